This design comes from an exercise in tuning for small area, a short achievable clock period and few clock cycles per item on the open sky130 flow, not from production work.
At most, simulation tests tie the RTL to the original design; equivalence was not proved.
Order is by start time. A run may have started before the one above it ended, and the first run may already hold edits.
The series may have gaps, and a smaller design here may also do less where the tests do not look.
The RTL of runs 3 to 10, 13, 16 and 19 to 21 was laid out without a check of its function.
Power and IR drop assume default switching activity.

--- run.sh ---
#!/bin/bash
# synth_recipe.tcl (not shown) runs the flow's synth.tcl, then flattens the netlist and writes it again
# the make line also repeats each setting of config.mk as NAME=value (left out here)
make -C /OpenROAD-flow-scripts/flow DESIGN_CONFIG=/design/flow/config.mk WORK_HOME=/design/flow/orfs CLKGATE_MAP_FILE= SYNTH_SCRIPT=/design/flow/synth_recipe.tcl finish
--- config.mk ---
export PLATFORM = sky130hd
export DESIGN_NAME = acc_cpu
export DESIGN_NICKNAME = acc_cpu
export VERILOG_FILES = /design/flow/design.v
export SDC_FILE = /design/flow/constraint.sdc
export NUM_CORES = 4
export LEC_CHECK = 0
export CAP_MARGIN = 20
export CORE_MARGIN = 2
export CORE_UTILIZATION = 40
export PLACE_DENSITY = 0.6
export SLEW_MARGIN = 20
--- constraint.sdc ---
create_clock -name core_clock -period 7.0 [get_ports {clk}]
set_input_delay 1.4000 -clock core_clock [delete_from_list [all_inputs] [get_ports {clk}]]
set_output_delay 1.4000 -clock core_clock [all_outputs]
set_load 0.01 [all_outputs]
--- design.v ---
`timescale 1ns / 1ps
module mux_2x1_rtl(in_0, in_1, select, out);
	input	select;
	input in_0; 
	input in_1;
	output out;
	assign out = (in_0 && ~select) || (in_1 && select);
endmodule
`timescale 1ns / 1ps
module mux_4x1_behavioral(in_0, in_1, in_2, in_3, select, out);
	input in_0;
	input in_1;
	input in_2;
	input in_3;
	input [1:0] select;
	output out;
	reg out;
	always@(select, in_0, in_1, in_2, in_3)
	begin
		case(select)
			2'b00: out = in_0;
			2'b01: out = in_1;
			2'b10: out = in_2;
			2'b11: out = in_3;
		endcase
	end
endmodule
`timescale 1ns / 1ps
module bfa_gl(in_0, in_1, carry_in, result, carry_out);
	input in_0, in_1, carry_in;
	output result, carry_out;
	wire w_xor, w_and_0, w_and_1;
	xor X0(w_xor, in_0, in_1);
	xor X1(result, w_xor, carry_in);
	and A0(w_and_0, w_xor, carry_in);
	and A1(w_and_1, in_0, in_1);
	or O1(carry_out, w_and_0, w_and_1);
endmodule
`timescale 1ns / 1ps
module alu_bitslice(in_a, in_b, in_carry, in_control, out_carry, out_result);
	input in_a, in_b, in_carry;
	input [2:0] in_control;
	wire w_xor_b_c0, w_invert_a, w_and_a_b, w_or_a_b, w_sum, w_2x1;
	output out_result;
	output out_carry;
	xor (w_xor_b_c0, in_b, in_control[0]);
	or  (w_or_a_b, in_a, w_xor_b_c0);
	and (w_and_a_b, in_a, w_xor_b_c0);
	not (w_invert_a, in_a);
	bfa_gl bfa (in_a, w_xor_b_c0, in_carry, w_sum, out_carry);
	mux_2x1_rtl mux_2x1 (w_invert_a, w_xor_b_c0, in_control[0], w_2x1);
	mux_4x1_behavioral mux_4x1 (w_sum, w_or_a_b, w_and_a_b, w_2x1, in_control[2:1], out_result);
endmodule
`timescale 1ns / 1ps
module n_bit_alu(a_in, b_in, control_in, sum_out, carry_out, overflow_out, zero_out);
	parameter n = 8;
	input [7:0] a_in;
	input [7:0] b_in;
	input [2:0] control_in;
	output [7:0] sum_out; 
	output carry_out, overflow_out, zero_out;
	wire [8:0] carry;
	wire is_zero_out;
	and is_zero(is_zero_out, ~sum_out[0], ~sum_out[1], ~sum_out[2], ~sum_out[3], ~sum_out[4], ~sum_out[5], ~sum_out[6], ~sum_out[7]);
	genvar i;
	assign carry_out = carry[n];
	assign overflow_out = carry[n - 1] ^ carry[n];
	assign zero_out = is_zero_out;
	assign carry[0] = control_in[0];
	alu_bitslice adder(a_in[0], b_in[0], carry[0], control_in, carry[1], sum_out[0]); 
	generate 
		for (i = 1; i < n; i = i + 1)
			begin: aluBitGen
				alu_bitslice adder(a_in[i], b_in[i], carry[i], control_in, carry[i+1], sum_out[i]);
			end
	endgenerate
endmodule
`timescale 1ns / 1ps
module acc_cpu(
	input clk,
	input rst,
	output [7:0] imem_addr,
	input [15:0] imem_rdata,
	output reg dmem_req,
	output reg dmem_we,
	output reg [7:0] dmem_addr,
	output [7:0] dmem_wdata,
	input dmem_ack,
	input [7:0] dmem_rdata,
	input [7:0] in_data,
	input in_valid,
	output in_ready,
	output [7:0] out_data,
	output out_valid,
	input out_ready,
	output halted,
	output [7:0] acc,
	output flag_c,
	output flag_z,
	output flag_v
);
parameter S_F0 = 4'd0;    
parameter S_F1 = 4'd1;    
parameter S_DEC = 4'd2;   
parameter S_IND = 4'd3;   
parameter S_MEM = 4'd4;   
parameter S_EX = 4'd5;    
parameter S_ST = 4'd6;    
parameter S_MUL = 4'd7;   
parameter S_DIV = 4'd8;   
parameter S_DIVW = 4'd9;  
parameter S_IN = 4'd10;   
parameter S_OUT = 4'd11;  
parameter S_NX = 4'd12;   
parameter S_HLT = 4'd13;  
reg [3:0] state;
reg [7:0] pc, npc;
reg [15:0] ir;
reg [7:0] ACC;
reg C, Z, V;
reg [7:0] mdata;
reg [7:0] JSRaddrReg;
reg [7:0] InteruptAdrReg;
reg [3:0] HVPIReg;
reg [7:0] MULreg, MULreg2;
reg [7:0] DIVreg;
reg ev_ov, ev_bi, ev_ba;
wire [4:0] op = ir[15:11];
wire [2:0] mode = ir[10:8];
wire [7:0] imm = ir[7:0];
wire is_alu = (op[4:3] == 2'b00);
wire is_ld = (op == 5'b01000);
wire is_st = (op == 5'b01001);
wire is_shl = (op == 5'b01010);
wire is_shr = (op == 5'b01011);
wire is_in = (op == 5'b01100);
wire is_out = (op == 5'b01101);
wire is_hlt = (op == 5'b01110);
wire is_hv = (op == 5'b01111);
wire is_mul = (op == 5'b11000);
wire is_div = (op == 5'b11001);
wire is_br = (op == 5'b11010);
wire is_bz = (op == 5'b11011);
wire is_jsr = (op == 5'b11100);
wire is_rts = (op == 5'b11101);
wire is_rti = (op == 5'b11110);
wire is_bad = (op[4:3] == 2'b10) || (op == 5'b11111);
wire bad_mode = (is_alu || is_ld) && (mode > 3'd2);
reg [7:0] alu_b;
reg [2:0] alu_ctl;
wire [7:0] alu_out;
wire alu_c, alu_v, alu_z;
n_bit_alu ALU(ACC, alu_b, alu_ctl, alu_out, alu_c, alu_v, alu_z);
always @(*) begin
	alu_b = (mode == 3'd0) ? imm : mdata;
	alu_ctl = op[2:0];
	if (state == S_MUL) begin
		alu_b = MULreg2;
		alu_ctl = 3'b000;
	end else if (state == S_DIV) begin
		alu_b = imm;
		alu_ctl = 3'b001;
	end
end
wire ovf_en = (HVPIReg == 4'b0000) || HVPIReg[0];
wire bi_en = (HVPIReg == 4'b0000) || HVPIReg[1];
wire ba_en = (HVPIReg == 4'b0000) || HVPIReg[2];
assign imem_addr = pc;
assign dmem_wdata = ACC;
assign in_ready = (state == S_IN);
assign out_valid = (state == S_OUT);
assign out_data = ACC;
assign halted = (state == S_HLT);
assign acc = ACC;
assign flag_c = C;
assign flag_z = Z;
assign flag_v = V;
always @(posedge clk) begin
	if (rst) begin
		state <= S_F0;
		pc <= 8'd0;
		npc <= 8'd0;
		ir <= 16'd0;
		ACC <= 8'd0;
		C <= 1'b0;
		Z <= 1'b0;
		V <= 1'b0;
		mdata <= 8'd0;
		JSRaddrReg <= 8'd0;
		InteruptAdrReg <= 8'd0;
		HVPIReg <= 4'd0;
		MULreg <= 8'd0;
		MULreg2 <= 8'd0;
		DIVreg <= 8'd0;
		ev_ov <= 1'b0;
		ev_bi <= 1'b0;
		ev_ba <= 1'b0;
		dmem_req <= 1'b0;
		dmem_we <= 1'b0;
		dmem_addr <= 8'd0;
	end else begin
		case (state)
		S_F0: begin
			ev_ov <= 1'b0;
			ev_bi <= 1'b0;
			ev_ba <= 1'b0;
			state <= S_F1;
		end
		S_F1: begin
			ir <= imem_rdata;
			state <= S_DEC;
		end
		S_DEC: begin
			npc <= pc + 8'd1;
			if (bad_mode) begin
				ev_ba <= 1'b1;
				state <= S_NX;
			end else if (is_bad) begin
				ev_bi <= 1'b1;
				state <= S_NX;
			end else if ((is_alu || is_ld) && mode == 3'd1) begin
				dmem_req <= 1'b1;
				dmem_we <= 1'b0;
				dmem_addr <= imm;
				state <= S_MEM;
			end else if ((is_alu || is_ld) && mode == 3'd2) begin
				dmem_req <= 1'b1;
				dmem_we <= 1'b0;
				dmem_addr <= imm;
				state <= S_IND;
			end else if (is_alu || is_ld) begin
				state <= S_EX;
			end else if (is_st) begin
				dmem_req <= 1'b1;
				dmem_we <= 1'b1;
				dmem_addr <= imm;
				state <= S_ST;
			end else if (is_mul) begin
				MULreg <= imm;
				MULreg2 <= ACC;
				state <= S_MUL;
			end else if (is_div) begin
				if (imm == 8'd0) begin
					ACC <= 8'hff;
					state <= S_NX;
				end else begin
					DIVreg <= 8'd0;
					state <= S_DIV;
				end
			end else if (is_in) begin
				state <= S_IN;
			end else if (is_out) begin
				state <= S_OUT;
			end else if (is_hlt) begin
				state <= S_HLT;
			end else begin
				if (is_shl) ACC <= {ACC[6:0], 1'b0};
				if (is_shr) ACC <= {1'b0, ACC[7:1]};
				if (is_hv) HVPIReg <= imm[3:0];
				if (is_br || (is_bz && Z)) npc <= imm;
				if (is_jsr) begin
					JSRaddrReg <= pc + 8'd1;
					npc <= imm;
				end
				if (is_rts) npc <= JSRaddrReg;
				if (is_rti) npc <= InteruptAdrReg;
				state <= S_NX;
			end
		end
		S_IND: begin
			if (dmem_ack) begin
				dmem_req <= 1'b0;
				dmem_addr <= dmem_rdata;
				state <= S_MEM;
			end else if (!dmem_req) begin
				dmem_req <= 1'b1;
			end
		end
		S_MEM: begin
			if (dmem_ack) begin
				dmem_req <= 1'b0;
				mdata <= dmem_rdata;
				state <= S_EX;
			end else begin
				dmem_req <= 1'b1;
			end
		end
		S_EX: begin
			if (is_ld) begin
				ACC <= (mode == 3'd0) ? imm : mdata;
			end else begin
				ACC <= alu_out;
				C <= alu_c;
				Z <= alu_z;
				V <= alu_v;
				ev_ov <= alu_v;
			end
			state <= S_NX;
		end
		S_ST: begin
			if (dmem_ack) begin
				dmem_req <= 1'b0;
				dmem_we <= 1'b0;
				state <= S_NX;
			end
		end
		S_MUL: begin
			ACC <= alu_out;
			MULreg <= MULreg - 8'd1;
			if (MULreg == 8'd2) state <= S_NX;
		end
		S_DIV: begin
			if (alu_c) begin
				ACC <= alu_out;
				DIVreg <= DIVreg + 8'd1;
			end else begin
				state <= S_DIVW;
			end
		end
		S_DIVW: begin
			ACC <= DIVreg;
			state <= S_NX;
		end
		S_IN: begin
			if (in_valid) begin
				ACC <= in_data;
				state <= S_NX;
			end
		end
		S_OUT: begin
			if (out_ready) state <= S_NX;
		end
		S_NX: begin
			if (ev_ov && ovf_en) begin
				InteruptAdrReg <= npc;
				pc <= 8'd100;
			end else if (ev_bi && bi_en) begin
				InteruptAdrReg <= npc;
				pc <= 8'd110;
			end else if (ev_ba && ba_en) begin
				InteruptAdrReg <= npc;
				pc <= 8'd120;
			end else begin
				pc <= npc;
			end
			state <= S_F0;
		end
		S_HLT: begin
		end
		default: state <= S_F0;
		endcase
	end
end
endmodule
==> flow_summary.yaml, run 1 <==
cells_and_area:
  num-nets-final: 1015
  area_growth_pct: 15.39
  drive_gt1_frac: 0.06276
  mostFrequentLayoutCell: "dfxtp_1"
  n_antenna_cell: 0
  postLayoutCoreUtil: 0.4711
  final_cell_mix: "dfxtp_1 (112), nor2_1 (110), nand2_1 (103), clkdlybuf4s50_1 (83), a21oi_1 (75)"
  fillCellCount: 1836
sta:
  fin_crit_sh: 0.9260
  maxSlewViolCount: 0
  clock.fmax_mhz: 154.3
  fin_tns_setup_ns: 0
  min_period_ns: 6.482
  hold_viol: 0
  skew_ns: 0.009360
  rsz0062_at_grt: "false"
  setup_viol: 0
  worstMarginPinSlew_ns: 1.011
  slew_headroom: 0.3248
power_and_ir_drop:
  intPower_mw: 1.728
  p_switching_mw: 1.433
  sequentialPowerShare: 0.292
  power_frac_comb: 0.524
  p_sw_frac: 0.4533
  power_density_nw_per_um2: 373.6
  cellLeakagePower_nw: 2.991
  p_clk_frac: 0.184
  peakVddDrop_uv: 329.8
die:
  core_um2: 17960
  initial_core_util: 0.4083
  die_h_um: 139.4
  die_area_um2: 19440
  ios: 85
  dieWidth_um: 139.4
  row_count: 49
drt:
  vias: 7186
  dr.pass1.iters: 5
  ant_nets: 0
  via_per_inst: 6.064
  post_drt_wl_per_cell_um: 20.55
  drc_errors: 0
  first_iter_violations: 699
  routed_wl_um: 24350
cts:
  clockBufferDepth: 2
  htree_levels: 3
  clockRootBuffer: "clkbuf_16"
  clk_pin_slew_ns: 0.08
  cts_tree: "yes"
  ctsResizeCount: 0
  numCtsBuffers: 9
  hold_buffers: 0
  postCtsSetupRepairBufs: 0
  clock_latency_ns: 0.37
  clkSinkCount: 112
place:
  globalplace.congestion: 0.9808
  hpwl_um: 17600
  portBuffers: 84
logic_synthesis:
  seq_area_frac_synth: 0.3057
  synth_edf_count: 0
  ys_types: 89
  syn_nets: 990
  synthFlopType: "dfxtp_1"
  async_flop_share: 0
  yosys_warnings: 2
  syn_area_per_cell_um2: 7.921
  syn_inst: 926
  ys_ff_latch: 112
  netlist_area_um2: 7335
grt:
  grt_pass1_vias: 6464
  grt_usage: 0.2487
  grt_first_pass_wirelength_um: 38270
  overflow: 0
  grt_max_degree: 63
  antenna_found_initial: 0
critical_path:
  crit_slowest_cell: "nor3_2"
  startpoint_type: "flop"
  crit_chain: "nor3_2, nor2_1, mux2i_1, o21ai_0, mux2_2, fa_1, fa_1, fa_1, fa_1, fa_1, fa_1, fa_1, and2_1, a2111oi_2, o21ai_1, a211o_1, a21oi_1"
  cp_common_cell: "fa_1"
  crit_cells: 17
  crit_family: "adder cells"
  path_buf_inv: 0
  cp_max_fo: 10
  arrival_ns: 6.78
  worstPathRequired_ns: 7.29
  rr_worst_depth: 17
  critPathKind: "reg -> reg"
  crit_path_max_incr_delay_ns: 0.56
  cp-end-kind: "flop"
flow_run:
  cap_violations: 0
hold_path:
  hp-class: "reg -> reg"
  holdPathStages: 2
status:
  status: "finished clean"
[logic make-up after synthesis]
group	synth area share
fa+ha+maj	0.05322
mux	0.06073
simple gates	0.2192
buf+inv	0.07540
xor+xnor	0.02150
flops	0.3057
compound gates	0.2642
[metal layers]
layer  up-vias  share of wire  track usage
li1       3398              -            -
met1      3440           0.47       0.3692
met2       306           0.42       0.3535
met3        42          0.087      0.05919
met4         0          0.023      0.07815
met5         -              0            0
[worst reg2reg max path: stages, from the launching register on]
cell and delay (ns):
dfxtp_1 0.40, nor3_2 0.57, nor2_1 0.18, mux2i_1 0.18, o21ai_0 0.26, mux2_2 0.38
fa_1 0.43, fa_1 0.43, fa_1 0.43, fa_1 0.44, fa_1 0.48, fa_1 0.49
fa_1 0.50, and2_1 0.21, a2111oi_2 0.39, o21ai_1 0.21, a211o_1 0.32, a21oi_1 0.12
[cells in the mapped netlist (9+ instances only)]
cell | number | area share
a221oi_1 | 12 | 0.014
nor3_1 | 21 | 0.014
nor2_1 | 111 | 0.057
a21oi_1 | 75 | 0.051
buf_4 | 26 | 0.027
buf_2 | 15 | 0.010
a31oi_1 | 9 | 0.0077
ha_1 | 20 | 0.034
mux2i_1 | 40 | 0.055
dfxtp_1 | 112 | 0.31
nand2_1 | 103 | 0.053
nand2b_1 | 11 | 0.0094
xor2_1 | 9 | 0.011
and3_1 | 10 | 0.0085
a211oi_1 | 24 | 0.025
inv_1 | 19 | 0.0097
xnor2_1 | 9 | 0.011
clkbuf_1 | 41 | 0.021
o21ai_0 | 47 | 0.032
nand3_1 | 17 | 0.012
[cell type report]
cell class / count / area (um2) / share of cell area
Clock buffer: 10 / 239.0 / 0.02824
Clock inverter: 6 / 90.09 / 0.01064
Inverter: 21 / 78.83 / 0.009314
Multi-Input combinational cell: 704 / 4548 / 0.5374
Sequential cell: 112 / 2242 / 0.2649
Tap cell: 229 / 286.5 / 0.03386
Timing Repair Buffer: 103 / 978.4 / 0.1156
[power by group through the flow]
stage | registers [mW] | logic, mW | clock network (mW)
6_report | 0.924 | 1.66 | 0.582
3_3_place_gp | 0.927 | 1.61 | 0
5_1_grt | 0.943 | 1.81 | 0.617
4_1_cts | 0.918 | 1.62 | 0.591
2_1_floorplan | 0.832 | 1.24 | 0
3_5_place_dp | 0.932 | 1.61 | 0
[state kept, by name, indices dropped and copies added, names as in the netlist]
| name | cells |
|---|---|
| JSRaddrReg | 8 |
| ACC | 8 |
| V | 1 |
| ev_bi | 1 |
| dmem_req | 1 |
| DIVreg | 8 |
| dmem_addr | 8 |
| C | 1 |
| dmem_we | 1 |
| Z | 1 |
| ev_ba | 1 |
| MULreg2 | 8 |
| HVPIReg | 4 |
| InteruptAdrReg | 8 |
| npc | 8 |
| ev_ov | 1 |
| MULreg | 8 |
| ir | 16 |
| state | 4 |
| pc | 8 |
| mdata | 8 |
[path summary, 6_finish.rpt]
kind	startpoint	end	slack [ns]
worst min-delay path	C	C	0.46
worst max register to register	ir[9]	state[0]	0.52
worst min register to register	C	C	0.46
worst max-delay path	ir[9]	state[0]	0.52
[stage by stage]
step	total power, mW	instance area, um2	hold WS [ns]	worst slack, ns	instances
after global routing	3.367	8463	0.4731	0.1086	1185
after global placement	2.538	8134	0.4469	0.7570	1169
final	3.162	8463	0.4595	0.5182	1185
after detailed placement	2.545	8134	0.4524	0.6363	1169
after floorplan	2.073	7335	0.4366	1.022	926
after CTS	3.134	8463	0.4649	0.5921	1185
Testbench counts, summed over its fixed seeds: cycles 707,973, programs 480.
==> run 2: changes to the inputs <==
==> design.v (replaced) <==
`timescale 1ns / 1ps
module acc_cpu(
	input clk,
	input rst,
	output [7:0] imem_addr,
	input [15:0] imem_rdata,
	output dmem_req,
	output dmem_we,
	output [7:0] dmem_addr,
	output [7:0] dmem_wdata,
	input dmem_ack,
	input [7:0] dmem_rdata,
	input [7:0] in_data,
	input in_valid,
	output in_ready,
	output [7:0] out_data,
	output out_valid,
	input out_ready,
	output halted,
	output [7:0] acc,
	output flag_c,
	output flag_z,
	output flag_v
);
localparam S_EXE = 3'd0;   
localparam S_RD1 = 3'd1;   
localparam S_RD2 = 3'd2;   
localparam S_STP = 3'd3;   
localparam S_OVF = 3'd4;   
localparam S_MUL = 3'd5;   
localparam S_DIV = 3'd6;   
reg [2:0] state;
reg [7:0] pc;        
reg [7:0] ACC;
reg C, Z, V;
reg [7:0] RET, IRET;
reg [3:0] HVPI;
reg hlt;
reg [7:0] P;         
reg [2:0] cnt;
reg hi;              
wire [15:0] I = imem_rdata;
wire [4:0] op = I[15:11];
wire [2:0] md = I[10:8];
wire [7:0] n = I[7:0];
wire is_alu = (op[4:3] == 2'b00);
wire is_ld  = (op == 5'b01000);
wire is_st  = (op == 5'b01001);
wire is_shl = (op == 5'b01010);
wire is_shr = (op == 5'b01011);
wire is_in  = (op == 5'b01100);
wire is_out = (op == 5'b01101);
wire is_hlt = (op == 5'b01110);
wire is_hv  = (op == 5'b01111);
wire is_mul = (op == 5'b11000);
wire is_div = (op == 5'b11001);
wire is_br  = (op == 5'b11010);
wire is_bz  = (op == 5'b11011);
wire is_jsr = (op == 5'b11100);
wire is_rts = (op == 5'b11101);
wire is_rti = (op == 5'b11110);
wire is_bad = (op[4:3] == 2'b10) || (op == 5'b11111);
wire aluld = is_alu | is_ld;
wire bad_mode = aluld & (md[2] | (md[1] & md[0]));
wire rd = aluld & ~bad_mode & (md[1] | md[0]);
wire needmem = rd | is_st;
wire ovf_en = (HVPI == 4'd0) | HVPI[0];
wire bi_en = (HVPI == 4'd0) | HVPI[1];
wire ba_en = (HVPI == 4'd0) | HVPI[2];
wire go = ~hlt & ((state == S_EXE) | ((state == S_STP) & dmem_ack & ~needmem));
wire rdv = (state == S_RD1) | (state == S_RD2);
wire [7:0] b = (state == S_MUL) ? P : rdv ? dmem_rdata : n;
wire [2:0] f = op[2:0];
wire [7:0] bx = b ^ {8{f[0]}};
wire [7:0] s7 = {1'b0, ACC[6:0]} + {1'b0, bx[6:0]} + {7'b0, f[0]};
wire c8 = (ACC[7] & bx[7]) | ((ACC[7] ^ bx[7]) & s7[7]);
wire [7:0] sum = {ACC[7] ^ bx[7] ^ s7[7], s7[6:0]};
reg [7:0] res;
always @(*) begin
	case (f[2:1])
	2'b00: res = sum;
	2'b01: res = ACC | bx;
	2'b10: res = ACC & bx;
	default: res = f[0] ? bx : ~ACC;
	endcase
end
wire vout = s7[7] ^ c8;
reg mbit, mlast;
always @(*) begin
	case (cnt)
	3'd0: begin mbit = n[0]; mlast = (n[7:1] == 7'd0); end
	3'd1: begin mbit = n[1]; mlast = (n[7:2] == 6'd0); end
	3'd2: begin mbit = n[2]; mlast = (n[7:3] == 5'd0); end
	3'd3: begin mbit = n[3]; mlast = (n[7:4] == 4'd0); end
	3'd4: begin mbit = n[4]; mlast = (n[7:5] == 3'd0); end
	3'd5: begin mbit = n[5]; mlast = (n[7:6] == 2'd0); end
	3'd6: begin mbit = n[6]; mlast = (n[7] == 1'b0); end
	default: begin mbit = n[7]; mlast = 1'b1; end
	endcase
end
wire dge = hi | c8;
wire [7:0] drem = dge ? sum : ACC;
wire n_one = (n == 8'd1);
wire dq0 = n_one & ACC[7];
wire [7:0] pc1 = pc + 8'd1;
reg [7:0] nxt;
reg adv;             
always @(*) begin
	adv = 1'b0;
	nxt = pc1;
	if (state == S_OVF) begin
		adv = 1'b1;
		nxt = 8'd100;
	end else if (go) begin
		adv = 1'b1;
		if (bad_mode) begin
			if (ba_en) nxt = 8'd120;
		end else if (is_bad) begin
			if (bi_en) nxt = 8'd110;
		end else if (rd) begin
			adv = 1'b0;
		end else if (is_in) begin
			adv = in_valid;
		end else if (is_out) begin
			adv = out_ready;
		end else if (is_hlt) begin
			adv = 1'b0;
		end else if (is_mul) begin
			adv = mlast;
		end else if (is_div) begin
			adv = (n == 8'd0) | ~c8;
		end else if (is_br | (is_bz & Z) | is_jsr) begin
			nxt = n;
		end else if (is_rts) begin
			nxt = RET;
		end else if (is_rti) begin
			nxt = IRET;
		end
	end else if (state == S_RD1) begin
		adv = dmem_ack & ~md[1];
	end else if (state == S_RD2) begin
		adv = dmem_ack;
	end else if (state == S_MUL) begin
		adv = mlast;
	end else if (state == S_DIV) begin
		adv = (cnt == 3'd7);
	end
end
assign imem_addr = rst ? 8'd0 : adv ? nxt : pc;
assign dmem_req = ~rst & ((go & needmem) | (state == S_RD1) | (state == S_RD2) | (state == S_STP));
assign dmem_we = (state == S_STP) | (go & is_st);
assign dmem_addr = ((state == S_RD2) | (state == S_STP)) ? P : n;
assign dmem_wdata = ACC;
assign in_ready = ~rst & go & is_in;
assign out_valid = ~rst & go & is_out;
assign out_data = ACC;
assign halted = hlt;
assign acc = ACC;
assign flag_c = C;
assign flag_z = Z;
assign flag_v = V;
wire ex_op = (go & aluld & ~bad_mode & ~rd) | (rdv & dmem_ack & ~((state == S_RD1) & md[1]));
always @(posedge clk) begin
	if (rst) begin
		state <= S_EXE;
		pc <= 8'd0;
		ACC <= 8'd0;
		C <= 1'b0;
		Z <= 1'b0;
		V <= 1'b0;
		RET <= 8'd0;
		IRET <= 8'd0;
		HVPI <= 4'd0;
		hlt <= 1'b0;
		P <= 8'd0;
		cnt <= 3'd0;
		hi <= 1'b0;
	end else begin
		pc <= imem_addr;
		if (ex_op) begin
			if (is_ld) begin
				ACC <= b;
				state <= S_EXE;
			end else begin
				ACC <= res;
				C <= c8;
				Z <= (res == 8'd0);
				V <= vout;
				if (vout & ovf_en) begin
					IRET <= pc1;
					state <= S_OVF;
				end else begin
					state <= S_EXE;
				end
			end
		end else if (state == S_OVF) begin
			state <= S_EXE;
		end else if (go) begin
			state <= S_EXE;
			if (bad_mode) begin
				if (ba_en) IRET <= pc1;
			end else if (is_bad) begin
				if (bi_en) IRET <= pc1;
			end else if (rd) begin
				state <= S_RD1;
			end else if (is_st) begin
				P <= n;
				state <= S_STP;
			end else if (is_shl) begin
				ACC <= {ACC[6:0], 1'b0};
			end else if (is_shr) begin
				ACC <= {1'b0, ACC[7:1]};
			end else if (is_in) begin
				if (in_valid) ACC <= in_data;
			end else if (is_hlt) begin
				hlt <= 1'b1;
			end else if (is_hv) begin
				HVPI <= n[3:0];
			end else if (is_mul) begin
				ACC <= mbit ? ACC : 8'd0;
				P <= {ACC[6:0], 1'b0};
				if (!mlast) begin
					cnt <= 3'd1;
					state <= S_MUL;
				end
			end else if (is_div) begin
				if (n == 8'd0) begin
					ACC <= 8'hff;
				end else if (!c8) begin
					ACC <= 8'd0;
				end else begin
					P <= {ACC[6:0], dq0};
					ACC <= {6'd0, ACC[7] & ~dq0, ACC[6]};
					hi <= 1'b0;
					cnt <= 3'd1;
					state <= S_DIV;
				end
			end else if (is_jsr) begin
				RET <= pc1;
			end
		end else if (state == S_RD1) begin
			if (dmem_ack) begin
				P <= dmem_rdata;
				state <= S_RD2;
			end
		end else if (state == S_STP) begin
			if (dmem_ack) state <= S_EXE;
		end else if (state == S_MUL) begin
			if (mbit) ACC <= sum;
			P <= {P[6:0], 1'b0};
			cnt <= cnt + 3'd1;
			if (mlast) begin
				cnt <= 3'd0;
				state <= S_EXE;
			end
		end else if (state == S_DIV) begin
			P <= {P[6:0], dge};
			cnt <= cnt + 3'd1;
			if (cnt == 3'd7) begin
				ACC <= {P[6:0], dge};
				state <= S_EXE;
			end else begin
				ACC <= {drem[6:0], P[6]};
				hi <= drem[7];
			end
		end
	end
end
endmodule
==> flow_summary.yaml, run 2 <==
cts:
  numCtsBuffers: 5
  cts_tree: "yes"
  clockRootBuffer: "clkbuf_16"
  htree_levels: 2
  clockBufferDepth: 2
  hold_buffers: 0
  clock_latency_ns: 0.32
  clk_pin_slew_ns: 0.08
  clkSinkCount: 55
place:
  pre_cts_ws_ns: -0.4582
  dpl_cell_area_um2: 7343
  placed_cells: 1127
  portBuffers: 84
  globalplace.congestion: 0.9674
  hpwl_um: 18350
logic_synthesis:
  syn_area_per_cell_um2: 7.100
  ys_ff_latch: 55
  syn_nets: 916
  synth_edf_count: 0
  yosys.area.top_type_share: 0.1816
  post-synth-top-count-cell: "nand2_1"
  netlist_area_um2: 6063
  synthTopCellsByCount: "nand2_1 (98), nor2_1 (95), dfxtp_1 (55)"
  seq_area_frac_synth: 0.1816
  yosys_warnings: 1
  syn_inst: 854
  synthFlopType: "dfxtp_1"
  async_flop_share: 0
  ys_types: 78
  synthTopCellsByArea: "dfxtp_1 (18%), mux2i_1 (6.1%), nand2_1 (6.1%)"
  yosysTopAreaCell: "dfxtp_1"
critical_path:
  critPathKind: "in -> out"
  rr_worst_depth: 23
  startpoint_type: "input pin"
  arrival_ns: 5.37
  cp-end-kind: "output pin"
  worstPathRequired_ns: 5.60
  cp_max_fo: 7
die:
  ios: 85
  initial_core_util: 0.4033
  row_count: 45
  die_h_um: 127.1
  core_um2: 15030
  dieWidth_um: 127.1
  die_area_um2: 16160
grt:
  antenna_found_initial: 0
  grt_pass1_vias: 6562
  grt_max_degree: 36
  grt_usage: 0.2899
  overflow: 0
  grt_first_pass_wirelength_um: 36890
sta:
  skew_ns: 0.008744
  setup_ws_ns: 0.2332
  slew_headroom: 0.3031
  hold_viol: 0
  clock.fmax_mhz: 147.8
  fin_tns_setup_ns: 0
  whs_ns: 0.4851
  fin_crit_sh: 0.9667
  worstMarginPinSlew_ns: 1.040
  maxSlewViolCount: 0
  setup_viol: 0
  rsz0062_at_grt: "true"
  min_period_ns: 6.767
drt:
  dr.pass1.iters: 5
  via_per_inst: 6.204
  first_iter_violations: 677
  ant_nets: 0
  drc_errors: 0
  routed_wl_um: 24080
  vias: 7066
  post_drt_wl_per_cell_um: 21.14
cells_and_area:
  drive_gt1_frac: 0.1483
  instances_no_fill: 1139
  fillCellCount: 1542
  multi_input_area_um2: 4577
  mostFrequentLayoutCell: "nand2_1"
  seq_area_um2: 1101
  final_area_um2: 7626
  num-nets-final: 1012
  final_cell_mix: "nand2_1 (97), nor2_1 (95), buf_4 (81), clkdlybuf4s50_1 (74), dfxtp_1 (55)"
  postLayoutCoreUtil: 0.5073
  area_growth_pct: 25.77
  n_antenna_cell: 0
power_and_ir_drop:
  cellLeakagePower_nw: 3.010
  peakVddDrop_uv: 138.9
  power_mw: 1.275
  p_sw_frac: 0.3987
  power_density_nw_per_um2: 167.2
  power_frac_comb: 0.457
  intPower_uw: 766.6
  p_switching_uw: 508.4
  sequentialPowerShare: 0.293
  p_clk_frac: 0.250
status:
  status: "finished clean"
hold_path:
  holdPathStages: 2
  hp-class: "reg -> reg"
flow_run:
  cap_violations: 0
## run 2: cell types whose count changed after synthesis, sizes merged, moves of 11 or more
| cell | previous run | this run |
|---|---|---|
| nor4 | 4 | 16 |
| nor2 | 111 | 96 |
| nor3 | 22 | 35 |
| dfxtp | 112 | 55 |
| nor2b | 8 | 20 |
| a21oi | 75 | 45 |
| inv | 19 | 30 |
## run 2: cell families (layout without fill, tap and decap cells)
family / after synthesis / in the layout / synth area share
buffers and inverters: 108 / 205 / 0.08192
adders and majority gates: 25 / 25 / 0.05407
and+or+nand+nor: 346 / 346 / 0.2784
AOI/OAI and AO/OA: 259 / 259 / 0.3058
muxes: 43 / 43 / 0.07222
xor gates and xnor gates: 18 / 18 / 0.02600
DFF: 55 / 55 / 0.1816
## run 2: timing repair
action                                 CTS  global route
buffers inserted                         3             1
resized for setup                       28            23
endpoints found under the hold margin    0             0
pin swaps                                6            11
setup endpoints to repair                8             8
## run 2: worst paths after layout
kind | slack [ns] | endpoint | from
max | 0.23 | imem_addr[4] | dmem_rdata[4]
max reg2reg | 2.19 | ACC[3] | state[2]
min | 0.49 | IRET[1] | IRET[1]
min reg2reg | 0.49 | IRET[1] | IRET[1]
## run 2: power groups by stage
stage               logic (mW)  registers [mW]  clock network, mW
floorplan                0.338           0.365                  0
global placement         0.557           0.378                  0
detailed placement       0.556           0.378                  0
CTS                      0.568           0.371              0.321
finish                   0.583           0.373              0.319
global route             0.626           0.377              0.333
## run 2: metal layers
layer	vias up	GRT usage	wire (um)
met2	342	0.4807	11070
met4	0	0.1054	981
li1	3343	-	-
met5	-	0	0
met1	3313	0.3894	10490
met3	68	0.03392	1549
## run 2: cell type report
cell class,instances,area share
clock inverter,3,0.006563
sequential,55,0.1444
clock buffer,5,0.01641
multi-input combinational,691,0.6002
inverter,31,0.01526
timing repair buffer,166,0.1864
tap,188,0.03085
## run 2: critical path, stage by stage
cell	delay, ns
clkdlybuf4s50_1	0.43
nor2b_1	0.16
a21o_1	0.18
a32oi_1	0.12
o21ai_0	0.10
buf_4	0.17
xnor2_2	0.15
inv_1	0.09
ha_4	0.27
nand2_1	0.05
a21oi_1	0.11
a211oi_1	0.06
buf_4	0.16
a31oi_4	0.18
nand2_2	0.08
fa_2	0.35
nor3_2	0.13
o21ai_2	0.10
o2111a_1	0.15
nor3_2	0.18
buf_6	0.14
buf_4	0.14
buf_4	0.12
nand3b_1	0.08
o21ai_1	0.09
buf_2	0.15
Testbench counts for the RTL of run 2, summed over its fixed seeds: cycles 152,102, programs 480.
==> run 3: changes to the inputs <==
--- a/design.v
+++ b/design.v
@@ -85,6 +85,10 @@
 	endcase
 end
 wire vout = s7[7] ^ c8;
+wire [7:0] hx = ACC ^ bx;
+wire [7:0] ho = ACC | bx;
+wire zsum = (hx == {ho[6:0], f[0]});
+wire zres = (f[2:1] == 2'b00) ? zsum : (res == 8'd0);
 reg mbit, mlast;
 always @(*) begin
 	case (cnt)
@@ -128,7 +132,7 @@
 		end else if (is_mul) begin
 			adv = mlast;
 		end else if (is_div) begin
-			adv = (n == 8'd0) | ~c8;
+			adv = (n == 8'd0);
 		end else if (is_br | (is_bz & Z) | is_jsr) begin
 			nxt = n;
 		end else if (is_rts) begin
@@ -184,7 +188,7 @@
 			end else begin
 				ACC <= res;
 				C <= c8;
-				Z <= (res == 8'd0);
+				Z <= zres;
 				V <= vout;
 				if (vout & ovf_en) begin
 					IRET <= pc1;
@@ -227,7 +231,11 @@
 				if (n == 8'd0) begin
 					ACC <= 8'hff;
 				end else if (!c8) begin
+					P <= 8'd0;
 					ACC <= 8'd0;
+					hi <= 1'b0;
+					cnt <= 3'd7;
+					state <= S_DIV;
 				end else begin
 					P <= {ACC[6:0], dq0};
 					ACC <= {6'd0, ACC[7] & ~dq0, ACC[6]};
==> flow_summary.yaml, run 3 <==
drt:
  drc_errors: 0
  dr.pass1.iters: 6
  post_drt_wl_per_cell_um: 22.63
  routed_wl_um: 25520
  first_iter_violations: 1074
  vias: 7297
  via_per_inst: 6.469
  ant_nets: 0
logic_synthesis:
  post-synth-top-count-cell: "nor2_1"
  syn_area_per_cell_um2: 7.328
  yosys_warnings: 1
  syn_nets: 930
  synthTopCellsByCount: "nor2_1 (84), nand2_1 (80), dfxtp_1 (55)"
  synthFlopType: "dfxtp_1"
  syn_inst: 868
  synth_edf_count: 0
  synthTopCellsByArea: "dfxtp_1 (17%), nor2_1 (5.0%), nand2_1 (4.7%)"
  ys_ff_latch: 55
  async_flop_share: 0
  yosys.area.top_type_share: 0.1731
  yosysTopAreaCell: "dfxtp_1"
  ys_types: 92
  netlist_area_um2: 6361
  seq_area_frac_synth: 0.1731
critical_path:
  reg2reg_to: "ACC[7]"
  worstPathRequired_ns: 5.60
  crit_start: "imem_rdata[11]"
  worstReg2RegStart: "state[1]"
  critPathKind: "in -> out"
  endpoint: "imem_addr[5]"
  startpoint_type: "input pin"
  arrival_ns: 4.89
  cp_max_fo: 11
  rrSetupSlack_ns: 1.29
  cp-end-kind: "output pin"
  rr_worst_depth: 19
grt:
  antenna_found_initial: 0
  grt_usage: 0.2984
  overflow: 0
  grt_max_degree: 35
  grt_pass1_vias: 6639
  grt_first_pass_wirelength_um: 38480
power_and_ir_drop:
  p_clk_frac: 0.199
  power_density_nw_per_um2: 190.3
  intPower_uw: 793.4
  p_sw_frac: 0.4398
  sequentialPowerShare: 0.283
  p_switching_uw: 622.8
  cellLeakagePower_nw: 2.650
  power_frac_comb: 0.518
  peakVddDrop_uv: 105.3
cells_and_area:
  n_antenna_cell: 0
  seq_area_um2: 1101
  drive_gt1_frac: 0.09649
  mostFrequentLayoutCell: "nor2_1"
  fillCellCount: 1583
  final_cell_mix: "nor2_1 (84), clkdlybuf4s50_1 (83), nand2_1 (80), dfxtp_1 (55), a21oi_1 (45)"
  area_growth_pct: 17.01
  num-nets-final: 973
  multi_input_area_um2: 4732
status:
  status: "finished clean"
cts:
  clock_latency_ns: 0.32
  clockBufferDepth: 2
  clkSinkCount: 55
  cts_tree: "yes"
  hold_buffers: 0
  numCtsBuffers: 5
  ctsResizeCount: 0
  clockRootBuffer: "clkbuf_16"
  postCtsSetupRepairBufs: 0
  clk_pin_slew_ns: 0.07
  htree_levels: 2
die:
  initial_core_util: 0.4048
  row_count: 46
  dieWidth_um: 130.1
  ios: 85
  core_um2: 15710
  die_h_um: 130.1
  die_area_um2: 16930
sta:
  skew_ns: 0.01236
  whs_ns: 0.4669
  clock.fmax_mhz: 158.9
  fin_crit_sh: 0.8992
  hold_viol: 0
  worstMarginPinSlew_ns: 0.9763
  maxSlewViolCount: 0
  setup_viol: 0
  slew_headroom: 0.3409
  rsz0062_at_grt: "false"
  min_period_ns: 6.294
  fin_tns_setup_ns: 0
hold_path:
  holdPathStages: 2
  hp-class: "reg -> reg"
flow_run:
  cap_violations: 0
place:
  portBuffers: 84
  globalplace.congestion: 1.018
  hpwl_um: 19500
-- run 3: cell types whose count changed after synthesis, moves of 6 or more --
cell	change
nor2_1	-11
a311oi_1	+12
o221ai_1	+6
and3_1	+8
a32oi_1	-8
nor4_1	-7
mux2_4	+6
mux2i_1	-25
nand2_1	-18
o21ai_0	-8
a221o_1	-9
o311ai_0	+6
-- run 3: kinds of logic after synthesis --
logic type                 share of synthesized area
adders and majority gates                    0.05154
AOI/OAI and AO/OA                             0.3403
DFF                                           0.1731
buffers and inverters                        0.08301
xor gates and xnor gates                     0.04131
muxes                                        0.05075
and+or+nand+nor                               0.2600
-- run 3: worst min-delay path by stage --
| stage | from | endpoint |
|---|---|---|
| 2_1_floorplan | IRET[1] | IRET[1] |
| 3_3_place_gp | V | V |
| 3_5_place_dp | V | V |
| 4_1_cts | V | V |
| 5_1_grt | V | V |
| 6_report | V | V |
-- run 3: cell type report --
type	count	share of cell area
Multi-Input combinational cell	701	0.6357
Sequential cell	55	0.1479
Timing Repair Buffer	113	0.1415
Tap cell	216	0.03631
Clock buffer	6	0.01866
Inverter	35	0.01765
Clock inverter	2	0.002185
-- run 3: per-stage QoR --
step                setup slack (ns)  instance area [um2]  utilization  instances  total power, mW
CTS                           0.7004                 7443       0.4737       1128            1.406
global placement              0.6732                 7288       0.4638       1120            1.123
floorplan                      1.337                 6361            -        868           0.8740
detailed placement            0.5781                 7288       0.4638       1120            1.122
finish                        0.7056                 7443       0.4737       1128            1.416
global route                  0.4774                 7443       0.4737       1128            1.491
-- run 3: critical path, cell delays in order --
cell,delay (ns)
clkdlybuf4s50_1,0.73
buf_4,0.26
inv_1,0.17
buf_4,0.23
a2bb2oi_1,0.22
o221ai_2,0.18
o21a_1,0.23
a21oi_2,0.35
nor3_1,0.10
a2111oi_0,0.41
clkdlybuf4s50_1,0.61
-- run 3: layer usage --
metal  global-route usage  routed length (um)
met3              0.05371                2435
met4               0.1069                 891
met1               0.4116               10960
met5                    0                   0
met2               0.4669               11240
-- run 3: power groups by stage --
| stage | Clock [mW] | Combinational, mW | Sequential [mW] |
|---|---|---|---|
| after floorplan | 0 | 0.489 | 0.385 |
| after global placement | 0 | 0.717 | 0.406 |
| after detailed placement | 0 | 0.716 | 0.406 |
| after CTS | 0.286 | 0.721 | 0.399 |
| after global routing | 0.296 | 0.789 | 0.406 |
| final | 0.282 | 0.734 | 0.401 |
==> run 4: changes to the inputs <==
--- a/config.mk
+++ b/config.mk
@@ -5,8 +5,10 @@
 export SDC_FILE = /design/flow/constraint.sdc
 export NUM_CORES = 4
 export LEC_CHECK = 0
+export ABC_CLOCK_PERIOD_IN_PS = 3500
 export CAP_MARGIN = 20
 export CORE_MARGIN = 2
 export CORE_UTILIZATION = 40
 export PLACE_DENSITY = 0.6
+export SETUP_SLACK_MARGIN = 3.5
 export SLEW_MARGIN = 20
==> flow_summary.yaml, run 4 <==
logic_synthesis:
  async_flop_share: 0
  synth_edf_count: 0
  syn_area_per_cell_um2: 7.328
  syn_nets: 930
  yosys_warnings: 1
  post-synth-top-count-cell: "nor2_1"
  yosys.area.top_type_share: 0.1731
  synthTopCellsByArea: "dfxtp_1 (17%), nor2_1 (5.0%), nand2_1 (4.7%)"
  syn_inst: 868
  yosysTopAreaCell: "dfxtp_1"
  netlist_area_um2: 6361
  synthFlopType: "dfxtp_1"
  synthTopCellsByCount: "nor2_1 (84), nand2_1 (80), dfxtp_1 (55)"
  seq_area_frac_synth: 0.1731
  ys_types: 92
  ys_ff_latch: 55
place:
  globalplace.congestion: 0.9744
  portBuffers: 84
  placed_cells: 1110
  hpwl_um: 19320
  dpl_cell_area_um2: 7497
  pre_cts_ws_ns: 0.7227
sta:
  clock.fmax_mhz: 198.0
  fin_tns_setup_ns: 0
  maxSlewViolCount: 0
  setup_ws_ns: 1.950
  whs_ns: 0.4776
  hold_viol: 0
  min_period_ns: 5.050
  skew_ns: 0.01025
  slew_headroom: 0.3320
  worstMarginPinSlew_ns: 0.9983
  setup_viol: 0
  fin_crit_sh: 0.7214
  rsz0062_at_grt: "true"
critical_path:
  cp-end-kind: "output pin"
  path_buf_inv: 3
  crit_path_max_incr_delay_ns: 0.37
  worstPathRequired_ns: 5.60
  reg2reg_to: "ACC[3]"
  startpoint_type: "input pin"
  crit_start: "imem_rdata[12]"
  rr_worst_depth: 20
  crit_family: "compound AO/OA/AOI/OAI gates"
  cp_common_cell: "buf_6"
  rrSetupSlack_ns: 2.49
  crit_slowest_cell: "a311oi_1"
  arrival_ns: 3.65
  critPathKind: "in -> out"
  cp_max_fo: 19
  worstReg2RegStart: "state[0]"
  crit_chain: "buf_6, buf_6, nor2_4, a22oi_1, or2_4, nor2_1, a311oi_1, o32ai_1, a2111oi_4, buf_2"
power_and_ir_drop:
  power_density_nw_per_um2: 189.3
  peakVddDrop_uv: 119.4
  power_mw: 1.745
  cellLeakagePower_nw: 3.414
hold_path:
  hp-class: "reg -> reg"
  holdPathStages: 2
  whs_endpoint: "C"
  worstHoldStart: "C"
grt:
  grt_max_degree: 60
  grt_usage: 0.3331
  grt_pass1_vias: 7466
  overflow: 0
  grt_first_pass_wirelength_um: 43280
  antenna_found_initial: 0
die:
  row_count: 46
  die_h_um: 130.1
  core_um2: 15710
  ios: 85
  initial_core_util: 0.4048
  dieWidth_um: 130.1
  die_area_um2: 16930
cts:
  clkSinkCount: 55
  clockBufferDepth: 2
  clk_pin_slew_ns: 0.08
  clockRootBuffer: "clkbuf_16"
  hold_buffers: 0
  htree_levels: 2
  numCtsBuffers: 5
  cts_tree: "yes"
  clock_latency_ns: 0.32
cells_and_area:
  fillCellCount: 1437
  seq_area_um2: 1109
  mostFrequentLayoutCell: "buf_4"
  multi_input_area_um2: 5635
  final_cell_mix: "buf_4 (83), nor2_1 (76), nand2_1 (67), dfxtp_1 (53)"
  area_growth_pct: 44.93
  drive_gt1_frac: 0.3367
  num-nets-final: 1062
  final_area_um2: 9219
  instances_no_fill: 1217
  postLayoutCoreUtil: 0.5867
  n_antenna_cell: 0
status:
  status: "finished clean"
drt:
  dr.pass1.iters: 8
  post_drt_wl_per_cell_um: 23.39
  met1_length_um: 11600
  first_iter_violations: 1223
  drc_errors: 0
  routed_wl_um: 28470
  route.met3.wl_um: 3185
  via_per_inst: 6.514
  wl_met2_um: 12420
  vias: 7927
  top_layer: "met4"
  ant_nets: 0
flow_run:
  cap_violations: 0
run 4: final cells by class:
| cell class | instances | area share |
|---|---|---|
| Multi-Input combinational cell | 701 | 0.6113 |
| Timing Repair Buffer | 202 | 0.2081 |
| Sequential cell | 55 | 0.1202 |
| Tap cell | 216 | 0.02932 |
| Inverter | 35 | 0.01493 |
| Clock buffer | 5 | 0.01357 |
| Clock inverter | 3 | 0.002579 |
run 4: kinds of logic after synthesis:
group | synth area share
compound gates | 0.3403
xor+xnor | 0.04131
fa+ha+maj | 0.05154
buf+inv | 0.08301
flops | 0.1731
mux | 0.05075
simple gates | 0.2600
run 4: what timing repair did:
item | 4_1_cts | 5_1_grt
buffers inserted | 77 | 20
resized for setup | 294 | 67
cloned | 2 | 0
endpoints found under the setup margin | 74 | 57
pin swaps | 79 | 38
endpoints found under the hold margin | 0 | 0
run 4: metal layers:
| metal | vias to the layer above | track usage |
|---|---|---|
| met3 | 125 | 0.07462 |
| met5 | - | 0 |
| met4 | 0 | 0.1373 |
| met2 | 542 | 0.5045 |
| li1 | 3542 | - |
| met1 | 3718 | 0.4579 |
run 4: power breakdown:
part           switching (mW)  internal (mW)
logic                   0.555          0.498
registers              0.0618          0.344
clock network           0.151          0.136
total                   0.767          0.978
run 4: how the worst max path moves through the flow:
| stage | to | slack [ns] | cells past startpoint |
|---|---|---|---|
| final | imem_addr[5] | 1.95 | 10 |
| after global routing | imem_addr[5] | 1.89 | 11 |
| after CTS | imem_addr[5] | 1.91 | 11 |
| after detailed placement | imem_addr[6] | 0.72 | 11 |
| after global placement | imem_addr[6] | 0.78 | 10 |
| after floorplan | ACC[7] | 2.21 | 21 |
run 4: tightest hold or removal path, stage by stage, from the launching register on:
cell and delay [ns]:
dfxtp_1 0.32, nand2_1 0.05, a21oi_1 0.06
==> run 5: changes to the inputs <==
==> design.v (replaced) <==
`timescale 1ns / 1ps
module acc_cpu(
	input clk,
	input rst,
	output [7:0] imem_addr,
	input [15:0] imem_rdata,
	output dmem_req,
	output dmem_we,
	output [7:0] dmem_addr,
	output [7:0] dmem_wdata,
	input dmem_ack,
	input [7:0] dmem_rdata,
	input [7:0] in_data,
	input in_valid,
	output in_ready,
	output [7:0] out_data,
	output out_valid,
	input out_ready,
	output halted,
	output [7:0] acc,
	output flag_c,
	output flag_z,
	output flag_v
);
localparam S_EXE = 3'b000;   
localparam S_RD1 = 3'b001;   
localparam S_RD2 = 3'b011;   
localparam S_ST  = 3'b010;   
localparam S_OVF = 3'b100;   
localparam S_MUL = 3'b101;   
localparam S_DIV = 3'b110;   
localparam S_HLT = 3'b111;   
reg [2:0] state;
reg [7:0] pc;        
reg [7:0] ACC;
reg C, Z, V;
reg [7:0] RET, IRET;
reg [3:0] HVPI;
reg [7:0] P;         
reg [2:0] cnt;       
wire exe = (state == S_EXE);
wire rd1 = (state == S_RD1);
wire rd2 = (state == S_RD2);
wire sst = (state == S_ST);
wire ovf = (state == S_OVF);
wire mul = (state == S_MUL);
wire div = (state == S_DIV);
wire rdv = rd1 | rd2;
wire [4:0] op = imem_rdata[15:11];
wire [2:0] md = imem_rdata[10:8];
wire [7:0] n = imem_rdata[7:0];
wire is_alu = (op[4:3] == 2'b00);
wire is_ld  = (op == 5'b01000);
wire is_st  = (op == 5'b01001);
wire is_shl = (op == 5'b01010);
wire is_shr = (op == 5'b01011);
wire is_in  = (op == 5'b01100);
wire is_out = (op == 5'b01101);
wire is_hlt = (op == 5'b01110);
wire is_hv  = (op == 5'b01111);
wire is_mul = (op == 5'b11000);
wire is_div = (op == 5'b11001);
wire is_br  = (op == 5'b11010);
wire is_bz  = (op == 5'b11011);
wire is_jsr = (op == 5'b11100);
wire is_rts = (op == 5'b11101);
wire is_rti = (op == 5'b11110);
wire is_bad = (op[4:3] == 2'b10) | (op == 5'b11111);
wire aluld = is_alu | is_ld;
wire bad_mode = aluld & (md[2] | (md[1] & md[0]));
wire m0 = (md == 3'd0);
wire rd = aluld & ~md[2] & (md[1] ^ md[0]);
wire hv0 = (HVPI == 4'd0);
wire ovf_en = hv0 | HVPI[0];
wire bi_en = hv0 | HVPI[1];
wire ba_en = hv0 | HVPI[2];
wire [7:0] a = div ? {P[6:0], ACC[7]} : ACC;
wire [7:0] b = rdv ? dmem_rdata : mul ? P : n;
wire [2:0] f = op[2:0];
wire [7:0] bx = b ^ {8{f[0]}};
wire [7:0] s7 = {1'b0, a[6:0]} + {1'b0, bx[6:0]} + {7'b0, f[0]};
wire c8 = (a[7] & bx[7]) | ((a[7] ^ bx[7]) & s7[7]);
wire [7:0] sum = {a[7] ^ bx[7] ^ s7[7], s7[6:0]};
reg [7:0] res;
always @(*) begin
	case (f[2:1])
	2'b00: res = sum;
	2'b01: res = a | bx;
	2'b10: res = a & bx;
	default: res = f[0] ? bx : ~a;
	endcase
end
wire vout = s7[7] ^ c8;
wire [7:0] hx = a ^ bx;
wire [7:0] ho = a | bx;
wire zsum = (hx == {ho[6:0], f[0]});
wire zres = (f[2:1] == 2'b00) ? zsum : (res == 8'd0);
reg mbit, mlast;
always @(*) begin
	case (cnt)
	3'd0: begin mbit = n[0]; mlast = (n[7:1] == 7'd0); end
	3'd1: begin mbit = n[1]; mlast = (n[7:2] == 6'd0); end
	3'd2: begin mbit = n[2]; mlast = (n[7:3] == 5'd0); end
	3'd3: begin mbit = n[3]; mlast = (n[7:4] == 4'd0); end
	3'd4: begin mbit = n[4]; mlast = (n[7:5] == 3'd0); end
	3'd5: begin mbit = n[5]; mlast = (n[7:6] == 2'd0); end
	3'd6: begin mbit = n[6]; mlast = ~n[7]; end
	default: begin mbit = n[7]; mlast = 1'b1; end
	endcase
end
wire dge = P[7] | c8;
wire nz = (n == 8'd0);
wire dq0 = (n == 8'd1) & ACC[7];    
wire ex_now = exe & aluld & m0;
wire ex_rd = (rd1 & ~md[1] | rd2) & dmem_ack;
wire ex = ex_now | ex_rd;
wire ex_alu = ex & is_alu;
wire ex_ld = ex & is_ld;
wire [7:0] pc1 = pc + 8'd1;
wire j_n   = exe & (is_br | (is_bz & Z) | is_jsr);
wire j_ret = exe & is_rts;
wire j_iret = exe & is_rti;
wire j_110 = exe & is_bad & bi_en;
wire j_120 = exe & bad_mode & ba_en;
wire stay_exe = rd | is_st | (is_in & ~in_valid) | (is_out & ~out_ready) | is_hlt |
	(is_mul & ~mlast) | (is_div & ~nz);
wire adv = (exe & ~stay_exe) | ovf | ex_rd | (sst & dmem_ack) | (mul & mlast) | (div & (cnt == 3'd7));
wire [7:0] jt = j_n ? n : j_ret ? RET : j_iret ? IRET :
	j_110 ? 8'd110 : j_120 ? 8'd120 : ovf ? 8'd100 : pc1;
assign imem_addr = rst ? 8'd0 : adv ? jt : pc;
assign dmem_req = ~rst & ((exe & (rd | is_st)) | rdv | sst);
assign dmem_we = sst | (exe & is_st);
assign dmem_addr = rd2 ? P : n;
assign dmem_wdata = ACC;
assign in_ready = ~rst & exe & is_in;
assign out_valid = ~rst & exe & is_out;
assign out_data = ACC;
assign halted = (state == S_HLT);
assign acc = ACC;
assign flag_c = C;
assign flag_z = Z;
assign flag_v = V;
wire div_go = exe & is_div & ~nz & c8;     
wire div_0 = exe & is_div & ~nz & ~c8;     
wire acc_res = ex_alu | (mul & mbit);
wire acc_b = ex_ld;
wire acc_in = exe & is_in & in_valid;
wire acc_shl = (exe & is_shl) | div | div_go;
wire acc_shr = exe & is_shr;
wire acc_ff = exe & is_div & nz;
wire acc_clr = div_0 | (exe & is_mul & ~mbit);
wire acc_keep = ~(acc_res | acc_b | acc_in | acc_shl | acc_shr | acc_ff | acc_clr);
wire shl_in = div ? dge : div_go & dq0;
wire [7:0] acc_nx = ({8{acc_res}} & res) | ({8{acc_b}} & b) | ({8{acc_in}} & in_data) |
	({8{acc_shl}} & {ACC[6:0], shl_in}) | ({8{acc_shr}} & {1'b0, ACC[7:1]}) |
	{8{acc_ff}} | ({8{acc_keep}} & ACC);
wire p_ptr = rd1 & dmem_ack;
wire p_sub = div & dge;
wire p_shift = mul | (div & ~dge);
wire p_mstart = exe & is_mul;
wire p_dfirst = div_go;
wire p_keep = ~(p_ptr | p_sub | p_shift | p_mstart | p_dfirst | div_0);
wire [7:0] p_nx = ({8{p_ptr}} & dmem_rdata) | ({8{p_sub}} & sum) |
	({8{p_shift}} & {P[6:0], div & ACC[7]}) | ({8{p_mstart}} & {ACC[6:0], 1'b0}) |
	{7'd0, p_dfirst & ACC[7] & ~dq0} | ({8{p_keep}} & P);
reg [2:0] st_nx;
always @(*) begin
	st_nx = state;
	case (state)
	S_EXE: begin
		if (ex_now) st_nx = (is_alu & vout & ovf_en) ? S_OVF : S_EXE;
		else if (rd) st_nx = S_RD1;
		else if (is_st) st_nx = S_ST;
		else if (is_hlt) st_nx = S_HLT;
		else if (is_mul & ~mlast) st_nx = S_MUL;
		else if (is_div & ~nz) st_nx = S_DIV;
	end
	S_RD1: if (dmem_ack) st_nx = md[1] ? S_RD2 : (is_alu & vout & ovf_en) ? S_OVF : S_EXE;
	S_RD2: if (dmem_ack) st_nx = (is_alu & vout & ovf_en) ? S_OVF : S_EXE;
	S_ST: if (dmem_ack) st_nx = S_EXE;
	S_OVF: st_nx = S_EXE;
	S_MUL: if (mlast) st_nx = S_EXE;
	S_DIV: if (cnt == 3'd7) st_nx = S_EXE;
	default: st_nx = state;
	endcase
end
always @(posedge clk) begin
	pc <= imem_addr;
	P <= p_nx;
	if (rst) begin
		state <= S_EXE;
		ACC <= 8'd0;
		C <= 1'b0;
		Z <= 1'b0;
		V <= 1'b0;
		RET <= 8'd0;
		IRET <= 8'd0;
		HVPI <= 4'd0;
		cnt <= 3'd0;
	end else begin
		state <= st_nx;
		ACC <= acc_nx;
		if (ex_alu) begin
			C <= c8;
			Z <= zres;
			V <= vout;
		end
		if ((ex_alu & vout & ovf_en) | j_110 | j_120) IRET <= pc1;
		if (exe & is_jsr) RET <= pc1;
		if (exe & is_hv) HVPI <= n[3:0];
		if (div_0) cnt <= 3'd7;
		else if ((exe & is_mul & ~mlast) | div_go | div | (mul & ~mlast)) cnt <= cnt + 3'd1;
		else if (mul) cnt <= 3'd0;
	end
end
endmodule
--- a/config.mk
+++ b/config.mk
@@ -5,10 +5,8 @@
 export SDC_FILE = /design/flow/constraint.sdc
 export NUM_CORES = 4
 export LEC_CHECK = 0
-export ABC_CLOCK_PERIOD_IN_PS = 3500
 export CAP_MARGIN = 20
 export CORE_MARGIN = 2
 export CORE_UTILIZATION = 40
 export PLACE_DENSITY = 0.6
-export SETUP_SLACK_MARGIN = 3.5
 export SLEW_MARGIN = 20
==> flow_summary.yaml, run 5 <==
hold_path:
  hp-class: "reg -> reg"
logic_synthesis:
  ys_types: 85
  synthTopCellsByCount: "nor2_1 (60), dfxtp_1 (53), nand2_1 (45)"
  ys_ff_latch: 53
  syn_area_per_cell_um2: 7.805
  synthTopCellsByArea: "dfxtp_1 (21%), ha_1 (6.1%), nor2_1 (4.4%)"
  syn_nets: 719
  synthFlopType: "dfxtp_1"
  post-synth-top-count-cell: "nor2_1"
  syn_inst: 655
  synth_edf_count: 0
  netlist_area_um2: 5112
  yosys_warnings: 1
  yosys.area.top_type_share: 0.2075
  yosysTopAreaCell: "dfxtp_1"
  seq_area_frac_synth: 0.2075
  async_flop_share: 0
die:
  core_um2: 12570
  die_area_um2: 13700
  initial_core_util: 0.4068
  row_count: 41
  ios: 85
  die_h_um: 117.1
  dieWidth_um: 117.1
critical_path:
  startpoint_type: "input pin"
  reg2reg_to: "P[5]"
  cp_max_fo: 13
  endpoint: "imem_addr[3]"
  worstReg2RegStart: "state[1]"
  crit_slowest_cell: "clkdlybuf4s50_1"
  critPathKind: "in -> out"
  path_buf_inv: 3
  crit_start: "imem_rdata[2]"
  crit_path_max_incr_delay_ns: 0.63
  worstPathRequired_ns: 5.60
  crit_cells: 11
  arrival_ns: 4.81
  cp-end-kind: "output pin"
  rrSetupSlack_ns: 1.60
  crit_chain: "clkdlybuf4s50_1, nor4b_1, o21bai_1, a31o_2, a41o_1, nor4_1, a221oi_1, buf_4, nor3_1, a31o_2, clkdlybuf4s50_1"
  rr_worst_depth: 15
  crit_family: "buffers and inverters"
drt:
  routed_wl_um: 18770
  met1_length_um: 8457
  top_layer: "met4"
  dr.pass1.iters: 6
  wl_met2_um: 8093
  post_drt_wl_per_cell_um: 21.33
  vias: 5425
  drc_errors: 0
  route.met3.wl_um: 1661
  first_iter_violations: 617
  ant_nets: 0
  via_per_inst: 6.165
cts:
  postCtsSetupRepairBufs: 0
  cts_tree: "yes"
  ctsResizeCount: 0
  hold_buffers: 0
  numCtsBuffers: 5
  clockBufferDepth: 2
  clock_latency_ns: 0.31
  clk_pin_slew_ns: 0.07
  clockRootBuffer: "clkbuf_16"
  htree_levels: 2
  clkSinkCount: 53
cells_and_area:
  num-nets-final: 771
  postLayoutCoreUtil: 0.4916
  final_cell_mix: "clkdlybuf4s50_1 (83), nor2_1 (60), dfxtp_1 (53), nand2_1 (45), a21oi_1 (40)"
  n_antenna_cell: 0
  drive_gt1_frac: 0.09181
  mostFrequentLayoutCell: "clkdlybuf4s50_1"
  area_growth_pct: 20.85
place:
  portBuffers: 84
  hpwl_um: 14020
  globalplace.congestion: 0.9187
flow_run:
  cap_violations: 0
power_and_ir_drop:
  power_density_nw_per_um2: 330.2
  peakVddDrop_uv: 157.4
  power_mw: 2.040
  cellLeakagePower_nw: 2.248
sta:
  slew_headroom: 0.3268
  min_period_ns: 6.207
  rsz0062_at_grt: "false"
  worstMarginPinSlew_ns: 0.9902
  clock.fmax_mhz: 161.1
  setup_viol: 0
  fin_tns_setup_ns: 0
  skew_ns: 0.01094
  whs_ns: 0.4980
  fin_crit_sh: 0.8867
  hold_viol: 0
  maxSlewViolCount: 0
grt:
  grt_first_pass_wirelength_um: 28810
  overflow: 0
  antenna_found_initial: 0
  grt_usage: 0.2750
  grt_max_degree: 47
  grt_pass1_vias: 5087
status:
  status: "finished clean"
-- run 5: cell count changes after synthesis, sizes merged, moves of 9 or more --
cell,before,now
nand2,80,45
nor2,86,60
clkbuf,44,22
a211oi,36,20
a31oi,20,6
a311oi,15,2
and3,15,2
a221oi,4,15
nand3,19,9
nor2b,18,9
-- run 5: per-layer routing --
metal / up-vias / GRT usage
met5: - / 0
li1: 2529 / -
met1: 2553 / 0.3910
met3: 44 / 0.05767
met4: 0 / 0.1020
met2: 299 / 0.4092
-- run 5: logic make-up after synthesis --
| logic type | share of synthesized area |
|---|---|
| DFF | 0.2075 |
| adders and majority gates | 0.06902 |
| muxes | 0.07905 |
| and+or+nand+nor | 0.2212 |
| buffers and inverters | 0.08639 |
| AOI/OAI and AO/OA | 0.2888 |
| xor gates and xnor gates | 0.04797 |
-- run 5: final cells by class --
class	instances	area [um2]
Multi-Input combinational cell	509	3621
Tap cell	172	215.2
Clock inverter	3	65.06
Inverter	40	150.1
Fill cell	1268	6390
Sequential cell	53	1061
Timing Repair Buffer	98	940.9
Clock buffer	5	125.1
-- run 5: where the power goes --
part	internal, mW	switching, mW	total (mW)
registers	0.373	0.0996	0.472
logic	0.534	0.698	1.23
clock network	0.205	0.131	0.336
-- run 5: worst reg2reg max path: stages, from the launching register on --
cell and delay, ns:
dfxtp_1 0.96, and3b_1 0.68, mux2i_1 0.41, inv_1 0.08, ha_1 0.36, a21oi_1 0.21
o21ai_0 0.13, a41oi_2 0.26, o21a_4 0.21, fa_1 0.45, inv_1 0.15, or4_1 0.48
a21oi_1 0.54, a22o_1 0.23, a221oi_1 0.05, o21ai_0 0.12
-- run 5: worst min path at each step --
stage | start | to | slack, ns | cells past startpoint
after floorplan | cnt[1] | cnt[1] | 0.45 | 2
after global placement | cnt[1] | cnt[1] | 0.47 | 2
after detailed placement | cnt[1] | cnt[1] | 0.48 | 2
after CTS | cnt[1] | cnt[1] | 0.49 | 2
after global routing | cnt[1] | cnt[1] | 0.53 | 2
final | cnt[1] | cnt[1] | 0.50 | 2
-- run 5: through the flow --
step,std cells,setup slack (ns),instance area (um2)
finish,880,0.7928,6178
global route,880,0.5867,6178
global placement,872,0.9815,5983
detailed placement,872,0.8301,5983
floorplan,655,1.519,5112
CTS,880,0.8294,6173
==> run 6: changes to the inputs <==
--- a/config.mk
+++ b/config.mk
@@ -9,4 +9,5 @@
 export CORE_MARGIN = 2
 export CORE_UTILIZATION = 40
 export PLACE_DENSITY = 0.6
+export SETUP_SLACK_MARGIN = 3.0
 export SLEW_MARGIN = 20
==> flow_summary.yaml, run 6 <==
status:
  status: "finished clean"
cells_and_area:
  n_antenna_cell: 0
  area_growth_pct: 52.28
  num-nets-final: 871
  mostFrequentLayoutCell: "buf_4"
  drive_gt1_frac: 0.3589
  final_cell_mix: "buf_4 (75), nor2_1 (53), dfxtp_1 (51), clkdlybuf4s50_1 (48), buf_6 (44)"
  postLayoutCoreUtil: 0.6194
  fillCellCount: 1075
critical_path:
  startpoint_type: "input pin"
  crit_chain: "buf_12, or4_4, nor3_4, a21oi_2, nor4_4, a221oi_2, buf_6, buf_4, nor3_2, a31o_4, buf_6"
  path_buf_inv: 4
  cp_common_cell: "buf_6"
  crit_family: "simple AND/OR/NAND/NOR gates"
  worstPathRequired_ns: 5.60
  arrival_ns: 3.61
  rrSetupSlack_ns: 2.54
  cp-end-kind: "output pin"
  critPathKind: "in -> out"
  crit_slowest_cell: "or4_4"
  reg2reg_to: "pc[1]"
  cp_max_fo: 5
  crit_path_max_incr_delay_ns: 0.56
  rr_worst_depth: 26
  worstReg2RegStart: "cnt[2]"
sta:
  skew_ns: 0.007828
  min_period_ns: 5.015
  worstMarginPinSlew_ns: 0.8820
  setup_viol: 0
  fin_tns_setup_ns: 0
  maxSlewViolCount: 0
  rsz0062_at_grt: "true"
  hold_viol: 0
  clock.fmax_mhz: 199.4
  fin_crit_sh: 0.7164
  slew_headroom: 0.4098
cts:
  clkSinkCount: 53
  clockRootBuffer: "clkbuf_16"
  htree_levels: 2
  clock_latency_ns: 0.31
  clockBufferDepth: 2
  cts_tree: "yes"
  clk_pin_slew_ns: 0.08
  hold_buffers: 0
  numCtsBuffers: 5
die:
  core_um2: 12570
  die_h_um: 117.1
  dieWidth_um: 117.1
  initial_core_util: 0.4068
  ios: 85
  die_area_um2: 13700
  row_count: 41
logic_synthesis:
  synth_top_family_by_area: "compound AO/OA/AOI/OAI gates"
  syn_nets: 719
  syn_inst: 655
  synth_compound_area_frac: 0.2888
  synthMuxAreaShare: 0.07905
  synth_xor_area_frac: 0.04797
  ys_ff_latch: 53
  ys_types: 85
  synthAdderAreaFrac: 0.06902
  synthTopCellsByArea: "dfxtp_1 (21%), ha_1 (6.1%), nor2_1 (4.4%)"
  yosys.area.top_type_share: 0.2075
  synthTopCellsByCount: "nor2_1 (60), dfxtp_1 (53), nand2_1 (45)"
  yosysTopAreaCell: "dfxtp_1"
  synth_edf_count: 0
  syn_area_per_cell_um2: 7.805
  async_flop_share: 0
  yosys_warnings: 1
  synthFlopType: "dfxtp_1"
  seq_area_frac_synth: 0.2075
  synth-simple-area-share: 0.2212
  post-synth-top-count-cell: "nor2_1"
  netlist_area_um2: 5112
place:
  portBuffers: 84
  globalplace.congestion: 0.9453
  hpwl_um: 14220
drt:
  routed_wl_um: 21570
  ant_nets: 0
  dr.pass1.iters: 7
  vias: 6037
  via_per_inst: 6.160
  first_iter_violations: 642
  post_drt_wl_per_cell_um: 22.01
  drc_errors: 0
hold_path:
  hp-class: "reg -> reg"
  worstHoldStart: "IRET[1]"
  whs_endpoint: "IRET[1]"
  holdPathStages: 2
grt:
  grt_max_degree: 27
  grt_first_pass_wirelength_um: 31800
  overflow: 0
  antenna_found_initial: 0
  grt_usage: 0.3030
  grt_pass1_vias: 5679
power_and_ir_drop:
  peakVddDrop_uv: 182.2
  power_mw: 2.680
  cellLeakagePower_nw: 3.014
  power_density_nw_per_um2: 344.2
flow_run:
  cap_violations: 0
## run 6: cell counts after synthesis
Identical to the previous run, type by type.
## run 6: worst max-delay path by stage
stage,from,to,cells past startpoint
after floorplan,imem_rdata[3],imem_addr[7],8
after global placement,imem_rdata[12],imem_addr[5],10
after detailed placement,imem_rdata[12],imem_addr[6],10
after CTS,imem_rdata[3],imem_addr[0],12
after global routing,imem_rdata[6],imem_addr[3],11
final,imem_rdata[6],imem_addr[3],11
## run 6: where the power goes
part / total (mW) / internal, mW / switching [mW]
Sequential: 0.482 / 0.374 / 0.108
Combinational: 1.93 / 0.961 / 0.964
Clock: 0.272 / 0.135 / 0.137
## run 6: worst min-delay path, stage by stage, from the launching register on
cell and delay, ns:
dfxtp_1 0.30, inv_1 0.07, o41ai_2 0.07
## run 6: cells by family after synthesis
logic type | count (synthesis)
AND/OR/NAND/NOR | 217
AO/OA/AOI/OAI | 202
buffers and inverters | 93
flip-flops | 53
multiplexers | 35
XOR/XNOR | 28
adder cells (fa/ha/maj) | 27
## run 6: layout make-up
| type | instances | area [um2] | area share |
|---|---|---|---|
| multi-input combinational | 509 | 4310 | 0.5537 |
| clock buffer | 5 | 125.1 | 0.01607 |
| inverter | 40 | 152.6 | 0.01961 |
| tap | 172 | 215.2 | 0.02764 |
| clock inverter | 3 | 25.02 | 0.003214 |
| sequential | 53 | 1064 | 0.1366 |
| timing repair buffer | 198 | 1893 | 0.2432 |
## run 6: metal layers
metal | part of all wire | wire length [um] | vias to the layer above | track usage
met4 | 0.041 | 875 | 0 | 0.1388
met3 | 0.077 | 1671 | 69 | 0.05149
li1 | - | - | 2734 | -
met5 | 0 | 0 | - | 0
met2 | 0.47 | 10130 | 323 | 0.4956
met1 | 0.41 | 8891 | 2911 | 0.3912
## run 6: timing repair
| action | 4_1_cts | 5_1_grt |
|---|---|---|
| resized for setup | 238 | 71 |
| gates cloned | 1 | 1 |
| pin swaps | 48 | 41 |
| setup endpoints to repair | 53 | 47 |
| endpoints found under the hold margin | 0 | 0 |
| setup buffers | 78 | 21 |
## run 6: stage by stage
step	area [um2]	hold slack (ns)	setup slack, ns	std cells
global placement	6188	0.4733	0.8394	871
floorplan	5391	0.4511	2.493	655
finish	7785	0.4847	1.985	980
CTS	7322	0.4875	2.022	958
global route	7785	0.5034	1.902	980
detailed placement	6188	0.4838	0.8459	871
==> run 7: changes to the inputs <==
--- a/design.v
+++ b/design.v
@@ -38,6 +38,7 @@
 reg [3:0] HVPI;
 reg [7:0] P;         
 reg [2:0] cnt;       
+reg mdone;           
 wire exe = (state == S_EXE);
 wire rd1 = (state == S_RD1);
 wire rd2 = (state == S_RD2);
@@ -78,9 +79,34 @@
 wire [7:0] b = rdv ? dmem_rdata : mul ? P : n;
 wire [2:0] f = op[2:0];
 wire [7:0] bx = b ^ {8{f[0]}};
-wire [7:0] s7 = {1'b0, a[6:0]} + {1'b0, bx[6:0]} + {7'b0, f[0]};
-wire c8 = (a[7] & bx[7]) | ((a[7] ^ bx[7]) & s7[7]);
-wire [7:0] sum = {a[7] ^ bx[7] ^ s7[7], s7[6:0]};
+wire [7:0] g0 = a & bx;
+wire [7:0] p0 = a ^ bx;
+wire [7:0] t0 = a | bx;
+wire [7:0] G1, T1, G2, T2, G3;
+assign G1[0] = g0[0] | (t0[0] & f[0]);
+genvar gi;
+generate for (gi = 1; gi < 8; gi = gi + 1) begin : pf1
+	assign G1[gi] = g0[gi] | (t0[gi] & g0[gi-1]);
+	assign T1[gi] = t0[gi] & t0[gi-1];
+end endgenerate
+assign G2[0] = G1[0];
+assign G2[1] = G1[1] | (T1[1] & f[0]);
+generate for (gi = 2; gi < 8; gi = gi + 1) begin : pf2
+	assign G2[gi] = G1[gi] | (T1[gi] & (gi == 2 ? G1[0] : G1[gi-2]));
+	if (gi >= 3) begin : t2
+		assign T2[gi] = T1[gi] & T1[gi-2];
+	end
+end endgenerate
+assign G3[0] = G2[0];
+assign G3[1] = G2[1];
+assign G3[2] = G2[2];
+assign G3[3] = G2[3] | (T2[3] & f[0]);
+generate for (gi = 4; gi < 8; gi = gi + 1) begin : pf3
+	assign G3[gi] = G2[gi] | (T2[gi] & G3[gi-4]);
+end endgenerate
+wire [8:0] cy = {G3, f[0]};
+wire c8 = cy[8];
+wire [7:0] sum = p0 ^ cy[7:0];
 reg [7:0] res;
 always @(*) begin
 	case (f[2:1])
@@ -90,22 +116,19 @@
 	default: res = f[0] ? bx : ~a;
 	endcase
 end
-wire vout = s7[7] ^ c8;
-wire [7:0] hx = a ^ bx;
-wire [7:0] ho = a | bx;
-wire zsum = (hx == {ho[6:0], f[0]});
+wire vout = cy[7] ^ c8;
+wire zsum = (p0 == {t0[6:0], f[0]});
 wire zres = (f[2:1] == 2'b00) ? zsum : (res == 8'd0);
-reg mbit, mlast;
+reg mbit, mnext;
 always @(*) begin
 	case (cnt)
-	3'd0: begin mbit = n[0]; mlast = (n[7:1] == 7'd0); end
-	3'd1: begin mbit = n[1]; mlast = (n[7:2] == 6'd0); end
-	3'd2: begin mbit = n[2]; mlast = (n[7:3] == 5'd0); end
-	3'd3: begin mbit = n[3]; mlast = (n[7:4] == 4'd0); end
-	3'd4: begin mbit = n[4]; mlast = (n[7:5] == 3'd0); end
-	3'd5: begin mbit = n[5]; mlast = (n[7:6] == 2'd0); end
-	3'd6: begin mbit = n[6]; mlast = ~n[7]; end
-	default: begin mbit = n[7]; mlast = 1'b1; end
+	3'd0: begin mbit = n[0]; mnext = (n[7:2] == 6'd0); end
+	3'd1: begin mbit = n[1]; mnext = (n[7:3] == 5'd0); end
+	3'd2: begin mbit = n[2]; mnext = (n[7:4] == 4'd0); end
+	3'd3: begin mbit = n[3]; mnext = (n[7:5] == 3'd0); end
+	3'd4: begin mbit = n[4]; mnext = (n[7:6] == 2'd0); end
+	3'd5: begin mbit = n[5]; mnext = ~n[7]; end
+	default: begin mbit = n[cnt]; mnext = 1'b1; end
 	endcase
 end
 wire dge = P[7] | c8;
@@ -122,9 +145,8 @@
 wire j_iret = exe & is_rti;
 wire j_110 = exe & is_bad & bi_en;
 wire j_120 = exe & bad_mode & ba_en;
-wire stay_exe = rd | is_st | (is_in & ~in_valid) | (is_out & ~out_ready) | is_hlt |
-	(is_mul & ~mlast) | (is_div & ~nz);
-wire adv = (exe & ~stay_exe) | ovf | ex_rd | (sst & dmem_ack) | (mul & mlast) | (div & (cnt == 3'd7));
+wire stay_exe = rd | is_st | (is_in & ~in_valid) | (is_out & ~out_ready) | is_hlt | is_mul | is_div;
+wire adv = (exe & ~stay_exe) | ovf | ex_rd | (sst & dmem_ack) | (mul & mdone) | (div & (cnt == 3'd7));
 wire [7:0] jt = j_n ? n : j_ret ? RET : j_iret ? IRET :
 	j_110 ? 8'd110 : j_120 ? 8'd120 : ovf ? 8'd100 : pc1;
 assign imem_addr = rst ? 8'd0 : adv ? jt : pc;
@@ -140,15 +162,16 @@
 assign flag_c = C;
 assign flag_z = Z;
 assign flag_v = V;
-wire div_go = exe & is_div & ~nz & c8;     
-wire div_0 = exe & is_div & ~nz & ~c8;     
+wire div_go = exe & is_div & ~nz & c8;      
+wire div_0 = exe & is_div & ~nz & ~c8;      
+wire div_ff = exe & is_div & nz;            
 wire acc_res = ex_alu | (mul & mbit);
 wire acc_b = ex_ld;
 wire acc_in = exe & is_in & in_valid;
 wire acc_shl = (exe & is_shl) | div | div_go;
 wire acc_shr = exe & is_shr;
-wire acc_ff = exe & is_div & nz;
-wire acc_clr = div_0 | (exe & is_mul & ~mbit);
+wire acc_ff = div_ff;
+wire acc_clr = div_0 | (exe & is_mul & ~n[0]);
 wire acc_keep = ~(acc_res | acc_b | acc_in | acc_shl | acc_shr | acc_ff | acc_clr);
 wire shl_in = div ? dge : div_go & dq0;
 wire [7:0] acc_nx = ({8{acc_res}} & res) | ({8{acc_b}} & b) | ({8{acc_in}} & in_data) |
@@ -172,14 +195,14 @@
 		else if (rd) st_nx = S_RD1;
 		else if (is_st) st_nx = S_ST;
 		else if (is_hlt) st_nx = S_HLT;
-		else if (is_mul & ~mlast) st_nx = S_MUL;
-		else if (is_div & ~nz) st_nx = S_DIV;
+		else if (is_mul) st_nx = S_MUL;
+		else if (is_div) st_nx = S_DIV;
 	end
 	S_RD1: if (dmem_ack) st_nx = md[1] ? S_RD2 : (is_alu & vout & ovf_en) ? S_OVF : S_EXE;
 	S_RD2: if (dmem_ack) st_nx = (is_alu & vout & ovf_en) ? S_OVF : S_EXE;
 	S_ST: if (dmem_ack) st_nx = S_EXE;
 	S_OVF: st_nx = S_EXE;
-	S_MUL: if (mlast) st_nx = S_EXE;
+	S_MUL: if (mdone) st_nx = S_EXE;
 	S_DIV: if (cnt == 3'd7) st_nx = S_EXE;
 	default: st_nx = state;
 	endcase
@@ -187,6 +210,7 @@
 always @(posedge clk) begin
 	pc <= imem_addr;
 	P <= p_nx;
+	mdone <= mnext;
 	if (rst) begin
 		state <= S_EXE;
 		ACC <= 8'd0;
@@ -208,8 +232,8 @@
 		if ((ex_alu & vout & ovf_en) | j_110 | j_120) IRET <= pc1;
 		if (exe & is_jsr) RET <= pc1;
 		if (exe & is_hv) HVPI <= n[3:0];
-		if (div_0) cnt <= 3'd7;
-		else if ((exe & is_mul & ~mlast) | div_go | div | (mul & ~mlast)) cnt <= cnt + 3'd1;
+		if (div_0 | div_ff) cnt <= 3'd7;
+		else if ((exe & is_mul) | div_go | div | (mul & ~mdone)) cnt <= cnt + 3'd1;
 		else if (mul) cnt <= 3'd0;
 	end
 end
--- a/config.mk
+++ b/config.mk
@@ -9,5 +9,4 @@
 export CORE_MARGIN = 2
 export CORE_UTILIZATION = 40
 export PLACE_DENSITY = 0.6
-export SETUP_SLACK_MARGIN = 3.0
 export SLEW_MARGIN = 20
==> flow_summary.yaml, run 7 <==
status:
  status: "finished clean"
logic_synthesis:
  ys_ff_latch: 54
  synth_edf_count: 0
  ys_types: 71
  async_flop_share: 0
  yosys_warnings: 1
  synthTopCellsByCount: "nand2_1 (66), nor2_1 (57), dfxtp_1 (54)"
  syn_area_per_cell_um2: 7.671
  syn_inst: 688
  seq_area_frac_synth: 0.2048
  yosys.area.top_type_share: 0.2048
  post-synth-top-count-cell: "nand2_1"
  synthFlopType: "dfxtp_1"
  syn_nets: 747
  synthTopCellsByArea: "dfxtp_1 (20%), mux2i_1 (7.2%), ha_1 (5.2%)"
  yosysTopAreaCell: "dfxtp_1"
  netlist_area_um2: 5278
cells_and_area:
  drive_gt1_frac: 0.08086
  mostFrequentLayoutCell: "clkdlybuf4s50_1"
  area_growth_pct: 20.03
  num-nets-final: 800
  final_cell_mix: "clkdlybuf4s50_1 (83), nand2_1 (66), nor2_1 (57), dfxtp_1 (54), o21ai_0 (51)"
  postLayoutCoreUtil: 0.4959
  n_antenna_cell: 0
  fillCellCount: 1257
sta:
  slew_headroom: 0.3048
  skew_ns: 0.006145
  min_period_ns: 6.174
  hold_viol: 0
  rsz0062_at_grt: "false"
  fin_crit_sh: 0.8820
  worstMarginPinSlew_ns: 1.034
  fin_tns_setup_ns: 0
  clock.fmax_mhz: 162.0
  maxSlewViolCount: 0
  setup_viol: 0
  whs_ns: 0.4904
drt:
  dr.pass1.iters: 8
  ant_nets: 0
  drc_errors: 0
  vias: 5743
  routed_wl_um: 19330
  post_drt_wl_per_cell_um: 21.15
  via_per_inst: 6.283
  first_iter_violations: 628
critical_path:
  startpoint_type: "input pin"
  worstPathRequired_ns: 5.60
  critPathKind: "in -> out"
  path_buf_inv: 2
  cp_max_fo: 12
  crit_family: "compound AO/OA/AOI/OAI gates"
  crit_slowest_cell: "clkdlybuf4s50_1"
  crit_path_max_incr_delay_ns: 0.85
  arrival_ns: 4.77
  cp-end-kind: "output pin"
  crit_chain: "clkdlybuf4s50_1, nor2b_1, o311ai_0, o21a_1, nand2_1, o21ai_0, mux2i_1, o21ai_0, mux2i_1, nor2_1, clkdlybuf4s50_1"
die:
  row_count: 41
  initial_core_util: 0.4132
  core_um2: 12770
  dieWidth_um: 118.9
  ios: 85
  die_h_um: 118.9
  die_area_um2: 14130
hold_path:
  hp-class: "reg -> reg"
place:
  globalplace.congestion: 0.9769
  hpwl_um: 14890
  portBuffers: 84
cts:
  clockRootBuffer: "clkbuf_16"
  hold_buffers: 0
  ctsResizeCount: 0
  clkSinkCount: 54
  cts_tree: "yes"
  clockBufferDepth: 2
  postCtsSetupRepairBufs: 0
  htree_levels: 2
  clock_latency_ns: 0.30
  clk_pin_slew_ns: 0.07
  numCtsBuffers: 5
power_and_ir_drop:
  cellLeakagePower_nw: 2.361
  power_density_nw_per_um2: 252.8
  peakVddDrop_uv: 198.7
grt:
  overflow: 0
  grt_usage: 0.2714
  grt_max_degree: 51
  grt_first_pass_wirelength_um: 30660
  grt_pass1_vias: 5528
  antenna_found_initial: 0
flow_run:
  cap_violations: 0
[run 7: changes by cell type after synthesis, moves of 5 or more]
cell / before / now
nand2_1: 45 / 66
mux2i_1: 18 / 38
o21ai_0: 31 / 51
nand3_1: 9 / 20
nor3b_1: 12 / 2
clkbuf_1: 22 / 30
a31o_2: 6 / 0
inv_1: 37 / 31
a222oi_1: 4 / 9
a22o_1: 6 / 1
o211ai_1: 4 / 9
o221ai_1: 1 / 6
[run 7: per-stage QoR]
step                      cell area [um2]  instances  power, mW  setup slack [ns]
after global routing                 6335        914      1.707            0.4892
after detailed placement             6181        906      1.324            0.9400
final                                6335        914      1.602            0.8260
after global placement               6175        906      1.311            0.9578
after floorplan                      5278        688      1.035             1.544
after CTS                            6335        914      1.593            0.9145
[run 7: cell families after synthesis]
logic type | after synthesis | share of synthesized area
simple gates | 232 | 0.2229
xor+xnor | 30 | 0.04979
buf+inv | 85 | 0.07397
fa+ha+maj | 22 | 0.05216
compound gates | 210 | 0.2817
flops | 54 | 0.2048
mux | 55 | 0.1147
[run 7: layout make-up]
class | instances | area [um2] | share of cell area
clock buffers | 5 | 125.1 | 0.01975
inverters | 31 | 116.4 | 0.01837
well taps | 172 | 215.2 | 0.03397
multi-input cells | 549 | 3812 | 0.6018
clock inverters | 3 | 28.78 | 0.004543
flip-flops and latches | 54 | 1081 | 0.1707
repair buffers | 100 | 955.9 | 0.1509
[run 7: power breakdown]
part / total (mW) / internal [mW] / switching [mW]
clock network: 0.266 / 0.137 / 0.130
registers: 0.452 / 0.372 / 0.0798
logic: 0.883 / 0.381 / 0.503
[run 7: path summary, 6_finish.rpt]
path         cells past startpoint           start           end  slack (ns)
max                             11  imem_rdata[11]  imem_addr[7]        0.83
min                              2         IRET[1]       IRET[1]        0.49
min reg2reg                      2         IRET[1]       IRET[1]        0.49
max reg2reg                     13        state[0]             Z        2.25
[run 7: worst register-to-register path, delay by kind of cell, from the launching register on]
family,cells,cell delay (ns)
DFF,1,0.81
and+or+nand+nor,2,0.73
adders and majority gates,1,0.31
muxes,1,0.53
AOI/OAI and AO/OA,7,1.80
xor gates and xnor gates,2,0.47
[run 7: metal layers]
layer	track usage	up-vias	part of all wire
met5	0	-	0
met4	0.1243	0	0.041
met3	0.03496	51	0.068
met2	0.4486	310	0.47
met1	0.3515	2717	0.42
li1	-	2665	-
==> run 8: changes to the inputs <==
==> flow/run.sh (new file) <==
#!/bin/bash
# Standard layout, with plain buf_1 cells as the port buffers.
bash standard.sh 'BUFFER_PORTS_ARGS=-buffer_cell sky130_fd_sc_hd__buf_1' > standard.log 2>&1
==> standard.sh (new file) <==
#!/bin/bash
# synth_recipe.tcl (not shown) runs the flow's synth.tcl, then flattens the netlist and writes it again
# the make line also repeats each setting of config.mk as NAME=value (left out here)
make -C /OpenROAD-flow-scripts/flow DESIGN_CONFIG=/design/flow/config.mk WORK_HOME=/design/flow/orfs CLKGATE_MAP_FILE= SYNTH_SCRIPT=/design/flow/synth_recipe.tcl "${@:-finish}"
removed: run.sh
==> flow_summary.yaml, run 8 <==
status:
  status: "finished clean"
logic_synthesis:
  seq_area_frac_synth: 0.2048
  synthTopCellsByCount: "nand2_1 (66), nor2_1 (57), dfxtp_1 (54)"
  syn_nets: 747
  post-synth-top-count-cell: "nand2_1"
  synth_edf_count: 0
  syn_inst: 688
  netlist_area_um2: 5278
  yosys_warnings: 1
  synthFlopType: "dfxtp_1"
  ys_types: 71
  synthTopCellsByArea: "dfxtp_1 (20%), mux2i_1 (7.2%), ha_1 (5.2%)"
  ys_ff_latch: 54
  yosysTopAreaCell: "dfxtp_1"
  yosys.area.top_type_share: 0.2048
  async_flop_share: 0
  syn_area_per_cell_um2: 7.671
cts:
  clk_pin_slew_ns: 0.08
  cts_tree: "yes"
  clkSinkCount: 54
  numCtsBuffers: 5
  postCtsSetupRepairBufs: 0
  hold_buffers: 0
  clockBufferDepth: 2
  htree_levels: 2
  clock_latency_ns: 0.31
  clockRootBuffer: "clkbuf_16"
  ctsResizeCount: 0
grt:
  grt_first_pass_wirelength_um: 29050
  grt_max_degree: 51
  antenna_found_initial: 0
  grt_usage: 0.2604
  grt_pass1_vias: 5378
  overflow: 0
power_and_ir_drop:
  cellLeakagePower_nw: 2.133
  power_density_nw_per_um2: 270.0
  peakVddDrop_uv: 292.0
critical_path:
  worstPathRequired_ns: 5.60
  endpoint: "imem_addr[6]"
  crit_start: "imem_rdata[15]"
  crit_slowest_cell: "nor2_1"
  reg2reg_to: "Z"
  crit_path_max_incr_delay_ns: 0.73
  critPathKind: "in -> out"
  rr_worst_depth: 13
  crit_chain: "buf_1, nor4b_1, nand3_1, nor2_1, o21ai_0, mux2_2, mux2i_1, nor2_1, buf_1"
  startpoint_type: "input pin"
  crit_cells: 9
  cp_max_fo: 15
  crit_family: "simple AND/OR/NAND/NOR gates"
  worstReg2RegStart: "state[0]"
  cp-end-kind: "output pin"
  rrSetupSlack_ns: 2.24
  arrival_ns: 4.32
  path_buf_inv: 2
sta:
  rsz0062_at_grt: "false"
  fin_tns_setup_ns: 0
  skew_ns: 0.01089
  clock.fmax_mhz: 174.7
  hold_viol: 0
  worstMarginPinSlew_ns: 1.099
  setup_viol: 0
  fin_crit_sh: 0.8176
  maxSlewViolCount: 0
  min_period_ns: 5.723
  whs_ns: 0.4867
  slew_headroom: 0.2671
die:
  die_h_um: 118.9
  dieWidth_um: 118.9
  core_um2: 12770
  row_count: 41
  die_area_um2: 14130
  ios: 85
  initial_core_util: 0.4132
drt:
  routed_wl_um: 18630
  vias: 5678
  drc_errors: 0
  post_drt_wl_per_cell_um: 20.54
  ant_nets: 0
  first_iter_violations: 559
  dr.pass1.iters: 8
  via_per_inst: 6.260
place:
  globalplace.congestion: 0.9769
  placed_cells: 900
  hpwl_um: 14500
  portBuffers: 84
  dpl_cell_area_um2: 5618
cells_and_area:
  postLayoutCoreUtil: 0.4531
  drive_gt1_frac: 0.07483
  area_growth_pct: 9.673
  instances_no_fill: 907
  final_area_um2: 5788
  mostFrequentLayoutCell: "buf_1"
  final_cell_mix: "buf_1 (82), nand2_1 (66), nor2_1 (57), dfxtp_1 (54), o21ai_0 (51)"
  n_antenna_cell: 0
  num-nets-final: 794
flow_run:
  cap_violations: 0
hold_path:
  hp-class: "reg -> reg"
==> run 8: per-stage QoR <==
step	power, mW	setup slack (ns)
CTS	1.551	1.321
floorplan	1.035	1.544
global placement	1.241	1.500
global route	1.658	1.046
detailed placement	1.257	1.337
finish	1.563	1.277
==> run 8: worst min-delay path by stage <==
| stage | start | end | slack (ns) | cells after the start |
|---|---|---|---|---|
| floorplan | IRET[1] | IRET[1] | 0.44 | 2 |
| global placement | IRET[1] | IRET[1] | 0.45 | 2 |
| detailed placement | IRET[1] | IRET[1] | 0.47 | 2 |
| CTS | IRET[1] | IRET[1] | 0.49 | 2 |
| global route | IRET[1] | IRET[1] | 0.49 | 2 |
| finish | IRET[1] | IRET[1] | 0.49 | 2 |
==> run 8: layout make-up <==
type / count / area [um2]
Fill cell: 1321 / 6985
Sequential cell: 54 / 1081
Timing Repair Buffer: 94 / 392.9
Multi-Input combinational cell: 549 / 3819
Inverter: 31 / 116.4
Clock inverter: 2 / 38.79
Tap cell: 172 / 215.2
Clock buffer: 5 / 125.1
==> run 8: tightest hold or removal path, stage by stage (launching register included) <==
cell and delay (ns):
dfxtp_1 0.32, nand3_1 0.06, a21oi_1 0.06
==> run 8: cell families after synthesis <==
group,synth area share
and+or+nand+nor,0.2229
AOI/OAI and AO/OA,0.2817
buffers and inverters,0.07397
muxes,0.1147
DFF,0.2048
xor gates and xnor gates,0.04979
adders and majority gates,0.05216
==> run 8: layer usage <==
metal	vias to the layer above	GRT usage	wire length [um]
met5	-	0	0
met1	2690	0.3332	7809
met2	287	0.4404	8961
li1	2659	-	-
met4	0	0.09598	605
met3	42	0.04167	1258
==> run 8: power breakdown <==
part / internal [mW] / total [mW] / switching (mW)
Clock: 0.168 / 0.293 / 0.126
Sequential: 0.372 / 0.454 / 0.0822
Combinational: 0.320 / 0.815 / 0.495
==> run 9: changes to the inputs <==
--- a/config.mk
+++ b/config.mk
@@ -9,4 +9,5 @@
 export CORE_MARGIN = 2
 export CORE_UTILIZATION = 40
 export PLACE_DENSITY = 0.6
+export SETUP_SLACK_MARGIN = 2
 export SLEW_MARGIN = 20
==> flow_summary.yaml, run 9 <==
critical_path:
  arrival_ns: 3.50
  startpoint_type: "input pin"
  path_buf_inv: 2
  crit_slowest_cell: "o311ai_2"
  worstPathRequired_ns: 5.60
  critPathKind: "in -> out"
  crit_chain: "clkbuf_2, nor2b_1, o311ai_2, o21a_1, nand2_1, o22ai_1, o21ai_0, mux2_2, mux2i_1, nor2_1, buf_1"
  crit_family: "compound AO/OA/AOI/OAI gates"
  cp_max_fo: 13
  crit_path_max_incr_delay_ns: 0.41
  cp-end-kind: "output pin"
die:
  ios: 85
  core_um2: 12770
  initial_core_util: 0.4132
  die_h_um: 118.9
  dieWidth_um: 118.9
  die_area_um2: 14130
  row_count: 41
sta:
  skew_ns: 0.005654
  whs_ns: 0.4835
  hold_viol: 0
  slew_headroom: 0.3480
  setup_ws_ns: 2.096
  maxSlewViolCount: 0
  setup_viol: 0
  min_period_ns: 4.904
  clock.fmax_mhz: 203.9
  fin_crit_sh: 0.7006
  rsz0062_at_grt: "true"
  fin_tns_setup_ns: 0
  worstMarginPinSlew_ns: 0.9706
cells_and_area:
  area_growth_pct: 12.49
  multi_input_area_um2: 3892
  fillCellCount: 1291
  n_antenna_cell: 0
  seq_area_um2: 1081
  mostFrequentLayoutCell: "buf_1"
  final_cell_mix: "buf_1 (77), nand2_1 (66), nor2_1 (56), dfxtp_1 (54), o21ai_0 (50)"
  postLayoutCoreUtil: 0.4648
  drive_gt1_frac: 0.1026
  instances_no_fill: 913
  final_area_um2: 5937
  num-nets-final: 799
logic_synthesis:
  async_flop_share: 0
  syn_area_per_cell_um2: 7.671
  synthAdderAreaFrac: 0.05216
  synthFlopType: "dfxtp_1"
  yosysTopAreaCell: "dfxtp_1"
  netlist_area_um2: 5278
  syn_nets: 747
  syn_inst: 688
  synth_edf_count: 0
  synth_compound_area_frac: 0.2817
  yosys.area.top_type_share: 0.2048
  post-synth-top-count-cell: "nand2_1"
  synthTopCellsByCount: "nand2_1 (66), nor2_1 (57), dfxtp_1 (54)"
  synth-simple-area-share: 0.2229
  synth_xor_area_frac: 0.04979
  synthMuxAreaShare: 0.1147
  ys_ff_latch: 54
  synth_top_family_by_area: "compound AO/OA/AOI/OAI gates"
  ys_types: 71
  synthTopCellsByArea: "dfxtp_1 (20%), mux2i_1 (7.2%), ha_1 (5.2%)"
  seq_area_frac_synth: 0.2048
  yosys_warnings: 1
grt:
  grt_max_degree: 51
  grt_first_pass_wirelength_um: 29490
  grt_pass1_vias: 5437
  antenna_found_initial: 0
  overflow: 0
  grt_usage: 0.2615
cts:
  clk_pin_slew_ns: 0.08
  htree_levels: 2
  clkSinkCount: 54
  clock_latency_ns: 0.30
  cts_tree: "yes"
  numCtsBuffers: 5
  hold_buffers: 0
  clockBufferDepth: 2
  clockRootBuffer: "clkbuf_16"
place:
  pre_cts_ws_ns: 1.399
  portBuffers: 84
  hpwl_um: 14250
  dpl_cell_area_um2: 5630
  placed_cells: 901
  globalplace.congestion: 0.9757
drt:
  ant_nets: 0
  drc_errors: 0
  post_drt_wl_per_cell_um: 20.80
  vias: 5757
  first_iter_violations: 618
  routed_wl_um: 18990
  dr.pass1.iters: 8
  via_per_inst: 6.306
flow_run:
  cap_violations: 0
power_and_ir_drop:
  power_mw: 1.618
  cellLeakagePower_nw: 2.195
  peakVddDrop_uv: 192.9
  power_density_nw_per_um2: 272.6
status:
  status: "finished clean"
hold_path:
  hp-class: "reg -> reg"
==> run 9: cell count changes in the layout (fill, tap and decap cells not counted), moves of 2 or more <==
cell / previous run / this run
buf_1: 82 / 77
buf_2: 0 / 2
buf_4: 10 / 13
clkbuf_4: 0 / 2
o31ai_1: 3 / 1
o31ai_2: 0 / 2
==> run 9: layout make-up <==
type	instances	share of cell area
sequential	54	0.1821
multi-input combinational	549	0.6556
clock inverter	3	0.008219
tap	172	0.03625
clock buffer	5	0.02107
timing repair buffer	99	0.07713
inverter	31	0.01960
==> run 9: path summary, 6_finish.rpt <==
kind | cells after the start | slack (ns) | start | endpoint
setup reg to reg | 14 | 2.42 | state[0] | Z
setup / recovery | 11 | 2.10 | imem_rdata[14] | imem_addr[6]
hold / removal | 2 | 0.48 | IRET[1] | IRET[1]
hold reg to reg | 2 | 0.48 | IRET[1] | IRET[1]
==> run 9: timing repair <==
action	4_1_cts	5_1_grt
buffers inserted	2	2
pin swaps	1	1
resized for setup	12	11
endpoints found under the setup margin	8	8
==> run 9: where the power goes <==
group	total, mW	internal, mW	switching, mW
clock network	0.305	0.172	0.133
registers	0.450	0.372	0.0782
logic	0.863	0.352	0.512
==> run 9: cell families after synthesis <==
group,after synthesis
AO/OA/AOI/OAI,210
XOR/XNOR,30
adder cells (fa/ha/maj),22
buffers and inverters,85
flip-flops,54
multiplexers,55
AND/OR/NAND/NOR,232
==> run 9: layer usage <==
metal  part of all wire  up-vias  GRT usage
met4              0.049        0     0.1302
li1                   -     2671          -
met5                  0        -          0
met3              0.072       60    0.04262
met2               0.46      313     0.4292
met1               0.42     2713     0.3315
==> run 9: worst reg2reg max path: stages (launching register included) <==
cell	delay (ns)
dfxtp_1	0.70
buf_4	0.37
nand2b_4	0.12
o221ai_1	0.51
xnor2_1	0.18
ha_1	0.30
or3_1	0.32
a211oi_1	0.19
a22oi_1	0.12
o311ai_2	0.18
o21ai_1	0.16
xor2_1	0.21
mux4_2	0.52
or3_1	0.38
o32ai_1	0.21
==> run 10: changes to the inputs <==
--- a/config.mk
+++ b/config.mk
@@ -9,5 +9,5 @@
 export CORE_MARGIN = 2
 export CORE_UTILIZATION = 40
 export PLACE_DENSITY = 0.6
-export SETUP_SLACK_MARGIN = 2
+export SETUP_SLACK_MARGIN = 3
 export SLEW_MARGIN = 20
==> flow_summary.yaml, run 10 <==
critical_path:
  rrSetupSlack_ns: 2.69
  rr_worst_depth: 25
  reg2reg_to: "pc[7]"
  cp_max_fo: 6
  worstReg2RegStart: "state[0]"
  worstPathRequired_ns: 5.60
  startpoint_type: "input pin"
  arrival_ns: 3.21
  critPathKind: "in -> out"
  cp-end-kind: "output pin"
sta:
  slew_headroom: 0.2732
  fin_crit_sh: 0.6589
  worstMarginPinSlew_ns: 1.081
  rsz0062_at_grt: "true"
  maxSlewViolCount: 0
  setup_ws_ns: 2.388
  min_period_ns: 4.612
  skew_ns: 0.01094
  setup_viol: 0
  hold_viol: 0
  clock.fmax_mhz: 216.8
  fin_tns_setup_ns: 0
logic_synthesis:
  synth_top_family_by_area: "compound AO/OA/AOI/OAI gates"
  synthFlopType: "dfxtp_1"
  yosysTopAreaCell: "dfxtp_1"
  synth_xor_area_frac: 0.04979
  ys_types: 71
  ys_ff_latch: 54
  synthTopCellsByCount: "nand2_1 (66), nor2_1 (57), dfxtp_1 (54)"
  seq_area_frac_synth: 0.2048
  synth_compound_area_frac: 0.2817
  async_flop_share: 0
  syn_area_per_cell_um2: 7.671
  netlist_area_um2: 5278
  synthMuxAreaShare: 0.1147
  synthAdderAreaFrac: 0.05216
  yosys_warnings: 1
  post-synth-top-count-cell: "nand2_1"
  yosys.area.top_type_share: 0.2048
  synth-simple-area-share: 0.2229
  synthTopCellsByArea: "dfxtp_1 (20%), mux2i_1 (7.2%), ha_1 (5.2%)"
  syn_nets: 747
  syn_inst: 688
  synth_edf_count: 0
power_and_ir_drop:
  power_density_nw_per_um2: 246.6
  peakVddDrop_uv: 120.8
  p_clk_frac: 0.155
  power_frac_comb: 0.585
  p_switching_uw: 822.9
  power_mw: 1.821
  p_sw_frac: 0.4518
  cellLeakagePower_nw: 2.913
  sequentialPowerShare: 0.259
  intPower_uw: 998.5
drt:
  vias: 6358
  dr.pass1.iters: 5
  post_drt_wl_per_cell_um: 22.14
  routed_wl_um: 21970
  drc_errors: 0
  first_iter_violations: 704
  via_per_inst: 6.409
  ant_nets: 0
cells_and_area:
  area_growth_pct: 39.95
  fillCellCount: 1145
  num-nets-final: 878
  drive_gt1_frac: 0.3073
  multi_input_area_um2: 4424
  seq_area_um2: 1082
  mostFrequentLayoutCell: "buf_4"
  final_cell_mix: "buf_4 (70), buf_1 (61), nand2_1 (60), dfxtp_1 (53), nor2_1 (48)"
  n_antenna_cell: 0
  final_area_um2: 7386
grt:
  grt_pass1_vias: 6004
  antenna_found_initial: 0
  overflow: 0
  grt_first_pass_wirelength_um: 32710
  grt_max_degree: 50
  grt_usage: 0.2936
cts:
  clk_pin_slew_ns: 0.08
  clkSinkCount: 54
  numCtsBuffers: 5
  hold_buffers: 0
  cts_tree: "yes"
  htree_levels: 2
  clockBufferDepth: 2
  clockRootBuffer: "clkbuf_16"
  clock_latency_ns: 0.32
die:
  dieWidth_um: 118.9
  core_um2: 12770
  die_h_um: 118.9
  initial_core_util: 0.4132
  row_count: 41
  die_area_um2: 14130
  ios: 85
hold_path:
  holdPathStages: 2
  worstHoldStart: "IRET[1]"
  whs_endpoint: "IRET[1]"
  hp-class: "reg -> reg"
place:
  globalplace.congestion: 0.9617
  dpl_cell_area_um2: 5749
  portBuffers: 84
  hpwl_um: 14800
  pre_cts_ws_ns: 1.358
status:
  status: "finished clean"
flow_run:
  cap_violations: 0
run 10: cell counts after synthesis:
Identical to the previous run, type by type.
run 10: kinds of logic after synthesis:
logic type	Yosys count
compound gates	210
buf+inv	85
mux	55
fa+ha+maj	22
xor+xnor	30
flops	54
simple gates	232
run 10: worst max path at each step:
| stage | slack (ns) | cells past startpoint | start | to |
|---|---|---|---|---|
| 2_1_floorplan | 2.46 | 13 | imem_rdata[13] | imem_addr[0] |
| 3_3_place_gp | 1.47 | 10 | imem_rdata[13] | imem_addr[5] |
| 3_5_place_dp | 1.36 | 10 | imem_rdata[13] | imem_addr[6] |
| 4_1_cts | 2.47 | 11 | imem_rdata[13] | imem_addr[6] |
| 5_1_grt | 2.29 | 11 | imem_rdata[11] | imem_addr[6] |
| 6_report | 2.39 | 11 | imem_rdata[11] | imem_addr[6] |
run 10: power by group through the flow:
stage	Sequential (mW)	Combinational, mW	Clock [mW]
finish	0.473	1.07	0.283
CTS	0.463	0.936	0.284
detailed placement	0.469	0.812	0
global placement	0.467	0.807	0
global route	0.481	1.13	0.298
floorplan	0.431	0.640	0
run 10: layout make-up:
| class | count | share of cell area |
|---|---|---|
| Sequential cell | 54 | 0.1465 |
| Multi-Input combinational cell | 549 | 0.5990 |
| Tap cell | 172 | 0.02914 |
| Inverter | 31 | 0.01745 |
| Clock inverter | 3 | 0.003896 |
| Timing Repair Buffer | 178 | 0.1870 |
| Clock buffer | 5 | 0.01694 |
run 10: metrics by stage:
stage | instances | hold slack [ns] | util
final | 992 | 0.4674 | 0.5782
after global routing | 992 | 0.5129 | 0.5782
after CTS | 962 | 0.4709 | 0.5337
after detailed placement | 900 | 0.4596 | 0.4501
after global placement | 900 | 0.4533 | 0.4501
after floorplan | 688 | 0.4406 | -
run 10: worst max-delay path: stages:
cell	delay (ns)
clkbuf_16	0.15
o31ai_4	0.28
nor3b_4	0.28
o221ai_4	0.20
nand2_2	0.16
o22ai_2	0.09
o21ai_1	0.15
mux2_4	0.16
mux2i_1	0.06
nor2_1	0.13
buf_2	0.15
run 10: what timing repair did:
action                     4_1_cts  5_1_grt
gates cloned                     2        1
buffers inserted                52       29
pin swaps                       21       45
resized for setup              114       74
setup endpoints to repair       43       41
run 10: layer usage:
layer | part of all wire | track usage | up-vias
met1 | 0.42 | 0.4031 | 3042
met2 | 0.44 | 0.4490 | 419
met3 | 0.11 | 0.05987 | 69
met4 | 0.035 | 0.1168 | 0
met5 | 0 | 0 | -
li1 | - | - | 2828
==> run 11: changes to the inputs <==
--- a/design.v
+++ b/design.v
@@ -146,10 +146,14 @@
 wire j_110 = exe & is_bad & bi_en;
 wire j_120 = exe & bad_mode & ba_en;
 wire stay_exe = rd | is_st | (is_in & ~in_valid) | (is_out & ~out_ready) | is_hlt | is_mul | is_div;
-wire adv = (exe & ~stay_exe) | ovf | ex_rd | (sst & dmem_ack) | (mul & mdone) | (div & (cnt == 3'd7));
-wire [7:0] jt = j_n ? n : j_ret ? RET : j_iret ? IRET :
-	j_110 ? 8'd110 : j_120 ? 8'd120 : ovf ? 8'd100 : pc1;
-assign imem_addr = rst ? 8'd0 : adv ? jt : pc;
+wire stall = (exe & stay_exe) | (rd1 & ~(dmem_ack & ~md[1])) | (rd2 & ~dmem_ack) |
+	(sst & ~dmem_ack) | (mul & ~mdone) | (div & (cnt != 3'd7)) | (state == S_HLT);
+wire jmp = j_n | j_ret | j_iret | j_110 | j_120 | ovf;
+wire s_pc1 = ~stall & ~jmp;
+wire [7:0] nxt = ({8{stall}} & pc) | ({8{s_pc1}} & pc1) | ({8{j_n}} & n) |
+	({8{j_ret}} & RET) | ({8{j_iret}} & IRET) |
+	({8{ovf}} & 8'd100) | ({8{j_110}} & 8'd110) | ({8{j_120}} & 8'd120);
+assign imem_addr = nxt & {8{~rst}};
 assign dmem_req = ~rst & ((exe & (rd | is_st)) | rdv | sst);
 assign dmem_we = sst | (exe & is_st);
 assign dmem_addr = rd2 ? P : n;
--- a/config.mk
+++ b/config.mk
@@ -9,5 +9,5 @@
 export CORE_MARGIN = 2
 export CORE_UTILIZATION = 40
 export PLACE_DENSITY = 0.6
-export SETUP_SLACK_MARGIN = 3
+export SETUP_SLACK_MARGIN = 2
 export SLEW_MARGIN = 20
==> flow_summary.yaml, run 11 <==
power_and_ir_drop:
  sequentialPowerShare: 0.265
  power_frac_comb: 0.571
  p_clk_frac: 0.164
  intPower_uw: 952.3
  p_sw_frac: 0.4671
  p_switching_uw: 834.7
  power_density_nw_per_um2: 311.6
  cellLeakagePower_nw: 2.200
  peakVddDrop_uv: 113.1
drt:
  dr.pass1.iters: 6
  post_drt_wl_per_cell_um: 21.15
  vias: 5512
  via_per_inst: 6.328
  drc_errors: 0
  routed_wl_um: 18430
  first_iter_violations: 721
  ant_nets: 0
logic_synthesis:
  yosys.area.top_type_share: 0.2155
  seq_area_frac_synth: 0.2155
  yosysTopAreaCell: "dfxtp_1"
  synthTopCellsByArea: "dfxtp_1 (22%), ha_1 (6.2%), nor2_1 (4.3%)"
  ys_types: 81
  synthFlopType: "dfxtp_1"
  post-synth-top-count-cell: "nor2_1"
  syn_nets: 711
  yosys_warnings: 1
  synth_edf_count: 0
  synthTopCellsByCount: "nor2_1 (58), nand2_1 (56), dfxtp_1 (54)"
  netlist_area_um2: 5017
  ys_ff_latch: 54
  syn_area_per_cell_um2: 7.731
  async_flop_share: 0
  syn_inst: 649
critical_path:
  critPathKind: "reg -> reg"
  worstPathRequired_ns: 7.19
  cp-end-kind: "flop"
  startpoint_type: "flop"
  arrival_ns: 5.18
  cp_max_fo: 22
  crit_start: "state[0]"
  worstReg2RegStart: "state[0]"
sta:
  skew_ns: 0.009799
  whs_ns: 0.4860
  setup_viol: 0
  fin_crit_sh: 0.7124
  clock.fmax_mhz: 200.5
  rsz0062_at_grt: "true"
  maxSlewViolCount: 0
  fin_tns_setup_ns: 0
  min_period_ns: 4.987
  hold_viol: 0
  slew_headroom: 0.3619
  worstMarginPinSlew_ns: 0.9561
cells_and_area:
  drive_gt1_frac: 0.1351
  num-nets-final: 765
  final_cell_mix: "buf_1 (69), nand2_1 (56), dfxtp_1 (54), nor2_1 (54), a21oi_1 (41)"
  area_growth_pct: 14.29
  mostFrequentLayoutCell: "buf_1"
  n_antenna_cell: 0
cts:
  clockBufferDepth: 2
  clkSinkCount: 54
  clockRootBuffer: "clkbuf_16"
  clock_latency_ns: 0.30
  htree_levels: 2
  numCtsBuffers: 5
  cts_tree: "yes"
  clk_pin_slew_ns: 0.08
hold_path:
  worstHoldStart: "IRET[1]"
  hp-class: "reg -> reg"
die:
  core_um2: 12110
  dieWidth_um: 116.0
  ios: 85
  die_h_um: 116.0
  row_count: 40
  die_area_um2: 13450
  initial_core_util: 0.4143
status:
  status: "finished clean"
flow_run:
  cap_violations: 0
grt:
  grt_pass1_vias: 5089
  grt_max_degree: 34
  overflow: 0
  antenna_found_initial: 0
  grt_usage: 0.2700
  grt_first_pass_wirelength_um: 28200
place:
  portBuffers: 84
  globalplace.congestion: 0.9911
  hpwl_um: 13600
## run 11: cell count changes after synthesis, sizes merged, moves of 8 or more
cell,change
a22oi,+8
nand2b,+11
o22ai,+9
o21ai,-31
nor3,-8
mux2i,-21
nand2,-10
## run 11: what timing repair did
item                                    in CTS  in global routing
gates resized for setup                     19                 37
hold buffers                                 0                  0
pin swaps                                    2                  9
endpoints found under the setup margin       9                 12
setup buffers                                3                  4
hold endpoints to repair                     0                  0
## run 11: stage by stage
step / util / power, mW / instances / cell area [um2] / setup WS [ns]
3_3_place_gp: 0.4395 / 1.394 / 857 / 5323 / 1.507
3_5_place_dp: 0.4395 / 1.397 / 857 / 5323 / 1.410
6_report: 0.4735 / 1.787 / 871 / 5734 / 2.013
2_1_floorplan: - / 1.153 / 649 / 5017 / 2.009
5_1_grt: 0.4735 / 1.886 / 871 / 5734 / 1.927
4_1_cts: 0.4602 / 1.725 / 867 / 5574 / 1.964
## run 11: worst max-delay path: stages, from the launching register on
cell,delay (ns)
dfxtp_1,0.92
nand2b_1,0.60
o221ai_1,0.73
xnor2_1,0.17
inv_1,0.09
ha_1,0.29
inv_2,0.04
a21oi_1,0.23
o31ai_1,0.16
or3_4,0.43
a211o_1,0.30
xnor2_2,0.18
a21boi_1,0.16
buf_4,0.24
mux2_4,0.32
## run 11: logic make-up after synthesis
logic type	count (synthesis)	synth area share
AO/OA/AOI/OAI	205	0.2908
flip-flops	54	0.2155
AND/OR/NAND/NOR	214	0.2142
XOR/XNOR	28	0.05037
adder cells (fa/ha/maj)	25	0.06234
buffers and inverters	88	0.08279
multiplexers	35	0.08404
## run 11: cell type report
class	count	area [um2]
Tap cell	168	210.2
Fill cell	1233	6377
Clock inverter	2	38.79
Sequential cell	54	1081
Timing Repair Buffer	98	457.9
Clock buffer	5	125.1
Multi-Input combinational cell	507	3677
Inverter	37	143.9
## run 11: worst paths after layout
check	endpoint	slack, ns	cells past startpoint
worst max-delay path	IRET[4]	2.01	14
worst min-delay path	IRET[1]	0.49	2
worst max register to register	IRET[4]	2.01	14
worst min register to register	IRET[1]	0.49	2
## run 11: layer usage
metal / global-route usage / wire [um] / vias up
met2: 0.4281 / 8273 / 323
li1: - / - / 2506
met5: 0 / 0 / -
met3: 0.05073 / 1772 / 34
met1: 0.3732 / 7987 / 2649
met4: 0.08175 / 394 / 0
## run 11: power groups by stage
stage	combinational (mW)	sequential, mW	clock, mW
CTS	0.963	0.468	0.293
finish	1.02	0.473	0.293
global placement	0.921	0.473	0
global route	1.10	0.482	0.306
floorplan	0.721	0.432	0
detailed placement	0.923	0.474	0
Testbench counts for the RTL of run 11, summed over its fixed seeds: cycles 162,768, programs 480.
==> run 12: changes to the inputs <==
--- a/config.mk
+++ b/config.mk
@@ -9,5 +9,5 @@
 export CORE_MARGIN = 2
 export CORE_UTILIZATION = 40
 export PLACE_DENSITY = 0.6
-export SETUP_SLACK_MARGIN = 2
+export SETUP_SLACK_MARGIN = 3
 export SLEW_MARGIN = 20
==> flow_summary.yaml, run 12 <==
logic_synthesis:
  synthAdderAreaFrac: 0.06234
  synthTopCellsByCount: "nor2_1 (58), nand2_1 (56), dfxtp_1 (54)"
  syn_area_per_cell_um2: 7.731
  synthTopCellsByArea: "dfxtp_1 (22%), ha_1 (6.2%), nor2_1 (4.3%)"
  synth-simple-area-share: 0.2142
  post-synth-top-count-cell: "nor2_1"
  yosysTopAreaCell: "dfxtp_1"
  async_flop_share: 0
  synthFlopType: "dfxtp_1"
  yosys.area.top_type_share: 0.2155
  netlist_area_um2: 5017
  syn_nets: 711
  synthMuxAreaShare: 0.08404
  synth_edf_count: 0
  synth_top_family_by_area: "compound AO/OA/AOI/OAI gates"
  yosys_warnings: 1
  synth_compound_area_frac: 0.2908
  syn_inst: 649
  ys_ff_latch: 54
  ys_types: 81
  seq_area_frac_synth: 0.2155
  synth_xor_area_frac: 0.05037
die:
  initial_core_util: 0.4143
  core_um2: 12110
  die_h_um: 116.0
  dieWidth_um: 116.0
  ios: 85
  die_area_um2: 13450
  row_count: 40
place:
  placed_cells: 856
  pre_cts_ws_ns: 1.585
  globalplace.congestion: 0.9588
  portBuffers: 84
  hpwl_um: 13900
cells_and_area:
  fillCellCount: 1151
  n_antenna_cell: 0
  final_cell_mix: "buf_4 (64), buf_1 (56), nand2_1 (52), dfxtp_1 (51), nor2_1 (51)"
  instances_no_fill: 940
  mostFrequentLayoutCell: "buf_4"
  drive_gt1_frac: 0.3096
  num-nets-final: 834
  area_growth_pct: 35.89
grt:
  antenna_found_initial: 0
  grt_max_degree: 57
  grt_first_pass_wirelength_um: 30580
  grt_usage: 0.2929
  met1_usage: 0.3955
  grtUsageMet3: 0.05596
  grt_pass1_vias: 5568
  busiest_layer: "met2"
  overflow: 0
  use_met2: 0.4671
flow_run:
  cap_violations: 0
drt:
  via_per_inst: 6.237
  drc_errors: 0
  ant_nets: 0
  dr.pass1.iters: 7
  vias: 5863
  post_drt_wl_per_cell_um: 21.72
  first_iter_violations: 841
  routed_wl_um: 20420
power_and_ir_drop:
  sequentialPowerShare: 0.247
  cellLeakagePower_nw: 2.713
  p_clk_frac: 0.125
  p_sw_frac: 0.4665
  intPower_mw: 1.083
  power_density_nw_per_um2: 297.8
  peakVddDrop_uv: 118.3
  p_switching_uw: 947.1
  power_frac_comb: 0.628
sta:
  min_period_ns: 4.828
  setup_viol: 0
  rsz0062_at_grt: "true"
  clock.fmax_mhz: 207.1
  worstMarginPinSlew_ns: 0.8546
  fin_crit_sh: 0.6897
  maxSlewViolCount: 0
  setup_ws_ns: 2.172
  fin_tns_setup_ns: 0
  skew_ns: 0.005227
  hold_viol: 0
  slew_headroom: 0.4271
  whs_ns: 0.4899
cts:
  numCtsBuffers: 5
  cts_tree: "yes"
  clkSinkCount: 54
  clockRootBuffer: "clkbuf_16"
  clock_latency_ns: 0.30
  clk_pin_slew_ns: 0.07
  hold_buffers: 0
  clockBufferDepth: 2
  htree_levels: 2
critical_path:
  cp-end-kind: "output pin"
  startpoint_type: "input pin"
  worstPathRequired_ns: 5.60
  cp_max_fo: 4
  arrival_ns: 3.43
  critPathKind: "in -> out"
hold_path:
  hp-class: "reg -> reg"
status:
  status: "finished clean"
-- run 12: worst paths after layout --
| check | start | end | slack [ns] | depth (start not counted) |
|---|---|---|---|---|
| hold / removal | IRET[2] | IRET[2] | 0.49 | 2 |
| setup / recovery | imem_rdata[9] | imem_addr[7] | 2.17 | 11 |
| hold reg to reg | IRET[2] | IRET[2] | 0.49 | 2 |
| setup reg to reg | state[2] | IRET[0] | 3.04 | 12 |
-- run 12: cells by family after synthesis --
group,count (synthesis)
fa+ha+maj,25
flops,54
simple gates,214
xor+xnor,28
compound gates,205
mux,35
buf+inv,88
-- run 12: power groups by stage --
stage / combinational, mW / clock, mW / sequential (mW)
after floorplan: 0.775 / 0 / 0.433
after global placement: 0.956 / 0 / 0.491
after detailed placement: 0.960 / 0 / 0.489
after CTS: 1.13 / 0.258 / 0.486
after global routing: 1.35 / 0.269 / 0.508
final: 1.27 / 0.255 / 0.501
-- run 12: area by class of cell --
class | count | area (um2) | area share
inverters | 37 | 156.4 | 0.02294
clock inverters | 2 | 13.76 | 0.002019
flip-flops and latches | 54 | 1087 | 0.1595
well taps | 168 | 210.2 | 0.03083
clock buffers | 5 | 125.1 | 0.01835
multi-input cells | 507 | 4073 | 0.5974
repair buffers | 167 | 1152 | 0.1690
-- run 12: routing by layer --
layer / part of all wire / vias up
met5: 0 / -
met4: 0.031 / 0
met3: 0.083 / 59
met2: 0.46 / 335
met1: 0.43 / 2804
li1: - / 2665
-- run 12: what timing repair did --
action	CTS	global route
endpoints found under the setup margin	43	39
resized for setup	102	63
hold endpoints to repair	0	0
pin swaps	32	35
setup buffers	53	24
-- run 12: worst max-delay path, stage by stage --
cell and delay, ns:
buf_12 0.11, buf_4 0.14, ha_4 0.16, o22ai_4 0.20, nor2_4 0.07, or3b_4 0.42
nor4b_4 0.37, buf_4 0.21, nand2_2 0.06, a21oi_2 0.15, buf_2 0.15
-- run 12: stage by stage --
step / total power [mW] / util / cell area, um2
global route: 2.128 / 0.5629 / 6818
global placement: 1.447 / 0.4499 / 5449
finish: 2.030 / 0.5629 / 6818
floorplan: 1.208 / - / 5202
CTS: 1.879 / 0.5251 / 6360
detailed placement: 1.449 / 0.4499 / 5449
==> run 13: changes to the inputs <==
--- a/design.v
+++ b/design.v
@@ -71,6 +71,8 @@
 wire bad_mode = aluld & (md[2] | (md[1] & md[0]));
 wire m0 = (md == 3'd0);
 wire rd = aluld & ~md[2] & (md[1] ^ md[0]);
+wire needmem = rd | is_st;
+wire go = exe | (sst & dmem_ack & ~needmem);
 wire hv0 = (HVPI == 4'd0);
 wire ovf_en = hv0 | HVPI[0];
 wire bi_en = hv0 | HVPI[1];
@@ -134,48 +136,48 @@
 wire dge = P[7] | c8;
 wire nz = (n == 8'd0);
 wire dq0 = (n == 8'd1) & ACC[7];    
-wire ex_now = exe & aluld & m0;
+wire ex_now = go & aluld & m0;
 wire ex_rd = (rd1 & ~md[1] | rd2) & dmem_ack;
 wire ex = ex_now | ex_rd;
 wire ex_alu = ex & is_alu;
 wire ex_ld = ex & is_ld;
 wire [7:0] pc1 = pc + 8'd1;
-wire j_n   = exe & (is_br | (is_bz & Z) | is_jsr);
-wire j_ret = exe & is_rts;
-wire j_iret = exe & is_rti;
-wire j_110 = exe & is_bad & bi_en;
-wire j_120 = exe & bad_mode & ba_en;
-wire stay_exe = rd | is_st | (is_in & ~in_valid) | (is_out & ~out_ready) | is_hlt | is_mul | is_div;
-wire stall = (exe & stay_exe) | (rd1 & ~(dmem_ack & ~md[1])) | (rd2 & ~dmem_ack) |
-	(sst & ~dmem_ack) | (mul & ~mdone) | (div & (cnt != 3'd7)) | (state == S_HLT);
+wire j_n   = go & (is_br | (is_bz & Z) | is_jsr);
+wire j_ret = go & is_rts;
+wire j_iret = go & is_rti;
+wire j_110 = go & is_bad & bi_en;
+wire j_120 = go & bad_mode & ba_en;
+wire stay_exe = rd | (is_in & ~in_valid) | (is_out & ~out_ready) | is_hlt | is_mul | is_div;
+wire stall = (go & stay_exe) | (rd1 & ~(dmem_ack & ~md[1])) | (rd2 & ~dmem_ack) |
+	(sst & ~go) | (mul & ~mdone) | (div & (cnt != 3'd7)) | (state == S_HLT);
 wire jmp = j_n | j_ret | j_iret | j_110 | j_120 | ovf;
 wire s_pc1 = ~stall & ~jmp;
 wire [7:0] nxt = ({8{stall}} & pc) | ({8{s_pc1}} & pc1) | ({8{j_n}} & n) |
 	({8{j_ret}} & RET) | ({8{j_iret}} & IRET) |
 	({8{ovf}} & 8'd100) | ({8{j_110}} & 8'd110) | ({8{j_120}} & 8'd120);
 assign imem_addr = nxt & {8{~rst}};
-assign dmem_req = ~rst & ((exe & (rd | is_st)) | rdv | sst);
+assign dmem_req = ~rst & ((exe & needmem) | rdv | sst);
 assign dmem_we = sst | (exe & is_st);
-assign dmem_addr = rd2 ? P : n;
+assign dmem_addr = (rd2 | sst) ? P : n;
 assign dmem_wdata = ACC;
-assign in_ready = ~rst & exe & is_in;
-assign out_valid = ~rst & exe & is_out;
+assign in_ready = ~rst & go & is_in;
+assign out_valid = ~rst & go & is_out;
 assign out_data = ACC;
 assign halted = (state == S_HLT);
 assign acc = ACC;
 assign flag_c = C;
 assign flag_z = Z;
 assign flag_v = V;
-wire div_go = exe & is_div & ~nz & c8;      
-wire div_0 = exe & is_div & ~nz & ~c8;      
-wire div_ff = exe & is_div & nz;            
+wire div_go = go & is_div & ~nz & c8;      
+wire div_0 = go & is_div & ~nz & ~c8;      
+wire div_ff = go & is_div & nz;            
 wire acc_res = ex_alu | (mul & mbit);
 wire acc_b = ex_ld;
-wire acc_in = exe & is_in & in_valid;
-wire acc_shl = (exe & is_shl) | div | div_go;
-wire acc_shr = exe & is_shr;
+wire acc_in = go & is_in & in_valid;
+wire acc_shl = (go & is_shl) | div | div_go;
+wire acc_shr = go & is_shr;
 wire acc_ff = div_ff;
-wire acc_clr = div_0 | (exe & is_mul & ~n[0]);
+wire acc_clr = div_0 | (go & is_mul & ~n[0]);
 wire acc_keep = ~(acc_res | acc_b | acc_in | acc_shl | acc_shr | acc_ff | acc_clr);
 wire shl_in = div ? dge : div_go & dq0;
 wire [7:0] acc_nx = ({8{acc_res}} & res) | ({8{acc_b}} & b) | ({8{acc_in}} & in_data) |
@@ -184,24 +186,25 @@
 wire p_ptr = rd1 & dmem_ack;
 wire p_sub = div & dge;
 wire p_shift = mul | (div & ~dge);
-wire p_mstart = exe & is_mul;
+wire p_mstart = go & is_mul;
 wire p_dfirst = div_go;
-wire p_keep = ~(p_ptr | p_sub | p_shift | p_mstart | p_dfirst | div_0);
+wire p_st = go & is_st;
+wire p_keep = ~(p_ptr | p_sub | p_shift | p_mstart | p_dfirst | div_0 | p_st);
 wire [7:0] p_nx = ({8{p_ptr}} & dmem_rdata) | ({8{p_sub}} & sum) |
 	({8{p_shift}} & {P[6:0], div & ACC[7]}) | ({8{p_mstart}} & {ACC[6:0], 1'b0}) |
-	{7'd0, p_dfirst & ACC[7] & ~dq0} | ({8{p_keep}} & P);
+	{7'd0, p_dfirst & ACC[7] & ~dq0} | ({8{p_st}} & n) | ({8{p_keep}} & P);
 reg [2:0] st_nx;
 always @(*) begin
 	st_nx = state;
-	case (state)
-	S_EXE: begin
+	if (go) begin
 		if (ex_now) st_nx = (is_alu & vout & ovf_en) ? S_OVF : S_EXE;
 		else if (rd) st_nx = S_RD1;
 		else if (is_st) st_nx = S_ST;
 		else if (is_hlt) st_nx = S_HLT;
 		else if (is_mul) st_nx = S_MUL;
 		else if (is_div) st_nx = S_DIV;
-	end
+		else st_nx = S_EXE;
+	end else case (state)
 	S_RD1: if (dmem_ack) st_nx = md[1] ? S_RD2 : (is_alu & vout & ovf_en) ? S_OVF : S_EXE;
 	S_RD2: if (dmem_ack) st_nx = (is_alu & vout & ovf_en) ? S_OVF : S_EXE;
 	S_ST: if (dmem_ack) st_nx = S_EXE;
@@ -234,10 +237,10 @@
 			V <= vout;
 		end
 		if ((ex_alu & vout & ovf_en) | j_110 | j_120) IRET <= pc1;
-		if (exe & is_jsr) RET <= pc1;
-		if (exe & is_hv) HVPI <= n[3:0];
+		if (go & is_jsr) RET <= pc1;
+		if (go & is_hv) HVPI <= n[3:0];
 		if (div_0 | div_ff) cnt <= 3'd7;
-		else if ((exe & is_mul) | div_go | div | (mul & ~mdone)) cnt <= cnt + 3'd1;
+		else if ((go & is_mul) | div_go | div | (mul & ~mdone)) cnt <= cnt + 3'd1;
 		else if (mul) cnt <= 3'd0;
 	end
 end
--- a/config.mk
+++ b/config.mk
@@ -9,5 +9,5 @@
 export CORE_MARGIN = 2
 export CORE_UTILIZATION = 40
 export PLACE_DENSITY = 0.6
-export SETUP_SLACK_MARGIN = 3
+export SETUP_SLACK_MARGIN = 2.5
 export SLEW_MARGIN = 20
==> flow_summary.yaml, run 13 <==
status:
  status: "finished clean"
critical_path:
  arrival_ns: 3.68
  crit_chain: "buf_2, buf_12, nand2_1, a2111oi_4, nor2_4, a22o_4, or4_4, nand2b_4, a311oi_2, buf_2"
  critPathKind: "in -> out"
  path_buf_inv: 3
  cp-end-kind: "output pin"
  worstPathRequired_ns: 5.60
  crit_slowest_cell: "or4_4"
  startpoint_type: "input pin"
  crit_path_max_incr_delay_ns: 0.48
  cp_max_fo: 6
  crit_family: "compound AO/OA/AOI/OAI gates"
  cp_common_cell: "buf_2"
sta:
  fin_crit_sh: 0.7259
  min_period_ns: 5.082
  rsz0062_at_grt: "true"
  setup_viol: 0
  slew_headroom: 0.4236
  fin_tns_setup_ns: 0
  skew_ns: 0.006368
  clock.fmax_mhz: 196.8
  worstMarginPinSlew_ns: 0.8600
  hold_viol: 0
  maxSlewViolCount: 0
cells_and_area:
  num-nets-final: 816
  mostFrequentLayoutCell: "nor2_1"
  area_growth_pct: 18.13
  postLayoutCoreUtil: 0.4863
  final_cell_mix: "nor2_1 (80), buf_1 (64), nand2_1 (57), dfxtp_1 (54), a21oi_1 (39)"
  n_antenna_cell: 0
  drive_gt1_frac: 0.1775
hold_path:
  hp-class: "reg -> reg"
die:
  ios: 85
  row_count: 41
  initial_core_util: 0.4117
  die_h_um: 118.2
  core_um2: 12670
  dieWidth_um: 118.2
  die_area_um2: 13970
drt:
  drc_errors: 0
  first_iter_violations: 687
  dr.pass1.iters: 8
  via_per_inst: 6.403
  ant_nets: 0
  vias: 5936
  routed_wl_um: 20110
  post_drt_wl_per_cell_um: 21.69
logic_synthesis:
  synth_xor_area_frac: 0.05037
  synth_top_family_by_area: "compound AO/OA/AOI/OAI gates"
  syn_nets: 750
  synthFlopType: "dfxtp_1"
  post-synth-top-count-cell: "nor2_1"
  async_flop_share: 0
  synthMuxAreaShare: 0.06620
  synth-simple-area-share: 0.2149
  yosysTopAreaCell: "dfxtp_1"
  syn_inst: 688
  ys_ff_latch: 54
  synthTopCellsByCount: "nor2_1 (84), nand2_1 (57), dfxtp_1 (54)"
  ys_types: 81
  synthAdderAreaFrac: 0.05997
  yosys_warnings: 1
  synthTopCellsByArea: "dfxtp_1 (21%), nor2_1 (6.0%), ha_1 (6.0%)"
  yosys.area.top_type_share: 0.2072
  synth_compound_area_frac: 0.3173
  syn_area_per_cell_um2: 7.582
  netlist_area_um2: 5216
  seq_area_frac_synth: 0.2072
  synth_edf_count: 0
power_and_ir_drop:
  p_sw_frac: 0.4447
  cellLeakagePower_nw: 2.356
  p_clk_frac: 0.197
  power_mw: 1.388
  power_density_nw_per_um2: 225.2
  power_frac_comb: 0.489
  intPower_uw: 770.6
  sequentialPowerShare: 0.314
  p_switching_uw: 617.3
  peakVddDrop_uv: 138.8
cts:
  clkSinkCount: 54
  numCtsBuffers: 5
  clk_pin_slew_ns: 0.08
  clockRootBuffer: "clkbuf_16"
  clockBufferDepth: 2
  clock_latency_ns: 0.31
  htree_levels: 2
  cts_tree: "yes"
  hold_buffers: 0
grt:
  overflow: 0
  grt_first_pass_wirelength_um: 30860
  grt_pass1_vias: 5594
  grt_max_degree: 48
  grt_usage: 0.2772
  antenna_found_initial: 0
place:
  hpwl_um: 14710
  portBuffers: 84
  globalplace.congestion: 0.9979
flow_run:
  cap_violations: 0
run 13: cell types whose count changed after synthesis, moves of 4 or more:
cell      previous run  this run
nor3_1              17        21
a222oi_1            10        15
a211o_1              5         1
nor2_1              58        84
o21ai_0             22        32
o21ai_1              1         9
a22oi_1             12         7
buf_2                6        11
o22ai_1             18        11
o211ai_1            14         1
nand2b_1            18        11
nand3_1             18        13
a211oi_2             0         5
inv_1               32        36
run 13: per-layer routing:
metal,vias up,GRT usage,share of wire
li1,2690,-,-
met1,2799,0.3702,0.42
met2,378,0.4252,0.44
met3,69,0.04778,0.087
met4,0,0.1461,0.047
met5,-,0,0
run 13: layout make-up:
type	instances	area, um2
Timing Repair Buffer	112	630.6
Sequential cell	54	1081
Multi-Input combinational cell	542	3919
Clock inverter	3	28.78
Inverter	39	162.7
Tap cell	172	215.2
Fill cell	1269	6509
Clock buffer	5	125.1
run 13: repair_timing:
item / CTS / global route
pin swaps: 8 / 7
setup endpoints to repair: 28 / 25
setup buffers: 11 / 5
cloned: 2 / 1
gates resized for setup: 46 / 23
run 13: power groups by stage:
stage,registers [mW],clock network (mW),logic (mW)
2_1_floorplan,0.411,0,0.454
3_3_place_gp,0.437,0,0.588
3_5_place_dp,0.440,0,0.593
4_1_cts,0.434,0.276,0.643
5_1_grt,0.445,0.289,0.730
6_report,0.436,0.274,0.678
run 13: tightest hold or removal path, stage by stage (launching register included):
cell,delay [ns]
dfxtp_1,0.33
a21oi_1,0.06
nor2_1,0.07
run 13: path summary, 6_finish.rpt:
kind | from | end | slack [ns] | depth (start not counted)
setup / recovery | imem_rdata[11] | imem_addr[7] | 1.92 | 10
hold / removal | C | C | 0.49 | 2
setup reg to reg | state[0] | IRET[7] | 2.64 | 14
hold reg to reg | C | C | 0.49 | 2
run 13: kinds of logic after synthesis:
logic type / after synthesis
adders and majority gates: 25
AOI/OAI and AO/OA: 223
buffers and inverters: 93
DFF: 54
and+or+nand+nor: 234
xor gates and xnor gates: 30
muxes: 29
run 13: through the flow:
step / area (um2) / std cells / setup WS (ns) / hold WS (ns)
after floorplan: 5306 / 688 / 1.983 / 0.4592
after global placement: 5609 / 900 / 1.365 / 0.4761
after detailed placement: 5609 / 900 / 1.257 / 0.4836
after CTS: 6048 / 921 / 1.929 / 0.5039
after global routing: 6162 / 927 / 1.828 / 0.5308
final: 6162 / 927 / 1.918 / 0.4946
==> run 14: changes to the inputs <==
==> design.v: back to that of run 11 <==
==> flow_summary.yaml, run 14 <==
status:
  status: "finished clean"
cells_and_area:
  area_growth_pct: 17.43
  num-nets-final: 772
  final_cell_mix: "buf_1 (64), nand2_1 (56), dfxtp_1 (53), nor2_1 (53), a21oi_1 (36)"
  n_antenna_cell: 0
  fillCellCount: 1265
  drive_gt1_frac: 0.1704
  mostFrequentLayoutCell: "buf_1"
hold_path:
  whs_endpoint: "IRET[2]"
  holdPathStages: 2
  worstHoldStart: "IRET[2]"
  hp-class: "reg -> reg"
critical_path:
  worstPathRequired_ns: 5.60
  rr_worst_depth: 15
  cp-end-kind: "output pin"
  worstReg2RegStart: "state[2]"
  path_buf_inv: 3
  crit_slowest_cell: "or3_4"
  crit_family: "simple AND/OR/NAND/NOR gates"
  crit_chain: "buf_4, o31a_1, or3_4, nor2_4, or3b_4, nor4b_4, buf_6, a21o_1, a221oi_2, nor2_2, buf_2"
  critPathKind: "in -> out"
  reg2reg_to: "IRET[4]"
  cp_max_fo: 10
  arrival_ns: 3.40
  crit_path_max_incr_delay_ns: 0.37
  rrSetupSlack_ns: 2.50
  startpoint_type: "input pin"
logic_synthesis:
  synthFlopType: "dfxtp_1"
  syn_area_per_cell_um2: 7.731
  yosysTopAreaCell: "dfxtp_1"
  synth_edf_count: 0
  ys_types: 81
  seq_area_frac_synth: 0.2155
  ys_ff_latch: 54
  synthTopCellsByCount: "nor2_1 (58), nand2_1 (56), dfxtp_1 (54)"
  async_flop_share: 0
  yosys.area.top_type_share: 0.2155
  syn_nets: 711
  yosys_warnings: 1
  netlist_area_um2: 5017
  synthTopCellsByArea: "dfxtp_1 (22%), ha_1 (6.2%), nor2_1 (4.3%)"
  post-synth-top-count-cell: "nor2_1"
  syn_inst: 649
sta:
  slew_headroom: 0.3325
  worstMarginPinSlew_ns: 1.000
  setup_viol: 0
  fin_tns_setup_ns: 0
  rsz0062_at_grt: "true"
  maxSlewViolCount: 0
  setup_ws_ns: 2.204
  whs_ns: 0.4832
  clock.fmax_mhz: 208.5
  min_period_ns: 4.796
  skew_ns: 0.01316
  fin_crit_sh: 0.6851
  hold_viol: 0
flow_run:
  cap_violations: 0
grt:
  grt_first_pass_wirelength_um: 28780
  grt_max_degree: 35
  antenna_found_initial: 0
  grt_usage: 0.2757
  overflow: 0
  grt_pass1_vias: 5204
place:
  portBuffers: 84
  hpwl_um: 13810
  pre_cts_ws_ns: 1.403
  globalplace.congestion: 0.9822
die:
  die_h_um: 116.0
  dieWidth_um: 116.0
  initial_core_util: 0.4143
  row_count: 40
  ios: 85
  core_um2: 12110
  die_area_um2: 13450
cts:
  hold_buffers: 0
  clockBufferDepth: 2
  clock_latency_ns: 0.30
  numCtsBuffers: 5
  cts_tree: "yes"
  clkSinkCount: 54
  clockRootBuffer: "clkbuf_16"
  clk_pin_slew_ns: 0.07
  htree_levels: 2
power_and_ir_drop:
  p_switching_uw: 846.6
  p_clk_frac: 0.141
  sequentialPowerShare: 0.266
  peakVddDrop_uv: 109.6
  cellLeakagePower_nw: 2.288
  power_frac_comb: 0.592
  power_mw: 1.791
  p_sw_frac: 0.4726
  power_density_nw_per_um2: 304.1
  intPower_uw: 944.9
drt:
  post_drt_wl_per_cell_um: 21.14
  first_iter_violations: 690
  drc_errors: 0
  via_per_inst: 6.325
  vias: 5553
  ant_nets: 0
  dr.pass1.iters: 7
  routed_wl_um: 18560
-- run 14: changes by cell type after synthesis, sizes merged, moves of 5 or more --
cell,before,now
a22oi,7,12
a222oi,15,10
o211ai,1,14
o22ai,11,18
nand2b,11,18
o21ai,42,23
nand3,13,18
nor2,85,58
a211oi,18,11
-- run 14: kinds of logic (layout without fill, tap and decap cells) --
logic type / Yosys count / after routing / synth area share
AO/OA/AOI/OAI: 205 / 205 / 0.2908
buffers and inverters: 88 / 149 / 0.08279
adder cells (fa/ha/maj): 25 / 25 / 0.06234
AND/OR/NAND/NOR: 214 / 214 / 0.2142
flip-flops: 54 / 54 / 0.2155
multiplexers: 35 / 35 / 0.08404
XOR/XNOR: 28 / 28 / 0.05037
-- run 14: worst max path at each step --
stage	startpoint	end	slack, ns	depth (start not counted)
after floorplan	imem_rdata[9]	imem_addr[5]	2.36	11
after global placement	imem_rdata[11]	imem_addr[5]	1.53	11
after detailed placement	imem_rdata[11]	imem_addr[5]	1.40	11
after CTS	imem_rdata[9]	imem_addr[5]	2.15	13
after global routing	imem_rdata[12]	imem_addr[5]	2.14	11
final	imem_rdata[12]	imem_addr[5]	2.20	11
-- run 14: per-layer routing --
layer,GRT usage,vias up,share of wire
li1,-,2533,-
met1,0.3820,2661,0.44
met2,0.4218,314,0.45
met3,0.06015,45,0.088
met4,0.09921,0,0.028
met5,0,-,0
-- run 14: area by class of cell --
cell class                      instances  area [um2]  area share
Sequential cell                        54        1082      0.1837
Multi-Input combinational cell        507        3755      0.6373
Tap cell                              168       210.2     0.03568
Clock buffer                            5       125.1     0.02124
Timing Repair Buffer                  105       549.3     0.09323
Clock inverter                          2       13.76    0.002336
Inverter                               37       156.4     0.02654
-- run 14: tightest hold or removal path, delay by kind of cell, from the launching register on --
kind,cells,cell delay (ns)
flip-flops,1,0.32
AND/OR/NAND/NOR,1,0.06
multiplexers,1,0.06
-- run 14: through the flow --
step	cell area, um2	cells	util
final	5892	878	0.4865
after global routing	5892	878	0.4865
after CTS	5776	871	0.4769
after detailed placement	5409	858	0.4466
after global placement	5409	858	0.4466
after floorplan	5114	649	-
-- run 14: timing repair --
item                       CTS  global route
pin swaps                   11            10
gates cloned                 1             0
setup buffers                5             7
setup endpoints to repair   36            35
hold endpoints to repair     0             0
resized for setup           55            17
-- run 14: power by group through the flow --
stage	clock network, mW	logic [mW]	registers [mW]
final	0.253	1.06	0.477
after floorplan	0	0.756	0.433
after CTS	0.257	1.02	0.473
after global placement	0	0.940	0.478
after global routing	0.270	1.15	0.489
after detailed placement	0	0.949	0.479
Testbench counts for the RTL of run 14, summed over its fixed seeds: cycles 162,768, programs 480.
==> run 15: changes to the inputs <==
--- a/config.mk
+++ b/config.mk
@@ -9,5 +9,5 @@
 export CORE_MARGIN = 2
 export CORE_UTILIZATION = 40
 export PLACE_DENSITY = 0.6
-export SETUP_SLACK_MARGIN = 2.5
+export SETUP_SLACK_MARGIN = 2.1
 export SLEW_MARGIN = 20
==> flow_summary.yaml, run 15 <==
cells_and_area:
  num-nets-final: 769
  seq_area_um2: 1082
  fillCellCount: 1261
  postLayoutCoreUtil: 0.4807
  final_cell_mix: "buf_1 (68), nand2_1 (55), nor2_1 (54), dfxtp_1 (53), a21oi_1 (39)"
  area_growth_pct: 16.03
  multi_input_area_um2: 3690
  drive_gt1_frac: 0.1483
  mostFrequentLayoutCell: "buf_1"
  instances_no_fill: 876
  final_area_um2: 5822
  n_antenna_cell: 0
logic_synthesis:
  syn_nets: 711
  synthTopCellsByCount: "nor2_1 (58), nand2_1 (56), dfxtp_1 (54)"
  synth-simple-area-share: 0.2142
  synth_compound_area_frac: 0.2908
  yosys.area.top_type_share: 0.2155
  synth_edf_count: 0
  synthMuxAreaShare: 0.08404
  yosysTopAreaCell: "dfxtp_1"
  synthAdderAreaFrac: 0.06234
  syn_area_per_cell_um2: 7.731
  post-synth-top-count-cell: "nor2_1"
  netlist_area_um2: 5017
  synth_top_family_by_area: "compound AO/OA/AOI/OAI gates"
  ys_types: 81
  seq_area_frac_synth: 0.2155
  synthFlopType: "dfxtp_1"
  yosys_warnings: 1
  synth_xor_area_frac: 0.05037
  ys_ff_latch: 54
  async_flop_share: 0
  synthTopCellsByArea: "dfxtp_1 (22%), ha_1 (6.2%), nor2_1 (4.3%)"
  syn_inst: 649
drt:
  via_per_inst: 6.247
  vias: 5472
  first_iter_violations: 853
  ant_nets: 0
  dr.pass1.iters: 6
  routed_wl_um: 18680
  drc_errors: 0
  post_drt_wl_per_cell_um: 21.32
critical_path:
  crit_slowest_cell: "or3_4"
  path_buf_inv: 3
  critPathKind: "in -> out"
  crit_path_max_incr_delay_ns: 0.37
  crit_family: "compound AO/OA/AOI/OAI gates"
  cp_max_fo: 10
  cp-end-kind: "output pin"
  arrival_ns: 3.44
  startpoint_type: "input pin"
  crit_chain: "clkbuf_4, o31a_1, or3_4, nor2_4, or3b_4, nor4b_4, buf_4, a21o_1, a221oi_2, nor2_1, buf_2"
  worstPathRequired_ns: 5.60
die:
  die_h_um: 116.0
  row_count: 40
  die_area_um2: 13450
  dieWidth_um: 116.0
  initial_core_util: 0.4143
  core_um2: 12110
  ios: 85
cts:
  numCtsBuffers: 5
  clk_pin_slew_ns: 0.07
  htree_levels: 2
  clkSinkCount: 54
  clockRootBuffer: "clkbuf_16"
  clockBufferDepth: 2
  clock_latency_ns: 0.30
  cts_tree: "yes"
power_and_ir_drop:
  p_clk_frac: 0.166
  p_switching_uw: 844.0
  sequentialPowerShare: 0.257
  power_frac_comb: 0.577
  power_density_nw_per_um2: 316.3
  peakVddDrop_uv: 127.0
  power_mw: 1.841
  cellLeakagePower_nw: 2.253
  p_sw_frac: 0.4583
  intPower_uw: 997.4
hold_path:
  hp-class: "reg -> reg"
sta:
  rsz0062_at_grt: "true"
  slew_headroom: 0.3742
  fin_crit_sh: 0.6918
  skew_ns: 0.008300
  setup_ws_ns: 2.157
  min_period_ns: 4.843
  maxSlewViolCount: 0
  fin_tns_setup_ns: 0
  clock.fmax_mhz: 206.5
  hold_viol: 0
  setup_viol: 0
  worstMarginPinSlew_ns: 0.9378
  whs_ns: 0.4808
place:
  hpwl_um: 13820
  portBuffers: 84
  dpl_cell_area_um2: 5324
  globalplace.congestion: 1.005
  placed_cells: 856
  pre_cts_ws_ns: 1.369
grt:
  busiest_layer: "met2"
  grt_pass1_vias: 5232
  grtUsageMet3: 0.04916
  use_met2: 0.4203
  overflow: 0
  grt_usage: 0.2750
  grt_first_pass_wirelength_um: 28700
  met1_usage: 0.3836
  antenna_found_initial: 0
  grt_max_degree: 34
status:
  status: "finished clean"
flow_run:
  cap_violations: 0
[run 15: cell type report]
class / count / area share
Clock buffer: 6 / 0.02386
Clock inverter: 2 / 0.006662
Inverter: 37 / 0.02515
Multi-Input combinational cell: 507 / 0.6338
Sequential cell: 54 / 0.1859
Tap cell: 168 / 0.03611
Timing Repair Buffer: 102 / 0.08855
[run 15: cell families after synthesis]
| logic type | count (synthesis) |
|---|---|
| fa+ha+maj | 25 |
| flops | 54 |
| buf+inv | 88 |
| xor+xnor | 28 |
| simple gates | 214 |
| compound gates | 205 |
| mux | 35 |
[run 15: worst register-to-register path: cells and delay by family (launching register included)]
kind                       cells  cell delay, ns
buffers and inverters          2            0.24
AOI/OAI and AO/OA              7            1.54
and+or+nand+nor                2            0.68
adders and majority gates      1            0.26
DFF                            1            0.72
muxes                          1            0.29
xor gates and xnor gates       2            0.60
[run 15: layer usage]
metal  part of all wire  wire, um
met5                  0         0
met4              0.025       470
met3              0.087      1632
met2               0.45      8403
met1               0.44      8170
[run 15: worst paths after layout]
path / start / cells past startpoint / slack [ns] / endpoint
setup reg to reg: state[1] / 15 / 2.56 / IRET[4]
setup / recovery: imem_rdata[12] / 11 / 2.16 / imem_addr[5]
hold reg to reg: IRET[1] / 2 / 0.48 / IRET[1]
hold / removal: IRET[1] / 2 / 0.48 / IRET[1]
[run 15: power by group through the flow]
stage	sequential [mW]	combinational, mW	clock [mW]
final	0.474	1.06	0.306
after global routing	0.482	1.14	0.324
after CTS	0.468	0.975	0.313
after detailed placement	0.474	0.928	0
after global placement	0.473	0.923	0
after floorplan	0.432	0.729	0
[run 15: timing repair]
action / 4_1_cts / 5_1_grt
buffers inserted: 4 / 7
hold buffers: 0 / 0
gates resized for setup: 28 / 38
pin swaps: 6 / 5
endpoints found under the setup margin: 23 / 35
cloned: 1 / 0
==> run 16: changes to the inputs <==
==> design.v: back to that of run 13 <==
--- a/config.mk
+++ b/config.mk
@@ -9,5 +9,5 @@
 export CORE_MARGIN = 2
 export CORE_UTILIZATION = 40
 export PLACE_DENSITY = 0.6
-export SETUP_SLACK_MARGIN = 2.1
+export SETUP_SLACK_MARGIN = 2.3
 export SLEW_MARGIN = 20
==> flow_summary.yaml, run 16 <==
cells_and_area:
  n_antenna_cell: 0
  area_growth_pct: 18.21
  drive_gt1_frac: 0.1702
  num-nets-final: 825
  instances_no_fill: 936
  postLayoutCoreUtil: 0.4866
  mostFrequentLayoutCell: "nor2_1"
  final_cell_mix: "nor2_1 (82), buf_1 (68), nand2_1 (57), dfxtp_1 (53), a21oi_1 (40)"
  fillCellCount: 1294
hold_path:
  worstHoldStart: "C"
  hp-class: "reg -> reg"
  whs_endpoint: "C"
  holdPathStages: 2
place:
  globalplace.congestion: 1.021
  placed_cells: 903
  hpwl_um: 14840
  pre_cts_ws_ns: 1.273
  portBuffers: 84
cts:
  clockBufferDepth: 2
  clock_latency_ns: 0.31
  hold_buffers: 0
  numCtsBuffers: 5
  htree_levels: 2
  clkSinkCount: 54
  clk_pin_slew_ns: 0.07
  clockRootBuffer: "clkbuf_16"
  cts_tree: "yes"
critical_path:
  reg2reg_to: "Z"
  cp_max_fo: 5
  arrival_ns: 3.72
  worstReg2RegStart: "state[0]"
  cp-end-kind: "output pin"
  critPathKind: "in -> out"
  startpoint_type: "input pin"
  rr_worst_depth: 14
  worstPathRequired_ns: 5.60
  rrSetupSlack_ns: 2.65
sta:
  setup_viol: 0
  skew_ns: 0.009792
  slew_headroom: 0.4005
  worstMarginPinSlew_ns: 0.8944
  rsz0062_at_grt: "true"
  fin_tns_setup_ns: 0
  fin_crit_sh: 0.7321
  maxSlewViolCount: 0
  min_period_ns: 5.125
  setup_ws_ns: 1.875
  clock.fmax_mhz: 195.1
  hold_viol: 0
logic_synthesis:
  ys_ff_latch: 54
  netlist_area_um2: 5216
  synthFlopType: "dfxtp_1"
  syn_nets: 750
  ys_types: 81
  yosysTopAreaCell: "dfxtp_1"
  synthTopCellsByArea: "dfxtp_1 (21%), nor2_1 (6.0%), ha_1 (6.0%)"
  seq_area_frac_synth: 0.2072
  yosys.area.top_type_share: 0.2072
  synthTopCellsByCount: "nor2_1 (84), nand2_1 (57), dfxtp_1 (54)"
  post-synth-top-count-cell: "nor2_1"
  async_flop_share: 0
  synth_edf_count: 0
  syn_inst: 688
  syn_area_per_cell_um2: 7.582
  yosys_warnings: 1
drt:
  via_per_inst: 6.324
  dr.pass1.iters: 7
  routed_wl_um: 19990
  ant_nets: 0
  first_iter_violations: 788
  drc_errors: 0
  vias: 5919
  post_drt_wl_per_cell_um: 21.36
power_and_ir_drop:
  cellLeakagePower_nw: 2.362
  peakVddDrop_uv: 135.2
  power_density_nw_per_um2: 222.5
grt:
  met1_usage: 0.3889
  grt_pass1_vias: 5432
  grt_usage: 0.2778
  antenna_found_initial: 0
  overflow: 0
  grt_first_pass_wirelength_um: 31050
  grtUsageMet3: 0.03958
  grt_max_degree: 48
  busiest_layer: "met2"
  use_met2: 0.4389
die:
  core_um2: 12670
  ios: 85
  dieWidth_um: 118.2
  die_h_um: 118.2
  die_area_um2: 13970
  initial_core_util: 0.4117
  row_count: 41
flow_run:
  cap_violations: 0
status:
  status: "finished clean"
==> run 16: cell types whose count changed after synthesis, sizes merged, moves of 5 or more <==
cell	before	now
nand2b	18	11
a211oi	11	18
o211ai	14	1
o22ai	18	11
a222oi	10	15
nor2	58	85
nand3	18	13
o21ai	23	42
a22oi	12	7
==> run 16: how the worst max path moves through the flow <==
| stage | startpoint | to | depth (start not counted) |
|---|---|---|---|
| final | imem_rdata[9] | imem_addr[7] | 11 |
| after global routing | imem_rdata[9] | imem_addr[2] | 12 |
| after CTS | imem_rdata[9] | imem_addr[7] | 11 |
| after detailed placement | imem_rdata[9] | imem_addr[7] | 11 |
| after global placement | imem_rdata[9] | imem_addr[2] | 12 |
| after floorplan | imem_rdata[8] | imem_addr[2] | 11 |
==> run 16: cell type report <==
class	instances	area, um2	share of cell area
Clock buffer	5	125.1	0.02029
Clock inverter	3	26.28	0.004261
Inverter	39	162.7	0.02638
Multi-Input combinational cell	542	3892	0.6313
Sequential cell	54	1082	0.1755
Tap cell	172	215.2	0.03490
Timing Repair Buffer	121	661.9	0.1073
==> run 16: stage by stage <==
stage / cell area [um2] / hold slack (ns) / power [mW]
CTS: 6012 / 0.5072 / 1.338
floorplan: 5296 / 0.4592 / 0.8638
finish: 6166 / 0.4998 / 1.372
global route: 6166 / 0.5201 / 1.449
global placement: 5625 / 0.4723 / 1.028
detailed placement: 5632 / 0.4867 / 1.033
==> run 16: kinds of logic (layout without fill, tap and decap cells) <==
logic type	after synthesis	after routing	share of synthesized area
AND/OR/NAND/NOR	234	235	0.2149
flip-flops	54	54	0.2072
adder cells (fa/ha/maj)	25	25	0.05997
buffers and inverters	93	168	0.08395
multiplexers	29	29	0.06620
XOR/XNOR	30	30	0.05037
AO/OA/AOI/OAI	223	223	0.3173
==> run 16: worst max-delay path, cell delays in order <==
cell and delay, ns:
buf_8 0.09, inv_8 0.03, ha_4 0.27, nand2b_4 0.06
a2111oi_4 0.39, nor2_4 0.06, a22o_4 0.26, or4_4 0.58
nand2b_4 0.17, a311oi_2 0.23, buf_2 0.18
==> run 16: timing repair <==
action                     in CTS  in global routing
gates resized for setup        39                 14
pin swaps                      13                  1
setup endpoints to repair      20                 24
cloned                          2                  0
setup buffers                  13                 10
==> run 16: metal layers <==
| layer | routed length (um) | vias up | part of all wire |
|---|---|---|---|
| met4 | 487 | 0 | 0.024 |
| met2 | 9173 | 333 | 0.46 |
| li1 | - | 2723 | - |
| met3 | 1562 | 38 | 0.078 |
| met5 | 0 | - | 0 |
| met1 | 8770 | 2825 | 0.44 |
==> run 16: report_power, final <==
part	leakage (nW)	internal, mW	switching (mW)
Sequential	0.442	0.360	0.0825
Combinational	1.85	0.274	0.391
Clock	0.0748	0.136	0.129
==> run 17: changes to the inputs <==
==> design.v: back to that of run 11 <==
==> flow/run.sh (replaced) <==
#!/bin/bash
# Standard layout, with plain buf_1 cells as the port buffers and power
# (size) recovery on non-critical gates after global routing.
bash standard.sh 'BUFFER_PORTS_ARGS=-buffer_cell sky130_fd_sc_hd__buf_1' RECOVER_POWER=100 > standard.log 2>&1
==> flow_summary.yaml, run 17 <==
logic_synthesis:
  synthFlopType: "dfxtp_1"
  post-synth-top-count-cell: "nor2_1"
  async_flop_share: 0
  syn_nets: 711
  ys_ff_latch: 54
  synthTopCellsByCount: "nor2_1 (58), nand2_1 (56), dfxtp_1 (54)"
  synth_edf_count: 0
  yosys_warnings: 1
  ys_types: 81
  syn_inst: 649
  netlist_area_um2: 5017
  yosys.area.top_type_share: 0.2155
  seq_area_frac_synth: 0.2155
  syn_area_per_cell_um2: 7.731
  synthTopCellsByArea: "dfxtp_1 (22%), ha_1 (6.2%), nor2_1 (4.3%)"
  yosysTopAreaCell: "dfxtp_1"
sta:
  rsz0062_at_grt: "true"
  fin_tns_setup_ns: 0
  skew_ns: 0.01099
  fin_crit_sh: 0.8135
  hold_viol: 0
  worstMarginPinSlew_ns: 1.087
  slew_headroom: 0.2658
  min_period_ns: 5.694
  whs_ns: 0.4931
  maxSlewViolCount: 0
  clock.fmax_mhz: 175.6
  setup_viol: 0
status:
  status: "finished clean"
flow_run:
  cap_violations: 0
power_and_ir_drop:
  power_mw: 1.713
  power_frac_comb: 0.584
  p_clk_frac: 0.146
  cellLeakagePower_nw: 2.127
  p_switching_uw: 815.7
  p_sw_frac: 0.4762
  intPower_uw: 897.3
  power_density_nw_per_um2: 302.0
  peakVddDrop_uv: 123.3
  sequentialPowerShare: 0.271
drt:
  via_per_inst: 6.229
  drc_errors: 0
  dr.pass1.iters: 8
  post_drt_wl_per_cell_um: 20.54
  routed_wl_um: 17990
  first_iter_violations: 641
  vias: 5457
  ant_nets: 0
cells_and_area:
  num-nets-final: 770
  mostFrequentLayoutCell: "buf_1"
  drive_gt1_frac: 0.1172
  area_growth_pct: 13.07
  fillCellCount: 1270
  final_cell_mix: "buf_1 (65), nand2_1 (55), dfxtp_1 (54), nor2_1 (54), a21oi_1 (39)"
  n_antenna_cell: 0
cts:
  numCtsBuffers: 5
  clockRootBuffer: "clkbuf_16"
  htree_levels: 2
  clkSinkCount: 54
  clk_pin_slew_ns: 0.07
  cts_tree: "yes"
  clockBufferDepth: 2
  clock_latency_ns: 0.30
grt:
  antenna_found_initial: 0
  grt_usage: 0.2717
  grt_max_degree: 57
  overflow: 0
  grt_first_pass_wirelength_um: 28480
  grt_pass1_vias: 5156
die:
  die_area_um2: 13450
  row_count: 40
  dieWidth_um: 116.0
  initial_core_util: 0.4143
  core_um2: 12110
  die_h_um: 116.0
  ios: 85
critical_path:
  crit_path_max_incr_delay_ns: 0.60
  cp_common_cell: "clkbuf_1"
  cp_max_fo: 12
  arrival_ns: 4.29
  critPathKind: "in -> out"
  crit_slowest_cell: "nor4b_1"
  crit_chain: "clkbuf_1, clkinvlp_4, a32oi_1, o2111ai_2, a41o_2, nor4b_1, clkbuf_1, a221oi_1, nor2_1, clkbuf_1"
  startpoint_type: "input pin"
  cp-end-kind: "output pin"
  worstPathRequired_ns: 5.60
place:
  hpwl_um: 13640
  portBuffers: 84
  globalplace.congestion: 1.041
hold_path:
  hp-class: "reg -> reg"
==> run 17: final timing paths <==
check / from / to / slack, ns / cells after the start
worst min register to register: IRET[6] / IRET[6] / 0.49 / 2
worst max register to register: state[0] / IRET[0] / 1.49 / 14
worst min-delay path: IRET[6] / IRET[6] / 0.49 / 2
worst max-delay path: imem_rdata[11] / imem_addr[2] / 1.31 / 10
==> run 17: layout make-up <==
cell class / count / area (um2) / area share
flip-flops and latches: 54 / 1081 / 0.1906
inverters: 37 / 152.6 / 0.02691
well taps: 168 / 210.2 / 0.03705
clock buffers: 5 / 125.1 / 0.02206
clock inverters: 2 / 15.01 / 0.002647
repair buffers: 103 / 485.5 / 0.08558
multi-input cells: 507 / 3603 / 0.6352
==> run 17: power groups by stage <==
| stage | Combinational, mW | Clock, mW | Sequential, mW |
|---|---|---|---|
| after floorplan | 0.739 | 0 | 0.432 |
| after global placement | 0.950 | 0 | 0.464 |
| after detailed placement | 0.947 | 0 | 0.465 |
| after CTS | 1.01 | 0.255 | 0.460 |
| after global routing | 1.08 | 0.265 | 0.473 |
| final | 1.00 | 0.250 | 0.464 |
==> run 17: routing by layer <==
| metal | vias to the layer above | share of wire | track usage |
|---|---|---|---|
| li1 | 2533 | - | - |
| met1 | 2596 | 0.45 | 0.3849 |
| met2 | 283 | 0.44 | 0.4183 |
| met3 | 45 | 0.081 | 0.05021 |
| met4 | 0 | 0.026 | 0.08651 |
| met5 | - | 0 | 0 |
==> run 17: kinds of logic after synthesis <==
family,synth area share
and+or+nand+nor,0.2142
AOI/OAI and AO/OA,0.2908
buffers and inverters,0.08279
DFF,0.2155
muxes,0.08404
xor gates and xnor gates,0.05037
adders and majority gates,0.06234
==> run 17: worst max-delay path: cells and delay by family <==
kind,cells,cell delay [ns]
buf+inv,4,1.31
compound gates,4,0.85
simple gates,2,0.74
==> run 17: through the flow <==
step / setup slack (ns) / utilization / instance area [um2] / cells
2_1_floorplan: 2.236 / - / 5047 / 649
3_3_place_gp: 1.538 / 0.4415 / 5348 / 858
4_1_cts: 2.116 / 0.4723 / 5720 / 873
3_5_place_dp: 1.520 / 0.4415 / 5348 / 858
5_1_grt: 1.110 / 0.4684 / 5673 / 876
6_report: 1.306 / 0.4684 / 5673 / 876
==> run 17: repair_timing <==
item	4_1_cts	5_1_grt
hold buffers	0	0
pin swaps	10	11
endpoints found under the hold margin	0	0
endpoints found under the setup margin	19	36
gates resized for setup	51	18
buffers inserted	8	3
Testbench counts for the RTL of run 17, summed over its fixed seeds: cycles 162,768, programs 480.
==> run 18: changes to the inputs <==
==> flow/run.sh (replaced) <==
#!/bin/bash
# Standard layout, with plain buf_1 cells as the port buffers.
bash standard.sh 'BUFFER_PORTS_ARGS=-buffer_cell sky130_fd_sc_hd__buf_1' > standard.log 2>&1
==> flow_summary.yaml, run 18 <==
status:
  status: "finished clean"
sta:
  setup_viol: 0
  min_period_ns: 4.774
  slew_headroom: 0.3907
  fin_tns_setup_ns: 0
  rsz0062_at_grt: "true"
  skew_ns: 0.01244
  clock.fmax_mhz: 209.5
  maxSlewViolCount: 0
  fin_crit_sh: 0.6820
  worstMarginPinSlew_ns: 0.9130
  hold_viol: 0
drt:
  routed_wl_um: 18070
  dr.pass1.iters: 7
  ant_nets: 0
  post_drt_wl_per_cell_um: 20.62
  via_per_inst: 6.249
  vias: 5474
  first_iter_violations: 628
  drc_errors: 0
critical_path:
  startpoint_type: "input pin"
  cp-end-kind: "output pin"
  crit_family: "compound AO/OA/AOI/OAI gates"
  crit_path_max_incr_delay_ns: 0.34
  worstPathRequired_ns: 5.60
  crit_chain: "buf_8, inv_4, ha_4, nor2b_4, a32oi_2, o2111ai_2, a41o_2, nor4b_4, buf_4, mux2i_1, a31oi_2, buf_2"
  path_buf_inv: 4
  arrival_ns: 3.37
  crit_slowest_cell: "nor4b_4"
  worstReg2RegStart: "state[1]"
  critPathKind: "in -> out"
  crit_start: "imem_rdata[8]"
  cp_max_fo: 3
die:
  core_um2: 12110
  die_h_um: 116.0
  dieWidth_um: 116.0
  initial_core_util: 0.4143
  ios: 85
  row_count: 40
  die_area_um2: 13450
cells_and_area:
  n_antenna_cell: 0
  mostFrequentLayoutCell: "buf_1"
  drive_gt1_frac: 0.1610
  final_area_um2: 5818
  postLayoutCoreUtil: 0.4804
  final_cell_mix: "buf_1 (66), nand2_1 (55), dfxtp_1 (54), nor2_1 (54), a21oi_1 (37)"
  num-nets-final: 770
  area_growth_pct: 15.96
  instances_no_fill: 876
cts:
  clkSinkCount: 54
  clock_latency_ns: 0.30
  htree_levels: 2
  numCtsBuffers: 5
  clk_pin_slew_ns: 0.07
  clockBufferDepth: 2
  clockRootBuffer: "clkbuf_16"
  cts_tree: "yes"
  hold_buffers: 0
flow_run:
  cap_violations: 0
logic_synthesis:
  seq_area_frac_synth: 0.2155
  ys_ff_latch: 54
  netlist_area_um2: 5017
  syn_area_per_cell_um2: 7.731
  syn_inst: 649
  ys_types: 81
  post-synth-top-count-cell: "nor2_1"
  synthTopCellsByCount: "nor2_1 (58), nand2_1 (56), dfxtp_1 (54)"
  synth_edf_count: 0
  synthFlopType: "dfxtp_1"
  yosysTopAreaCell: "dfxtp_1"
  yosys_warnings: 1
  syn_nets: 711
  yosys.area.top_type_share: 0.2155
  async_flop_share: 0
  synthTopCellsByArea: "dfxtp_1 (22%), ha_1 (6.2%), nor2_1 (4.3%)"
power_and_ir_drop:
  peakVddDrop_uv: 123.1
  p_sw_frac: 0.4733
  cellLeakagePower_nw: 2.234
  sequentialPowerShare: 0.262
  power_frac_comb: 0.595
  p_switching_uw: 837.0
  p_clk_frac: 0.143
  power_density_nw_per_um2: 304.0
  intPower_uw: 931.4
grt:
  grt_first_pass_wirelength_um: 28480
  grt_usage: 0.2717
  grt_max_degree: 57
  antenna_found_initial: 0
  overflow: 0
  grt_pass1_vias: 5156
place:
  placed_cells: 858
  hpwl_um: 13640
  portBuffers: 84
  dpl_cell_area_um2: 5348
  globalplace.congestion: 1.041
hold_path:
  hp-class: "reg -> reg"
  worstHoldStart: "IRET[6]"
## run 18: cell types whose count changed in the layout (fill, tap and decap cells not counted), sizes merged
cell and delta:
buf +14, clkbuf -14
## run 18: power by group through the flow
stage / logic (mW) / clock network [mW] / registers, mW
detailed placement: 0.947 / 0 / 0.465
global route: 1.14 / 0.265 / 0.473
global placement: 0.950 / 0 / 0.464
floorplan: 0.739 / 0 / 0.432
finish: 1.05 / 0.252 / 0.464
CTS: 1.01 / 0.255 / 0.460
## run 18: worst min-delay path: stages (launching register included)
cell      delay, ns
dfxtp_1        0.32
nand2b_1       0.07
mux2i_1        0.06
## run 18: worst paths after layout
check / end / slack (ns) / cells past startpoint
max reg2reg: IRET[0] / 2.47 / 16
min reg2reg: IRET[6] / 0.49 / 2
max: imem_addr[0] / 2.23 / 12
min: IRET[6] / 0.49 / 2
## run 18: kinds of logic (layout without fill, tap and decap cells)
logic type	count (synthesis)	count (layout)	share of synthesized area
buf+inv	88	147	0.08279
compound gates	205	205	0.2908
xor+xnor	28	28	0.05037
simple gates	214	214	0.2142
fa+ha+maj	25	25	0.06234
flops	54	54	0.2155
mux	35	35	0.08404
## run 18: per-stage QoR
| stage | power (mW) | setup slack, ns | hold WS [ns] |
|---|---|---|---|
| 2_1_floorplan | 1.171 | 2.236 | 0.4524 |
| 3_3_place_gp | 1.413 | 1.538 | 0.4651 |
| 3_5_place_dp | 1.412 | 1.520 | 0.4806 |
| 4_1_cts | 1.729 | 2.116 | 0.4928 |
| 5_1_grt | 1.877 | 2.126 | 0.5107 |
| 6_report | 1.768 | 2.226 | 0.4913 |
## run 18: cell type report
cell class | instances | area (um2)
Clock buffer | 5 | 125.1
Multi-Input combinational cell | 507 | 3716
Tap cell | 168 | 210.2
Inverter | 37 | 152.6
Clock inverter | 2 | 15.01
Timing Repair Buffer | 103 | 518.0
Fill cell | 1245 | 6294
Sequential cell | 54 | 1081
## run 18: repair_timing
action	4_1_cts	5_1_grt
endpoints found under the setup margin	19	36
buffers inserted	8	3
pin swaps	10	11
gates resized for setup	51	18
## run 18: metal layers
metal  wire length [um]  vias to the layer above  global-route usage
met4                428                        0             0.08651
met3               1395                       49             0.05021
met5                  0                        -                   0
li1                   -                     2534                   -
met2               7941                      300              0.4183
met1               8300                     2591              0.3849
==> run 19: changes to the inputs <==
--- a/design.v
+++ b/design.v
@@ -68,9 +68,11 @@
 wire is_rti = (op == 5'b11110);
 wire is_bad = (op[4:3] == 2'b10) | (op == 5'b11111);
 wire aluld = is_alu | is_ld;
-wire bad_mode = aluld & (md[2] | (md[1] & md[0]));
 wire m0 = (md == 3'd0);
-wire rd = aluld & ~md[2] & (md[1] ^ md[0]);
+wire m1 = (md == 3'd1);
+wire m2 = (md == 3'd2);
+wire bad_mode = aluld & ~(m0 | m1 | m2);
+wire rd = aluld & (m1 | m2);
 wire hv0 = (HVPI == 4'd0);
 wire ovf_en = hv0 | HVPI[0];
 wire bi_en = hv0 | HVPI[1];
==> flow_summary.yaml, run 19 <==
power_and_ir_drop:
  sequentialPowerShare: 0.281
  power_frac_comb: 0.570
  intPower_uw: 901.5
  p_switching_uw: 820.5
  peakVddDrop_uv: 110.8
  p_sw_frac: 0.4765
  power_density_nw_per_um2: 299.9
  cellLeakagePower_nw: 2.249
  p_clk_frac: 0.149
  power_mw: 1.722
logic_synthesis:
  yosys.area.top_type_share: 0.2190
  seq_area_frac_synth: 0.2190
  synthTopCellsByCount: "nor2_1 (68), nand2_1 (65), dfxtp_1 (54)"
  async_flop_share: 0
  netlist_area_um2: 4937
  post-synth-top-count-cell: "nor2_1"
  synth_edf_count: 0
  yosys_warnings: 1
  syn_nets: 700
  syn_area_per_cell_um2: 7.714
  synthFlopType: "dfxtp_1"
  yosysTopAreaCell: "dfxtp_1"
  ys_types: 79
  synthTopCellsByArea: "dfxtp_1 (22%), ha_1 (5.8%), nor2_1 (5.2%)"
  syn_inst: 640
  ys_ff_latch: 54
cts:
  numCtsBuffers: 5
  hold_buffers: 0
  clockRootBuffer: "clkbuf_16"
  cts_tree: "yes"
  htree_levels: 2
  clockBufferDepth: 2
  clkSinkCount: 54
  clk_pin_slew_ns: 0.07
  clock_latency_ns: 0.30
die:
  core_um2: 12010
  row_count: 40
  die_h_um: 115.1
  initial_core_util: 0.4110
  die_area_um2: 13250
  ios: 85
  dieWidth_um: 115.1
drt:
  routed_wl_um: 18630
  first_iter_violations: 878
  dr.pass1.iters: 8
  vias: 5478
  post_drt_wl_per_cell_um: 21.81
  via_per_inst: 6.415
  drc_errors: 0
  ant_nets: 0
sta:
  maxSlewViolCount: 0
  slew_headroom: 0.2593
  worstMarginPinSlew_ns: 1.111
  fin_tns_setup_ns: 0
  hold_viol: 0
  skew_ns: 0.005877
  min_period_ns: 4.880
  clock.fmax_mhz: 204.9
  rsz0062_at_grt: "true"
  setup_ws_ns: 2.120
  setup_viol: 0
  fin_crit_sh: 0.6971
grt:
  grt_usage: 0.2715
  grt_pass1_vias: 4927
  grt_first_pass_wirelength_um: 27780
  antenna_found_initial: 0
  overflow: 0
  grt_max_degree: 50
critical_path:
  worstReg2RegStart: "state[1]"
  arrival_ns: 3.48
  crit_start: "imem_rdata[11]"
  startpoint_type: "input pin"
  worstPathRequired_ns: 5.60
  cp-end-kind: "output pin"
  cp_max_fo: 7
  critPathKind: "in -> out"
place:
  hpwl_um: 13330
  pre_cts_ws_ns: 1.308
  globalplace.congestion: 1.023
  placed_cells: 827
  portBuffers: 84
cells_and_area:
  instances_no_fill: 854
  mostFrequentLayoutCell: "nor2_1"
  area_growth_pct: 16.30
  n_antenna_cell: 0
  final_cell_mix: "nor2_1 (67), buf_1 (65), nand2_1 (63), dfxtp_1 (52), a21oi_1 (38)"
  postLayoutCoreUtil: 0.4780
  num-nets-final: 767
  drive_gt1_frac: 0.1556
flow_run:
  cap_violations: 0
hold_path:
  worstHoldStart: "IRET[4]"
  hp-class: "reg -> reg"
status:
  status: "finished clean"
[run 19: power groups by stage]
stage / combinational, mW / sequential (mW) / clock (mW)
after floorplan: 0.690 / 0.430 / 0
after global placement: 0.856 / 0.481 / 0
after detailed placement: 0.855 / 0.481 / 0
after CTS: 0.912 / 0.478 / 0.258
after global routing: 1.05 / 0.493 / 0.267
final: 0.982 / 0.484 / 0.256
[run 19: what timing repair did]
| action | CTS | global route |
|---|---|---|
| pin swaps | 7 | 7 |
| gates cloned | 1 | 0 |
| resized for setup | 40 | 20 |
| buffers inserted | 12 | 7 |
| setup endpoints to repair | 24 | 30 |
[run 19: logic make-up (layout without fill, tap and decap cells)]
group                      after synthesis  count (layout)  share of synthesized area
adders and majority gates               23              23                    0.05829
muxes                                   36              36                    0.08413
DFF                                     54              54                     0.2190
AOI/OAI and AO/OA                      188             188                     0.2823
buffers and inverters                   82             149                    0.08084
xor gates and xnor gates                28              28                    0.04967
and+or+nand+nor                        229             229                     0.2258
[run 19: per-layer routing]
layer	global-route usage	wire (um)
met1	0.3895	8116
met2	0.4106	8386
met3	0.05482	1719
met4	0.08112	407
met5	0	0
[run 19: through the flow]
step                area (um2)  hold slack (ns)
global route              5742           0.5175
CTS                       5619           0.5064
detailed placement        5225           0.4863
floorplan                 4984           0.4611
finish                    5742           0.5047
global placement          5225           0.4820
[run 19: cell type report]
class | count | area (um2)
clock buffer | 5 | 125.1
clock inverter | 2 | 13.76
fill | 1208 | 6270
inverter | 34 | 127.6
multi-input combinational | 504 | 3607
sequential | 54 | 1084
tap | 147 | 183.9
timing repair buffer | 108 | 600.6
[run 19: worst max-delay path, stage by stage]
cell and delay [ns]:
buf_8 0.10, buf_12 0.12, o31a_1 0.27, nand3b_1 0.22, o21a_1 0.15, a21boi_4 0.14
o41ai_4 0.24, and3b_2 0.32, a221oi_2 0.26, nor2_1 0.08, buf_2 0.19
[run 19: path summary, 6_finish.rpt]
check | slack [ns] | depth (start not counted) | endpoint
worst max-delay path | 2.12 | 11 | imem_addr[6]
worst max register to register | 2.60 | 15 | Z
worst min register to register | 0.50 | 2 | IRET[4]
worst min-delay path | 0.50 | 2 | IRET[4]
==> run 20: changes to the inputs <==
--- a/config.mk
+++ b/config.mk
@@ -9,5 +9,5 @@
 export CORE_MARGIN = 2
 export CORE_UTILIZATION = 40
 export PLACE_DENSITY = 0.6
-export SETUP_SLACK_MARGIN = 2.3
+export SETUP_SLACK_MARGIN = 2.5
 export SLEW_MARGIN = 20
==> flow_summary.yaml, run 20 <==
status:
  status: "finished clean"
logic_synthesis:
  ys_ff_latch: 54
  yosys_warnings: 1
  synthFlopType: "dfxtp_1"
  synth_edf_count: 0
  post-synth-top-count-cell: "nor2_1"
  syn_area_per_cell_um2: 7.714
  synthTopCellsByArea: "dfxtp_1 (22%), ha_1 (5.8%), nor2_1 (5.2%)"
  synthTopCellsByCount: "nor2_1 (68), nand2_1 (65), dfxtp_1 (54)"
  seq_area_frac_synth: 0.2190
  syn_nets: 700
  yosysTopAreaCell: "dfxtp_1"
  yosys.area.top_type_share: 0.2190
  ys_types: 79
  netlist_area_um2: 4937
  async_flop_share: 0
  syn_inst: 640
critical_path:
  arrival_ns: 3.37
  worstReg2RegStart: "state[2]"
  worstPathRequired_ns: 5.60
  rrSetupSlack_ns: 2.78
  cp_common_cell: "buf_4"
  crit_family: "compound AO/OA/AOI/OAI gates"
  cp_max_fo: 8
  crit_cells: 12
  crit_slowest_cell: "a221oi_1"
  reg2reg_to: "Z"
  critPathKind: "in -> out"
  crit_path_max_incr_delay_ns: 0.43
  path_buf_inv: 5
  startpoint_type: "input pin"
  cp-end-kind: "output pin"
  rr_worst_depth: 14
  crit_chain: "buf_12, buf_4, nor4bb_2, a21oi_1, o32ai_2, a21boi_4, o41ai_4, buf_4, buf_6, a221oi_1, a21oi_4, buf_2"
cts:
  clkSinkCount: 54
  clockBufferDepth: 2
  htree_levels: 2
  numCtsBuffers: 5
  clock_latency_ns: 0.30
  clockRootBuffer: "clkbuf_16"
  hold_buffers: 0
  cts_tree: "yes"
  clk_pin_slew_ns: 0.08
drt:
  vias: 5476
  ant_nets: 0
  first_iter_violations: 728
  drc_errors: 0
  via_per_inst: 6.360
  post_drt_wl_per_cell_um: 21.23
  routed_wl_um: 18280
  dr.pass1.iters: 10
place:
  portBuffers: 84
  globalplace.congestion: 1.052
  pre_cts_ws_ns: 1.399
  placed_cells: 828
  hpwl_um: 13350
sta:
  skew_ns: 0.007858
  fin_crit_sh: 0.6808
  min_period_ns: 4.766
  setup_viol: 0
  fin_tns_setup_ns: 0
  setup_ws_ns: 2.234
  maxSlewViolCount: 0
  worstMarginPinSlew_ns: 1.019
  hold_viol: 0
  slew_headroom: 0.3170
  clock.fmax_mhz: 209.8
  rsz0062_at_grt: "true"
cells_and_area:
  n_antenna_cell: 0
  seq_area_um2: 1085
  mostFrequentLayoutCell: "buf_1"
  drive_gt1_frac: 0.1835
  num-nets-final: 774
  fillCellCount: 1192
  multi_input_area_um2: 3681
  final_cell_mix: "buf_1 (66), nor2_1 (65), nand2_1 (61), dfxtp_1 (51), a21oi_1 (34)"
  instances_no_fill: 861
  area_growth_pct: 18.68
hold_path:
  worstHoldStart: "RET[4]"
  hp-class: "reg -> reg"
  holdPathStages: 2
  whs_endpoint: "RET[4]"
power_and_ir_drop:
  sequentialPowerShare: 0.276
  cellLeakagePower_nw: 2.289
  p_switching_uw: 838.1
  power_density_nw_per_um2: 300.6
  p_sw_frac: 0.4759
  peakVddDrop_uv: 115.0
  p_clk_frac: 0.143
  power_mw: 1.761
  intPower_uw: 923.0
  power_frac_comb: 0.581
die:
  die_area_um2: 13250
  die_h_um: 115.1
  initial_core_util: 0.4110
  row_count: 40
  ios: 85
  core_um2: 12010
  dieWidth_um: 115.1
grt:
  grt_first_pass_wirelength_um: 27630
  grt_usage: 0.2686
  overflow: 0
  grt_max_degree: 50
  grt_pass1_vias: 4948
  antenna_found_initial: 0
flow_run:
  cap_violations: 0
run 20: cell counts after synthesis:
No cell type changed its count.
run 20: metrics by stage:
stage	hold slack [ns]	instance area [um2]	utilization
6_report	0.5065	5859	0.4878
5_1_grt	0.5299	5859	0.4878
4_1_cts	0.5090	5664	0.4716
3_5_place_dp	0.4898	5250	0.4371
3_3_place_gp	0.4755	5250	0.4371
2_1_floorplan	0.4611	5004	-
run 20: power groups by stage:
| stage | Sequential (mW) | Clock [mW] | Combinational [mW] |
|---|---|---|---|
| 2_1_floorplan | 0.430 | 0 | 0.694 |
| 3_3_place_gp | 0.483 | 0 | 0.855 |
| 3_5_place_dp | 0.482 | 0 | 0.858 |
| 4_1_cts | 0.480 | 0.256 | 0.931 |
| 5_1_grt | 0.498 | 0.267 | 1.10 |
| 6_report | 0.486 | 0.252 | 1.02 |
run 20: cell type report:
| cell class | instances | share of cell area |
|---|---|---|
| tap | 147 | 0.03139 |
| sequential | 54 | 0.1851 |
| timing repair buffer | 115 | 0.1098 |
| clock inverter | 2 | 0.002349 |
| inverter | 34 | 0.02178 |
| multi-input combinational | 504 | 0.6282 |
| clock buffer | 5 | 0.02135 |
run 20: layer usage:
metal	GRT usage	part of all wire	wire, um
met3	0.04744	0.10	1888
met5	0	0	0
met1	0.3925	0.43	7827
met2	0.4012	0.45	8153
met4	0.08353	0.022	409
run 20: tightest hold or removal path: cells and delay by family, from the launching register on:
family	cells	cell delay, ns
AND/OR/NAND/NOR	1	0.07
multiplexers	1	0.07
flip-flops	1	0.33
run 20: cells by family (layout without fill, tap and decap cells):
family,after synthesis,count (layout),share of synthesized area
AO/OA/AOI/OAI,188,188,0.2823
XOR/XNOR,28,28,0.04967
multiplexers,36,36,0.08413
flip-flops,54,54,0.2190
buffers and inverters,82,156,0.08084
adder cells (fa/ha/maj),23,23,0.05829
AND/OR/NAND/NOR,229,229,0.2258
run 20: repair_timing:
item | in CTS | in global routing
setup endpoints to repair | 37 | 38
buffers inserted | 17 | 9
hold endpoints to repair | 0 | 0
pin swaps | 11 | 12
gates resized for setup | 42 | 36
run 20: worst max path at each step:
stage                         from            to  slack, ns
finish              imem_rdata[11]  imem_addr[1]       2.23
global route        imem_rdata[15]  imem_addr[0]       2.15
CTS                 imem_rdata[11]  imem_addr[2]       2.18
detailed placement  imem_rdata[12]  imem_addr[5]       1.40
global placement    imem_rdata[12]  imem_addr[5]       1.45
floorplan           imem_rdata[12]  imem_addr[5]       2.22
==> run 21: changes to the inputs <==
--- a/design.v
+++ b/design.v
@@ -68,11 +68,9 @@
 wire is_rti = (op == 5'b11110);
 wire is_bad = (op[4:3] == 2'b10) | (op == 5'b11111);
 wire aluld = is_alu | is_ld;
+wire bad_mode = aluld & (md[2] | (md[1] & md[0]));
 wire m0 = (md == 3'd0);
-wire m1 = (md == 3'd1);
-wire m2 = (md == 3'd2);
-wire bad_mode = aluld & ~(m0 | m1 | m2);
-wire rd = aluld & (m1 | m2);
+wire rd = aluld & ~md[2] & (md[1] ^ md[0]);
 wire hv0 = (HVPI == 4'd0);
 wire ovf_en = hv0 | HVPI[0];
 wire bi_en = hv0 | HVPI[1];
@@ -168,30 +166,34 @@
 assign flag_c = C;
 assign flag_z = Z;
 assign flag_v = V;
-wire div_go = exe & is_div & ~nz & c8;      
+wire div_any = exe & is_div & ~nz & c8;     
+wire d4 = (n[7:4] != 4'd0) | (ACC[7:4] < n[3:0]);
+wire div_go = div_any & ~d4;
+wire div_4 = div_any & d4;
 wire div_0 = exe & is_div & ~nz & ~c8;      
 wire div_ff = exe & is_div & nz;            
 wire acc_res = ex_alu | (mul & mbit);
 wire acc_b = ex_ld;
 wire acc_in = exe & is_in & in_valid;
 wire acc_shl = (exe & is_shl) | div | div_go;
+wire acc_sh4 = div_4;
 wire acc_shr = exe & is_shr;
 wire acc_ff = div_ff;
 wire acc_clr = div_0 | (exe & is_mul & ~n[0]);
-wire acc_keep = ~(acc_res | acc_b | acc_in | acc_shl | acc_shr | acc_ff | acc_clr);
+wire acc_keep = ~(acc_res | acc_b | acc_in | acc_shl | acc_shr | acc_ff | acc_clr | acc_sh4);
 wire shl_in = div ? dge : div_go & dq0;
 wire [7:0] acc_nx = ({8{acc_res}} & res) | ({8{acc_b}} & b) | ({8{acc_in}} & in_data) |
-	({8{acc_shl}} & {ACC[6:0], shl_in}) | ({8{acc_shr}} & {1'b0, ACC[7:1]}) |
+	({8{acc_shl}} & {ACC[6:0], shl_in}) | ({8{acc_shr}} & {1'b0, ACC[7:1]}) | ({8{acc_sh4}} & {ACC[3:0], 4'd0}) |
 	{8{acc_ff}} | ({8{acc_keep}} & ACC);
 wire p_ptr = rd1 & dmem_ack;
 wire p_sub = div & dge;
 wire p_shift = mul | (div & ~dge);
 wire p_mstart = exe & is_mul;
 wire p_dfirst = div_go;
-wire p_keep = ~(p_ptr | p_sub | p_shift | p_mstart | p_dfirst | div_0);
+wire p_keep = ~(p_ptr | p_sub | p_shift | p_mstart | p_dfirst | div_0 | div_4);
 wire [7:0] p_nx = ({8{p_ptr}} & dmem_rdata) | ({8{p_sub}} & sum) |
 	({8{p_shift}} & {P[6:0], div & ACC[7]}) | ({8{p_mstart}} & {ACC[6:0], 1'b0}) |
-	{7'd0, p_dfirst & ACC[7] & ~dq0} | ({8{p_keep}} & P);
+	{7'd0, p_dfirst & ACC[7] & ~dq0} | {4'd0, {4{div_4}} & ACC[7:4]} | ({8{p_keep}} & P);
 reg [2:0] st_nx;
 always @(*) begin
 	st_nx = state;
@@ -239,6 +241,7 @@
 		if (exe & is_jsr) RET <= pc1;
 		if (exe & is_hv) HVPI <= n[3:0];
 		if (div_0 | div_ff) cnt <= 3'd7;
+		else if (div_4) cnt <= 3'd4;
 		else if ((exe & is_mul) | div_go | div | (mul & ~mdone)) cnt <= cnt + 3'd1;
 		else if (mul) cnt <= 3'd0;
 	end
--- a/config.mk
+++ b/config.mk
@@ -9,5 +9,5 @@
 export CORE_MARGIN = 2
 export CORE_UTILIZATION = 40
 export PLACE_DENSITY = 0.6
-export SETUP_SLACK_MARGIN = 2.5
+export SETUP_SLACK_MARGIN = 2.3
 export SLEW_MARGIN = 20
==> flow_summary.yaml, run 21 <==
status:
  status: "finished clean"
drt:
  dr.pass1.iters: 9
  ant_nets: 0
  wl_met2_um: 8434
  top_layer: "met4"
  drc_errors: 0
  post_drt_wl_per_cell_um: 20.91
  vias: 5563
  first_iter_violations: 603
  met1_length_um: 7946
  via_per_inst: 6.133
  routed_wl_um: 18960
  route.met3.wl_um: 1718
cells_and_area:
  final_cell_mix: "buf_1 (68), nor2_1 (65), nand2_1 (57), dfxtp_1 (53), inv_1 (40)"
  num-nets-final: 799
  mostFrequentLayoutCell: "buf_1"
  n_antenna_cell: 0
  drive_gt1_frac: 0.1565
  postLayoutCoreUtil: 0.4705
  area_growth_pct: 15.74
critical_path:
  startpoint_type: "input pin"
  critPathKind: "in -> out"
  cp-end-kind: "output pin"
  cp_max_fo: 8
  arrival_ns: 3.36
  worstPathRequired_ns: 5.60
  rrSetupSlack_ns: 2.69
sta:
  worstMarginPinSlew_ns: 0.8604
  rsz0062_at_grt: "true"
  setup_viol: 0
  maxSlewViolCount: 0
  fin_crit_sh: 0.6801
  fin_tns_setup_ns: 0
  skew_ns: 0.01072
  min_period_ns: 4.760
  hold_viol: 0
  slew_headroom: 0.4216
  clock.fmax_mhz: 210.1
die:
  initial_core_util: 0.4065
  row_count: 41
  core_um2: 12520
  dieWidth_um: 116.8
  die_h_um: 116.8
  die_area_um2: 13640
  ios: 85
logic_synthesis:
  yosys.area.top_type_share: 0.2124
  synth_edf_count: 0
  syn_area_per_cell_um2: 7.641
  post-synth-top-count-cell: "nor2_1"
  async_flop_share: 0
  seq_area_frac_synth: 0.2124
  synthTopCellsByArea: "dfxtp_1 (21%), ha_1 (6.9%), mux2i_1 (5.1%)"
  netlist_area_um2: 5089
  yosys_warnings: 1
  syn_nets: 731
  synthTopCellsByCount: "nor2_1 (69), nand2_1 (59), dfxtp_1 (54)"
  synthFlopType: "dfxtp_1"
  ys_ff_latch: 54
  yosysTopAreaCell: "dfxtp_1"
  ys_types: 73
  syn_inst: 666
cts:
  clk_pin_slew_ns: 0.07
  clock_latency_ns: 0.31
  cts_tree: "yes"
  numCtsBuffers: 5
  clockRootBuffer: "clkbuf_16"
  htree_levels: 2
  clockBufferDepth: 2
  clkSinkCount: 54
grt:
  antenna_found_initial: 0
  grt_first_pass_wirelength_um: 29370
  overflow: 0
  grt_max_degree: 51
  grt_usage: 0.2809
  grt_pass1_vias: 5276
power_and_ir_drop:
  power_density_nw_per_um2: 238.0
  peakVddDrop_uv: 278.3
  cellLeakagePower_nw: 2.280
hold_path:
  hp-class: "reg -> reg"
place:
  hpwl_um: 13950
  globalplace.congestion: 0.9768
  portBuffers: 84
flow_run:
  cap_violations: 0
[run 21: cell types whose count changed in the layout (fill, tap and decap cells not counted), sizes merged, moves of 5 or more]
| cell | delta |
|---|---|
| o211ai | -8 |
| inv | +9 |
| mux2i | +7 |
| ha | +5 |
| xor2 | -9 |
| o21ai | +7 |
| nand2 | -6 |
| xnor2 | +11 |
[run 21: layout make-up]
class                   instances  area [um2]
well taps                     172       215.2
flip-flops and latches         54        1082
clock inverters                 3       26.28
multi-input cells             520        3692
repair buffers                112       594.3
clock buffers                   5       125.1
fillers                      1277        6628
inverters                      41       153.9
[run 21: what timing repair did]
action	in CTS	in global routing
pin swaps	10	8
endpoints found under the hold margin	0	0
buffers inserted	10	10
endpoints found under the setup margin	35	31
hold buffers	0	0
gates resized for setup	41	18
[run 21: cell families after synthesis]
logic type,count (synthesis),synth area share
muxes,43,0.09589
and+or+nand+nor,234,0.2321
AOI/OAI and AO/OA,185,0.2520
DFF,54,0.2124
xor gates and xnor gates,30,0.05163
buffers and inverters,92,0.08704
adders and majority gates,28,0.06885
[run 21: path summary, 6_finish.rpt]
path	startpoint	end	depth (start not counted)
worst max-delay path	imem_rdata[12]	imem_addr[6]	11
worst min-delay path	IRET[1]	IRET[1]	2
worst max register to register	state[1]	ACC[2]	15
worst min register to register	IRET[1]	IRET[1]	2
[run 21: layer usage]
| metal | up-vias | GRT usage |
|---|---|---|
| li1 | 2566 | - |
| met1 | 2588 | 0.3686 |
| met2 | 346 | 0.4416 |
| met3 | 63 | 0.05252 |
| met4 | 0 | 0.1435 |
| met5 | - | 0 |
[run 21: report_power, final]
group / internal [mW] / leakage, nW / switching (mW)
Clock: 0.136 / 0.0748 / 0.130
Sequential: 0.364 / 0.440 / 0.0838
Combinational: 0.273 / 1.77 / 0.414
Total: 0.774 / 2.28 / 0.628
[run 21: critical path, stage by stage]
cell and delay (ns):
buf_8 0.10, buf_6 0.12, o31a_1 0.30, nor4b_4 0.24
a21o_1 0.15, nor3_2 0.05, o21ai_2 0.18, and3b_2 0.32
a221oi_2 0.25, nor2_1 0.08, buf_2 0.17
[run 21: metrics by stage]
| step | hold WS (ns) | power (mW) | setup slack, ns | std cells | cell area (um2) |
|---|---|---|---|---|---|
| 5_1_grt | 0.5434 | 1.491 | 2.110 | 907 | 5889 |
| 3_5_place_dp | 0.4860 | 1.053 | 1.560 | 879 | 5401 |
| 6_report | 0.5039 | 1.401 | 2.240 | 907 | 5889 |
| 2_1_floorplan | 0.4592 | 0.8940 | 2.348 | 666 | 5097 |
| 4_1_cts | 0.5020 | 1.375 | 2.136 | 897 | 5781 |
| 3_3_place_gp | 0.4723 | 1.048 | 1.653 | 879 | 5401 |

## separate check: timing with driven ports
How much do the figures lean on ideal ports? The routed layouts below were timed once more, with nothing changed but the port constraints.
Step 1, drivers: a clkbuf_16 drives clk and a buf_2 each remaining input, both assumed.
Step 2 adds t to the input delays and takes it off the output delays; t is the mean of the earliest and latest rising clock arrival at the registers after step 1. Input paths then give back, and output paths get back, about the clock's delay inside the block.
Three values: no drivers, after step 1, after step 2; two values: the first two.
run | shift t [ns] | setup WS [ns] | latest minus earliest clock arrival (ns) | cell pins on the clock port's net
run 1 | 0.409 | 0.518 / 0.518 / 0.518 | 0.009 / 0.009 | 1
run 2 | 0.351 | 0.233 / 0.207 / 0.207 | 0.009 / 0.009 | 1
run 3 | 0.353 | 0.706 / 0.683 / 0.483 | 0.013 / 0.013 | 1
run 4 | 0.366 | 1.950 / 1.911 / 1.911 | 0.011 / 0.011 | 1
run 5 | 0.341 | 0.793 / 0.771 / 0.771 | 0.011 / 0.011 | 1
run 6 | 0.351 | 1.985 / 1.936 / 1.925 | 0.008 / 0.008 | 1
run 7 | 0.336 | 0.826 / 0.798 / 0.798 | 0.006 / 0.007 | 1
run 8 | 0.347 | 1.277 / 1.233 / 1.233 | 0.011 / 0.011 | 1
run 9 | 0.343 | 2.096 / 2.063 / 1.866 | 0.005 / 0.005 | 1
run 10 | 0.353 | 2.388 / 2.321 / 2.082 | 0.011 / 0.011 | 1
run 11 | 0.339 | 2.013 / 1.981 / 1.828 | 0.010 / 0.010 | 1
run 12 | 0.338 | 2.172 / 2.124 / 2.124 | 0.006 / 0.007 | 1
run 13 | 0.342 | 1.918 / 1.873 / 1.873 | 0.006 / 0.007 | 1
run 14 | 0.339 | 2.204 / 2.174 / 2.057 | 0.013 / 0.013 | 1
run 15 | 0.339 | 2.157 / 2.137 / 1.999 | 0.008 / 0.009 | 1
run 16 | 0.342 | 1.875 / 1.827 / 1.827 | 0.010 / 0.010 | 1
run 17 | 0.334 | 1.306 / 1.269 / 1.269 | 0.011 / 0.011 | 1
run 18 | 0.337 | 2.226 / 2.183 / 2.058 | 0.013 / 0.012 | 1
run 19 | 0.336 | 2.120 / 2.083 / 2.083 | 0.005 / 0.005 | 1
run 20 | 0.333 | 2.234 / 2.188 / 2.188 | 0.008 / 0.008 | 1
run 21 | 0.345 | 2.240 / 2.188 / 2.188 | 0.010 / 0.011 | 1
After both steps every run listed still meets setup and hold. The setup slack of run 10, which loses most, moves by -0.067 ns with the drivers and by -0.306 ns with both steps.
